Background: an optimization exercise with open tools, aiming at small area. Do not read the settings as production practice. Where RTL was checked, it was by simulation tests only, not by an equivalence proof against the original. Order is by start time. A run may have started before the one above it ended, and the first run may already hold edits. Not every run is shown, and edits may drop behaviour that the tests do not exercise. Only the layout flow was run in run 4; the RTL was not checked for function there. The clock cells of runs 8 to 16 come from the design's own scripts or RTL, not from TritonCTS. No driver is modelled on the clock port, so clock power and skew are understated where the tree is cut down; a real chip needs a root buffer or a tree. Power and IR drop assume default switching activity.

$ cat flow/config.mk
export PLATFORM = sky130hd
export DESIGN_NAME = zxkbd
export DESIGN_NICKNAME = zxkbd
export VERILOG_FILES = /design/flow/design.v
export SDC_FILE = /design/flow/constraint.sdc
export NUM_CORES = 4
export LEC_CHECK = 0
export CAP_MARGIN = 20
export CORE_MARGIN = 2
export CORE_UTILIZATION = 40
export PLACE_DENSITY = 0.6
export SLEW_MARGIN = 20
$ cat flow/design.v
module ps2_keyboard (
  clk,
  reset,
  ps2_clk_en_o_,
  ps2_data_en_o_,
  ps2_clk_i,
  ps2_data_i,
  rx_extended,
  rx_released,
  rx_shift_key_on,
  rx_scan_code,
  rx_ascii,
  rx_data_ready,        
  rx_read,              
  tx_data,
  tx_write,
  tx_write_ack_o,
  tx_error_no_keyboard_ack,
  translate
  );
parameter TIMER_60USEC_VALUE_PP = 2950;   
parameter TIMER_60USEC_BITS_PP  = 12;    
parameter TIMER_5USEC_VALUE_PP = 185;    
parameter TIMER_5USEC_BITS_PP  = 8;      
parameter TRAP_SHIFT_KEYS_PP = 0;        
parameter m1_rx_clk_h = 1;
parameter m1_rx_clk_l = 0;
parameter m1_rx_falling_edge_marker = 13;
parameter m1_rx_rising_edge_marker = 14;
parameter m1_tx_force_clk_l = 3;
parameter m1_tx_first_wait_clk_h = 10;
parameter m1_tx_first_wait_clk_l = 11;
parameter m1_tx_reset_timer = 12;
parameter m1_tx_wait_clk_h = 2;
parameter m1_tx_clk_h = 4;
parameter m1_tx_clk_l = 5;
parameter m1_tx_wait_keyboard_ack = 6;
parameter m1_tx_done_recovery = 7;
parameter m1_tx_error_no_keyboard_ack = 8;
parameter m1_tx_rising_edge_marker = 9;
parameter m2_rx_data_ready = 1;
parameter m2_rx_data_ready_ack = 0;
input clk;
input reset;
output ps2_clk_en_o_ ;
output ps2_data_en_o_ ;
input  ps2_clk_i ;
input  ps2_data_i ;
output rx_extended;
output rx_released;
output rx_shift_key_on;
output [7:0] rx_scan_code;
output [7:0] rx_ascii;
output rx_data_ready;
input rx_read;
input [7:0] tx_data;
input tx_write;
output tx_write_ack_o;
output tx_error_no_keyboard_ack;
input  translate ;
reg rx_extended;
reg rx_released;
reg [7:0] rx_scan_code;
reg [7:0] rx_ascii;
reg rx_data_ready;
reg tx_error_no_keyboard_ack;
wire timer_60usec_done;
wire timer_5usec_done;
wire extended;
wire released;
wire shift_key_on;
wire rx_output_event;     
wire rx_output_strobe;    
wire tx_parity_bit;
wire rx_shifting_done;
wire tx_shifting_done;
wire [11:0] shift_key_plus_code;
reg [11-1:0] q;
reg [3:0] m1_state;
reg [3:0] m1_next_state;
reg m2_state;
reg m2_next_state;
reg [3:0] bit_count;
reg enable_timer_60usec;
reg enable_timer_5usec;
reg [TIMER_60USEC_BITS_PP-1:0] timer_60usec_count;
reg [TIMER_5USEC_BITS_PP-1:0] timer_5usec_count;
reg [7:0] ascii;       
reg left_shift_key;
reg right_shift_key;
reg hold_extended;     
reg hold_released;     
reg ps2_clk_s;         
reg ps2_data_s;        
reg ps2_clk_hi_z;      
reg ps2_data_hi_z;     
assign ps2_clk_en_o_  = ps2_clk_hi_z  ;
assign ps2_data_en_o_ = ps2_data_hi_z ;
always @(posedge clk)
begin
  ps2_clk_s <= ps2_clk_i;
  ps2_data_s <= ps2_data_i;
end
always @(posedge clk)
begin : m1_state_register
  if (reset) m1_state <= m1_rx_clk_h;
  else m1_state <= m1_next_state;
end
always @(m1_state
         or q
         or tx_shifting_done
         or tx_write
         or ps2_clk_s
         or ps2_data_s
         or timer_60usec_done
         or timer_5usec_done
         )
begin : m1_state_logic
  ps2_clk_hi_z <= 1;
  ps2_data_hi_z <= 1;
  tx_error_no_keyboard_ack <= 0;
  enable_timer_60usec <= 0;
  enable_timer_5usec <= 0;
  case (m1_state)
    m1_rx_clk_h :
      begin
        enable_timer_60usec <= 1;
        if (tx_write) m1_next_state <= m1_tx_reset_timer;
        else if (~ps2_clk_s) m1_next_state <= m1_rx_falling_edge_marker;
        else m1_next_state <= m1_rx_clk_h;
      end
    m1_rx_falling_edge_marker :
      begin
        enable_timer_60usec <= 0;
        m1_next_state <= m1_rx_clk_l;
      end
    m1_rx_rising_edge_marker :
      begin
        enable_timer_60usec <= 0;
        m1_next_state <= m1_rx_clk_h;
      end
    m1_rx_clk_l :
      begin
        enable_timer_60usec <= 1;
        if (tx_write) m1_next_state <= m1_tx_reset_timer;
        else if (ps2_clk_s) m1_next_state <= m1_rx_rising_edge_marker;
        else m1_next_state <= m1_rx_clk_l;
      end
    m1_tx_reset_timer:
      begin
        enable_timer_60usec <= 0;
        m1_next_state <= m1_tx_force_clk_l;
      end
    m1_tx_force_clk_l :
      begin
        enable_timer_60usec <= 1;
        ps2_clk_hi_z <= 0;   
        if (timer_60usec_done) m1_next_state <= m1_tx_first_wait_clk_h;
        else m1_next_state <= m1_tx_force_clk_l;
      end
    m1_tx_first_wait_clk_h :
      begin
        enable_timer_5usec <= 1;
        ps2_data_hi_z <= 0;         
        if (~ps2_clk_s && timer_5usec_done)
          m1_next_state <= m1_tx_clk_l;
        else
          m1_next_state <= m1_tx_first_wait_clk_h;
      end
    m1_tx_first_wait_clk_l :
      begin
        ps2_data_hi_z <= 0;
        if (~ps2_clk_s) m1_next_state <= m1_tx_clk_l;
        else m1_next_state <= m1_tx_first_wait_clk_l;
      end
    m1_tx_wait_clk_h :
      begin
        enable_timer_5usec <= 1;
        ps2_data_hi_z <= q[0];
        if (ps2_clk_s && timer_5usec_done)
          m1_next_state <= m1_tx_rising_edge_marker;
        else
          m1_next_state <= m1_tx_wait_clk_h;
      end
    m1_tx_rising_edge_marker :
      begin
        ps2_data_hi_z <= q[0];
        m1_next_state <= m1_tx_clk_h;
      end
    m1_tx_clk_h :
      begin
        ps2_data_hi_z <= q[0];
        if (tx_shifting_done) m1_next_state <= m1_tx_wait_keyboard_ack;
        else if (~ps2_clk_s) m1_next_state <= m1_tx_clk_l;
        else m1_next_state <= m1_tx_clk_h;
      end
    m1_tx_clk_l :
      begin
        ps2_data_hi_z <= q[0];
        if (ps2_clk_s) m1_next_state <= m1_tx_wait_clk_h;
        else m1_next_state <= m1_tx_clk_l;
      end
    m1_tx_wait_keyboard_ack :
      begin
        if (~ps2_clk_s && ps2_data_s)
          m1_next_state <= m1_tx_error_no_keyboard_ack;
        else if (~ps2_clk_s && ~ps2_data_s)
          m1_next_state <= m1_tx_done_recovery;
        else m1_next_state <= m1_tx_wait_keyboard_ack;
      end
    m1_tx_done_recovery :
      begin
        if (ps2_clk_s && ps2_data_s) m1_next_state <= m1_rx_clk_h;
        else m1_next_state <= m1_tx_done_recovery;
      end
    m1_tx_error_no_keyboard_ack :
      begin
        tx_error_no_keyboard_ack <= 1;
        if (ps2_clk_s && ps2_data_s) m1_next_state <= m1_rx_clk_h;
        else m1_next_state <= m1_tx_error_no_keyboard_ack;
      end
    default : m1_next_state <= m1_rx_clk_h;
  endcase
end
always @(posedge clk)
begin : m2_state_register
  if (reset) m2_state <= m2_rx_data_ready_ack;
  else m2_state <= m2_next_state;
end
always @(m2_state or rx_output_strobe or rx_read)
begin : m2_state_logic
  case (m2_state)
    m2_rx_data_ready_ack:
          begin
            rx_data_ready <= 1'b0;
            if (rx_output_strobe) m2_next_state <= m2_rx_data_ready;
            else m2_next_state <= m2_rx_data_ready_ack;
          end
    m2_rx_data_ready:
          begin
            rx_data_ready <= 1'b1;
            if (rx_read) m2_next_state <= m2_rx_data_ready_ack;
            else m2_next_state <= m2_rx_data_ready;
          end
    default : m2_next_state <= m2_rx_data_ready_ack;
  endcase
end
always @(posedge clk)
begin
  if (   reset
      || rx_shifting_done
      || (m1_state == m1_tx_wait_keyboard_ack)         
      ) bit_count <= 0;   
  else if (timer_60usec_done
           && (m1_state == m1_rx_clk_h)
           && (ps2_clk_s)
      ) bit_count <= 0;   
  else if ( (m1_state == m1_rx_falling_edge_marker)    
           ||(m1_state == m1_tx_rising_edge_marker)    
           )
    bit_count <= bit_count + 1;
end
assign rx_shifting_done = (bit_count == 11);
assign tx_shifting_done = (bit_count == 11-1);
assign tx_write_ack_o = (  (tx_write && (m1_state == m1_rx_clk_h))
                         ||(tx_write && (m1_state == m1_rx_clk_l))
                         );
assign tx_parity_bit = ~^tx_data;
always @(posedge clk)
begin
  if (reset) q <= 0;
  else if (tx_write_ack_o) q <= {1'b1,tx_parity_bit,tx_data,1'b0};
  else if ( (m1_state == m1_rx_falling_edge_marker)
           ||(m1_state == m1_tx_rising_edge_marker) )
    q <= {ps2_data_s,q[11-1:1]};
end
always @(posedge clk)
begin
  if (reset || ~enable_timer_60usec) timer_60usec_count <= 0;
  else if (~timer_60usec_done) timer_60usec_count <= timer_60usec_count + 1;
end
assign timer_60usec_done = (timer_60usec_count == (TIMER_60USEC_VALUE_PP - 1));
always @(posedge clk)
begin
  if (reset || ~enable_timer_5usec) timer_5usec_count <= 0;
  else if (~timer_5usec_done) timer_5usec_count <= timer_5usec_count + 1;
end
assign timer_5usec_done = (timer_5usec_count == TIMER_5USEC_VALUE_PP - 1);
assign extended = 1'b0 ;
assign released = (q[8:1] == 16'hF0) && rx_shifting_done && translate ;
always @(posedge clk)
begin
  if (reset || rx_output_event)
  begin
    hold_extended <= 0;
    hold_released <= 0;
  end
  else
  begin
    if (rx_shifting_done && extended) hold_extended <= 1;
    if (rx_shifting_done && released) hold_released <= 1;
  end
end
always @(posedge clk)
begin
  if (reset) left_shift_key <= 0;
  else if ((q[8:1] == 16'h12) && rx_shifting_done && ~hold_released)
    left_shift_key <= 1;
  else if ((q[8:1] == 16'h12) && rx_shifting_done && hold_released)
    left_shift_key <= 0;
end
always @(posedge clk)
begin
  if (reset) right_shift_key <= 0;
  else if ((q[8:1] == 16'h59) && rx_shifting_done && ~hold_released)
    right_shift_key <= 1;
  else if ((q[8:1] == 16'h59) && rx_shifting_done && hold_released)
    right_shift_key <= 0;
end
assign rx_shift_key_on = left_shift_key || right_shift_key;
always @(posedge clk)
begin
  if (reset)
  begin
    rx_extended <= 0;
    rx_released <= 0;
    rx_scan_code <= 0;
    rx_ascii <= 0;
  end
  else if (rx_output_strobe)
  begin
    rx_extended <= hold_extended;
    rx_released <= hold_released;
    rx_scan_code <= q[8:1];
    rx_ascii <= ascii;
  end
end
assign rx_output_event  = (rx_shifting_done
                          && ~extended 
                          && ~released
                          );
assign rx_output_strobe = (rx_shifting_done
                          && ~extended 
                          && ~released
                          && ( (TRAP_SHIFT_KEYS_PP == 0) 
                               || ( (q[8:1] != 16'h59)
                                    &&(q[8:1] != 16'h12)
                                  )
                             )
                          );
assign shift_key_plus_code = {3'b0,rx_shift_key_on,q[8:1]};
always @(shift_key_plus_code)
begin
  casez (shift_key_plus_code)
    12'h?66 : ascii <= 8'h08;   
    12'h?0d : ascii <= 8'h09;   
    12'h?5a : ascii <= 8'h0d;   
    12'h?76 : ascii <= 8'h1b;   
    12'h?29 : ascii <= 8'h20;   
    12'h116 : ascii <= 8'h21;   
    12'h152 : ascii <= 8'h22;   
    12'h126 : ascii <= 8'h23;   
    12'h125 : ascii <= 8'h24;   
    12'h12e : ascii <= 8'h25;   
    12'h13d : ascii <= 8'h26;   
    12'h052 : ascii <= 8'h27;   
    12'h146 : ascii <= 8'h28;   
    12'h145 : ascii <= 8'h29;   
    12'h13e : ascii <= 8'h2a;   
    12'h155 : ascii <= 8'h2b;   
    12'h041 : ascii <= 8'h2c;   
    12'h04e : ascii <= 8'h2d;   
    12'h049 : ascii <= 8'h2e;   
    12'h04a : ascii <= 8'h2f;   
    12'h045 : ascii <= 8'h30;   
    12'h016 : ascii <= 8'h31;   
    12'h01e : ascii <= 8'h32;   
    12'h026 : ascii <= 8'h33;   
    12'h025 : ascii <= 8'h34;   
    12'h02e : ascii <= 8'h35;   
    12'h036 : ascii <= 8'h36;   
    12'h03d : ascii <= 8'h37;   
    12'h03e : ascii <= 8'h38;   
    12'h046 : ascii <= 8'h39;   
    12'h14c : ascii <= 8'h3a;   
    12'h04c : ascii <= 8'h3b;   
    12'h141 : ascii <= 8'h3c;   
    12'h055 : ascii <= 8'h3d;   
    12'h149 : ascii <= 8'h3e;   
    12'h14a : ascii <= 8'h3f;   
    12'h11e : ascii <= 8'h40;   
    12'h11c : ascii <= 8'h41;   
    12'h132 : ascii <= 8'h42;   
    12'h121 : ascii <= 8'h43;   
    12'h123 : ascii <= 8'h44;   
    12'h124 : ascii <= 8'h45;   
    12'h12b : ascii <= 8'h46;   
    12'h134 : ascii <= 8'h47;   
    12'h133 : ascii <= 8'h48;   
    12'h143 : ascii <= 8'h49;   
    12'h13b : ascii <= 8'h4a;   
    12'h142 : ascii <= 8'h4b;   
    12'h14b : ascii <= 8'h4c;   
    12'h13a : ascii <= 8'h4d;   
    12'h131 : ascii <= 8'h4e;   
    12'h144 : ascii <= 8'h4f;   
    12'h14d : ascii <= 8'h50;   
    12'h115 : ascii <= 8'h51;   
    12'h12d : ascii <= 8'h52;   
    12'h11b : ascii <= 8'h53;   
    12'h12c : ascii <= 8'h54;   
    12'h13c : ascii <= 8'h55;   
    12'h12a : ascii <= 8'h56;   
    12'h11d : ascii <= 8'h57;   
    12'h122 : ascii <= 8'h58;   
    12'h135 : ascii <= 8'h59;   
    12'h11a : ascii <= 8'h5a;   
    12'h054 : ascii <= 8'h5b;   
    12'h05d : ascii <= 8'h5c;   
    12'h05b : ascii <= 8'h5d;   
    12'h136 : ascii <= 8'h5e;   
    12'h14e : ascii <= 8'h5f;   
    12'h00e : ascii <= 8'h60;   
    12'h01c : ascii <= 8'h61;   
    12'h032 : ascii <= 8'h62;   
    12'h021 : ascii <= 8'h63;   
    12'h023 : ascii <= 8'h64;   
    12'h024 : ascii <= 8'h65;   
    12'h02b : ascii <= 8'h66;   
    12'h034 : ascii <= 8'h67;   
    12'h033 : ascii <= 8'h68;   
    12'h043 : ascii <= 8'h69;   
    12'h03b : ascii <= 8'h6a;   
    12'h042 : ascii <= 8'h6b;   
    12'h04b : ascii <= 8'h6c;   
    12'h03a : ascii <= 8'h6d;   
    12'h031 : ascii <= 8'h6e;   
    12'h044 : ascii <= 8'h6f;   
    12'h04d : ascii <= 8'h70;   
    12'h015 : ascii <= 8'h71;   
    12'h02d : ascii <= 8'h72;   
    12'h01b : ascii <= 8'h73;   
    12'h02c : ascii <= 8'h74;   
    12'h03c : ascii <= 8'h75;   
    12'h02a : ascii <= 8'h76;   
    12'h01d : ascii <= 8'h77;   
    12'h022 : ascii <= 8'h78;   
    12'h035 : ascii <= 8'h79;   
    12'h01a : ascii <= 8'h7a;   
    12'h154 : ascii <= 8'h7b;   
    12'h15d : ascii <= 8'h7c;   
    12'h15b : ascii <= 8'h7d;   
    12'h10e : ascii <= 8'h7e;   
    12'h?71 : ascii <= 8'h7f;   
    default : ascii <= 8'h2e;   
  endcase
end
endmodule
`default_nettype none
module zxkbd
(
input				clk,
input				reset,
output              res_k,
output		[12:1]	f,		
input				ps2_clk, 
input				ps2_data,
input		[7:0]	zx_kb_scan,
output		[4:0]	zx_kb_out,
output		[4:0]	k_joy,		  
output				num_joy
);
assign          res_k       =   res_key;
assign			f			=	f_key;
assign			k_joy		=	kempston;
assign			num_joy		=	numlock;
reg		[7:0]	zx_kb;
reg             res_key;
reg		[12:1]	f_key;
reg				ex_code;
reg		[3:0]	state;
reg				press_release;
reg				strobe;
reg		[4:0]	kempston;
reg				numlock;
reg				ps2rden;
wire	[7:0]	ps2q;
wire			ps2dsr;
always @(posedge clk) begin
	if (reset) begin
		state			<= 0;
		f_key			<= 12'b000000000000;
		res_key         <= 0;
		ex_code			<= 0;
		zx_kb			<= 8'h00;
		press_release	<= 0;
		strobe			<= 0;
		numlock			<= 0;
		ps2rden			<= 0;				
	end 
	else begin
		case (state)
		0: begin
			if (ps2dsr) begin
					ps2rden <= 1;
					state <= 1;
					end
			end
		1:	begin
				state <= 2;
				ps2rden <= 0;
			end
		2:	begin
				ps2rden <= 0;
				if (ps2q == 8'hF0) begin
					state <= 6;
				end
				else if (ps2q == 8'hE0) begin
						ex_code	<= 1;
						state <= 0;
					end
							else	begin
									state <= 4;
									end
			end		
		4:	begin
			if ((ps2q == 8'h12) && ex_code) begin
				ex_code <= 0;
				state <= 0;
			end
				else
					case(ps2q)
						8'h7e:          res_key     	<= 1'b1;         
						8'h07:			f_key[12]		<= 1'b1;
						8'h78:			f_key[11]		<= 1'b1;
						8'h09:			f_key[10]		<= 1'b1;
						8'h01:			f_key[9]		<= 1'b1;
						8'h0a:			f_key[8]		<= 1'b1;
						8'h83:			f_key[7]		<= 1'b1;
						8'h0b:			f_key[6]		<= 1'b1;
						8'h03:			f_key[5]		<= 1'b1;
						8'h0c:			f_key[4]		<= 1'b1;
						8'h04:			f_key[3]		<= 1'b1;
						8'h06:			f_key[2]		<= 1'b1;
						8'h05:			f_key[1]		<= 1'b1;
						8'h77:			numlock			<= ~numlock;
						default: begin
									zx_kb <= ps2q;
									press_release	<= 1'b1;
									strobe	<=	1'b1;
						end
					endcase
			state <= 5;
			end
		5:	begin
			strobe	<=	1'b0;
			state	<=	0;
			ex_code <=  0;
			end
		6:	begin
				if (ps2dsr) begin
					ps2rden <= 1;
					state <= 7;
				end
			end
		7:	begin
				ps2rden <= 0;
				state <= 8;
			end
		8:	begin
			if (ps2q == 8'hE0) begin
				ex_code <= 1'b1;
				state <=  6;
				end
			else	begin	
					state <= 9;
					end
			end
		9:	begin
				if ((ps2q == 8'h12) && ex_code) begin
					ex_code <= 0;
					state <= 6;
				end
			else
				case(ps2q)
					8'h7e:          res_key     	<= 1'b0;         
					8'h07:			f_key[12]		<= 1'b0;
					8'h78:			f_key[11]		<= 1'b0;
					8'h09:			f_key[10]		<= 1'b0;
					8'h01:			f_key[9]		<= 1'b0;
					8'h0a:			f_key[8]		<= 1'b0;
					8'h83:			f_key[7]		<= 1'b0;
					8'h0b:			f_key[6]		<= 1'b0;
					8'h03:			f_key[5]		<= 1'b0;
					8'h0c:			f_key[4]		<= 1'b0;
					8'h04:			f_key[3]		<= 1'b0;
					8'h06:			f_key[2]		<= 1'b0;
					8'h05:			f_key[1]		<= 1'b0;
					default: 
						begin
						zx_kb <= ps2q;
						press_release	<= 1'b0;
						strobe	<=	1'b1;
						end
				endcase
				state <= 10;
			end
		10:	begin
			ex_code <=  0;
			strobe	<=	1'b0;
			state	<=	0;
			end
		endcase
	end
end
assign	zx_kb_out = ~(5'b000 |  ((zx_kb_scan[0]==1'b0)? keymatrix[7]: 5'h0) |
								((zx_kb_scan[1]==1'b0)? keymatrix[6]: 5'h0) |
								((zx_kb_scan[2]==1'b0)? keymatrix[5]: 5'h0) |
								((zx_kb_scan[3]==1'b0)? keymatrix[4]: 5'h0) |
								((zx_kb_scan[4]==1'b0)? keymatrix[3]: 5'h0) |
								((zx_kb_scan[5]==1'b0)? keymatrix[2]: 5'h0) |
								((zx_kb_scan[6]==1'b0)? keymatrix[1]: 5'h0) |
								((zx_kb_scan[7]==1'b0)? keymatrix[0]: 5'h0) );
reg		[4:0]	keymatrix[0:7];
always	@(posedge	clk)
begin
	if (reset) begin
		keymatrix[0]	<= 5'h0;
		keymatrix[1]	<= 5'h0;
		keymatrix[2]	<= 5'h0;
		keymatrix[3]	<= 5'h0;
		keymatrix[4]	<= 5'h0;
		keymatrix[5]	<= 5'h0;
		keymatrix[6]	<= 5'h0;
		keymatrix[7]	<= 5'h0;
		kempston		<= 5'h0;
	end
	else	begin
				if (strobe) begin
					case ({ex_code, zx_kb[7:0]})
					9'h029:	keymatrix[0][0]	<= press_release;  
			 9'h114,9'h014:	keymatrix[0][1]	<= press_release;  
					9'h03a:	keymatrix[0][2]	<= press_release;  
			 9'h071,9'h049: begin
					        keymatrix[0][2]	<= press_release;  
					        keymatrix[0][1]	<= press_release; 
					        end
					9'h031:	keymatrix[0][3]	<= press_release;  
					9'h032:	keymatrix[0][4]	<= press_release;  
					9'h07c: begin
					        keymatrix[0][4]	<= press_release;  
					        keymatrix[0][1]	<= press_release; 
					        end
			 9'h15a,9'h05a:	keymatrix[1][0]	<= press_release;  
					9'h04b:	keymatrix[1][1]	<= press_release;  
					9'h042:	keymatrix[1][2]	<= press_release;  
					9'h079: begin
					        keymatrix[1][2]	<= press_release;  
					        keymatrix[0][1]	<= press_release; 
					        end
					9'h03b:	keymatrix[1][3]	<= press_release;  
		     9'h07b,9'h04e: begin
					        keymatrix[1][3]	<= press_release;  
					        keymatrix[0][1]	<= press_release; 
					        end
					9'h033:	keymatrix[1][4]	<= press_release;  
					9'h04d:	keymatrix[2][0]	<= press_release;  
					9'h044:	keymatrix[2][1]	<= press_release;  
					9'h043:	keymatrix[2][2]	<= press_release;  
					9'h03c:	keymatrix[2][3]	<= press_release;  
					9'h035:	keymatrix[2][4]	<= press_release;  
		     9'h045,9'h070:	keymatrix[3][0]	<= press_release;  
					9'h066: begin
					        keymatrix[3][0]	<= press_release;  
					        keymatrix[7][0]	<= press_release; 
					        end
    		  9'h046,9'h07d:keymatrix[3][1]	<= press_release;  
					 9'h03e:keymatrix[3][2]	<= press_release;  
			  9'h03d,9'h06c:keymatrix[3][3]	<= press_release;  
					 9'h036:keymatrix[3][4]	<= press_release;  
    		  9'h016,9'h069:keymatrix[4][0]	<= press_release;  
			        9'h00d: begin
			                keymatrix[4][0]	<= press_release;  
					        keymatrix[7][0]	<= press_release; 
					        end
			  9'h01e,9'h072:keymatrix[4][1]	<= press_release;  
			        9'h058: begin
					        keymatrix[4][1]	<= press_release;  
					        keymatrix[7][0]	<= press_release; 
					        end
			  9'h026,9'h07a:keymatrix[4][2]	<= press_release;  
					 9'h025:keymatrix[4][3]	<= press_release;  
					 9'h02e:keymatrix[4][4]	<= press_release;  
			        9'h015:	keymatrix[5][0]	<= press_release;  
			        9'h01d:	keymatrix[5][1]	<= press_release;  
					9'h024:	keymatrix[5][2]	<= press_release;  
					9'h02d:	keymatrix[5][3]	<= press_release;  
					9'h02c:	keymatrix[5][4]	<= press_release;  
		            9'h01c:	keymatrix[6][0]	<= press_release;  
			        9'h01b:	keymatrix[6][1]	<= press_release;  
			        9'h023:	keymatrix[6][2]	<= press_release;  
			        9'h02b:	keymatrix[6][3]	<= press_release;  
			        9'h034:	keymatrix[6][4]	<= press_release;  
		      9'h012,9'h059:keymatrix[7][0]	<= press_release;  
		            9'h076: begin
					        keymatrix[0][1]	<= press_release;  
					        keymatrix[7][0]	<= press_release; 
					        end
					9'h01a:	keymatrix[7][1]	<= press_release;  
					9'h022:	keymatrix[7][2]	<= press_release;  
					9'h021:	keymatrix[7][3]	<= press_release;  
					9'h02a:	keymatrix[7][4]	<= press_release;  
			 9'h14a,9'h04a: begin
					        keymatrix[7][4]	<= press_release;  
					        keymatrix[0][1]	<= press_release; 
					        end
					9'h041: begin
					        keymatrix[0][3]	<= press_release;  
					        keymatrix[0][1]	<= press_release; 
					        end
					9'h04c: begin
					        keymatrix[2][1]	<= press_release;  
					        keymatrix[0][1]	<= press_release; 
					        end
					9'h052: begin
					        keymatrix[2][0]	<= press_release;  
					        keymatrix[0][1]	<= press_release; 
					        end
					9'h05d: begin
					        keymatrix[7][1]	<= press_release;  
					        keymatrix[0][1]	<= press_release; 
					        end 
					9'h055: begin
					        keymatrix[1][1]	<= press_release;  
					        keymatrix[0][1]	<= press_release; 
					        end
					9'h054: begin
					        keymatrix[3][2]	<= press_release;  
					        keymatrix[0][1]	<= press_release; 
					        end
					9'h05b: begin
					        keymatrix[3][1]	<= press_release;  
					        keymatrix[0][1]	<= press_release; 
					        end
					9'h16b: begin
							keymatrix[7][0]	<= press_release;  
							keymatrix[4][4]	<= press_release;  
							end
					9'h175: begin
							keymatrix[7][0]	<= press_release;  
							keymatrix[3][3]	<= press_release;  
							end
					9'h174: begin
							keymatrix[7][0]	<= press_release;  
							keymatrix[3][2]	<= press_release;  
							end
					9'h172: begin
							keymatrix[7][0]	<= press_release;  
							keymatrix[3][4]	<= press_release;  
							end
			9'h06b :if (~numlock) keymatrix[4][3]	<= press_release;  
					else kempston[1] <= press_release;  
			9'h073 :if (~numlock) keymatrix[4][4]	<= press_release;  
					else kempston[2] <= press_release;  
			9'h074 :if (~numlock) keymatrix[3][4]	<= press_release;  
					else kempston[0] <= press_release;  
			9'h075 :if (~numlock) keymatrix[3][2]	<= press_release;  
					else kempston[3] <= press_release;  
					9'h111: kempston[4] <= press_release;  
					endcase
				end
		end
end
ps2_keyboard ps2_keyboard(
	.clk							(clk),
	.reset							(reset),
	.ps2_clk_i						(ps2_clk),
	.ps2_data_i						(ps2_data),
	.rx_released					(),
	.rx_shift_key_on				(),
	.rx_scan_code					(ps2q),
	.rx_ascii						(),
	.rx_data_ready					(ps2dsr),
	.rx_read						(ps2rden),
	.tx_data						(8'h00),
	.tx_write						(1'b0),
	.translate						(1'b0)
  );
endmodule
$ cat flow/constraint.sdc
create_clock -name core_clock -period 5.0 [get_ports {clk}]
set_input_delay 1.0000 -clock core_clock [delete_from_list [all_inputs] [get_ports {clk}]]
set_output_delay 1.0000 -clock core_clock [all_outputs]
set_load 0.01 [all_outputs]
$ cat flow/run.sh
#!/bin/bash
# synth_recipe.tcl (not shown) runs the flow's synth.tcl, then flattens the netlist and writes it again
# the make line also repeats each setting of config.mk as NAME=value (left out here)
make -C /OpenROAD-flow-scripts/flow DESIGN_CONFIG=/design/flow/config.mk WORK_HOME=/design/flow/orfs CLKGATE_MAP_FILE= SYNTH_SCRIPT=/design/flow/synth_recipe.tcl finish
==> results.cfg, run 1 <==
[status]
status = finished clean

[run]
maxCapViolCount = 0

[placed_design]
io_buffers = 35
dpl.hpwl_um = 11730
place.gp.congestion = 0.8509

[worst_setup_path]
endpoint_kind = primary output
critPathMaxStageDelay_ns = 0.59
critPathTopFamily = buffers and inverters
path_common_cell = clkdlybuf4s50_1
start_kind = input port
crit_slowest_cell = clkdlybuf4s50_1
reg2reg_from = zx_kb[0]
r2r-end = keymatrix[3][2]
cp.arrival_ns = 2.63
critPathBufInv = 2
reg2reg_depth = 6
reg2reg_setup_slack_ns = 2.19
required_ns = 4.00
crit_type = in2out
crit_fanout = 5
worstPathCellList = clkdlybuf4s50_1, o22ai_1, nor4_1, clkdlybuf4s50_1

[global_route]
track_usage_pct = 19.63
grt_pass1_vias = 5694
grt_pass1_wl_um = 28980
grt_max_degree = 70
antenna_found_initial = 0
grt_overflow = 0

[die]
die_h_um = 135.7
num_rows = 48
die_w_um = 135.7
io-pin-count = 36
dieArea_sq_um = 18410
core_area_sq_um = 17120
start_util_pct = 40.53

[logic_synthesis]
synthArstFlopShare_pct = 0
ys_ff_latch = 124
synth_mux_area_share_pct = 7.973
synth_compound_area_share_pct = 14.97
yosysSeqAreaShare_pct = 35.79
synthCells = 902
synth-adder-area-share_pct = 1.371
synth_cell_types = 77
synth_nets = 920
ys_warn_count = 3
synth_top_family_by_area = simple AND/OR/NAND/NOR gates
postSynthAreaPerCell_sq_um = 7.690
synth_ff_type = dfxtp_1
synth_edf_count = 0
syn_area_sq_um = 6937
synth_xor_area_share_pct = 3.030
synth-simple-area-share_pct = 29.64

[drt]
viasPerCell = 5.542
routed-wl-met2_um = 7914
top_layer = met4
first_iter_violations = 640
dr.pass1.iters = 6
vias = 6262
wl_um = 17660
drc_errors = 0
wl_met1_um = 8684
ant_nets = 0
wl_met3_um = 742
wl_per_cell_um = 15.63

[sta]
period_minus_slack_ns = 3.626
holdWs_ns = 0.4544
rsz0062_at_grt = false
setup_tns_ns = 0
fin_crit_sh_pct = 72.51
fin_skew_ns = 0.005739
final_max_slew_viol_count = 0
final-hold-violation-count = 0
slew_headroom_pct = 34.86
setup_viol = 0
worst_pin_slew_ns = 0.9756
max_freq_ghz = 0.2758

[clock_network]
post-cts-setup-buffers = 0
cts_tree = done
cts.htree.levels = 4
ctsResizeCount = 0
clock_sinks = 124
clock_path_buffers = 2
cts_root_buffer = clkbuf_16
postCtsHoldBufs = 0
cts_buffers = 17
clk_latency_ns = 0.42
clkTransAtPathRegs_ns = 0.06

[power_and_ir_drop]
cellLeakagePower_uw = 0.002733
power_density_nw_per_um2 = 329.4
vdd_drop_max_mv = 0.2428

[final_layout]
n_antenna_cell = 0
num-nets-final = 910
fill_cells = 1765
drive_gt1_share_pct = 6.519
synthToLayoutAreaGrowth_pct = 14.02

[min_path]
hold_depth = 2
hold_path_end = ps2_keyboard.q[9]
worstHoldPathType = reg2reg
holdCritStartpoint = ps2_keyboard.q[10]
## power by group
part | switching [uW] | leakage [uW] | total (uW) | internal [uW]
clock network | 467 | 0.000284 | 1260 | 796
logic | 152 | 0.00145 | 253 | 100
registers | 70.4 | 0.00100 | 1090 | 1020
total | 690 | 0.00273 | 2600 | 1920
## registers in the layout, indices dropped and copies added, names as in the netlist, 4 cells and up
signal	cells
f_key	12
kempston	5
keymatrix	40
ps2_keyboard.bit_count	4
ps2_keyboard.m1_state	4
ps2_keyboard.q	10
ps2_keyboard.rx_scan_code	8
ps2_keyboard.timer_5usec_count	8
ps2_keyboard.timer_60usec_count	12
state	4
zx_kb	8
## kinds of logic (layout without fill, tap and decap cells)
group                      count (synthesis)  count (layout)
adders and majority gates                  8               8
and+or+nand+nor                          405             405
buffers and inverters                    120             123
muxes                                     55              55
DFF                                      124             124
AOI/OAI and AO/OA                        166             166
xor gates and xnor gates                  24              24
## per-stage QoR
step / utilization (%) / cells / setup slack [ns] / area, sq um / power (uW)
after detailed placement: 42.65 / 1098 / 1.406 / 7301 / 1360
after global placement: 42.65 / 1098 / 1.391 / 7301 / 1361
after CTS: 46.21 / 1130 / 1.394 / 7909 / 2627
final: 46.21 / 1130 / 1.374 / 7909 / 2605
after floorplan: - / 902 / 2.490 / 6937 / 1297
after global routing: 46.21 / 1130 / 1.307 / 7909 / 2719
## per-layer routing
layer / global-route usage [%] / up-vias
li1: - / 3128
met1: 27.74 / 2962
met3: 3.853 / 25
met4: 7.755 / 0
met2: 29.35 / 147
met5: 0 / -
## area by class of cell
| class | instances | area [sq um] | share of cell area (%) |
|---|---|---|---|
| sequential | 124 | 2482 | 31.39 |
| tap | 225 | 281.5 | 3.560 |
| multi-input combinational | 658 | 3960 | 50.07 |
| clock buffer | 18 | 439.2 | 5.553 |
| timing repair buffer | 40 | 385.4 | 4.873 |
| clock inverter | 14 | 168.9 | 2.136 |
| inverter | 51 | 191.4 | 2.421 |
## tightest hold or removal path, cell delays in order, from the launching register on
cell	delay [ns]
dfxtp_1	0.31
nand2_1	0.05
a21oi_1	0.05
## Yosys cell counts, types with 6 or more instances
| library cell | instances | area, sq um |
|---|---|---|
| inv_1 | 51 | 191.4 |
| clkbuf_1 | 38 | 142.6 |
| a21oi_1 | 57 | 285.3 |
| nor3b_1 | 12 | 90.09 |
| nor3_1 | 22 | 110.1 |
| nor4_1 | 11 | 68.82 |
| xor2_1 | 15 | 131.4 |
| nand4_1 | 10 | 62.56 |
| ha_1 | 6 | 75.07 |
| nor2b_1 | 12 | 75.07 |
| nand2b_1 | 13 | 81.33 |
| nand2_1 | 88 | 330.3 |
| o21ai_0 | 24 | 120.1 |
| and3b_1 | 6 | 52.55 |
| xnor2_1 | 9 | 78.83 |
| and3_1 | 8 | 50.05 |
| nand3_1 | 45 | 225.2 |
| dfxtp_1 | 124 | 2482 |
| nor2_1 | 138 | 518.0 |
| o22ai_1 | 29 | 181.4 |
| a31oi_1 | 9 | 56.30 |
| buf_2 | 23 | 115.1 |
| mux2i_1 | 53 | 530.5 |
## cells in the final DEF, fill, tap and decap left out, types with 22 or more instances in the layout
master	instances
nand2_1	88
nor3_1	22
mux2i_1	53
nand3_1	45
o22ai_1	29
nor2_1	138
dfxtp_1	124
a21oi_1	57
clkdlybuf4s50_1	34
inv_1	51
o21ai_0	24
## how the worst max path moves through the flow
stage / from / end / slack (ns) / cells past startpoint
after CTS: zx_kb_scan[7] / zx_kb_out[4] / 1.39 / 4
after floorplan: zx_kb_scan[7] / zx_kb_out[0] / 2.49 / 2
after detailed placement: zx_kb_scan[6] / zx_kb_out[2] / 1.41 / 4
after global placement: zx_kb_scan[3] / zx_kb_out[3] / 1.39 / 4
after global routing: zx_kb_scan[3] / zx_kb_out[3] / 1.31 / 4
final: zx_kb_scan[7] / zx_kb_out[4] / 1.37 / 4
==> inputs of run 2 (changes only) <==
==> flow/design.v (replaced) <==
module ps2_keyboard (
  input  wire       clk,
  input  wire       reset,
  input  wire       ps2_clk_i,
  input  wire       ps2_data_i,
  output wire       rx_strobe,
  output reg  [7:0] rx_data
);
reg  [1:0]  m;
reg  [3:0]  bit_count;
reg  [11:0] timer;
wire in_h  = (m == 2'b00);
wire in_fm = (m == 2'b01);
wire done  = (timer == 12'h6fc);
wire fb    = ~(timer[11] ^ timer[5] ^ timer[3] ^ timer[0]);
always @(posedge clk) begin
  if (reset) begin
    m         <= {1'b0, ~ps2_clk_i};
    bit_count <= 4'd0;
    timer     <= 12'h001;
  end else begin
    m[1] <= m[0];
    m[0] <= (m[1] == m[0]) ? ~ps2_clk_i : m[0];
    if (bit_count == 4'd11)
      bit_count <= 4'd0;
    else if (in_h && ps2_clk_i && done)
      bit_count <= 4'd0;
    else if (in_fm)
      bit_count <= bit_count + 4'd1;
    timer <= in_h ? {timer[10:0], fb} : 12'h000;
  end
end
always @(posedge clk)
  if (in_fm && bit_count != 4'd0 && bit_count <= 4'd8)
    rx_data <= {ps2_data_i, rx_data[7:1]};
assign rx_strobe = (bit_count == 4'd11) && !reset;
endmodule
`default_nettype none
module zxkbd
(
input               clk,
input               reset,
output              res_k,
output      [12:1]  f,
input               ps2_clk,
input               ps2_data,
input       [7:0]   zx_kb_scan,
output      [4:0]   zx_kb_out,
output      [4:0]   k_joy,        
output              num_joy
);
wire        rx_strobe;
wire [7:0]  b;
ps2_keyboard ps2_keyboard (
  .clk        (clk),
  .reset      (reset),
  .ps2_clk_i  (ps2_clk),
  .ps2_data_i (ps2_data),
  .rx_strobe  (rx_strobe),
  .rx_data    (b)
);
reg  [2:0]  phase;
reg         ex_code;      
reg         brk;          
reg         res_key;
reg  [12:1] f_key;
reg         numlock;
reg  [4:0]  kempston;
reg  [4:0]  keymatrix [0:7];
assign res_k   = res_key;
assign f       = f_key;
assign k_joy   = kempston;
assign num_joy = numlock;
wire p5  = (phase == 3'd5);
wire p6  = (phase == 3'd6);
wire val = ~reset & ~brk;     
always @(posedge clk) begin
  if (reset)
    phase <= 3'd0;
  else if (phase != 3'd0)
    phase <= (phase == 3'd6) ? 3'd0 : phase + 3'd1;
  else if (rx_strobe)
    phase <= 3'd1;
end
always @(posedge clk) begin
  if (reset) begin
    ex_code <= 1'b0;
    brk     <= 1'b0;
  end else if (p6) begin
    ex_code <= (b == 8'hE0) | (~brk & (b == 8'hF0) & ex_code);
    brk     <= brk ? (b == 8'hE0) : (b == 8'hF0);
  end
end
reg  [13:0] fhit;
always @(*) begin
  fhit = 14'd0;
  case (b)
    8'h05: fhit[1]  = 1'b1;
    8'h06: fhit[2]  = 1'b1;
    8'h04: fhit[3]  = 1'b1;
    8'h0c: fhit[4]  = 1'b1;
    8'h03: fhit[5]  = 1'b1;
    8'h0b: fhit[6]  = 1'b1;
    8'h83: fhit[7]  = 1'b1;
    8'h0a: fhit[8]  = 1'b1;
    8'h01: fhit[9]  = 1'b1;
    8'h09: fhit[10] = 1'b1;
    8'h78: fhit[11] = 1'b1;
    8'h07: fhit[12] = 1'b1;
    8'h7e: fhit[0]  = 1'b1;
    8'h77: fhit[13] = 1'b1;
    default: ;
  endcase
end
integer i;
always @(posedge clk) begin
  for (i = 1; i <= 12; i = i + 1)
    if (reset | (p5 & fhit[i])) f_key[i] <= val;
  if (reset | (p5 & fhit[0])) res_key <= val;
  if (reset)
    numlock <= 1'b0;
  else if (p5 & fhit[13] & ~brk)
    numlock <= ~numlock;
end
reg  [44:0] hit;
always @(*) begin
  hit = 45'd0;
  case ({ex_code, b})
    9'h029:         hit[0*5+0] = 1'b1;                       
    9'h114, 9'h014: hit[0*5+1] = 1'b1;                       
    9'h03a:         hit[0*5+2] = 1'b1;                       
    9'h071, 9'h049: begin hit[0*5+2] = 1'b1; hit[0*5+1] = 1'b1; end  
    9'h031:         hit[0*5+3] = 1'b1;                       
    9'h032:         hit[0*5+4] = 1'b1;                       
    9'h07c:         begin hit[0*5+4] = 1'b1; hit[0*5+1] = 1'b1; end  
    9'h15a, 9'h05a: hit[1*5+0] = 1'b1;                       
    9'h04b:         hit[1*5+1] = 1'b1;                       
    9'h042:         hit[1*5+2] = 1'b1;                       
    9'h079:         begin hit[1*5+2] = 1'b1; hit[0*5+1] = 1'b1; end  
    9'h03b:         hit[1*5+3] = 1'b1;                       
    9'h07b, 9'h04e: begin hit[1*5+3] = 1'b1; hit[0*5+1] = 1'b1; end  
    9'h033:         hit[1*5+4] = 1'b1;                       
    9'h04d:         hit[2*5+0] = 1'b1;                       
    9'h044:         hit[2*5+1] = 1'b1;                       
    9'h043:         hit[2*5+2] = 1'b1;                       
    9'h03c:         hit[2*5+3] = 1'b1;                       
    9'h035:         hit[2*5+4] = 1'b1;                       
    9'h045, 9'h070: hit[3*5+0] = 1'b1;                       
    9'h066:         begin hit[3*5+0] = 1'b1; hit[7*5+0] = 1'b1; end  
    9'h046, 9'h07d: hit[3*5+1] = 1'b1;                       
    9'h03e:         hit[3*5+2] = 1'b1;                       
    9'h03d, 9'h06c: hit[3*5+3] = 1'b1;                       
    9'h036:         hit[3*5+4] = 1'b1;                       
    9'h016, 9'h069: hit[4*5+0] = 1'b1;                       
    9'h00d:         begin hit[4*5+0] = 1'b1; hit[7*5+0] = 1'b1; end  
    9'h01e, 9'h072: hit[4*5+1] = 1'b1;                       
    9'h058:         begin hit[4*5+1] = 1'b1; hit[7*5+0] = 1'b1; end  
    9'h026, 9'h07a: hit[4*5+2] = 1'b1;                       
    9'h025:         hit[4*5+3] = 1'b1;                       
    9'h02e:         hit[4*5+4] = 1'b1;                       
    9'h015:         hit[5*5+0] = 1'b1;                       
    9'h01d:         hit[5*5+1] = 1'b1;                       
    9'h024:         hit[5*5+2] = 1'b1;                       
    9'h02d:         hit[5*5+3] = 1'b1;                       
    9'h02c:         hit[5*5+4] = 1'b1;                       
    9'h01c:         hit[6*5+0] = 1'b1;                       
    9'h01b:         hit[6*5+1] = 1'b1;                       
    9'h023:         hit[6*5+2] = 1'b1;                       
    9'h02b:         hit[6*5+3] = 1'b1;                       
    9'h034:         hit[6*5+4] = 1'b1;                       
    9'h012, 9'h059: hit[7*5+0] = 1'b1;                       
    9'h076:         begin hit[0*5+1] = 1'b1; hit[7*5+0] = 1'b1; end  
    9'h01a:         hit[7*5+1] = 1'b1;                       
    9'h022:         hit[7*5+2] = 1'b1;                       
    9'h021:         hit[7*5+3] = 1'b1;                       
    9'h02a:         hit[7*5+4] = 1'b1;                       
    9'h14a, 9'h04a: begin hit[7*5+4] = 1'b1; hit[0*5+1] = 1'b1; end  
    9'h041:         begin hit[0*5+3] = 1'b1; hit[0*5+1] = 1'b1; end  
    9'h04c:         begin hit[2*5+1] = 1'b1; hit[0*5+1] = 1'b1; end  
    9'h052:         begin hit[2*5+0] = 1'b1; hit[0*5+1] = 1'b1; end  
    9'h05d:         begin hit[7*5+1] = 1'b1; hit[0*5+1] = 1'b1; end  
    9'h055:         begin hit[1*5+1] = 1'b1; hit[0*5+1] = 1'b1; end  
    9'h054:         begin hit[3*5+2] = 1'b1; hit[0*5+1] = 1'b1; end  
    9'h05b:         begin hit[3*5+1] = 1'b1; hit[0*5+1] = 1'b1; end  
    9'h16b:         begin hit[7*5+0] = 1'b1; hit[4*5+4] = 1'b1; end  
    9'h175:         begin hit[7*5+0] = 1'b1; hit[3*5+3] = 1'b1; end  
    9'h174:         begin hit[7*5+0] = 1'b1; hit[3*5+2] = 1'b1; end  
    9'h172:         begin hit[7*5+0] = 1'b1; hit[3*5+4] = 1'b1; end  
    9'h06b:         if (~numlock) hit[4*5+3] = 1'b1; else hit[40+1] = 1'b1;  
    9'h073:         if (~numlock) hit[4*5+4] = 1'b1; else hit[40+2] = 1'b1;  
    9'h074:         if (~numlock) hit[3*5+4] = 1'b1; else hit[40+0] = 1'b1;  
    9'h075:         if (~numlock) hit[3*5+2] = 1'b1; else hit[40+3] = 1'b1;  
    9'h111:         hit[40+4] = 1'b1;                        
    default: ;
  endcase
end
integer r, c;
always @(posedge clk) begin
  for (r = 0; r < 8; r = r + 1)
    for (c = 0; c < 5; c = c + 1)
      if (reset | (p6 & hit[r*5+c])) keymatrix[r][c] <= val;
  for (c = 0; c < 5; c = c + 1)
    if (reset | (p6 & hit[40+c])) kempston[c] <= val;
end
assign  zx_kb_out = ~(((zx_kb_scan[0]==1'b0)? keymatrix[7]: 5'h0) |
                      ((zx_kb_scan[1]==1'b0)? keymatrix[6]: 5'h0) |
                      ((zx_kb_scan[2]==1'b0)? keymatrix[5]: 5'h0) |
                      ((zx_kb_scan[3]==1'b0)? keymatrix[4]: 5'h0) |
                      ((zx_kb_scan[4]==1'b0)? keymatrix[3]: 5'h0) |
                      ((zx_kb_scan[5]==1'b0)? keymatrix[2]: 5'h0) |
                      ((zx_kb_scan[6]==1'b0)? keymatrix[1]: 5'h0) |
                      ((zx_kb_scan[7]==1'b0)? keymatrix[0]: 5'h0) );
endmodule
==> run 2 against run 1 <==
Compared with the run above: final area decreased by 33%; synthesized cell count decreased by 48%; sequential share of layout area increased by 15 points; total power decreased by 35%; critical path type unchanged; maximum frequency increased by 0.56%.
==> results.cfg, run 2 <==
[global_route]
grt_pass1_wl_um = 19220
antenna_found_initial = 0
grt_max_degree = 59
grt_overflow = 0
grt_pass1_vias = 3541
track_usage_pct = 19.81

[power_and_ir_drop]
vdd_drop_max_mv = 0.1418
power_density_nw_per_um2 = 320.3
cellLeakagePower_uw = 0.001958

[logic_synthesis]
synth_cell_types = 58
synth_ff_type = edfxtp_1
yosysSeqAreaShare_pct = 53.93
synth_top_area_cell = edfxtp_1
synth_nets = 489
synth_edf_count = 67
postSynthAreaPerCell_sq_um = 9.692
synth_area_leaders = edfxtp_1 44%, dfxtp_1 10%, nand2_1 4.3%
ys_warn_count = 3
synthArstFlopShare_pct = 0
syn_area_sq_um = 4584
ys_ff_latch = 90
synth_common_cells = 67 x edfxtp_1, 53 x nand2_1, 49 x inv_1
netlist.area_leader.share_pct = 43.89
yosysMostFrequentCell = edfxtp_1
synthCells = 473

[clock_network]
cts_buffers = 9
clk_latency_ns = 0.34
clock_sinks = 90
cts_root_buffer = clkbuf_16
ctsResizeCount = 0
postCtsHoldBufs = 0
cts_tree = done
clock_path_buffers = 2
clkTransAtPathRegs_ns = 0.06
cts.htree.levels = 3
post-cts-setup-buffers = 0

[drt]
dr.pass1.iters = 5
ant_nets = 0
vias = 3649
drc_errors = 0
wl_per_cell_um = 18.54
first_iter_violations = 453
viasPerCell = 5.693
wl_um = 11890

[sta]
rsz0062_at_grt = false
worst_pin_slew_ns = 1.098
final_max_slew_viol_count = 0
setup_ws_ns = 1.394
fin_crit_sh_pct = 72.11
final-hold-violation-count = 0
max_freq_ghz = 0.2774
fin_skew_ns = 0.005211
slew_headroom_pct = 26.24
period_minus_slack_ns = 3.606
setup_tns_ns = 0
setup_viol = 0

[worst_setup_path]
required_ns = 4.00
cp.arrival_ns = 2.61
path_common_cell = clkdlybuf4s50_1
endpoint_kind = primary output
critPathTopFamily = buffers and inverters
crit_type = in2out
worstPathCellList = clkdlybuf4s50_1, o22ai_1, nor4_1, clkdlybuf4s50_1
critPathMaxStageDelay_ns = 0.59
crit_fanout = 5
crit_slowest_cell = clkdlybuf4s50_1
critPathBufInv = 2
start_kind = input port

[placed_design]
place.gp.congestion = 0.9332
io_buffers = 35
dpl.hpwl_um = 8318
pre_cts_ws_ns = 1.397

[final_layout]
regMostFlops = keymatrix
final_cell_mix = 67 x edfxtp_1, 53 x nand2_1, 49 x inv_1
largest_reg_flops = 40
top_regs = keymatrix x40, f_key x12, ps2_keyboard.timer x12
n_antenna_cell = 0
num-nets-final = 509
fill_cells = 1091
drive_gt1_share_pct = 5.823
synthToLayoutAreaGrowth_pct = 16.02
layout_commonest_cell = edfxtp_1
finish.utilization_pct = 46.98

[die]
start_util_pct = 40.50
die_h_um = 111.1
num_rows = 39
dieArea_sq_um = 12330
io-pin-count = 36
core_area_sq_um = 11320
die_w_um = 111.1

[run]
maxCapViolCount = 0

[min_path]
worstHoldPathType = reg2reg

[status]
status = finished clean
-- run 2: cell types whose count changed after synthesis, moves of 20 or more --
cell and change:
dfxtp_1 -101, nor2_1 -101, a21oi_1 -46, mux2i_1 -52, nand2_1 -35, clkbuf_1 -20
nand3_1 -30, edfxtp_1 +67
-- run 2: metal layers --
layer / wire length (um) / vias up / GRT usage [%] / share of wire (%)
met5: 0 / - / 0 / 0
met4: 311 / 0 / 8.066 / 2.6
met3: 809 / 29 / 3.609 / 6.8
met2: 5589 / 146 / 30.96 / 47
met1: 5176 / 1726 / 27.37 / 44
li1: - / 1748 / - / -
-- run 2: layout make-up --
cell class / instances / area [sq um] / share of cell area (%)
flip-flops and latches: 90 / 2472 / 46.48
multi-input cells: 304 / 1799 / 33.83
repair buffers: 39 / 392.9 / 7.387
clock buffers: 9 / 225.2 / 4.234
inverters: 49 / 183.9 / 3.458
well taps: 143 / 178.9 / 3.364
clock inverters: 7 / 66.31 / 1.247
-- run 2: worst reg2reg max path, cell delays in order, from the launching register on --
cell,delay [ns]
edfxtp_1,0.77
nand2b_1,0.40
nor3_1,0.51
a221oi_1,0.17
o311ai_0,0.40
-- run 2: logic make-up (layout without fill, tap and decap cells) --
group,after synthesis,in the layout,synth area share [%]
buffers and inverters,79,104,6.987
AOI/OAI and AO/OA,105,105,15.39
adders and majority gates,4,4,1.092
and+or+nand+nor,186,186,20.85
muxes,1,1,0.2183
xor gates and xnor gates,8,8,1.528
DFF,90,90,53.93
-- run 2: per-stage QoR --
stage	hold slack (ns)	std cells	area (sq um)	power (uW)
after floorplan	0.4206	473	4584	983.7
final	0.4547	641	5319	1703
after global placement	0.4308	624	5007	1052
after CTS	0.4605	640	5299	1716
after detailed placement	0.4382	624	5007	1053
after global routing	0.4836	641	5319	1772
-- run 2: final timing paths --
kind,start,to,slack (ns),cells past startpoint
hold reg to reg,ps2_keyboard.timer[8],ps2_keyboard.timer[9],0.45,1
hold / removal,ps2_keyboard.timer[8],ps2_keyboard.timer[9],0.45,1
setup / recovery,zx_kb_scan[0],zx_kb_out[1],1.39,4
setup reg to reg,ps2_keyboard.rx_data[2],keymatrix[3][2],2.42,4
-- run 2: where the power goes --
part	total (uW)	internal [uW]	switching (uW)
Combinational	161	66.5	94.6
Clock	665	387	278
Sequential	878	844	33.8
Total	1700	1300	406
==> inputs of run 3 (changes only) <==
==> flow/flow/run.sh (new file) <==
#!/bin/bash
# Standard ORFS flow with smaller port buffers and a leaner clock tree.
export BUFFER_PORTS_ARGS="-buffer_cell sky130_fd_sc_hd__buf_1"
export CTS_ARGS="-sink_clustering_enable -repair_clock_nets -dont_use_dummy_load -buf_list sky130_fd_sc_hd__clkbuf_8 -root_buf sky130_fd_sc_hd__clkbuf_8"
bash standard.sh > standard.log 2>&1
==> flow/standard.sh (new file) <==
#!/bin/bash
# synth_recipe.tcl (not shown) runs the flow's synth.tcl, then flattens the netlist and writes it again
# the make line also repeats each setting of config.mk as NAME=value (left out here)
make -C /OpenROAD-flow-scripts/flow DESIGN_CONFIG=/design/flow/config.mk WORK_HOME=/design/flow/orfs CLKGATE_MAP_FILE= SYNTH_SCRIPT=/design/flow/synth_recipe.tcl "${@:-finish}"
--- a/flow/config.mk
+++ b/flow/config.mk
@@ -7,2 +7,3 @@
 export LEC_CHECK = 0
+export ABC_AREA = 1
 export CAP_MARGIN = 20
removed: flow/run.sh
==> run 3 against run 2 <==
Compared with the run above: still clean; total power shrank 20%; final cell count up 3.1%; critical path depth grew 4; clock-buffer cell count did not move; combinational power is 22% lower; non-clock buffer count decreased by 2; routed wire length decreased by 9.6%; synthesized cell count grew 4.2%; first-iteration DRC count is 37% lower; via count fell by 3.2%; worst setup slack improved by 0.74 ns; largest cell class unchanged; highest routed layer unchanged.
==> results.cfg, run 3 <==
[sta]
worst_pin_slew_ns = 1.002
setup_tns_ns = 0
rsz0062_at_grt = false
slew_headroom_pct = 33.16
period_minus_slack_ns = 2.862
holdWs_ns = 0.4413
setup_ws_ns = 2.138
fin_skew_ns = 0.02701
max_freq_ghz = 0.3494
final_max_slew_viol_count = 0
final-hold-violation-count = 0
fin_crit_sh_pct = 57.24
setup_viol = 0

[worst_setup_path]
critPathBufInv = 3
cp.arrival_ns = 1.86
start_kind = input port
endpoint_kind = primary output
worstPathCellList = buf_1, inv_1, nand2_1, nand3_1, a21oi_1, nand4_1, a21oi_1, buf_1
critPathTopFamily = buffers and inverters
crit_slowest_cell = buf_1
crit_type = in2out
required_ns = 4.00
critPathMaxStageDelay_ns = 0.16
crit_fanout = 5

[placed_design]
io_buffers = 35
place_inst = 652
pre_cts_ws_ns = 2.108
place.gp.congestion = 0.9050
dpl.hpwl_um = 7882

[logic_synthesis]
ys_warn_count = 3
synthArstFlopShare_pct = 0
postSynthAreaPerCell_sq_um = 8.769
synthCells = 493
yosysSeqAreaShare_pct = 57.19
ys_ff_latch = 90
yosysMostFrequentCell = nand2_1
synth_common_cells = 110 x nand2_1, 67 x edfxtp_1, 66 x nor2_1
synth_top_area_cell = edfxtp_1
synth_edf_count = 67
synth_nets = 509
netlist.area_leader.share_pct = 46.54
synth_area_leaders = edfxtp_1 47%, dfxtp_1 11%, nand2_1 9.6%
syn_area_sq_um = 4323
synth_ff_type = edfxtp_1
synth_cell_types = 31

[global_route]
track_usage_pct = 19.79
grt_max_degree = 45
antenna_found_initial = 0
grt_pass1_vias = 3495
grt_pass1_wl_um = 17520
grt_overflow = 0

[drt]
dr.pass1.iters = 5
first_iter_violations = 284
ant_nets = 0
wl_um = 10740
wl_per_cell_um = 16.25
vias = 3534
drc_errors = 0
viasPerCell = 5.346

[clock_network]
clock_sinks = 90
cts_root_buffer = clkbuf_8
clkTransAtPathRegs_ns = 0.09
clk_latency_ns = 0.37
post-cts-setup-buffers = 0
ctsResizeCount = 0
postCtsHoldBufs = 0
cts.htree.levels = 3
clock_path_buffers = 2
cts_tree = done
cts_buffers = 9

[power_and_ir_drop]
p_int_uw = 1038
power_density_nw_per_um2 = 289.8
comb_power_share_pct = 9.1
clkPwrFrac_pct = 27.8
vdd_drop_max_mv = 0.1733
p_sw_share_pct = 23.80
power_frac_seq_pct = 63.1
p_switching_uw = 324.3
cellLeakagePower_uw = 0.001732
total_power_uw = 1363

[die]
die_h_um = 108.0
start_util_pct = 41.50
io-pin-count = 36
num_rows = 37
die_w_um = 108.0
core_area_sq_um = 10420
dieArea_sq_um = 11650

[status]
status = finished clean

[final_layout]
drive_gt1_share_pct = 2.667
regMostFlops = keymatrix
layout_commonest_cell = nand2_1
n_antenna_cell = 0
fill_cells = 1041
multi_input_area_sq_um = 1556
top_regs = keymatrix x40, f_key x12, ps2_keyboard.timer x12
synthToLayoutAreaGrowth_pct = 8.770
num-nets-final = 543
fin_cells = 661
largest_reg_flops = 40
final_cell_mix = 110 x nand2_1, 67 x edfxtp_1, 65 x nor2_1
final-seq-area_sq_um = 2472

[run]
maxCapViolCount = 0

[min_path]
worstHoldPathType = reg2reg
-- run 3: changes by cell type in the layout (fill, tap and decap cells not counted), moves of 8 or more --
cell,before,now
nand2_1,53,110
buf_1,0,35
clkdlybuf4s50_1,35,0
nor2_1,36,65
o21ai_0,30,54
o22ai_1,21,1
nand3_1,15,31
and2_1,14,0
inv_1,49,61
clkbuf_16,9,0
clkbuf_8,0,9
nor3_1,13,4
nand2b_1,8,0
nor2b_1,8,0
-- run 3: final cells by class --
class / instances / area share [%]
Clock buffer: 9 / 2.634
Timing Repair Buffer: 37 / 3.113
Tap cell: 136 / 3.619
Multi-Input combinational cell: 327 / 33.10
Sequential cell: 90 / 52.58
Inverter: 62 / 4.949
-- run 3: stage by stage --
step | util, % | area (sq um)
2_1_floorplan | - | 4323
3_3_place_gp | 43.95 | 4578
3_5_place_dp | 43.95 | 4578
4_1_cts | 45.14 | 4702
5_1_grt | 45.14 | 4702
6_report | 45.14 | 4702
-- run 3: worst register-to-register path, stage by stage, from the launching register on --
cell and delay (ns):
edfxtp_1 0.47, inv_1 0.12, nand2_1 0.10, nor2_1 0.61
inv_1 0.38, nor2_1 0.31, inv_1 0.07, o21ai_0 0.29
-- run 3: path summary, 6_finish.rpt --
path              cells after the start                    start  slack (ns)                     to
setup / recovery                      8            zx_kb_scan[2]        2.14           zx_kb_out[1]
hold reg to reg                       2    ps2_keyboard.timer[1]        0.44  ps2_keyboard.timer[2]
hold / removal                        2    ps2_keyboard.timer[1]        0.44  ps2_keyboard.timer[2]
setup reg to reg                      7  ps2_keyboard.rx_data[7]        2.32                res_key
-- run 3: per-layer routing --
layer	share of wire [%]	GRT usage (%)
met5	0	0
met3	5.5	3.617
met2	48	32.66
met1	43	25.11
met4	3.5	9.615
-- run 3: cells by family (layout without fill, tap and decap cells) --
logic type / after synthesis / count (layout) / synth area share, %
AO/OA/AOI/OAI: 93 / 93 / 12.21
XOR/XNOR: 4 / 4 / 0.8106
adder cells (fa/ha/maj): 4 / 4 / 1.158
buffers and inverters: 76 / 108 / 6.859
flip-flops: 90 / 90 / 57.19
AND/OR/NAND/NOR: 226 / 226 / 21.77
-- run 3: power by group through the flow --
stage	registers, uW	logic, uW	clock network (uW)
after floorplan	875	80.2	0
after global placement	875	123	0
after detailed placement	877	125	0
after CTS	860	126	390
after global routing	863	142	412
final	860	125	378
==> inputs of run 4 (changes only) <==
--- a/flow/design.v
+++ b/flow/design.v
@@ -5,3 +5,4 @@
   input  wire       ps2_data_i,
-  output wire       rx_strobe,
+  output wire       rx_p5,
+  output wire       rx_p6,
   output reg  [7:0] rx_data
@@ -9,4 +10,5 @@
 reg  [1:0]  m;
-reg  [3:0]  bit_count;
-reg  [11:0] timer;
+reg  [4:0]  s;
+reg  [11:0] timer_r;
+wire [11:0] timer = timer_r ^ 12'haaa;
 wire in_h  = (m == 2'b00);
@@ -17,5 +19,5 @@
   if (reset) begin
-    m         <= {1'b0, ~ps2_clk_i};
-    bit_count <= 4'd0;
-    timer     <= 12'h001;
+    m     <= {1'b0, ~ps2_clk_i};
+    s     <= 5'd0;
+    timer_r <= 12'h001 ^ 12'haaa;
   end else begin
@@ -23,9 +25,11 @@
     m[0] <= (m[1] == m[0]) ? ~ps2_clk_i : m[0];
-    if (bit_count == 4'd11)
-      bit_count <= 4'd0;
+    if (s[4])
+      s <= (s[3:1] == 3'd6) ? {4'd0, s[0] | in_fm} : {1'b1, s[3:1] + 3'd1, s[0] | in_fm};
+    else if (s[3:0] == 4'd11)
+      s <= 5'b1_001_0;
     else if (in_h && ps2_clk_i && done)
-      bit_count <= 4'd0;
+      s <= 5'd0;
     else if (in_fm)
-      bit_count <= bit_count + 4'd1;
-    timer <= in_h ? {timer[10:0], fb} : 12'h000;
+      s <= s + 5'd1;
+    timer_r <= (in_h ? {timer[10:0], fb} : 12'h000) ^ 12'haaa;
   end
@@ -33,5 +37,6 @@
 always @(posedge clk)
-  if (in_fm && bit_count != 4'd0 && bit_count <= 4'd8)
+  if (in_fm && !s[4] && s[3:0] != 4'd0 && s[3:0] <= 4'd8)
     rx_data <= {ps2_data_i, rx_data[7:1]};
-assign rx_strobe = (bit_count == 4'd11) && !reset;
+assign rx_p5 = s[4] && (s[3:1] == 3'd5);
+assign rx_p6 = s[4] && (s[3:1] == 3'd6);
 endmodule
@@ -51,3 +56,3 @@
 );
-wire        rx_strobe;
+wire        p5, p6;
 wire [7:0]  b;
@@ -58,6 +63,6 @@
   .ps2_data_i (ps2_data),
-  .rx_strobe  (rx_strobe),
+  .rx_p5      (p5),
+  .rx_p6      (p6),
   .rx_data    (b)
 );
-reg  [2:0]  phase;
 reg         ex_code;      
@@ -68,3 +73,3 @@
 reg  [4:0]  kempston;
-reg  [4:0]  keymatrix [0:7];
+reg  [4:0]  keymatrix_n [0:7];
 assign res_k   = res_key;
@@ -73,13 +78,3 @@
 assign num_joy = numlock;
-wire p5  = (phase == 3'd5);
-wire p6  = (phase == 3'd6);
 wire val = ~reset & ~brk;     
-always @(posedge clk) begin
-  if (reset)
-    phase <= 3'd0;
-  else if (phase != 3'd0)
-    phase <= (phase == 3'd6) ? 3'd0 : phase + 3'd1;
-  else if (rx_strobe)
-    phase <= 3'd1;
-end
 always @(posedge clk) begin
@@ -200,3 +195,3 @@
     for (c = 0; c < 5; c = c + 1)
-      if (reset | (p6 & hit[r*5+c])) keymatrix[r][c] <= val;
+      if (reset | (p6 & hit[r*5+c])) keymatrix_n[r][c] <= ~val;
   for (c = 0; c < 5; c = c + 1)
@@ -204,10 +199,10 @@
 end
-assign  zx_kb_out = ~(((zx_kb_scan[0]==1'b0)? keymatrix[7]: 5'h0) |
-                      ((zx_kb_scan[1]==1'b0)? keymatrix[6]: 5'h0) |
-                      ((zx_kb_scan[2]==1'b0)? keymatrix[5]: 5'h0) |
-                      ((zx_kb_scan[3]==1'b0)? keymatrix[4]: 5'h0) |
-                      ((zx_kb_scan[4]==1'b0)? keymatrix[3]: 5'h0) |
-                      ((zx_kb_scan[5]==1'b0)? keymatrix[2]: 5'h0) |
-                      ((zx_kb_scan[6]==1'b0)? keymatrix[1]: 5'h0) |
-                      ((zx_kb_scan[7]==1'b0)? keymatrix[0]: 5'h0) );
+assign  zx_kb_out = (zx_kb_scan[0] ? 5'h1f : keymatrix_n[7]) &
+                    (zx_kb_scan[1] ? 5'h1f : keymatrix_n[6]) &
+                    (zx_kb_scan[2] ? 5'h1f : keymatrix_n[5]) &
+                    (zx_kb_scan[3] ? 5'h1f : keymatrix_n[4]) &
+                    (zx_kb_scan[4] ? 5'h1f : keymatrix_n[3]) &
+                    (zx_kb_scan[5] ? 5'h1f : keymatrix_n[2]) &
+                    (zx_kb_scan[6] ? 5'h1f : keymatrix_n[1]) &
+                    (zx_kb_scan[7] ? 5'h1f : keymatrix_n[0]);
 endmodule
==> flow/flow/run.sh (replaced) <==
#!/bin/bash
# The standard ORFS flow (standard.sh) with three changes:
#  - synthesis maps with an area-only ABC script (flow/my_synth.tcl),
#  - ports are buffered with buf_1 instead of the default buffer,
#  - the clock tree uses clkbuf_8 and no dummy loads.
set -euo pipefail
export MY_FLOW_DIR=$PWD
sed "s#SYNTH_SCRIPT=[^ ]*#SYNTH_SCRIPT=$PWD/flow/my_synth.tcl#" standard.sh > my_standard.sh
export BUFFER_PORTS_ARGS="-buffer_cell sky130_fd_sc_hd__buf_1"
export CTS_ARGS="-sink_clustering_enable -repair_clock_nets -dont_use_dummy_load -buf_list sky130_fd_sc_hd__clkbuf_8 -root_buf sky130_fd_sc_hd__clkbuf_8"
bash my_standard.sh > standard.log 2>&1
==> flow/flow/abc_area.script (new file) <==
strash
balance
rewrite
refactor
balance
rewrite
rewrite -z
balance
refactor -z
rewrite -z
balance
dch -f
map -a
mfs2
strash
dch -f
map -a
topo
==> flow/flow/my_synth.tcl (new file) <==
# The standard synthesis script, with ABC's technology mapping run with an
# area-only script (flow/abc_area.script) instead of ORFS's timing-driven one.
proc abc {args} {
  set i [lsearch $args -script]
  if {$i >= 0} { lset args [expr {$i+1}] $::env(MY_FLOW_DIR)/flow/abc_area.script }
  yosys abc {*}$args
}
source $::env(MY_FLOW_DIR)/synth_recipe.tcl
==> run 4 against run 3 <==
Compared with the run above: worst setup slack worse by 0.063 ns; final cell count is 9.2% lower; combinational power is 23% higher; largest cell class unchanged.
==> results.cfg, run 4 <==
[sta]
rsz0062_at_grt = false
holdWs_ns = 0.3913
period_minus_slack_ns = 2.925
fin_skew_ns = 0.01655
slew_headroom_pct = 41.54
max_freq_ghz = 0.3419
setup_tns_ns = 0
final-hold-violation-count = 0
final_max_slew_viol_count = 0
fin_crit_sh_pct = 58.50
worst_pin_slew_ns = 0.8715
setup_viol = 0

[logic_synthesis]
yosysSeqAreaShare_pct = 59.72
postSynthAreaPerCell_sq_um = 9.674
yosysMostFrequentCell = nor2_1
synth_common_cells = 74 x nor2_1, 67 x edfxtp_1, 64 x clkinv_1
synth_edf_count = 67
netlist.area_leader.share_pct = 49.40
synthCells = 421
syn_area_sq_um = 4073
synth_area_leaders = edfxtp_1 49%, dfxtp_1 10%, nor2_1 6.8%
ys_warn_count = 3
synth_ff_type = edfxtp_1
synth_nets = 437
ys_ff_latch = 88
synth_cell_types = 31
synthArstFlopShare_pct = 0
synth_top_area_cell = edfxtp_1

[clock_network]
post-cts-setup-buffers = 0
ctsResizeCount = 0
cts.htree.levels = 3
clock_sinks = 88
clkTransAtPathRegs_ns = 0.07
clock_path_buffers = 2
cts_root_buffer = clkbuf_8
cts_tree = done
postCtsHoldBufs = 0
cts_buffers = 9
clk_latency_ns = 0.36

[placed_design]
io_buffers = 35
place.gp.congestion = 0.9361
dpl.hpwl_um = 7632

[power_and_ir_drop]
cellLeakagePower_uw = 0.001371
power_density_nw_per_um2 = 307.0
vdd_drop_max_mv = 0.1201
total_power_uw = 1385

[final_layout]
fill_cells = 1010
regMostFlops = keymatrix_n
final_cell_mix = 73 x nor2_1, 67 x edfxtp_1, 64 x clkinv_1
largest_reg_flops = 40
drive_gt1_share_pct = 3.426
layout_commonest_cell = nor2_1
synthToLayoutAreaGrowth_pct = 10.78
num-nets-final = 485
top_regs = keymatrix_n x40, f_key x12, ps2_keyboard.timer_r x12
n_antenna_cell = 0

[worst_setup_path]
required_ns = 4.82
start_kind = input port
crit_type = in2reg
crit_fanout = 40
endpoint_kind = flop
cp.arrival_ns = 2.74

[die]
die_w_um = 104.9
num_rows = 36
start_util_pct = 41.48
die_h_um = 104.9
io-pin-count = 36
dieArea_sq_um = 11010
core_area_sq_um = 9819

[drt]
first_iter_violations = 331
viasPerCell = 5.635
drc_errors = 0
wl_per_cell_um = 17.30
dr.pass1.iters = 7
vias = 3381
ant_nets = 0
wl_um = 10380

[min_path]
worstHoldPathType = reg2reg

[global_route]
antenna_found_initial = 0
track_usage_pct = 19.43
grt_overflow = 0
grt_pass1_vias = 3087
grt_max_degree = 52
grt_pass1_wl_um = 16300

[run]
maxCapViolCount = 0

[status]
status = finished clean
run 4: cell count changes in the layout (fill, tap and decap cells not counted), sizes merged, moves of 4 or more:
cell / delta
nand2: -72
clkinv: +63
inv: -61
nand3: -25
o22ai: +18
nor2: +7
o21ai: -6
nand4: -5
nor4: +5
a221oi: +4
a22o: -4
a22oi: +4
a31oi: +4
run 4: path summary, 6_finish.rpt:
path	start	to	slack (ns)	depth (start not counted)
max reg2reg	ps2_keyboard.rx_data[6]	keymatrix_n[3][0]	2.17	8
min	ps2_keyboard.timer_r[2]	ps2_keyboard.timer_r[3]	0.39	1
max	reset	keymatrix_n[4][1]	2.07	4
min reg2reg	ps2_keyboard.timer_r[2]	ps2_keyboard.timer_r[3]	0.39	1
run 4: metrics by stage:
step	cell area, sq um	setup slack (ns)	util (%)	cells
5_1_grt	4512	1.772	45.95	600
2_1_floorplan	4073	2.388	-	421
3_5_place_dp	4385	1.232	44.66	591
4_1_cts	4509	1.596	45.92	600
6_report	4512	2.075	45.95	600
3_3_place_gp	4385	1.389	44.66	591
run 4: worst max-delay path, stage by stage:
cell      delay, ns
buf_1          0.07
buf_4          0.20
nor2_2         0.55
clkinv_1       0.91
run 4: routing by layer:
metal	wire length, um	GRT usage (%)	up-vias	part of all wire, %
met5	0	0	-	0
met4	262	7.429	0	2.5
met3	766	4.180	22	7.4
met2	4657	29.17	155	45
met1	4692	27.53	1586	45
li1	-	-	1618	-
run 4: power breakdown:
group          internal, uW  switching (uW)  total, uW
logic                  42.8             111        154
clock network           161             217        378
registers               832            21.6        853
run 4: final cells by class:
cell class                 count  area [sq um]  share of cell area, %
sequential                    88          2432                  53.91
clock buffer                   9         123.9                  2.745
multi-input combinational    269          1403                  31.09
tap                          133         166.4                  3.688
timing repair buffer          37         146.4                  3.245
inverter                      64         240.2                  5.324
run 4: cell families (layout without fill, tap and decap cells):
| group | Yosys count | in the layout | share of synthesized area, % |
|---|---|---|---|
| buffers and inverters | 64 | 110 | 5.899 |
| adder cells (fa/ha/maj) | 4 | 4 | 1.229 |
| XOR/XNOR | 3 | 3 | 0.6453 |
| AND/OR/NAND/NOR | 138 | 138 | 13.95 |
| AO/OA/AOI/OAI | 124 | 124 | 18.56 |
| flip-flops | 88 | 88 | 59.72 |
==> inputs of run 5 (changes only) <==
==> flow/design.v (replaced) <==
module ps2_keyboard (
  input  wire       clk,
  input  wire       reset,
  input  wire       ps2_clk_i,
  input  wire       ps2_data_i,
  output wire       rx_p5,
  output wire       rx_p6,
  output reg  [7:0] rx_data
);
reg  [1:0]  m;
reg  [4:0]  s;
reg  [11:0] timer_r;
wire [11:0] timer = timer_r ^ 12'haaa;
wire in_h  = (m == 2'b00);
wire in_fm = (m == 2'b01);
wire done  = (timer == 12'h6fc);
wire fb    = ~(timer[11] ^ timer[5] ^ timer[3] ^ timer[0]);
always @(posedge clk) begin
  if (reset) begin
    m     <= {1'b0, ~ps2_clk_i};
    s     <= 5'd0;
    timer_r <= 12'h001 ^ 12'haaa;
  end else begin
    m[1] <= m[0];
    m[0] <= (m[1] == m[0]) ? ~ps2_clk_i : m[0];
    if (s[4])
      s <= (s[3:1] == 3'd6) ? {4'd0, s[0] | in_fm} : {1'b1, s[3:1] + 3'd1, s[0] | in_fm};
    else if (s[3:0] == 4'd11)
      s <= 5'b1_001_0;
    else if (in_h && ps2_clk_i && done)
      s <= 5'd0;
    else if (in_fm)
      s <= s + 5'd1;
    timer_r <= (in_h ? {timer[10:0], fb} : 12'h000) ^ 12'haaa;
  end
end
always @(posedge clk)
  if (in_fm && !s[4] && s[3:0] != 4'd0 && s[3:0] <= 4'd8)
    rx_data <= {ps2_data_i, rx_data[7:1]};
assign rx_p5 = s[4] && (s[3:1] == 3'd5);
assign rx_p6 = s[4] && (s[3:1] == 3'd6);
endmodule
`default_nettype none
module zxkbd
(
input               clk,
input               reset,
output              res_k,
output      [12:1]  f,
input               ps2_clk,
input               ps2_data,
input       [7:0]   zx_kb_scan,
output      [4:0]   zx_kb_out,
output      [4:0]   k_joy,        
output              num_joy
);
wire        p5, p6;
wire [7:0]  b;
ps2_keyboard ps2_keyboard (
  .clk        (clk),
  .reset      (reset),
  .ps2_clk_i  (ps2_clk),
  .ps2_data_i (ps2_data),
  .rx_p5      (p5),
  .rx_p6      (p6),
  .rx_data    (b)
);
reg         ex_code;      
reg         brk;          
reg         res_key;
reg  [12:1] f_key;
reg         numlock;
reg  [4:0]  kempston;
reg  [4:0]  keymatrix_n [0:7];    
assign res_k   = res_key;
assign f       = f_key;
assign k_joy   = kempston;
assign num_joy = numlock;
wire val = ~reset & ~brk;     
always @(posedge clk) begin
  if (reset) begin
    ex_code <= 1'b0;
    brk     <= 1'b0;
  end else if (p6) begin
    ex_code <= (b == 8'hE0) | (~brk & (b == 8'hF0) & ex_code);
    brk     <= brk ? (b == 8'hE0) : (b == 8'hF0);
  end
end
always @(posedge clk) begin
  if (reset)
    numlock <= 1'b0;
  else if (p5 & ~brk & (b == 8'h77))
    numlock <= ~numlock;
end
wire l0 = (b[3:0] == 4'h0) | reset;
wire l1 = (b[3:0] == 4'h1) | reset;
wire l2 = (b[3:0] == 4'h2) | reset;
wire l3 = (b[3:0] == 4'h3) | reset;
wire l4 = (b[3:0] == 4'h4) | reset;
wire l5 = (b[3:0] == 4'h5) | reset;
wire l6 = (b[3:0] == 4'h6) | reset;
wire l7 = (b[3:0] == 4'h7) | reset;
wire l8 = (b[3:0] == 4'h8) | reset;
wire l9 = (b[3:0] == 4'h9) | reset;
wire la = (b[3:0] == 4'ha) | reset;
wire lb = (b[3:0] == 4'hb) | reset;
wire lc = (b[3:0] == 4'hc) | reset;
wire ld = (b[3:0] == 4'hd) | reset;
wire le = (b[3:0] == 4'he) | reset;
wire f0 = (p5 & (b[7:4] == 4'h0)) | reset;
wire f7 = (p5 & (b[7:4] == 4'h7)) | reset;
wire f8 = (p5 & (b[7:4] == 4'h8)) | reset;
wire h00 = (p6 & ~ex_code & (b[7:4] == 4'h0)) | reset;
wire h01 = (p6 & ~ex_code & (b[7:4] == 4'h1)) | reset;
wire h02 = (p6 & ~ex_code & (b[7:4] == 4'h2)) | reset;
wire h03 = (p6 & ~ex_code & (b[7:4] == 4'h3)) | reset;
wire h04 = (p6 & ~ex_code & (b[7:4] == 4'h4)) | reset;
wire h05 = (p6 & ~ex_code & (b[7:4] == 4'h5)) | reset;
wire h06 = (p6 & ~ex_code & (b[7:4] == 4'h6)) | reset;
wire h07 = (p6 & ~ex_code & (b[7:4] == 4'h7)) | reset;
wire h11 = (p6 & ex_code & (b[7:4] == 4'h1)) | reset;
wire h14 = (p6 & ex_code & (b[7:4] == 4'h4)) | reset;
wire h15 = (p6 & ex_code & (b[7:4] == 4'h5)) | reset;
wire h16 = (p6 & ex_code & (b[7:4] == 4'h6)) | reset;
wire h17 = (p6 & ex_code & (b[7:4] == 4'h7)) | reset;
wire nl1 = numlock | reset;
wire nl0 = ~numlock | reset;
always @(posedge clk) if (f7 & le) res_key <= val;
always @(posedge clk) if (f0 & l5) f_key[1] <= val;
always @(posedge clk) if (f0 & l6) f_key[2] <= val;
always @(posedge clk) if (f0 & l4) f_key[3] <= val;
always @(posedge clk) if (f0 & lc) f_key[4] <= val;
always @(posedge clk) if (f0 & l3) f_key[5] <= val;
always @(posedge clk) if (f0 & lb) f_key[6] <= val;
always @(posedge clk) if (f8 & l3) f_key[7] <= val;
always @(posedge clk) if (f0 & la) f_key[8] <= val;
always @(posedge clk) if (f0 & l1) f_key[9] <= val;
always @(posedge clk) if (f0 & l9) f_key[10] <= val;
always @(posedge clk) if (f7 & l8) f_key[11] <= val;
always @(posedge clk) if (f0 & l7) f_key[12] <= val;
always @(posedge clk) if ((h02 & l9))
  keymatrix_n[0][0] <= ~val;
always @(posedge clk) if ((h11 & l4) | (h01 & l4) | (h07 & l1) | (h04 & l9) | (h07 & lc) | (h07 & l9) | (h07 & lb) | (h04 & le) | (h07 & l6) | (h14 & la) | (h04 & la) | (h04 & l1) | (h04 & lc) | (h05 & l2) | (h05 & ld) | (h05 & l5) | (h05 & l4) | (h05 & lb))
  keymatrix_n[0][1] <= ~val;
always @(posedge clk) if ((h03 & la) | (h07 & l1) | (h04 & l9))
  keymatrix_n[0][2] <= ~val;
always @(posedge clk) if ((h03 & l1) | (h04 & l1))
  keymatrix_n[0][3] <= ~val;
always @(posedge clk) if ((h03 & l2) | (h07 & lc))
  keymatrix_n[0][4] <= ~val;
always @(posedge clk) if ((h15 & la) | (h05 & la))
  keymatrix_n[1][0] <= ~val;
always @(posedge clk) if ((h04 & lb) | (h05 & l5))
  keymatrix_n[1][1] <= ~val;
always @(posedge clk) if ((h04 & l2) | (h07 & l9))
  keymatrix_n[1][2] <= ~val;
always @(posedge clk) if ((h03 & lb) | (h07 & lb) | (h04 & le))
  keymatrix_n[1][3] <= ~val;
always @(posedge clk) if ((h03 & l3))
  keymatrix_n[1][4] <= ~val;
always @(posedge clk) if ((h04 & ld) | (h05 & l2))
  keymatrix_n[2][0] <= ~val;
always @(posedge clk) if ((h04 & l4) | (h04 & lc))
  keymatrix_n[2][1] <= ~val;
always @(posedge clk) if ((h04 & l3))
  keymatrix_n[2][2] <= ~val;
always @(posedge clk) if ((h03 & lc))
  keymatrix_n[2][3] <= ~val;
always @(posedge clk) if ((h03 & l5))
  keymatrix_n[2][4] <= ~val;
always @(posedge clk) if ((h04 & l5) | (h07 & l0) | (h06 & l6))
  keymatrix_n[3][0] <= ~val;
always @(posedge clk) if ((h04 & l6) | (h07 & ld) | (h05 & lb))
  keymatrix_n[3][1] <= ~val;
always @(posedge clk) if ((h03 & le) | (h05 & l4) | (h17 & l4) | (h07 & l5 & nl0))
  keymatrix_n[3][2] <= ~val;
always @(posedge clk) if ((h03 & ld) | (h06 & lc) | (h17 & l5))
  keymatrix_n[3][3] <= ~val;
always @(posedge clk) if ((h03 & l6) | (h17 & l2) | (h07 & l4 & nl0))
  keymatrix_n[3][4] <= ~val;
always @(posedge clk) if ((h01 & l6) | (h06 & l9) | (h00 & ld))
  keymatrix_n[4][0] <= ~val;
always @(posedge clk) if ((h01 & le) | (h07 & l2) | (h05 & l8))
  keymatrix_n[4][1] <= ~val;
always @(posedge clk) if ((h02 & l6) | (h07 & la))
  keymatrix_n[4][2] <= ~val;
always @(posedge clk) if ((h02 & l5) | (h06 & lb & nl0))
  keymatrix_n[4][3] <= ~val;
always @(posedge clk) if ((h02 & le) | (h16 & lb) | (h07 & l3 & nl0))
  keymatrix_n[4][4] <= ~val;
always @(posedge clk) if ((h01 & l5))
  keymatrix_n[5][0] <= ~val;
always @(posedge clk) if ((h01 & ld))
  keymatrix_n[5][1] <= ~val;
always @(posedge clk) if ((h02 & l4))
  keymatrix_n[5][2] <= ~val;
always @(posedge clk) if ((h02 & ld))
  keymatrix_n[5][3] <= ~val;
always @(posedge clk) if ((h02 & lc))
  keymatrix_n[5][4] <= ~val;
always @(posedge clk) if ((h01 & lc))
  keymatrix_n[6][0] <= ~val;
always @(posedge clk) if ((h01 & lb))
  keymatrix_n[6][1] <= ~val;
always @(posedge clk) if ((h02 & l3))
  keymatrix_n[6][2] <= ~val;
always @(posedge clk) if ((h02 & lb))
  keymatrix_n[6][3] <= ~val;
always @(posedge clk) if ((h03 & l4))
  keymatrix_n[6][4] <= ~val;
always @(posedge clk) if ((h06 & l6) | (h00 & ld) | (h05 & l8) | (h01 & l2) | (h05 & l9) | (h07 & l6) | (h16 & lb) | (h17 & l5) | (h17 & l4) | (h17 & l2))
  keymatrix_n[7][0] <= ~val;
always @(posedge clk) if ((h01 & la) | (h05 & ld))
  keymatrix_n[7][1] <= ~val;
always @(posedge clk) if ((h02 & l2))
  keymatrix_n[7][2] <= ~val;
always @(posedge clk) if ((h02 & l1))
  keymatrix_n[7][3] <= ~val;
always @(posedge clk) if ((h02 & la) | (h14 & la) | (h04 & la))
  keymatrix_n[7][4] <= ~val;
always @(posedge clk) if ((h07 & l4 & nl1))
  kempston[0] <= val;
always @(posedge clk) if ((h06 & lb & nl1))
  kempston[1] <= val;
always @(posedge clk) if ((h07 & l3 & nl1))
  kempston[2] <= val;
always @(posedge clk) if ((h07 & l5 & nl1))
  kempston[3] <= val;
always @(posedge clk) if ((h11 & l1))
  kempston[4] <= val;
assign  zx_kb_out = (zx_kb_scan[0] ? 5'h1f : keymatrix_n[7]) &
                    (zx_kb_scan[1] ? 5'h1f : keymatrix_n[6]) &
                    (zx_kb_scan[2] ? 5'h1f : keymatrix_n[5]) &
                    (zx_kb_scan[3] ? 5'h1f : keymatrix_n[4]) &
                    (zx_kb_scan[4] ? 5'h1f : keymatrix_n[3]) &
                    (zx_kb_scan[5] ? 5'h1f : keymatrix_n[2]) &
                    (zx_kb_scan[6] ? 5'h1f : keymatrix_n[1]) &
                    (zx_kb_scan[7] ? 5'h1f : keymatrix_n[0]);
endmodule
==> flow/flow/run.sh (replaced) <==
#!/bin/bash
# The standard ORFS flow (standard.sh) with three changes:
#  - synthesis maps with an area-only ABC script (flow/my_synth.tcl),
#  - ports are buffered with buf_1 instead of the default buffer,
#  - the clock tree uses clkbuf_4/clkbuf_8 and no dummy loads.
set -euo pipefail
export MY_FLOW_DIR=$PWD
sed "s#SYNTH_SCRIPT=[^ ]*#SYNTH_SCRIPT=$PWD/flow/my_synth.tcl#" standard.sh > my_standard.sh
export BUFFER_PORTS_ARGS="-buffer_cell sky130_fd_sc_hd__buf_1"
export CTS_ARGS="-repair_clock_nets -dont_use_dummy_load -buf_list {sky130_fd_sc_hd__clkbuf_4 sky130_fd_sc_hd__clkbuf_8} -root_buf sky130_fd_sc_hd__clkbuf_8"
bash my_standard.sh > standard.log 2>&1
==> run 5 against run 4 <==
Compared with the run above: largest cell class unchanged; clock power decreased by 1%; final area fell by 3.7%; synthesized cell count decreased by 6.7%; clock skew up 0.014 ns; maximum frequency shrank 4.3%; global-route usage is 0.50 points higher; highest routed layer unchanged; sequential power shrank 0.6%; sequential share of layout area up 2.1 points; register-to-register slack got worse by 0.19 ns; die area is 4.4% lower; first-iteration DRC count shrank 25%; flip-flop and latch count did not move.
==> results.cfg, run 5 <==
[status]
status = finished clean

[final_layout]
num-nets-final = 460
largest_reg_flops = 40
fin_cells = 571
final_cell_mix = 87 x nor2_1, 67 x edfxtp_1, 51 x clkinv_1
regMostFlops = keymatrix_n
layout_commonest_cell = nor2_1
top_regs = keymatrix_n x40, f_key x12, ps2_keyboard.timer_r x12
finish.utilization_pct = 46.57
synthToLayoutAreaGrowth_pct = 11.82
final_area_sq_um = 4344
final-seq-area_sq_um = 2432
drive_gt1_share_pct = 3.394
multi_input_area_sq_um = 1266
fill_cells = 921
n_antenna_cell = 0

[drt]
ant_nets = 0
wl_um = 10070
dr.pass1.iters = 5
wl_per_cell_um = 17.63
vias = 3100
viasPerCell = 5.429
first_iter_violations = 249
drc_errors = 0

[worst_setup_path]
crit_fanout = 15
crit_slowest_cell = a21oi_1
cp.arrival_ns = 3.14
reg2reg_setup_slack_ns = 1.98
reg2reg_depth = 11
start_kind = input port
crit_path_start = reset
reg2reg_from = ps2_keyboard.s[2]
r2r-end = keymatrix_n[3][3]
critPathTopFamily = compound AO/OA/AOI/OAI gates
worstPathCellList = buf_1, a21oi_1, clkinv_1, o41ai_1, nand3_1, a2111oi_0, nand4_1
required_ns = 5.09
critPathBufInv = 2
endpoint_kind = flop
crit_type = in2reg
critPathMaxStageDelay_ns = 0.69

[placed_design]
place.gp.congestion = 0.9124
place_inst = 561
place_area_sq_um = 4208
io_buffers = 35
dpl.hpwl_um = 7278

[sta]
worst_pin_slew_ns = 0.9642
fin_crit_sh_pct = 61.16
final-hold-violation-count = 0
setup_tns_ns = 0
final_max_slew_viol_count = 0
slew_headroom_pct = 35.72
rsz0062_at_grt = false
holdWs_ns = 0.3961
period_minus_slack_ns = 3.058
setup_viol = 0
max_freq_ghz = 0.3270
fin_skew_ns = 0.03016

[global_route]
grt_max_degree = 41
grt_pass1_vias = 3056
grt_overflow = 0
use_met2_pct = 33.28
groute.layer.met3.usage_pct = 3.797
grt_pass1_wl_um = 15680
track_usage_pct = 19.93
grt.busiest_layer = met2
antenna_found_initial = 0
met1_usage_pct = 25.89

[min_path]
hold_depth = 1
holdCritStartpoint = ps2_keyboard.timer_r[6]
hold_path_end = ps2_keyboard.timer_r[7]
worstHoldPathType = reg2reg

[power_and_ir_drop]
p_int_uw = 1037
comb_power_share_pct = 11.7
cellLeakagePower_uw = 0.001412
p_sw_share_pct = 25.08
power_density_nw_per_um2 = 318.7
clkPwrFrac_pct = 27.0
power_frac_seq_pct = 61.3
p_switching_uw = 347.3
vdd_drop_max_mv = 0.1849

[clock_network]
cts_root_buffer = clkbuf_8
cts_buffers = 9
clock_path_buffers = 2
clock_sinks = 88
postCtsHoldBufs = 0
clk_latency_ns = 0.35
post-cts-setup-buffers = 0
cts_tree = done
cts.htree.levels = 3
ctsResizeCount = 0
clkTransAtPathRegs_ns = 0.08

[die]
dieArea_sq_um = 10520
start_util_pct = 41.65
die_h_um = 102.6
io-pin-count = 36
core_area_sq_um = 9328
num_rows = 35
die_w_um = 102.6

[logic_synthesis]
ys_warn_count = 3
synth_area_leaders = edfxtp_1 52%, dfxtp_1 11%, nor2_1 8.4%
synth_ff_type = edfxtp_1
synth_cell_types = 27
ys_ff_latch = 88
synthCells = 393
synth_top_area_cell = edfxtp_1
synth_common_cells = 87 x nor2_1, 67 x edfxtp_1, 51 x clkinv_1
syn_area_sq_um = 3885
synthArstFlopShare_pct = 0
synth_nets = 409
postSynthAreaPerCell_sq_um = 9.885
yosysMostFrequentCell = nor2_1
synth_edf_count = 67
netlist.area_leader.share_pct = 51.79
yosysSeqAreaShare_pct = 62.61

[run]
maxCapViolCount = 0
run 5: worst max-delay path by stage:
stage / slack (ns) / cells past startpoint / to
2_1_floorplan: 2.39 / 2 / keymatrix_n[0][0]
3_3_place_gp: 1.63 / 7 / keymatrix_n[0][1]
5_1_grt: 1.72 / 7 / keymatrix_n[0][1]
4_1_cts: 2.00 / 7 / keymatrix_n[0][1]
3_5_place_dp: 1.67 / 7 / keymatrix_n[0][1]
6_report: 1.94 / 7 / keymatrix_n[0][1]
run 5: kinds of logic (layout without fill, tap and decap cells):
logic type | Yosys count | in the layout | synth area share, %
AO/OA/AOI/OAI | 98 | 98 | 15.01
XOR/XNOR | 1 | 1 | 0.2255
adder cells (fa/ha/maj) | 4 | 4 | 1.288
buffers and inverters | 51 | 100 | 4.927
flip-flops | 88 | 88 | 62.61
AND/OR/NAND/NOR | 151 | 151 | 15.94
run 5: metrics by stage:
stage	setup slack (ns)	total power, uW
4_1_cts	2.002	1392
2_1_floorplan	2.388	961.5
6_report	1.942	1385
3_3_place_gp	1.633	1023
3_5_place_dp	1.674	1024
5_1_grt	1.718	1440
run 5: power by group through the flow:
stage | logic (uW) | registers [uW] | clock network (uW)
4_1_cts | 160 | 848 | 383
5_1_grt | 182 | 852 | 407
2_1_floorplan | 99.2 | 862 | 0
3_3_place_gp | 159 | 864 | 0
6_report | 162 | 848 | 374
3_5_place_dp | 160 | 865 | 0
run 5: per-layer routing:
metal,share of wire (%),vias up
met5,0,-
met4,2.4,0
met3,5.2,21
met2,48,117
met1,44,1454
li1,-,1508
run 5: worst reg2reg max path, cell delays in order, from the launching register on:
cell	delay, ns
dfxtp_1	0.44
clkinv_1	0.15
nor2_1	0.16
clkinv_1	0.12
nor3_1	0.16
buf_4	0.18
clkinv_1	0.09
nor2_1	0.29
clkinv_1	0.20
nor3_1	0.38
nor2_1	0.28
o21ai_0	0.29
run 5: final cells by class:
type	count	share of cell area (%)
Tap cell	129	3.715
Clock buffer	9	2.851
Multi-Input combinational cell	254	29.15
Inverter	51	4.407
Sequential cell	88	55.99
Timing Repair Buffer	40	3.888
==> inputs of run 6 (changes only) <==
==> flow/flow/run.sh (replaced) <==
#!/bin/bash
# The standard ORFS flow (standard.sh) with three changes:
#  - synthesis maps with an area-only ABC script (flow/my_synth.tcl),
#  - ports are buffered with buf_1 instead of the default buffer,
#  - the clock tree uses clkbuf_8 and no dummy loads.
set -euo pipefail
export MY_FLOW_DIR=$PWD
sed "s#SYNTH_SCRIPT=[^ ]*#SYNTH_SCRIPT=$PWD/flow/my_synth.tcl#" standard.sh > my_standard.sh
export BUFFER_PORTS_ARGS="-buffer_cell sky130_fd_sc_hd__buf_1"
export CTS_ARGS="-sink_clustering_enable -repair_clock_nets -dont_use_dummy_load -buf_list sky130_fd_sc_hd__clkbuf_8 -root_buf sky130_fd_sc_hd__clkbuf_8"
bash my_standard.sh > standard.log 2>&1
==> flow/flow/abc_area.script (replaced) <==
strash
balance
rewrite
refactor
balance
rewrite
rewrite -z
balance
refactor -z
rewrite -z
balance
dch
amap
mfs2
strash
dch
amap
topo
==> run 6 against run 5 <==
Compared with the run above: still clean; first-iteration DRC count down 11%; final area down 0.60%; clock-buffer cell count unchanged; non-clock buffer count down 2; largest cell class unchanged; largest power group unchanged.
==> results.cfg, run 6 <==
[worst_setup_path]
required_ns = 5.07
critPathBufInv = 4
crit_type = in2reg
critPathMaxStageDelay_ns = 0.49
worstPathCellList = buf_1, buf_4, clkinv_1, o21ai_0, clkinv_1, o22ai_1, nor3_1, nand3_1
cp.depth = 8
start_kind = input port
crit_slowest_cell = clkinv_1
endpoint_kind = flop
cp-endpoint = keymatrix_n[0][1]
cp.arrival_ns = 3.25
reg2reg_from = ps2_keyboard.s[1]
critPathTopFamily = buffers and inverters
crit_path_start = reset
reg2reg_setup_slack_ns = 2.16
path_common_cell = clkinv_1
r2r-end = keymatrix_n[4][3]
reg2reg_depth = 8
crit_fanout = 31

[logic_synthesis]
synth_edf_count = 67
synth_area_leaders = edfxtp_1 52%, dfxtp_1 11%, nor2_1 9.8%
postSynthAreaPerCell_sq_um = 10.16
synth_cell_types = 31
yosysSeqAreaShare_pct = 62.81
synth_ff_type = edfxtp_1
synthArstFlopShare_pct = 0
ys_warn_count = 3
yosysMostFrequentCell = nor2_1
syn_area_sq_um = 3872
synth_nets = 397
synth_common_cells = 101 x nor2_1, 67 x edfxtp_1, 33 x clkinv_1
synthCells = 381
netlist.area_leader.share_pct = 51.95
ys_ff_latch = 88
synth_top_area_cell = edfxtp_1

[global_route]
grt_max_degree = 41
grt_pass1_vias = 3081
grt_overflow = 0
antenna_found_initial = 0
grt_pass1_wl_um = 15390
track_usage_pct = 19.79

[power_and_ir_drop]
cellLeakagePower_uw = 0.001378
power_density_nw_per_um2 = 323.7
p_sw_share_pct = 25.35
vdd_drop_max_mv = 0.1227
clkPwrFrac_pct = 26.9
p_switching_uw = 354.3
power_frac_seq_pct = 61.2
comb_power_share_pct = 11.9
p_int_uw = 1044

[clock_network]
clkTransAtPathRegs_ns = 0.09
cts_tree = done
ctsResizeCount = 0
clock_path_buffers = 2
cts.htree.levels = 3
cts_root_buffer = clkbuf_8
clock_sinks = 88
postCtsHoldBufs = 0
cts_buffers = 9
post-cts-setup-buffers = 0
clk_latency_ns = 0.36

[run]
maxCapViolCount = 0

[die]
start_util_pct = 41.52
die_w_um = 102.4
core_area_sq_um = 9328
dieArea_sq_um = 10480
num_rows = 35
die_h_um = 102.4
io-pin-count = 36

[drt]
routed-wl-met2_um = 4814
wl_met3_um = 505
ant_nets = 0
wl_met1_um = 4055
wl_per_cell_um = 17.33
dr.pass1.iters = 5
wl_um = 9655
viasPerCell = 5.549
vias = 3091
first_iter_violations = 221
top_layer = met4
drc_errors = 0

[final_layout]
final-seq-area_sq_um = 2432
final_cell_mix = 101 x nor2_1, 67 x edfxtp_1, 35 x buf_1
finish.utilization_pct = 46.29
regMostFlops = keymatrix_n
largest_reg_flops = 40
n_antenna_cell = 0
multi_input_area_sq_um = 1323
layout_commonest_cell = nor2_1
synthToLayoutAreaGrowth_pct = 11.50
drive_gt1_share_pct = 3.037
fill_cells = 913
num-nets-final = 446
top_regs = keymatrix_n x40, f_key x12, ps2_keyboard.timer_r x12
final_area_sq_um = 4318

[sta]
rsz0062_at_grt = false
fin_skew_ns = 0.02738
max_freq_ghz = 0.3144
slew_headroom_pct = 31.18
period_minus_slack_ns = 3.180
final_max_slew_viol_count = 0
setup_tns_ns = 0
final-hold-violation-count = 0
fin_crit_sh_pct = 63.61
setup_viol = 0
worst_pin_slew_ns = 1.028

[min_path]
worstHoldPathType = reg2reg

[placed_design]
io_buffers = 35
place.gp.congestion = 0.9320
dpl.hpwl_um = 7139
place_area_sq_um = 4194

[status]
status = finished clean
run 6: logic make-up (layout without fill, tap and decap cells):
family,count (synthesis),count (layout),share of synthesized area [%]
adders and majority gates,4,4,1.292
buffers and inverters,33,80,3.199
AOI/OAI and AO/OA,85,85,13.57
DFF,88,88,62.81
and+or+nand+nor,171,171,19.13
run 6: layout make-up:
type / instances / share of cell area [%]
Tap cell: 129 / 3.738
Multi-Input combinational cell: 260 / 30.63
Timing Repair Buffer: 38 / 3.564
Inverter: 33 / 2.869
Sequential cell: 88 / 56.33
Clock buffer: 9 / 2.869
run 6: how the worst min path moves through the flow:
stage / slack (ns) / startpoint / endpoint / cells past startpoint
final: 0.40 / ps2_keyboard.timer_r[5] / ps2_keyboard.timer_r[6] / 1
after detailed placement: 0.39 / ps2_keyboard.timer_r[4] / ps2_keyboard.timer_r[5] / 1
after CTS: 0.41 / ps2_keyboard.timer_r[5] / ps2_keyboard.timer_r[6] / 1
after floorplan: 0.37 / ps2_keyboard.timer_r[4] / ps2_keyboard.timer_r[5] / 1
after global placement: 0.38 / ps2_keyboard.timer_r[4] / ps2_keyboard.timer_r[5] / 1
after global routing: 0.42 / ps2_keyboard.timer_r[8] / ps2_keyboard.timer_r[9] / 1
run 6: power by group through the flow:
| stage | combinational, uW | clock [uW] | sequential [uW] |
|---|---|---|---|
| floorplan | 105 | 0 | 868 |
| global placement | 166 | 0 | 871 |
| detailed placement | 167 | 0 | 872 |
| CTS | 167 | 387 | 856 |
| global route | 188 | 418 | 860 |
| finish | 167 | 376 | 855 |
run 6: stage by stage:
stage | hold slack [ns] | total power [uW] | instances | worst slack (ns)
finish | 0.4028 | 1398 | 557 | 1.820
global route | 0.4183 | 1465 | 557 | 1.596
CTS | 0.4066 | 1410 | 557 | 1.930
detailed placement | 0.3857 | 1039 | 548 | 1.566
global placement | 0.3804 | 1037 | 548 | 1.622
floorplan | 0.3681 | 972.7 | 381 | 2.388
run 6: worst register-to-register path, stage by stage, from the launching register on:
cell and delay, ns:
dfxtp_1 0.48, clkinv_1 0.18, nand4_1 0.17, clkinv_1 0.20
nand2_1 0.21, or3_1 0.19, nor2_1 0.05, nor2_1 0.77
o22ai_1 0.29
run 6: routing by layer:
layer	GRT usage, %	vias to the layer above
met4	7.179	0
met1	24.07	1459
met3	4.583	24
li1	-	1496
met2	34.41	112
met5	0	-
==> inputs of run 7 (changes only) <==
--- a/flow/flow/run.sh
+++ b/flow/flow/run.sh
@@ -9,3 +9,3 @@
 export BUFFER_PORTS_ARGS="-buffer_cell sky130_fd_sc_hd__buf_1"
-export CTS_ARGS="-sink_clustering_enable -repair_clock_nets -dont_use_dummy_load -buf_list sky130_fd_sc_hd__clkbuf_8 -root_buf sky130_fd_sc_hd__clkbuf_8"
+export CTS_ARGS="-sink_clustering_enable -sink_clustering_size 24 -sink_clustering_max_diameter 300 -repair_clock_nets -dont_use_dummy_load -buf_list sky130_fd_sc_hd__clkbuf_8 -root_buf sky130_fd_sc_hd__clkbuf_8"
 bash my_standard.sh > standard.log 2>&1
==> run 7 against run 6 <==
Compared with the run above: final area is the same; routed wire length did not move; die area unchanged; combinational power barely moved; maximum frequency unchanged; utilization stayed put; clock-buffer cell count unchanged; critical endpoint unchanged; final cell count did not move; still clean on timing, DRC and antenna; global-route usage unchanged.
==> results.cfg, run 7 <==
[logic_synthesis]
synth_top_area_cell = edfxtp_1
syn_area_sq_um = 3872
synth_common_cells = 101 x nor2_1, 67 x edfxtp_1, 33 x clkinv_1
ys_warn_count = 3
synthCells = 381
synth_edf_count = 67
synth_ff_type = edfxtp_1
yosysMostFrequentCell = nor2_1
yosysSeqAreaShare_pct = 62.81
postSynthAreaPerCell_sq_um = 10.16
synthArstFlopShare_pct = 0
synth_nets = 397
synth_area_leaders = edfxtp_1 52%, dfxtp_1 11%, nor2_1 9.8%
netlist.area_leader.share_pct = 51.95
ys_ff_latch = 88
synth_cell_types = 31

[status]
status = finished clean

[drt]
wl_per_cell_um = 17.33
wl_um = 9655
viasPerCell = 5.549
ant_nets = 0
vias = 3091
dr.pass1.iters = 5
first_iter_violations = 221
drc_errors = 0

[sta]
setup_viol = 0
fin_skew_ns = 0.02738
max_freq_ghz = 0.3144
final-hold-violation-count = 0
slew_headroom_pct = 31.18
rsz0062_at_grt = false
setup_tns_ns = 0
fin_crit_sh_pct = 63.61
worst_pin_slew_ns = 1.028
final_max_slew_viol_count = 0
period_minus_slack_ns = 3.180

[clock_network]
postCtsHoldBufs = 0
clkTransAtPathRegs_ns = 0.09
post-cts-setup-buffers = 0
cts.htree.levels = 3
clock_path_buffers = 2
cts_root_buffer = clkbuf_8
ctsResizeCount = 0
cts_buffers = 9
clock_sinks = 88
cts_tree = done
clk_latency_ns = 0.36

[global_route]
antenna_found_initial = 0
track_usage_pct = 19.79
grt_max_degree = 41
grt_pass1_wl_um = 15390
grt_overflow = 0
grt_pass1_vias = 3081

[worst_setup_path]
crit_type = in2reg
required_ns = 5.07
r2r-end = keymatrix_n[4][3]
reg2reg_depth = 8
reg2reg_from = ps2_keyboard.s[1]
endpoint_kind = flop
start_kind = input port
reg2reg_setup_slack_ns = 2.16
crit_fanout = 31
cp.arrival_ns = 3.25

[placed_design]
place.gp.congestion = 0.9320
io_buffers = 35
dpl.hpwl_um = 7139

[final_layout]
n_antenna_cell = 0
regMostFlops = keymatrix_n
fill_cells = 913
layout_commonest_cell = nor2_1
finish.utilization_pct = 46.29
drive_gt1_share_pct = 3.037
num-nets-final = 446
synthToLayoutAreaGrowth_pct = 11.50
final_cell_mix = 101 x nor2_1, 67 x edfxtp_1, 35 x buf_1
largest_reg_flops = 40
top_regs = keymatrix_n x40, f_key x12, ps2_keyboard.timer_r x12

[die]
io-pin-count = 36
die_w_um = 102.4
num_rows = 35
die_h_um = 102.4
start_util_pct = 41.52
dieArea_sq_um = 10480
core_area_sq_um = 9328

[min_path]
hold_depth = 1
worstHoldPathType = reg2reg
hold_path_end = ps2_keyboard.timer_r[6]
holdCritStartpoint = ps2_keyboard.timer_r[5]

[power_and_ir_drop]
power_density_nw_per_um2 = 323.7
vdd_drop_max_mv = 0.1227
p_switching_uw = 354.3
clkPwrFrac_pct = 26.9
cellLeakagePower_uw = 0.001378
p_int_uw = 1044
comb_power_share_pct = 11.9
p_sw_share_pct = 25.35
power_frac_seq_pct = 61.2

[run]
maxCapViolCount = 0
[run 7: cell counts in the layout (fill, tap and decap cells not counted)]
No cell type changed its count.
[run 7: cell type report]
| class | instances | area (sq um) | area share (%) |
|---|---|---|---|
| sequential | 88 | 2432 | 56.33 |
| tap | 129 | 161.4 | 3.738 |
| inverter | 33 | 123.9 | 2.869 |
| clock buffer | 9 | 123.9 | 2.869 |
| multi-input combinational | 260 | 1323 | 30.63 |
| timing repair buffer | 38 | 153.9 | 3.564 |
[run 7: critical path, cell delays in order]
cell and delay, ns:
buf_1 0.06, buf_4 0.30, clkinv_1 0.49, o21ai_0 0.44
clkinv_1 0.46, o22ai_1 0.31, nor3_1 0.09, nand3_1 0.09
[run 7: cells by family (layout without fill, tap and decap cells)]
group	after synthesis	count (layout)	share of synthesized area, %
compound gates	85	85	13.57
fa+ha+maj	4	4	1.292
buf+inv	33	80	3.199
flops	88	88	62.81
simple gates	171	171	19.13
[run 7: metal layers]
layer  track usage (%)  vias to the layer above  wire, um
met2             34.41                      112      4814
li1                  -                     1496         -
met5                 0                        -         0
met3             4.583                       24       505
met4             7.179                        0       279
met1             24.07                     1459      4055
[run 7: worst max-delay path by stage]
stage | slack (ns) | startpoint | depth (start not counted) | to
after floorplan | 2.39 | reset | 2 | keymatrix_n[0][0]
after global placement | 1.62 | reset | 8 | keymatrix_n[0][1]
after global routing | 1.60 | reset | 8 | keymatrix_n[3][2]
after CTS | 1.93 | reset | 8 | keymatrix_n[0][1]
final | 1.82 | reset | 8 | keymatrix_n[0][1]
after detailed placement | 1.57 | reset | 8 | keymatrix_n[0][1]
[run 7: metrics by stage]
stage | cells | hold WS (ns) | power [uW] | worst slack [ns] | area [sq um]
2_1_floorplan | 381 | 0.3681 | 972.7 | 2.388 | 3872
3_3_place_gp | 548 | 0.3804 | 1037 | 1.622 | 4194
3_5_place_dp | 548 | 0.3857 | 1039 | 1.566 | 4194
4_1_cts | 557 | 0.4066 | 1410 | 1.930 | 4318
5_1_grt | 557 | 0.4183 | 1465 | 1.596 | 4318
6_report | 557 | 0.4028 | 1398 | 1.820 | 4318
[run 7: power by group through the flow]
stage | Clock, uW | Sequential (uW) | Combinational (uW)
floorplan | 0 | 868 | 105
CTS | 387 | 856 | 167
global placement | 0 | 871 | 166
global route | 418 | 860 | 188
finish | 376 | 855 | 167
detailed placement | 0 | 872 | 167
==> inputs of run 8 (changes only) <==
==> flow/flow/run.sh (replaced) <==
#!/bin/bash
# The standard ORFS flow (standard.sh) with three changes:
#  - synthesis maps with an area-only ABC script (flow/my_synth.tcl),
#  - ports are buffered with buf_1 instead of the default buffer,
#  - the clock tree is a clkbuf_4 root driving five clkbuf_8 leaves
#    (flow/my_cts.tcl, run as ORFS's PRE_CTS_TCL hook).
set -euo pipefail
export MY_FLOW_DIR=$PWD
sed "s#SYNTH_SCRIPT=[^ ]*#SYNTH_SCRIPT=$PWD/flow/my_synth.tcl#" standard.sh > my_standard.sh
export BUFFER_PORTS_ARGS="-buffer_cell sky130_fd_sc_hd__buf_1"
export PRE_CTS_TCL=$PWD/flow/my_cts.tcl
bash my_standard.sh > standard.log 2>&1
==> flow/flow/my_cts.tcl (new file) <==
# PRE_CTS_TCL hook: a two-level clock tree built here instead of TritonCTS.
# The clock port drives one root buffer, which drives $nleaf leaf buffers,
# one per group of placed flip-flops (recursive bisection of the flip-flop
# locations into groups of equal size); each leaf buffer sits at the centre
# of its flip-flops, the root at the centre of the leaves.
# clock_tree_synthesis is then skipped; the rest of ORFS's CTS step
# (legalisation, timing repair) runs as usual.
set nleaf 5
set leafm [[ord::get_db] findMaster sky130_fd_sc_hd__clkbuf_8]
set rootm [[ord::get_db] findMaster sky130_fd_sc_hd__clkbuf_4]
set block [ord::get_db_block]
set clk [$block findNet clk]

set sinks {}
foreach it [$clk getITerms] {
  set bb [[$it getInst] getBBox]
  lappend sinks [list $it [expr {([$bb xMin] + [$bb xMax]) / 2}] [expr {([$bb yMin] + [$bb yMax]) / 2}]]
}

# split the sinks into k groups of (nearly) equal size, cutting the longer
# side of their bounding box
proc split_sinks {sinks k} {
  if {$k <= 1} { return [list $sinks] }
  set xs {}; set ys {}
  foreach s $sinks { lappend xs [lindex $s 1]; lappend ys [lindex $s 2] }
  set xs [lsort -integer $xs]; set ys [lsort -integer $ys]
  set w [expr {[lindex $xs end] - [lindex $xs 0]}]
  set h [expr {[lindex $ys end] - [lindex $ys 0]}]
  set idx [expr {$w >= $h ? 1 : 2}]
  set sinks [lsort -integer -index $idx $sinks]
  set ka [expr {$k / 2}]
  set kb [expr {$k - $ka}]
  set na [expr {([llength $sinks] * $ka + $k / 2) / $k}]
  return [concat [split_sinks [lrange $sinks 0 [expr {$na - 1}]] $ka] \
                 [split_sinks [lrange $sinks $na end] $kb]]
}

set root [odb::dbInst_create $block $rootm clkbuf_root]
set rnet [odb::dbNet_create $block clknet_root]
$rnet setSigType CLOCK
[$root findITerm A] connect $clk
[$root findITerm X] connect $rnet

set k 0
set lx 0; set ly 0
foreach g [split_sinks $sinks $nleaf] {
  set sx 0; set sy 0
  foreach s $g { incr sx [lindex $s 1]; incr sy [lindex $s 2] }
  set cx [expr {$sx / [llength $g]}]
  set cy [expr {$sy / [llength $g]}]
  set buf [odb::dbInst_create $block $leafm clkbuf_leaf_$k]
  set net [odb::dbNet_create $block clknet_leaf_$k]
  $net setSigType CLOCK
  [$buf findITerm A] connect $rnet
  [$buf findITerm X] connect $net
  foreach s $g {
    set it [lindex $s 0]
    $it disconnect
    $it connect $net
  }
  $buf setLocation $cx $cy
  $buf setPlacementStatus PLACED
  puts "clock buffer clkbuf_leaf_$k: [llength $g] flip-flops, at $cx $cy"
  incr lx $cx; incr ly $cy
  incr k
}
$root setLocation [expr {$lx / $k}] [expr {$ly / $k}]
$root setPlacementStatus PLACED
$clk setSigType CLOCK
set_propagated_clock [all_clocks]

proc clock_tree_synthesis {args} {
  puts "clock_tree_synthesis skipped: the clock tree was built by flow/my_cts.tcl"
}
==> run 8 against run 7 <==
Compared with the run above: hold slack improved by 0.0069 ns; die area did not move; critical path type unchanged; final area fell by 1.0%; via count rose by 0.91%; utilization fell by 0.48 points; maximum frequency rose by 2.3%; synthesized cell count did not move; total power fell by 4.9%.
==> results.cfg, run 8 <==
[drt]
ant_nets = 0
wl_per_cell_um = 17.52
first_iter_violations = 245
vias = 3119
wl_um = 9724
viasPerCell = 5.620
dr.pass1.iters = 5
drc_errors = 0

[worst_setup_path]
reg2reg_depth = 8
endpoint_kind = flop
crit_path_start = reset
cp-endpoint = keymatrix_n[0][1]
crit_type = in2reg
r2r-end = keymatrix_n[4][3]
cp.arrival_ns = 3.26
reg2reg_from = ps2_keyboard.s[1]
start_kind = input port
reg2reg_setup_slack_ns = 2.17
required_ns = 5.15
crit_fanout = 31

[final_layout]
fill_cells = 911
synthToLayoutAreaGrowth_pct = 10.34
num-nets-final = 443
drive_gt1_share_pct = 2.353
multi_input_area_sq_um = 1323
final-seq-area_sq_um = 2432
largest_reg_flops = 40
final_area_sq_um = 4273
layout_commonest_cell = nor2_1
final_cell_mix = 101 x nor2_1, 67 x edfxtp_1, 35 x buf_1
regMostFlops = keymatrix_n
top_regs = keymatrix_n x40, f_key x12, ps2_keyboard.timer_r x12

[status]
status = finished clean

[logic_synthesis]
synth_nets = 397
ys_warn_count = 3
synthCells = 381
synth_area_leaders = edfxtp_1 52%, dfxtp_1 11%, nor2_1 9.8%
ys_ff_latch = 88
synth_cell_types = 31
synthArstFlopShare_pct = 0
yosysMostFrequentCell = nor2_1
syn_area_sq_um = 3872
synth_top_area_cell = edfxtp_1
postSynthAreaPerCell_sq_um = 10.16
netlist.area_leader.share_pct = 51.95
synth_ff_type = edfxtp_1
synth_common_cells = 101 x nor2_1, 67 x edfxtp_1, 33 x clkinv_1
yosysSeqAreaShare_pct = 62.81
synth_edf_count = 67

[die]
die_w_um = 102.4
die_h_um = 102.4
num_rows = 35
core_area_sq_um = 9328
start_util_pct = 41.52
io-pin-count = 36
dieArea_sq_um = 10480

[power_and_ir_drop]
clkPwrFrac_pct = 23.2
p_sw_share_pct = 26.16
p_switching_uw = 347.8
vdd_drop_max_mv = 0.1762
cellLeakagePower_uw = 0.001353
power_frac_seq_pct = 64.3
p_int_uw = 981.9
comb_power_share_pct = 12.5
power_density_nw_per_um2 = 311.2

[sta]
setup_tns_ns = 0
period_minus_slack_ns = 3.109
final_max_slew_viol_count = 0
fin_skew_ns = 0.008647
fin_crit_sh_pct = 62.18
final-hold-violation-count = 0
setup_viol = 0
rsz0062_at_grt = false
max_freq_ghz = 0.3217
slew_headroom_pct = 32.35
worst_pin_slew_ns = 1.011

[clock_network]
post-cts-setup-buffers = 0
ctsResizeCount = 0
clkTransAtPathRegs_ns = 0.11
postCtsHoldBufs = 0
clk_latency_ns = 0.42

[global_route]
track_usage_pct = 18.84
grt_overflow = 0
grt_pass1_wl_um = 15460
grt_max_degree = 41
grt_pass1_vias = 3049
antenna_found_initial = 1

[placed_design]
place.gp.congestion = 0.9320
io_buffers = 35
dpl.hpwl_um = 7139
place_area_sq_um = 4194

[min_path]
worstHoldPathType = reg2reg

[run]
maxCapViolCount = 0
-- run 8: cell counts after synthesis --
Identical to the previous run, type by type.
-- run 8: worst min path at each step --
stage	startpoint	to	slack (ns)	cells after the start
final	ps2_keyboard.timer_r[4]	ps2_keyboard.timer_r[5]	0.41	1
after global routing	ps2_keyboard.timer_r[10]	ps2_keyboard.timer_r[11]	0.43	1
after CTS	ps2_keyboard.timer_r[4]	ps2_keyboard.timer_r[5]	0.41	1
after detailed placement	ps2_keyboard.timer_r[4]	ps2_keyboard.timer_r[5]	0.39	1
after global placement	ps2_keyboard.timer_r[4]	ps2_keyboard.timer_r[5]	0.38	1
after floorplan	ps2_keyboard.timer_r[4]	ps2_keyboard.timer_r[5]	0.37	1
-- run 8: power by group through the flow --
stage,logic [uW],registers [uW],clock network [uW]
after floorplan,105,868,0
after global placement,166,871,0
after detailed placement,167,872,0
after CTS,167,855,322
after global routing,188,859,348
final,167,855,308
-- run 8: kinds of logic after synthesis --
logic type / share of synthesized area (%)
fa+ha+maj: 1.292
simple gates: 19.13
compound gates: 13.57
buf+inv: 3.199
flops: 62.81
-- run 8: final cells by class --
class	count	area share (%)
flip-flops and latches	88	56.93
multi-input cells	260	30.95
well taps	129	3.777
repair buffers	38	3.602
inverters	33	2.899
plain buffers	6	1.786
diodes	1	0.05857
-- run 8: through the flow --
stage / hold WS (ns) / util, % / cells / worst slack (ns) / total power, uW
floorplan: 0.3681 / - / 381 / 2.388 / 972.7
CTS: 0.4113 / 45.78 / 554 / 2.015 / 1344
global route: 0.4315 / 45.78 / 554 / 1.661 / 1396
finish: 0.4097 / 45.81 / 555 / 1.891 / 1330
global placement: 0.3804 / 44.96 / 548 / 1.622 / 1037
detailed placement: 0.3857 / 44.96 / 548 / 1.566 / 1039
-- run 8: per-layer routing --
layer	part of all wire, %	global-route usage (%)
met3	4.7	2.257
met4	2.6	3.795
met5	0	0
met2	51	34.21
met1	42	24.33
-- run 8: critical path: stages --
cell,delay (ns)
buf_1,0.06
buf_4,0.29
clkinv_1,0.48
o21ai_0,0.45
clkinv_1,0.47
o22ai_1,0.31
nor3_1,0.09
nand3_1,0.09
==> inputs of run 9 (changes only) <==
--- a/flow/flow/run.sh
+++ b/flow/flow/run.sh
@@ -2,3 +2,4 @@
 # The standard ORFS flow (standard.sh) with three changes:
-#  - synthesis maps with an area-only ABC script (flow/my_synth.tcl),
+#  - synthesis maps with area-only ABC scripts, keeping the smallest result
+#    (flow/my_synth.tcl, flow/abc_*.script),
 #  - ports are buffered with buf_1 instead of the default buffer,
==> flow/flow/abc_a1.script (new file) <==
strash
dch
map -a
mfs2
strash
dch
map -a
topo
==> flow/flow/abc_a3.script (new file) <==
strash
balance
rewrite
refactor
balance
rewrite
rewrite -z
balance
refactor -z
rewrite -z
balance
dch -f
map -a
mfs2
strash
dch -f
map -a
topo
==> flow/flow/abc_b3.script (new file) <==
strash
balance
rewrite
refactor
balance
rewrite
rewrite -z
balance
refactor -z
rewrite -z
balance
dch -f
amap
mfs2
strash
dch -f
amap
topo
==> flow/flow/abc_b5.script (new file) <==
strash
balance
rewrite
refactor
balance
rewrite
rewrite -z
balance
refactor -z
rewrite -z
balance
dch -f
amap
mfs2
strash
dch -f
amap
mfs2
strash
dch -f
amap
topo
==> flow/flow/abc_b6.script (new file) <==
strash
balance
rewrite
refactor
balance
rewrite
rewrite -z
balance
refactor -z
rewrite -z
balance
dch
amap
mfs2
strash
dch
amap
topo
==> flow/flow/abc_c2.script (new file) <==
strash
balance
rewrite
refactor
balance
rewrite
rewrite -z
balance
refactor -z
rewrite -z
balance
dch -f
amap -m
topo
==> flow/flow/my_synth.tcl (replaced) <==
# The standard synthesis script, with ABC's technology mapping run with
# area-only scripts (flow/abc_*.script) instead of ORFS's timing-driven one:
# each script is tried and the netlist with the smallest cell area is kept.
proc abc {args} {
  set i [lsearch $args -script]
  set lib [lindex $args [expr {[lsearch $args -liberty] + 1}]]
  set dir $::env(MY_FLOW_DIR)/flow
  set best ""
  set best_area 1e30
  yosys design -save pre_abc
  foreach s [lsort [glob $dir/abc_*.script]] {
    yosys design -load pre_abc
    lset args [expr {$i + 1}] $s
    yosys abc {*}$args
    yosys tee -q -o $::env(MY_FLOW_DIR)/abc_stat.txt stat -liberty $lib
    set f [open $::env(MY_FLOW_DIR)/abc_stat.txt]
    set txt [read $f]
    close $f
    regexp {Chip area for module '[^']*': ([0-9.]+)} $txt -> area
    puts "ABC script $s: area $area"
    if {$area < $best_area} { set best_area $area; set best $s }
  }
  yosys design -load pre_abc
  lset args [expr {$i + 1}] $best
  puts "ABC script chosen: $best (area $best_area)"
  yosys abc {*}$args
}
source $::env(MY_FLOW_DIR)/synth_recipe.tcl
removed: flow/flow/abc_area.script
==> run 9 against run 8 <==
Compared with the run above: still clean; global-route usage fell by 0.19 points; worst setup slack got worse by 0.16 ns; total power fell by 0.87%; maximum frequency fell by 5.0%; clock skew rose by 0.0014 ns; critical path type unchanged; critical endpoint unchanged; largest cell class unchanged.
==> results.cfg, run 9 <==
[status]
status = finished clean

[logic_synthesis]
synth_common_cells = 93 x nor2_1, 67 x edfxtp_1, 35 x clkinv_1
synthArstFlopShare_pct = 0
netlist.area_leader.share_pct = 51.95
yosysMostFrequentCell = nor2_1
synth_xor_area_share_pct = 0
yosysSeqAreaShare_pct = 62.81
syn_area_sq_um = 3872
synth_nets = 397
postSynthAreaPerCell_sq_um = 10.16
synth_top_family_by_area = simple AND/OR/NAND/NOR gates
synth_ff_type = edfxtp_1
ys_warn_count = 3
synth-adder-area-share_pct = 1.292
synth-simple-area-share_pct = 19.26
synth_area_leaders = edfxtp_1 52%, dfxtp_1 11%, nor2_1 9.0%
synthCells = 381
ys_ff_latch = 88
synth_edf_count = 67
synth_cell_types = 29
synth_mux_area_share_pct = 0
synth_top_area_cell = edfxtp_1
synth_compound_area_share_pct = 13.25

[sta]
rsz0062_at_grt = false
max_freq_ghz = 0.3055
slew_headroom_pct = 32.05
worst_pin_slew_ns = 1.016
fin_skew_ns = 0.01009
period_minus_slack_ns = 3.274
final-hold-violation-count = 0
fin_crit_sh_pct = 65.47
holdWs_ns = 0.4122
setup_viol = 0
final_max_slew_viol_count = 0
setup_tns_ns = 0

[drt]
vias = 3087
first_iter_violations = 216
dr.pass1.iters = 5
wl_um = 9685
viasPerCell = 5.582
wl_per_cell_um = 17.51
ant_nets = 0
drc_errors = 0

[final_layout]
largest_reg_flops = 40
final_area_sq_um = 4257
fin_cells = 553
drive_gt1_share_pct = 1.887
layout_commonest_cell = nor2_1
num-nets-final = 442
finish.utilization_pct = 45.63
fill_cells = 906
synthToLayoutAreaGrowth_pct = 9.919
final_cell_mix = 93 x nor2_1, 67 x edfxtp_1, 35 x clkinv_1, 35 x buf_1, 29 x o22ai_1
regMostFlops = keymatrix_n
top_regs = keymatrix_n x40, f_key x12, ps2_keyboard.timer_r x12
n_antenna_cell = 0

[global_route]
grt_pass1_vias = 3054
grt_max_degree = 41
grt_pass1_wl_um = 15280
antenna_found_initial = 0
track_usage_pct = 18.65
grt_overflow = 0

[worst_setup_path]
required_ns = 5.15
crit_type = in2reg
endpoint_kind = flop
reg2reg_from = ps2_keyboard.s[1]
cp.arrival_ns = 3.43
start_kind = input port
crit_path_start = reset
reg2reg_depth = 7
r2r-end = keymatrix_n[7][4]
crit_fanout = 21
reg2reg_setup_slack_ns = 2.26

[clock_network]
postCtsHoldBufs = 0
ctsResizeCount = 0
post-cts-setup-buffers = 0
clkTransAtPathRegs_ns = 0.11
clk_latency_ns = 0.42

[die]
dieArea_sq_um = 10480
num_rows = 35
die_h_um = 102.4
die_w_um = 102.4
io-pin-count = 36
start_util_pct = 41.52
core_area_sq_um = 9328

[run]
maxCapViolCount = 0

[power_and_ir_drop]
power_density_nw_per_um2 = 309.7
vdd_drop_max_mv = 0.1369
cellLeakagePower_uw = 0.001333

[min_path]
hold_depth = 1
holdCritStartpoint = ps2_keyboard.timer_r[4]
worstHoldPathType = reg2reg
hold_path_end = ps2_keyboard.timer_r[5]

[placed_design]
place_area_sq_um = 4180
place_inst = 547
dpl.hpwl_um = 7063
io_buffers = 35
place.gp.congestion = 1.008
-- run 9: cell count changes after synthesis, sizes merged, moves of 2 or more --
cell	delta
clkinv	+2
or3	+2
nand2	+2
o21ai	+2
o21bai	-2
a21oi	+2
a211oi	+2
nor2	-8
nand4	+2
-- run 9: cells by family (layout without fill, tap and decap cells) --
family                   count (synthesis)  count (layout)
buffers and inverters                   35              78
adder cells (fa/ha/maj)                  4               4
flip-flops                              88              88
AND/OR/NAND/NOR                        169             169
AO/OA/AOI/OAI                           85              85
-- run 9: critical path: stages --
cell,delay [ns]
buf_1,0.46
clkinv_1,0.62
o21ai_0,0.39
clkinv_1,0.43
nor2_1,0.25
a2111oi_0,0.11
nand4_1,0.15
-- run 9: worst max path at each step --
stage                        end  slack (ns)  cells past startpoint
2_1_floorplan  keymatrix_n[0][0]        2.39                      2
3_3_place_gp   keymatrix_n[0][1]        1.43                      7
3_5_place_dp   keymatrix_n[0][1]        1.36                      7
4_1_cts        keymatrix_n[0][1]        1.80                      7
5_1_grt        keymatrix_n[0][1]        1.39                      7
6_report       keymatrix_n[0][1]        1.73                      7
-- run 9: per-layer routing --
metal / GRT usage [%] / share of wire (%)
met5: 0 / 0
met4: 4.513 / 2.4
met3: 1.573 / 5.9
met2: 33.70 / 50
met1: 24.30 / 42
-- run 9: metrics by stage --
stage | setup slack, ns | power [uW]
detailed placement | 1.360 | 1029
global route | 1.385 | 1374
finish | 1.726 | 1318
CTS | 1.798 | 1330
floorplan | 2.388 | 967.4
global placement | 1.428 | 1026
-- run 9: cell type report --
| type | count | area (sq um) | area share [%] |
|---|---|---|---|
| flip-flops and latches | 88 | 2432 | 57.14 |
| multi-input cells | 258 | 1309 | 30.75 |
| well taps | 129 | 161.4 | 3.792 |
| repair buffers | 37 | 146.4 | 3.439 |
| inverters | 35 | 131.4 | 3.086 |
| plain buffers | 6 | 76.32 | 1.793 |
-- run 9: report_power, final --
group,internal [uW],switching (uW)
registers,832,22.6
logic,46.4,112
clock network,99.9,205
total,978,340
==> inputs of run 10 (changes only) <==
==> flow/flow/abc_d2.script (new file) <==
strash
balance
rewrite
refactor
balance
rewrite
rewrite -z
balance
refactor -z
rewrite -z
balance
&get -n
&deepsyn -T 40
&put
dch -f
amap
mfs2
strash
dch -f
amap
topo
==> flow/flow/abc_e2.script (new file) <==
strash
balance
rewrite
refactor
balance
rewrite
rewrite -z
balance
refactor -z
rewrite -z
balance
&get -n
&deepsyn -T 40 -S 7
&put
dch -f
amap
mfs2
strash
dch -f
amap
topo
--- a/flow/flow/my_synth.tcl
+++ b/flow/flow/my_synth.tcl
@@ -20,8 +20,10 @@
     puts "ABC script $s: area $area"
-    if {$area < $best_area} { set best_area $area; set best $s }
+    if {$area < $best_area} {
+      set best_area $area
+      set best $s
+      yosys design -save best_abc
+    }
   }
-  yosys design -load pre_abc
-  lset args [expr {$i + 1}] $best
   puts "ABC script chosen: $best (area $best_area)"
-  yosys abc {*}$args
+  yosys design -load best_abc
 }
==> run 10 against run 9 <==
Compared with the run above: synthesized cell count decreased by 4.7%; register-to-register slack got worse by 0.09 ns; clock skew fell by 0.0018 ns; largest power group unchanged.
==> results.cfg, run 10 <==
[drt]
viasPerCell = 5.776
first_iter_violations = 262
wl_per_cell_um = 17.80
wl_um = 9236
ant_nets = 0
vias = 2998
dr.pass1.iters = 4
drc_errors = 0

[power_and_ir_drop]
p_sw_share_pct = 24.71
vdd_drop_max_mv = 0.1671
power_frac_seq_pct = 66.0
comb_power_share_pct = 10.9
p_int_uw = 974.1
clkPwrFrac_pct = 23.1
p_switching_uw = 319.7
cellLeakagePower_uw = 0.001314
power_density_nw_per_um2 = 310.7

[global_route]
grt_pass1_vias = 2915
grt_pass1_wl_um = 14570
antenna_found_initial = 0
track_usage_pct = 17.70
grt_max_degree = 41
grt_overflow = 0

[final_layout]
largest_reg_flops = 40
regMostFlops = keymatrix_n
n_antenna_cell = 0
final_cell_mix = 86 x nor2_1, 67 x edfxtp_1, 35 x buf_1
drive_gt1_share_pct = 2.451
top_regs = keymatrix_n x40, f_key x12, ps2_keyboard.timer_r x12
fill_cells = 881
num-nets-final = 426
layout_commonest_cell = nor2_1
synthToLayoutAreaGrowth_pct = 9.944

[worst_setup_path]
worstPathCellList = buf_1, o22ai_1, nor4_1, buf_1
critPathMaxStageDelay_ns = 0.31
crit_fanout = 5
r2r-end = keymatrix_n[4][1]
required_ns = 4.00
crit_type = in2out
crit_slowest_cell = nor4_1
reg2reg_from = ps2_keyboard.s[3]
critPathBufInv = 2
critPathTopFamily = buffers and inverters
cp.arrival_ns = 1.84
reg2reg_setup_slack_ns = 2.17
endpoint_kind = primary output
reg2reg_depth = 7
path_common_cell = buf_1
start_kind = input port

[logic_synthesis]
ys_ff_latch = 88
synth_nets = 379
ys_warn_count = 3
synth_common_cells = 86 x nor2_1, 67 x edfxtp_1, 31 x clkinv_1
synth_top_area_cell = edfxtp_1
synthArstFlopShare_pct = 0
synth_area_leaders = edfxtp_1 53%, dfxtp_1 11%, nor2_1 8.5%
synthCells = 363
synth_cell_types = 27
yosysSeqAreaShare_pct = 64.22
synth_ff_type = edfxtp_1
netlist.area_leader.share_pct = 53.12
yosysMostFrequentCell = nor2_1
synth_edf_count = 67
syn_area_sq_um = 3787
postSynthAreaPerCell_sq_um = 10.43

[min_path]
hold_depth = 1
holdCritStartpoint = ps2_keyboard.timer_r[2]
hold_path_end = ps2_keyboard.timer_r[3]
worstHoldPathType = reg2reg

[sta]
fin_crit_sh_pct = 56.87
period_minus_slack_ns = 2.844
rsz0062_at_grt = false
final_max_slew_viol_count = 0
slew_headroom_pct = 25.94
fin_skew_ns = 0.008253
setup_viol = 0
setup_tns_ns = 0
max_freq_ghz = 0.3517
final-hold-violation-count = 0
setup_ws_ns = 2.156
worst_pin_slew_ns = 1.106

[placed_design]
place.gp.congestion = 0.9358
dpl.hpwl_um = 6608
io_buffers = 35
pre_cts_ws_ns = 2.126

[run]
maxCapViolCount = 0

[die]
dieArea_sq_um = 10260
num_rows = 35
io-pin-count = 36
die_w_um = 101.3
core_area_sq_um = 9196
start_util_pct = 41.18
die_h_um = 101.3

[clock_network]
clkTransAtPathRegs_ns = 0.09
postCtsHoldBufs = 0
post-cts-setup-buffers = 0
ctsResizeCount = 0
clk_latency_ns = 0.41

[status]
status = finished clean
==> run 10: cell type report <==
class	count	area, sq um	share of cell area, %
Buffer	6	76.32	1.833
Timing Repair Buffer	39	161.4	3.876
Inverter	31	116.4	2.794
Tap cell	111	138.9	3.335
Sequential cell	88	2432	58.41
Multi-Input combinational cell	244	1239	29.75
==> run 10: how the worst max path moves through the flow <==
stage                                 start           endpoint  slack [ns]  depth (start not counted)
final                         zx_kb_scan[5]       zx_kb_out[0]        2.16                          4
after global routing      ps2_keyboard.s[3]  keymatrix_n[4][4]        1.98                         10
after CTS                     zx_kb_scan[5]       zx_kb_out[0]        2.14                          4
after detailed placement              reset  keymatrix_n[6][1]        2.13                          5
after global placement                reset  keymatrix_n[6][1]        2.14                          5
after floorplan                       reset  keymatrix_n[0][0]        2.39                          2
==> run 10: power groups by stage <==
stage | logic [uW] | clock network [uW] | registers (uW)
after global routing | 157 | 327 | 857
after floorplan | 85.7 | 0 | 866
after CTS | 140 | 309 | 854
after global placement | 138 | 0 | 871
after detailed placement | 140 | 0 | 870
final | 141 | 299 | 853
==> run 10: layer usage <==
metal / vias up / share of wire [%] / track usage (%)
met5: - / 0 / 0
li1: 1431 / - / -
met2: 129 / 48 / 30.67
met1: 1409 / 43 / 23.77
met3: 29 / 7.0 / 1.794
met4: 0 / 2.8 / 4.886
==> run 10: logic make-up after synthesis <==
kind of cell             share of synthesized area [%]
adder cells (fa/ha/maj)                          1.321
AND/OR/NAND/NOR                                  17.94
flip-flops                                       64.22
AO/OA/AOI/OAI                                    13.45
buffers and inverters                            3.072
==> run 10: per-stage QoR <==
step           power, uW  std cells  hold WS, ns  util, %  instance area [sq um]
2_1_floorplan      951.4        363       0.3833        -                   3787
4_1_cts             1303        519       0.4178    45.28                   4164
5_1_grt             1342        519       0.4340    45.28                   4164
6_report            1294        519       0.4157    45.28                   4164
3_5_place_dp        1010        513       0.3937    44.45                   4088
3_3_place_gp        1009        513       0.3916    44.45                   4088
==> inputs of run 11 (changes only) <==
--- a/flow/flow/run.sh
+++ b/flow/flow/run.sh
@@ -5,3 +5,3 @@
 #  - ports are buffered with buf_1 instead of the default buffer,
-#  - the clock tree is a clkbuf_4 root driving five clkbuf_8 leaves
+#  - the clock tree is a clkbuf_2 root driving five clkbuf_8 leaves
 #    (flow/my_cts.tcl, run as ORFS's PRE_CTS_TCL hook).
--- a/flow/flow/my_cts.tcl
+++ b/flow/flow/my_cts.tcl
@@ -9,3 +9,3 @@
 set leafm [[ord::get_db] findMaster sky130_fd_sc_hd__clkbuf_8]
-set rootm [[ord::get_db] findMaster sky130_fd_sc_hd__clkbuf_4]
+set rootm [[ord::get_db] findMaster sky130_fd_sc_hd__clkbuf_2]
 set block [ord::get_db_block]
--- a/flow/config.mk
+++ b/flow/config.mk
@@ -8,3 +8,3 @@
 export ABC_AREA = 1
-export CAP_MARGIN = 20
+export CAP_MARGIN = 0
 export CORE_MARGIN = 2
@@ -12,2 +12,2 @@
 export PLACE_DENSITY = 0.6
-export SLEW_MARGIN = 20
+export SLEW_MARGIN = 0
==> run 11 against run 10 <==
Compared with the run above: still clean on timing, DRC and antenna; sequential share of layout area barely moved; utilization about the same; die area did not move; via count decreased by 0.97%; clock skew shrank 0.0018 ns; clock power fell by 2%; total power down 0.47%; worst setup slack got worse by 0.012 ns; routed wire length down 0.24%; register-to-register slack better by 0.03 ns; combinational power barely moved; first-iteration DRC count fell by 14%.
==> results.cfg, run 11 <==
[final_layout]
drive_gt1_share_pct = 2.451
final_area_sq_um = 4161
num-nets-final = 426
synthToLayoutAreaGrowth_pct = 9.878
final_cell_mix = 86 x nor2_1, 67 x edfxtp_1, 35 x buf_1
layout_commonest_cell = nor2_1
regMostFlops = keymatrix_n
largest_reg_flops = 40
fill_cells = 883
top_regs = keymatrix_n x40, f_key x12, ps2_keyboard.timer_r x12
n_antenna_cell = 0

[drt]
dr.pass1.iters = 5
wl_um = 9214
viasPerCell = 5.721
first_iter_violations = 226
drc_errors = 0
wl_per_cell_um = 17.75
vias = 2969
ant_nets = 0

[global_route]
grt_overflow = 0
antenna_found_initial = 0
grt_pass1_wl_um = 14530
grt_pass1_vias = 2910
grt_max_degree = 41
track_usage_pct = 17.67

[sta]
max_freq_ghz = 0.3501
setup_tns_ns = 0
setup_viol = 0
worst_pin_slew_ns = 1.109
final-hold-violation-count = 0
period_minus_slack_ns = 2.856
final_max_slew_viol_count = 0
rsz0062_at_grt = false
slew_headroom_pct = 25.69
fin_skew_ns = 0.006443
fin_crit_sh_pct = 57.12

[worst_setup_path]
crit_path_start = zx_kb_scan[3]
crit_type = in2out
cp.arrival_ns = 1.86
reg2reg_from = ps2_keyboard.s[3]
endpoint_kind = primary output
required_ns = 4.00
crit_fanout = 5
start_kind = input port

[power_and_ir_drop]
power_frac_seq_pct = 66.3
comb_power_share_pct = 11.0
p_switching_uw = 319.1
power_density_nw_per_um2 = 309.4
p_sw_share_pct = 24.78
cellLeakagePower_uw = 0.001314
p_int_uw = 968.6
clkPwrFrac_pct = 22.8
vdd_drop_max_mv = 0.1682

[die]
core_area_sq_um = 9196
num_rows = 35
dieArea_sq_um = 10260
io-pin-count = 36
die_w_um = 101.3
die_h_um = 101.3
start_util_pct = 41.18

[logic_synthesis]
synth_common_cells = 86 x nor2_1, 67 x edfxtp_1, 31 x clkinv_1
syn_area_sq_um = 3787
synth_nets = 379
ys_ff_latch = 88
synth_top_area_cell = edfxtp_1
postSynthAreaPerCell_sq_um = 10.43
synth-simple-area-share_pct = 17.94
synthArstFlopShare_pct = 0
synth_cell_types = 27
ys_warn_count = 3
synth_xor_area_share_pct = 0
synth_edf_count = 67
yosysMostFrequentCell = nor2_1
synth_compound_area_share_pct = 13.45
synth_top_family_by_area = simple AND/OR/NAND/NOR gates
netlist.area_leader.share_pct = 53.12
yosysSeqAreaShare_pct = 64.22
synth_area_leaders = edfxtp_1 53%, dfxtp_1 11%, nor2_1 8.5%
synth-adder-area-share_pct = 1.321
synth_ff_type = edfxtp_1
synthCells = 363
synth_mux_area_share_pct = 0

[placed_design]
dpl.hpwl_um = 6608
place.gp.congestion = 0.9358
place_area_sq_um = 4088
io_buffers = 35

[run]
maxCapViolCount = 0

[clock_network]
clkTransAtPathRegs_ns = 0.10
ctsResizeCount = 0
clk_latency_ns = 0.49
post-cts-setup-buffers = 0
postCtsHoldBufs = 0

[min_path]
worstHoldPathType = reg2reg
holdCritStartpoint = ps2_keyboard.timer_r[2]

[status]
status = finished clean
-- run 11: critical path, stage by stage --
cell,delay (ns)
buf_1,0.23
o22ai_1,0.13
nor4_1,0.30
buf_1,0.19
-- run 11: cell families after synthesis --
| group | Yosys count |
|---|---|
| flops | 88 |
| simple gates | 156 |
| compound gates | 84 |
| buf+inv | 31 |
| fa+ha+maj | 4 |
-- run 11: metal layers --
layer / GRT usage, % / wire length, um
met4: 4.886 / 243
met1: 23.73 / 3914
met5: 0 / 0
met2: 30.62 / 4359
met3: 1.794 / 697
-- run 11: power by group through the flow --
stage | logic [uW] | registers [uW] | clock network [uW]
2_1_floorplan | 85.7 | 866 | 0
3_3_place_gp | 138 | 871 | 0
3_5_place_dp | 140 | 870 | 0
4_1_cts | 140 | 854 | 304
5_1_grt | 157 | 857 | 321
6_report | 141 | 853 | 293
-- run 11: path summary, 6_finish.rpt --
check / to / slack, ns / depth (start not counted)
worst max-delay path: zx_kb_out[0] / 2.14 / 4
worst min-delay path: ps2_keyboard.timer_r[3] / 0.42 / 1
worst max register to register: keymatrix_n[4][1] / 2.20 / 7
worst min register to register: ps2_keyboard.timer_r[3] / 0.42 / 1
-- run 11: cell type report --
type                            count  area [sq um]  area share [%]
Tap cell                          111         138.9           3.337
Sequential cell                    88          2432           58.45
Inverter                           31         116.4           2.796
Timing Repair Buffer               39         161.4           3.879
Multi-Input combinational cell    244          1239           29.77
Buffer                              6         73.82           1.774
-- run 11: per-stage QoR --
step / setup WS, ns / instances / utilization (%) / power [uW] / hold slack, ns
after floorplan: 2.388 / 363 / - / 951.4 / 0.3833
after global placement: 2.144 / 513 / 44.45 / 1009 / 0.3916
after detailed placement: 2.126 / 513 / 44.45 / 1010 / 0.3937
after CTS: 2.140 / 519 / 45.25 / 1298 / 0.4182
after global routing: 2.008 / 519 / 45.25 / 1336 / 0.4343
final: 2.144 / 519 / 45.25 / 1288 / 0.4160
==> inputs of run 12 (changes only) <==
--- a/flow/flow/run.sh
+++ b/flow/flow/run.sh
@@ -5,3 +5,3 @@
 #  - ports are buffered with buf_1 instead of the default buffer,
-#  - the clock tree is a clkbuf_2 root driving five clkbuf_8 leaves
+#  - the clock port drives four leaf buffers (one clkbuf_16, three clkbuf_8)
 #    (flow/my_cts.tcl, run as ORFS's PRE_CTS_TCL hook).
==> flow/flow/my_cts.tcl (replaced) <==
# PRE_CTS_TCL hook: a one-level clock tree built here instead of TritonCTS.
# The clock port drives four leaf buffers directly: one clkbuf_16 for a group
# of 34 (or so) flip-flops and three clkbuf_8 for groups of about 18, the
# groups made by recursive bisection of the placed flip-flop locations; each
# buffer sits at the centre of its flip-flops.
# clock_tree_synthesis is then skipped; the rest of ORFS's CTS step
# (legalisation, timing repair) runs as usual.
set db [ord::get_db]
set block [ord::get_db_block]
set clk [$block findNet clk]

set sinks {}
foreach it [$clk getITerms] {
  set bb [[$it getInst] getBBox]
  lappend sinks [list $it [expr {([$bb xMin] + [$bb xMax]) / 2}] [expr {([$bb yMin] + [$bb yMax]) / 2}]]
}
set n [llength $sinks]
# leaf cells and their share of the flip-flops
set leaves [list [list sky130_fd_sc_hd__clkbuf_16 34] [list sky130_fd_sc_hd__clkbuf_8 18] \
                 [list sky130_fd_sc_hd__clkbuf_8 18] [list sky130_fd_sc_hd__clkbuf_8 18]]

# split the sinks into groups whose sizes are proportional to the weights,
# cutting the longer side of their bounding box
proc split_sinks {sinks weights} {
  if {[llength $weights] <= 1} { return [list $sinks] }
  set xs {}; set ys {}
  foreach s $sinks { lappend xs [lindex $s 1]; lappend ys [lindex $s 2] }
  set xs [lsort -integer $xs]; set ys [lsort -integer $ys]
  set w [expr {[lindex $xs end] - [lindex $xs 0]}]
  set h [expr {[lindex $ys end] - [lindex $ys 0]}]
  set idx [expr {$w >= $h ? 1 : 2}]
  set sinks [lsort -integer -index $idx $sinks]
  set k [llength $weights]
  set ka [expr {$k / 2}]
  set wa [lrange $weights 0 [expr {$ka - 1}]]
  set wb [lrange $weights $ka end]
  set sa 0; foreach x $wa { incr sa $x }
  set st 0; foreach x $weights { incr st $x }
  set na [expr {int(round(double([llength $sinks]) * $sa / $st))}]
  return [concat [split_sinks [lrange $sinks 0 [expr {$na - 1}]] $wa] \
                 [split_sinks [lrange $sinks $na end] $wb]]
}

set weights {}
foreach l $leaves { lappend weights [lindex $l 1] }
set k 0
foreach g [split_sinks $sinks $weights] {
  set m [$db findMaster [lindex [lindex $leaves $k] 0]]
  set sx 0; set sy 0
  foreach s $g { incr sx [lindex $s 1]; incr sy [lindex $s 2] }
  set cx [expr {$sx / [llength $g]}]
  set cy [expr {$sy / [llength $g]}]
  set buf [odb::dbInst_create $block $m clkbuf_leaf_$k]
  set net [odb::dbNet_create $block clknet_leaf_$k]
  $net setSigType CLOCK
  [$buf findITerm A] connect $clk
  [$buf findITerm X] connect $net
  foreach s $g {
    set it [lindex $s 0]
    $it disconnect
    $it connect $net
  }
  $buf setLocation $cx $cy
  $buf setPlacementStatus PLACED
  puts "clock buffer clkbuf_leaf_$k ([$m getName]): [llength $g] flip-flops, at $cx $cy"
  incr k
}
$clk setSigType CLOCK
set_propagated_clock [all_clocks]

proc clock_tree_synthesis {args} {
  puts "clock_tree_synthesis skipped: the clock tree was built by flow/my_cts.tcl"
}
==> run 12 against run 11 <==
Compared with the run above: register-to-register slack about the same; hold slack worse by 0.011 ns; global-route usage up 0.059 points; synthesized cell count unchanged; highest routed layer unchanged; clock skew up 0.020 ns.
==> results.cfg, run 12 <==
[logic_synthesis]
synth_area_leaders = edfxtp_1 53%, dfxtp_1 11%, nor2_1 8.5%
synth_cell_types = 27
yosysSeqAreaShare_pct = 64.22
ys_ff_latch = 88
synth_nets = 379
yosysMostFrequentCell = nor2_1
synth_ff_type = edfxtp_1
synthCells = 363
synth_common_cells = 86 x nor2_1, 67 x edfxtp_1, 31 x clkinv_1
synth_edf_count = 67
synth_top_area_cell = edfxtp_1
syn_area_sq_um = 3787
ys_warn_count = 3
synthArstFlopShare_pct = 0
netlist.area_leader.share_pct = 53.12
postSynthAreaPerCell_sq_um = 10.43

[worst_setup_path]
endpoint_kind = primary output
cp.arrival_ns = 1.84
r2r-end = keymatrix_n[4][1]
required_ns = 4.00
reg2reg_from = ps2_keyboard.s[3]
start_kind = input port
reg2reg_setup_slack_ns = 2.20
crit_type = in2out
crit_fanout = 5
reg2reg_depth = 7

[final_layout]
regMostFlops = keymatrix_n
finish.utilization_pct = 45.17
final-seq-area_sq_um = 2432
final_cell_mix = 86 x nor2_1, 67 x edfxtp_1, 35 x buf_1
n_antenna_cell = 0
largest_reg_flops = 40
layout_commonest_cell = nor2_1
num-nets-final = 424
fill_cells = 876
top_regs = keymatrix_n x40, f_key x12, ps2_keyboard.timer_r x12
synthToLayoutAreaGrowth_pct = 9.679
multi_input_area_sq_um = 1239
fin_cells = 517
drive_gt1_share_pct = 1.970

[placed_design]
dpl.hpwl_um = 6608
place.gp.congestion = 0.9358
pre_cts_ws_ns = 2.126
place_inst = 513
io_buffers = 35

[drt]
dr.pass1.iters = 5
first_iter_violations = 248
drc_errors = 0
ant_nets = 0
viasPerCell = 5.760
routed-wl-met2_um = 4418
wl_per_cell_um = 17.83
wl_met3_um = 626
wl_um = 9218
vias = 2978
wl_met1_um = 3962
top_layer = met4

[clock_network]
clkTransAtPathRegs_ns = 0.12
clk_latency_ns = 0.18
post-cts-setup-buffers = 0
postCtsHoldBufs = 0
ctsResizeCount = 0

[global_route]
grt_overflow = 0
grt_pass1_wl_um = 14550
track_usage_pct = 17.73
grt_max_degree = 41
antenna_found_initial = 0
grt_pass1_vias = 2902

[die]
core_area_sq_um = 9196
start_util_pct = 41.18
die_w_um = 101.3
die_h_um = 101.3
io-pin-count = 36
dieArea_sq_um = 10260
num_rows = 35

[sta]
setup_ws_ns = 2.158
setup_viol = 0
worst_pin_slew_ns = 1.125
slew_headroom_pct = 24.66
fin_skew_ns = 0.02663
setup_tns_ns = 0
final-hold-violation-count = 0
rsz0062_at_grt = false
max_freq_ghz = 0.3519
fin_crit_sh_pct = 56.84
period_minus_slack_ns = 2.842
final_max_slew_viol_count = 0

[power_and_ir_drop]
total_power_uw = 1263
power_density_nw_per_um2 = 304.1
vdd_drop_max_mv = 0.2004
cellLeakagePower_uw = 0.001308

[min_path]
hold_depth = 1
worstHoldPathType = reg2reg
hold_path_end = ps2_keyboard.timer_r[11]
holdCritStartpoint = ps2_keyboard.timer_r[10]

[run]
maxCapViolCount = 0

[status]
status = finished clean
## run 12: kinds of logic after synthesis
logic type,after synthesis,share of synthesized area [%]
adder cells (fa/ha/maj),4,1.321
AND/OR/NAND/NOR,156,17.94
flip-flops,88,64.22
AO/OA/AOI/OAI,84,13.45
buffers and inverters,31,3.072
## run 12: area by class of cell
type                            count  area share, %
Inverter                           31          2.801
Sequential cell                    88          58.55
Multi-Input combinational cell    244          29.82
Tap cell                          111          3.343
Buffer                              4          1.596
Timing Repair Buffer               39          3.886
## run 12: power by group
part / internal [uW] / switching [uW]
clock network: 93.6 / 175
logic: 41.3 / 99.4
registers: 833 / 20.6
## run 12: routing by layer
metal / GRT usage (%) / vias up
li1: - / 1428
met1: 24.04 / 1390
met2: 30.62 / 136
met3: 1.863 / 24
met4: 4.470 / 0
met5: 0 / -
## run 12: per-stage QoR
step                      area [sq um]  hold slack [ns]
after floorplan                   3787           0.3833
after global placement            4088           0.3916
after detailed placement          4088           0.3937
after CTS                         4154           0.4114
after global routing              4154           0.4344
final                             4154           0.4051
## run 12: critical path, stage by stage
cell and delay, ns:
buf_1 0.22, o22ai_1 0.13, nor4_1 0.30, buf_1 0.19
## run 12: how the worst max path moves through the flow
stage | start | end | slack [ns]
2_1_floorplan | reset | keymatrix_n[0][0] | 2.39
3_3_place_gp | reset | keymatrix_n[6][1] | 2.14
3_5_place_dp | reset | keymatrix_n[6][1] | 2.13
4_1_cts | zx_kb_scan[5] | zx_kb_out[0] | 2.14
5_1_grt | ps2_keyboard.s[3] | keymatrix_n[4][1] | 1.99
6_report | zx_kb_scan[3] | zx_kb_out[0] | 2.16
==> inputs of run 13 (changes only) <==
--- a/flow/flow/run.sh
+++ b/flow/flow/run.sh
@@ -5,3 +5,3 @@
 #  - ports are buffered with buf_1 instead of the default buffer,
-#  - the clock port drives four leaf buffers (one clkbuf_16, three clkbuf_8)
+#  - the clock tree is a clkbuf_2 root driving five clkbuf_8 leaves
 #    (flow/my_cts.tcl, run as ORFS's PRE_CTS_TCL hook).
==> flow/flow/my_cts.tcl: back to that of run 11 <==
--- a/flow/config.mk
+++ b/flow/config.mk
@@ -11,2 +11,3 @@
 export CORE_UTILIZATION = 40
+export GPL_TIMING_DRIVEN = 0
 export PLACE_DENSITY = 0.6
==> run 13 against run 12 <==
Compared with the run above: synthesized area stayed put; routed wire length decreased by 1.3%; worst setup slack got worse by 0.83 ns; total power increased by 2.4%; clock skew down 0.016 ns; die area did not move; synthesized cell count unchanged; critical path depth decreased by 1; flip-flop and latch count is the same; critical path type is now in2reg.
==> results.cfg, run 13 <==
[logic_synthesis]
synth_common_cells = 86 x nor2_1, 67 x edfxtp_1, 31 x clkinv_1
ys_warn_count = 3
synth_edf_count = 67
synthArstFlopShare_pct = 0
netlist.area_leader.share_pct = 53.12
yosysMostFrequentCell = nor2_1
synthCells = 363
synth_ff_type = edfxtp_1
synth_nets = 379
syn_area_sq_um = 3787
synth_cell_types = 27
synth_area_leaders = edfxtp_1 53%, dfxtp_1 11%, nor2_1 8.5%
postSynthAreaPerCell_sq_um = 10.43
yosysSeqAreaShare_pct = 64.22
synth_top_area_cell = edfxtp_1
ys_ff_latch = 88

[status]
status = finished clean

[global_route]
met1_usage_pct = 25.15
use_met2_pct = 29.29
groute.layer.met3.usage_pct = 2.208
grt_pass1_vias = 2941
grt_pass1_wl_um = 14770
grt_overflow = 0
grt_max_degree = 41
grt.busiest_layer = met2
track_usage_pct = 18.00
antenna_found_initial = 0

[clock_network]
post-cts-setup-buffers = 0
clkTransAtPathRegs_ns = 0.10
clk_latency_ns = 0.52
ctsResizeCount = 0
postCtsHoldBufs = 0

[final_layout]
n_antenna_cell = 0
final-seq-area_sq_um = 2432
multi_input_area_sq_um = 1239
num-nets-final = 422
largest_reg_flops = 40
layout_commonest_cell = nor2_1
drive_gt1_share_pct = 1.485
fill_cells = 865
regMostFlops = keymatrix_n
top_regs = keymatrix_n x40, f_key x12, ps2_keyboard.timer_r x12
final_cell_mix = 86 x nor2_1, 67 x edfxtp_1, 35 x buf_1
final_area_sq_um = 4131
synthToLayoutAreaGrowth_pct = 9.085

[min_path]
worstHoldPathType = reg2reg
hold_depth = 1

[die]
start_util_pct = 41.18
io-pin-count = 36
num_rows = 35
die_w_um = 101.3
die_h_um = 101.3
dieArea_sq_um = 10260
core_area_sq_um = 9196

[placed_design]
dpl.hpwl_um = 6449
place.gp.congestion = 0.9056
place_area_sq_um = 4058
io_buffers = 35

[drt]
first_iter_violations = 259
viasPerCell = 5.802
wl_per_cell_um = 17.66
wl_um = 9095
vias = 2988
ant_nets = 0
drc_errors = 0
dr.pass1.iters = 5

[power_and_ir_drop]
power_density_nw_per_um2 = 312.9
vdd_drop_max_mv = 0.1596
cellLeakagePower_uw = 0.001294

[worst_setup_path]
start_kind = input port
crit_fanout = 40
cp.arrival_ns = 3.63
endpoint_kind = flop
worstPathCellList = buf_1, nor2_1, clkinv_1
crit_type = in2reg
critPathMaxStageDelay_ns = 1.12
required_ns = 4.95
reg2reg_depth = 2
crit_slowest_cell = clkinv_1

[sta]
setup_tns_ns = 0
fin_skew_ns = 0.01048
rsz0062_at_grt = false
final-hold-violation-count = 0
slew_headroom_pct = 19.16
setup_viol = 0
fin_crit_sh_pct = 73.52
period_minus_slack_ns = 3.676
max_freq_ghz = 0.2720
worst_pin_slew_ns = 1.204
final_max_slew_viol_count = 0

[run]
maxCapViolCount = 0
[run 13: cell types whose count changed in the layout (fill, tap and decap cells not counted), sizes merged]
cell,change
buf,-4
clkbuf,+2
[run 13: final timing paths]
path	slack, ns	end	start
worst max-delay path	1.32	keymatrix_n[6][3]	reset
worst min-delay path	0.42	ps2_keyboard.timer_r[2]	ps2_keyboard.timer_r[1]
worst max register to register	2.08	keymatrix_n[6][3]	brk
worst min register to register	0.42	ps2_keyboard.timer_r[2]	ps2_keyboard.timer_r[1]
[run 13: final cells by class]
| cell class | count | share of cell area [%] |
|---|---|---|
| inverters | 31 | 2.816 |
| repair buffers | 35 | 3.180 |
| flip-flops and latches | 88 | 58.87 |
| well taps | 111 | 3.362 |
| plain buffers | 6 | 1.787 |
| multi-input cells | 244 | 29.98 |
[run 13: critical path: cells and delay by family]
family / cells / cell delay, ns
and+or+nand+nor: 1 / 1.04
buffers and inverters: 2 / 1.56
[run 13: report_power, final]
part | switching [uW] | internal (uW)
logic | 100 | 38.6
registers | 18.2 | 833
clock network | 209 | 94.1
total | 327 | 966
[run 13: kinds of logic after synthesis]
family,count (synthesis),share of synthesized area (%)
flops,88,64.22
buf+inv,31,3.072
compound gates,84,13.45
simple gates,156,17.94
fa+ha+maj,4,1.321
[run 13: through the flow]
stage	setup WS, ns	total power (uW)	hold slack (ns)	util [%]	instances
floorplan	2.388	951.4	0.3833	-	363
global placement	0.8951	1004	0.3921	44.12	509
detailed placement	0.8098	1006	0.3950	44.12	509
CTS	1.341	1300	0.4185	44.93	515
global route	1.037	1343	0.4304	44.93	515
finish	1.324	1293	0.4162	44.93	515
[run 13: layer usage]
metal	up-vias	routed length, um
li1	1425	-
met1	1400	4038
met2	139	4143
met3	24	633
met4	0	279
met5	-	0
==> inputs of run 14 (changes only) <==
--- a/flow/config.mk
+++ b/flow/config.mk
@@ -8,3 +8,3 @@
 export ABC_AREA = 1
-export CAP_MARGIN = 0
+export CAP_MARGIN = 20
 export CORE_MARGIN = 2
@@ -13,2 +13,2 @@
 export PLACE_DENSITY = 0.6
-export SLEW_MARGIN = 0
+export SLEW_MARGIN = 20
==> run 14 against run 13 <==
Compared with the run above: still clean on timing, DRC and antenna; global-route usage stayed put; sequential share of layout area is 0.25 points lower; maximum frequency is 24% higher; flip-flop and latch count stayed put; synthesized area stayed put; critical path type unchanged; critical endpoint unchanged; largest cell class unchanged.
==> results.cfg, run 14 <==
[sta]
worst_pin_slew_ns = 0.9698
final_max_slew_viol_count = 0
max_freq_ghz = 0.3365
setup_tns_ns = 0
setup_viol = 0
slew_headroom_pct = 35.05
fin_skew_ns = 0.01168
fin_crit_sh_pct = 59.43
holdWs_ns = 0.4162
final-hold-violation-count = 0
period_minus_slack_ns = 2.972
rsz0062_at_grt = false

[min_path]
worstHoldPathType = reg2reg
holdCritStartpoint = ps2_keyboard.timer_r[1]
hold_path_end = ps2_keyboard.timer_r[2]
hold_depth = 1

[final_layout]
final_cell_mix = 85 x nor2_1, 67 x edfxtp_1, 34 x buf_1
n_antenna_cell = 0
drive_gt1_share_pct = 2.469
regMostFlops = keymatrix_n
top_regs = keymatrix_n x40, f_key x12, ps2_keyboard.timer_r x12
layout_commonest_cell = nor2_1
largest_reg_flops = 40
synthToLayoutAreaGrowth_pct = 9.547
final_area_sq_um = 4149
finish.utilization_pct = 45.12
num-nets-final = 423

[logic_synthesis]
yosysMostFrequentCell = nor2_1
synth_area_leaders = edfxtp_1 53%, dfxtp_1 11%, nor2_1 8.5%
synth_common_cells = 86 x nor2_1, 67 x edfxtp_1, 31 x clkinv_1
yosysSeqAreaShare_pct = 64.22
postSynthAreaPerCell_sq_um = 10.43
ys_warn_count = 3
synth_edf_count = 67
netlist.area_leader.share_pct = 53.12
synth_ff_type = edfxtp_1
synth_cell_types = 27
synth_nets = 379
synthCells = 363
syn_area_sq_um = 3787
synth_top_area_cell = edfxtp_1
ys_ff_latch = 88
synthArstFlopShare_pct = 0

[global_route]
antenna_found_initial = 0
grt_overflow = 0
grt_pass1_vias = 2941
grt_max_degree = 41
track_usage_pct = 18.00
grt_pass1_wl_um = 14770

[worst_setup_path]
r2r-end = keymatrix_n[4][1]
endpoint_kind = flop
required_ns = 4.97
crit_type = in2reg
reg2reg_depth = 7
reg2reg_setup_slack_ns = 2.24
crit_fanout = 40
reg2reg_from = ps2_keyboard.s[3]
cp.arrival_ns = 2.94
start_kind = input port

[clock_network]
clk_latency_ns = 0.52
postCtsHoldBufs = 0
post-cts-setup-buffers = 0
clkTransAtPathRegs_ns = 0.10
ctsResizeCount = 0

[drt]
ant_nets = 0
viasPerCell = 5.773
wl_per_cell_um = 17.68
drc_errors = 0
first_iter_violations = 303
dr.pass1.iters = 5
wl_um = 9124
vias = 2979

[placed_design]
dpl.hpwl_um = 6449
io_buffers = 35
place.gp.congestion = 0.9056
place_area_sq_um = 4058

[power_and_ir_drop]
power_density_nw_per_um2 = 312.0
vdd_drop_max_mv = 0.1602
cellLeakagePower_uw = 0.001303
total_power_uw = 1294

[die]
dieArea_sq_um = 10260
die_h_um = 101.3
io-pin-count = 36
die_w_um = 101.3
core_area_sq_um = 9196
start_util_pct = 41.18
num_rows = 35

[status]
status = finished clean

[run]
maxCapViolCount = 0
[run 14: power by group]
group	internal, uW	switching, uW
Combinational	39.8	101
Sequential	833	18.3
Clock	94.1	208
[run 14: routing by layer]
| metal | GRT usage (%) | vias to the layer above | wire length, um | share of wire, % |
|---|---|---|---|---|
| met3 | 2.208 | 27 | 638 | 7.0 |
| met2 | 29.29 | 130 | 4135 | 45 |
| met5 | 0 | - | 0 | 0 |
| li1 | - | 1426 | - | - |
| met4 | 6.029 | 0 | 279 | 3.1 |
| met1 | 25.15 | 1396 | 4070 | 45 |
[run 14: worst max-delay path by stage]
stage	start	endpoint	slack [ns]	cells past startpoint
floorplan	reset	keymatrix_n[0][0]	2.39	2
finish	reset	keymatrix_n[6][3]	2.03	3
global placement	reset	keymatrix_n[1][0]	0.90	3
CTS	reset	keymatrix_n[1][2]	1.34	3
detailed placement	reset	keymatrix_n[1][0]	0.81	3
global route	reset	keymatrix_n[0][2]	1.78	3
[run 14: critical path, cell delays in order]
cell and delay [ns]:
clkbuf_2 0.32, nor2_2 0.65, clkinv_1 0.95
[run 14: kinds of logic (layout without fill, tap and decap cells)]
logic type	after synthesis	in the layout	synth area share, %
AOI/OAI and AO/OA	84	84	13.45
adders and majority gates	4	4	1.321
buffers and inverters	31	73	3.072
DFF	88	88	64.22
and+or+nand+nor	156	156	17.94
[run 14: per-stage QoR]
step | worst slack [ns] | std cells
6_report | 2.028 | 516
3_3_place_gp | 0.8951 | 509
2_1_floorplan | 2.388 | 363
4_1_cts | 1.341 | 515
3_5_place_dp | 0.8098 | 509
5_1_grt | 1.778 | 516
[run 14: final cells by class]
cell class                      instances  area [sq um]
Multi-Input combinational cell        244          1247
Fill cell                             865          5047
Tap cell                              111         138.9
Sequential cell                        88          2432
Timing Repair Buffer                   36         140.1
Buffer                                  6         73.82
Inverter                               31         116.4
==> inputs of run 15 (changes only) <==
==> flow/flow/abc_h2.script (new file) <==
strash
balance
rewrite
refactor
balance
rewrite
rewrite -z
balance
refactor -z
rewrite -z
balance
&get -n
&deepsyn -T 40 -S 3
&put
dch -f
amap
mfs2
strash
dch -f
amap
topo
==> flow/flow/abc_h3.script (new file) <==
strash
balance
rewrite
refactor
balance
rewrite
rewrite -z
balance
refactor -z
rewrite -z
balance
&get -n
&deepsyn -T 40 -S 11
&put
dch -f
amap
mfs2
strash
dch -f
amap
topo
==> flow/flow/abc_i2.script (new file) <==
strash
balance
rewrite
refactor
balance
rewrite
rewrite -z
balance
refactor -z
rewrite -z
balance
&get -n
&deepsyn -T 40 -S 7
&put
dch
amap
mfs2
strash
dch
amap
mfs2
strash
dch -f
amap
topo
--- a/flow/config.mk
+++ b/flow/config.mk
@@ -8,3 +8,3 @@
 export ABC_AREA = 1
-export CAP_MARGIN = 20
+export CAP_MARGIN = 0
 export CORE_MARGIN = 2
@@ -13,2 +13,2 @@
 export PLACE_DENSITY = 0.6
-export SLEW_MARGIN = 20
+export SLEW_MARGIN = 0
==> run 15 against run 14 <==
Compared with the run above: register-to-register slack worse by 0.16 ns; clock power about the same; hold slack about the same; clock skew down 0.0012 ns; critical path depth unchanged; largest cell class unchanged; highest routed layer unchanged; synthesized area unchanged; critical endpoint unchanged; final cell count down 0.19%.
==> results.cfg, run 15 <==
[status]
status = finished clean

[drt]
vias = 2988
viasPerCell = 5.802
ant_nets = 0
drc_errors = 0
wl_per_cell_um = 17.66
first_iter_violations = 259
dr.pass1.iters = 5
wl_um = 9095

[power_and_ir_drop]
power_density_nw_per_um2 = 312.9
vdd_drop_max_mv = 0.1596
cellLeakagePower_uw = 0.001294

[logic_synthesis]
synthCells = 363
synth_ff_type = edfxtp_1
ys_warn_count = 3
synth-adder-area-share_pct = 1.321
netlist.area_leader.share_pct = 53.12
synth_mux_area_share_pct = 0
synth_xor_area_share_pct = 0
synth_area_leaders = edfxtp_1 53%, dfxtp_1 11%, nor2_1 8.5%
postSynthAreaPerCell_sq_um = 10.43
synth_compound_area_share_pct = 13.45
yosysMostFrequentCell = nor2_1
synth_top_family_by_area = simple AND/OR/NAND/NOR gates
syn_area_sq_um = 3787
synth_edf_count = 67
synth_top_area_cell = edfxtp_1
synth-simple-area-share_pct = 17.94
ys_ff_latch = 88
synth_nets = 379
synth_common_cells = 86 x nor2_1, 67 x edfxtp_1, 31 x clkinv_1
synthArstFlopShare_pct = 0
synth_cell_types = 27
yosysSeqAreaShare_pct = 64.22

[worst_setup_path]
required_ns = 4.95
reg2reg_setup_slack_ns = 2.08
cp.arrival_ns = 3.63
crit_type = in2reg
endpoint_kind = flop
cp-endpoint = keymatrix_n[6][3]
reg2reg_from = brk
reg2reg_depth = 2
critPathTopFamily = buffers and inverters
worstPathCellList = buf_1, nor2_1, clkinv_1
crit_path_start = reset
critPathMaxStageDelay_ns = 1.12
crit_slowest_cell = clkinv_1
crit_fanout = 40
r2r-end = keymatrix_n[6][3]
start_kind = input port
cp.depth = 3
critPathBufInv = 2

[die]
die_w_um = 101.3
start_util_pct = 41.18
num_rows = 35
io-pin-count = 36
core_area_sq_um = 9196
dieArea_sq_um = 10260
die_h_um = 101.3

[sta]
setup_viol = 0
slew_headroom_pct = 19.16
max_freq_ghz = 0.2720
final_max_slew_viol_count = 0
fin_crit_sh_pct = 73.52
fin_skew_ns = 0.01048
period_minus_slack_ns = 3.676
setup_ws_ns = 1.324
rsz0062_at_grt = false
final-hold-violation-count = 0
setup_tns_ns = 0
worst_pin_slew_ns = 1.204
holdWs_ns = 0.4162

[final_layout]
n_antenna_cell = 0
finish.utilization_pct = 44.93
layout_commonest_cell = nor2_1
drive_gt1_share_pct = 1.485
num-nets-final = 422
final_area_sq_um = 4131
largest_reg_flops = 40
final_cell_mix = 86 x nor2_1, 67 x edfxtp_1, 35 x buf_1
synthToLayoutAreaGrowth_pct = 9.085
top_regs = keymatrix_n x40, f_key x12, ps2_keyboard.timer_r x12
regMostFlops = keymatrix_n

[clock_network]
ctsResizeCount = 0
clkTransAtPathRegs_ns = 0.10
clk_latency_ns = 0.52
postCtsHoldBufs = 0
post-cts-setup-buffers = 0

[global_route]
grt_overflow = 0
antenna_found_initial = 0
grt_max_degree = 41
grt_pass1_wl_um = 14770
track_usage_pct = 18.00
grt_pass1_vias = 2941

[placed_design]
pre_cts_ws_ns = 0.8098
io_buffers = 35
place.gp.congestion = 0.9056
place_area_sq_um = 4058
dpl.hpwl_um = 6449

[run]
maxCapViolCount = 0

[min_path]
worstHoldPathType = reg2reg
==> run 15: cell types whose count changed in the layout (fill, tap and decap cells not counted), sizes merged <==
cell    previous run  this run
clkbuf             7         6
==> run 15: worst min path at each step <==
stage,from,end,slack [ns],cells past startpoint
3_5_place_dp,ps2_keyboard.timer_r[2],ps2_keyboard.timer_r[3],0.40,1
4_1_cts,ps2_keyboard.timer_r[1],ps2_keyboard.timer_r[2],0.42,1
6_report,ps2_keyboard.timer_r[1],ps2_keyboard.timer_r[2],0.42,1
5_1_grt,ps2_keyboard.timer_r[2],ps2_keyboard.timer_r[3],0.43,1
2_1_floorplan,ps2_keyboard.timer_r[7],ps2_keyboard.timer_r[8],0.38,1
3_3_place_gp,ps2_keyboard.timer_r[4],ps2_keyboard.timer_r[5],0.39,1
==> run 15: cell type report <==
type | instances | area (sq um)
Timing Repair Buffer | 35 | 131.4
Inverter | 31 | 116.4
Fill cell | 865 | 5065
Tap cell | 111 | 138.9
Sequential cell | 88 | 2432
Buffer | 6 | 73.82
Multi-Input combinational cell | 244 | 1239
==> run 15: layer usage <==
layer | global-route usage [%] | vias up | wire (um)
li1 | - | 1425 | -
met1 | 25.15 | 1400 | 4038
met2 | 29.29 | 139 | 4143
met3 | 2.208 | 24 | 633
met4 | 6.029 | 0 | 279
met5 | 0 | - | 0
==> run 15: through the flow <==
step,cells,total power [uW]
2_1_floorplan,363,951.4
3_3_place_gp,509,1004
3_5_place_dp,509,1006
4_1_cts,515,1300
5_1_grt,515,1343
6_report,515,1293
==> run 15: logic make-up (layout without fill, tap and decap cells) <==
kind of cell / count (synthesis) / count (layout)
and+or+nand+nor: 156 / 156
DFF: 88 / 88
AOI/OAI and AO/OA: 84 / 84
buffers and inverters: 31 / 72
adders and majority gates: 4 / 4
==> run 15: report_power, final <==
| group | switching, uW | internal, uW | total (uW) |
|---|---|---|---|
| Clock | 209 | 94.1 | 303 |
| Sequential | 18.2 | 833 | 851 |
| Combinational | 100 | 38.6 | 139 |
| Total | 327 | 966 | 1290 |
==> inputs of run 16 (changes only) <==
--- a/flow/flow/run.sh
+++ b/flow/flow/run.sh
@@ -5,3 +5,3 @@
 #  - ports are buffered with buf_1 instead of the default buffer,
-#  - the clock tree is a clkbuf_2 root driving five clkbuf_8 leaves
+#  - the clock port drives four clkbuf_8 leaf buffers
 #    (flow/my_cts.tcl, run as ORFS's PRE_CTS_TCL hook).
--- a/flow/flow/my_cts.tcl
+++ b/flow/flow/my_cts.tcl
@@ -1,11 +1,9 @@
-# PRE_CTS_TCL hook: a two-level clock tree built here instead of TritonCTS.
-# The clock port drives one root buffer, which drives $nleaf leaf buffers,
-# one per group of placed flip-flops (recursive bisection of the flip-flop
-# locations into groups of equal size); each leaf buffer sits at the centre
-# of its flip-flops, the root at the centre of the leaves.
+# PRE_CTS_TCL hook: a one-level clock tree built here instead of TritonCTS.
+# The clock port drives $nleaf leaf buffers directly, one per group of placed
+# flip-flops (recursive bisection of the flip-flop locations into groups of
+# equal size); each leaf buffer sits at the centre of its flip-flops.
 # clock_tree_synthesis is then skipped; the rest of ORFS's CTS step
 # (legalisation, timing repair) runs as usual.
-set nleaf 5
+set nleaf 4
 set leafm [[ord::get_db] findMaster sky130_fd_sc_hd__clkbuf_8]
-set rootm [[ord::get_db] findMaster sky130_fd_sc_hd__clkbuf_2]
 set block [ord::get_db_block]
@@ -37,7 +35,3 @@
 
-set root [odb::dbInst_create $block $rootm clkbuf_root]
-set rnet [odb::dbNet_create $block clknet_root]
-$rnet setSigType CLOCK
-[$root findITerm A] connect $clk
-[$root findITerm X] connect $rnet
+set rnet $clk
 
@@ -66,4 +60,2 @@
 }
-$root setLocation [expr {$lx / $k}] [expr {$ly / $k}]
-$root setPlacementStatus PLACED
 $clk setSigType CLOCK
--- a/flow/config.mk
+++ b/flow/config.mk
@@ -10,5 +10,5 @@
 export CORE_MARGIN = 2
-export CORE_UTILIZATION = 40
+export CORE_UTILIZATION = 70
 export GPL_TIMING_DRIVEN = 0
-export PLACE_DENSITY = 0.6
+export PLACE_DENSITY = 0.8
 export SLEW_MARGIN = 0
removed: flow/flow/abc_h2.script
removed: flow/flow/abc_h3.script
removed: flow/flow/abc_i2.script
==> run 16 against run 15 <==
Compared with the run above: critical path depth is the same; total power shrank 5.0%; synthesized cell count is the same; final area shrank 1.7%; via count shrank 0.10%; synthesized area is the same; register-to-register slack gained 0.10 ns; sequential power is essentially flat; sequential share of layout area grew 1.0 points; maximum frequency shrank 6.0%.
==> results.cfg, run 16 <==
[status]
status = finished clean

[sta]
final-hold-violation-count = 0
setup_tns_ns = 0
period_minus_slack_ns = 3.912
setup_ws_ns = 1.088
max_freq_ghz = 0.2556
worst_pin_slew_ns = 1.159
final_max_slew_viol_count = 0
rsz0062_at_grt = false
setup_viol = 0
fin_skew_ns = 0.007001
fin_crit_sh_pct = 78.23
slew_headroom_pct = 22.73

[placed_design]
pre_cts_ws_ns = 1.025
dpl.hpwl_um = 5809
place.gp.congestion = 0.9297
io_buffers = 35

[die]
dieArea_sq_um = 6015
core_area_sq_um = 5172
num_rows = 26
die_w_um = 77.56
io-pin-count = 36
die_h_um = 77.56
start_util_pct = 73.22

[drt]
wl_um = 8129
dr.pass1.iters = 5
vias = 2985
wl_per_cell_um = 17.22
viasPerCell = 6.324
drc_errors = 0
first_iter_violations = 344
ant_nets = 0

[final_layout]
final_cell_mix = 86 x nor2_1, 67 x edfxtp_1, 35 x buf_1
drive_gt1_share_pct = 0.9950
largest_reg_flops = 40
layout_commonest_cell = nor2_1
synthToLayoutAreaGrowth_pct = 7.235
regMostFlops = keymatrix_n
top_regs = keymatrix_n x40, f_key x12, ps2_keyboard.timer_r x12
n_antenna_cell = 0
num-nets-final = 420

[logic_synthesis]
syn_area_sq_um = 3787
postSynthAreaPerCell_sq_um = 10.43
synth_edf_count = 67
synth-adder-area-share_pct = 1.321
synth_top_family_by_area = simple AND/OR/NAND/NOR gates
synth_mux_area_share_pct = 0
synth_ff_type = edfxtp_1
synthArstFlopShare_pct = 0
synth-simple-area-share_pct = 17.94
synth_area_leaders = edfxtp_1 53%, dfxtp_1 11%, nor2_1 8.5%
ys_warn_count = 3
yosysMostFrequentCell = nor2_1
synthCells = 363
synth_common_cells = 86 x nor2_1, 67 x edfxtp_1, 31 x clkinv_1
synth_nets = 379
synth_top_area_cell = edfxtp_1
synth_compound_area_share_pct = 13.45
netlist.area_leader.share_pct = 53.12
synth_xor_area_share_pct = 0
ys_ff_latch = 88
synth_cell_types = 27
yosysSeqAreaShare_pct = 64.22

[global_route]
grt_pass1_vias = 2655
track_usage_pct = 26.82
antenna_found_initial = 0
grt_pass1_wl_um = 12850
grt_overflow = 0
grt_max_degree = 41

[clock_network]
ctsResizeCount = 0
clk_latency_ns = 0.18
post-cts-setup-buffers = 0
postCtsHoldBufs = 0
clkTransAtPathRegs_ns = 0.12

[power_and_ir_drop]
cellLeakagePower_uw = 0.001283
power_density_nw_per_um2 = 302.4
vdd_drop_max_mv = 0.2191

[worst_setup_path]
required_ns = 4.65
cp.arrival_ns = 3.56
crit_fanout = 40
start_kind = input port
endpoint_kind = flop
crit_type = in2reg

[min_path]
worstHoldPathType = reg2reg

[run]
maxCapViolCount = 0
[run 16: changes by cell type in the layout (fill, tap and decap cells not counted), sizes merged]
cell and delta:
clkbuf -2
[run 16: path summary, 6_finish.rpt]
check	cells after the start	slack (ns)	from	to
min reg2reg	1	0.42	ps2_keyboard.timer_r[4]	ps2_keyboard.timer_r[5]
min	1	0.42	ps2_keyboard.timer_r[4]	ps2_keyboard.timer_r[5]
max	3	1.09	reset	keymatrix_n[4][0]
max reg2reg	2	2.18	brk	keymatrix_n[4][0]
[run 16: layout make-up]
type	count	area (sq um)
Sequential cell	88	2432
Multi-Input combinational cell	244	1239
Inverter	31	116.4
Timing Repair Buffer	35	131.4
Fill cell	363	1111
Tap cell	70	87.58
Buffer	4	55.05
[run 16: per-stage QoR]
stage               cell area (sq um)  power, uW  std cells  hold slack [ns]  utilization (%)
finish                           4061       1228        472           0.4183            78.52
global route                     4061       1273        472           0.4278            78.52
CTS                              4061       1227        472           0.4182            78.52
detailed placement               4006       1001        468           0.3934            77.46
global placement                 4006      997.3        468           0.3879            77.46
floorplan                        3787      951.4        363           0.3833                -
[run 16: critical path: stages]
cell,delay (ns)
buf_1,0.45
nor2_1,1.04
clkinv_1,1.05
[run 16: power breakdown]
part | total [uW] | internal (uW) | leakage [uW] | switching, uW
sequential | 851 | 833 | 0.000799 | 18.4
combinational | 136 | 38.7 | 0.000455 | 97.6
clock | 240 | 75.3 | 0.0000288 | 165
total | 1230 | 947 | 0.00128 | 281
[run 16: kinds of logic (layout without fill, tap and decap cells)]
| group | count (synthesis) | count (layout) |
|---|---|---|
| fa+ha+maj | 4 | 4 |
| buf+inv | 31 | 70 |
| compound gates | 84 | 84 |
| flops | 88 | 88 |
| simple gates | 156 | 156 |
[run 16: metal layers]
layer  GRT usage (%)  vias to the layer above  share of wire (%)
met5               0                        -                  0
li1                -                     1426                  -
met1           36.67                     1380                 40
met2           47.48                      155                 50
met3           2.791                       24                7.5
met4           5.000                        0                1.9

## separate check: timing with driven ports
No port has a modelled driver above. Below, the same layouts with a new extraction and two added sets of constraints.
Step 1 assumes that a clkbuf_16 drives the clock port and a buf_2 every other input.
Step 2 also shifts input and output timing later by t, the mid clock arrival at the registers, as if the neighbouring blocks saw the same clock.
a / b / c = ideal / step 1 / step 2; a / b = the first two.
| run | t, ns | slack for setup (ns) | clock arrival spread, ns |
|---|---|---|---|
| run 1 | 0.454 | 1.374 / 1.352 / 1.352 | 0.007 / 0.007 |
| run 2 | 0.376 | 1.394 / 1.366 / 1.366 | 0.006 / 0.006 |
| run 3 | 0.386 | 2.138 / 2.114 / 2.114 | 0.031 / 0.032 |
| run 4 | 0.385 | 2.075 / 2.084 / 1.705 | 0.018 / 0.017 |
| run 5 | 0.366 | 1.942 / 1.934 / 1.568 | 0.030 / 0.030 |
| run 6 | 0.381 | 1.820 / 1.828 / 1.447 | 0.027 / 0.028 |
| run 7 | 0.381 | 1.820 / 1.828 / 1.447 | 0.027 / 0.028 |
| run 8 | 0.445 | 1.891 / 1.900 / 1.455 | 0.008 / 0.009 |
| run 9 | 0.447 | 1.726 / 1.731 / 1.284 | 0.016 / 0.016 |
| run 10 | 0.434 | 2.156 / 2.131 / 2.129 | 0.010 / 0.010 |
| run 11 | 0.513 | 2.144 / 2.120 / 2.120 | 0.009 / 0.008 |
| run 12 | 0.237 | 2.158 / 2.134 / 2.134 | 0.026 / 0.026 |
| run 13 | 0.539 | 1.324 / 1.332 / 0.793 | 0.010 / 0.010 |
| run 14 | 0.538 | 2.028 / 2.034 / 1.496 | 0.011 / 0.012 |
| run 15 | 0.539 | 1.324 / 1.332 / 0.793 | 0.010 / 0.010 |
| run 16 | 0.228 | 1.088 / 1.125 / 0.897 | 0.008 / 0.007 |
After both steps every run listed still meets setup and hold. The setup slack of run 14, which loses most, moves by +0.006 ns with the drivers and by -0.532 ns with both steps.
